This is an optimization exercise on Yosys and OpenROAD, whose aim is small area, not a production implementation.
Where RTL was checked, it was by simulation tests only, not by an equivalence proof against the original.
Order is by start time. A run may have started before the one above it ended, and the first run may already hold edits.
Some runs may be left out. An edit can pass the tests and still lose a function that they never use.
No functional check of the RTL was part of runs 4 to 9, 11 to 13, 15, 18 and 19.
Power figures rest on the tool's default switching activity, not on a simulated workload. No driver is modelled on the clock port, so clocking that relies on it looks cheaper here than on a real chip.

## flow/config.mk

```make
export PLATFORM = sky130hd
export DESIGN_NAME = router_top
export DESIGN_NICKNAME = router_top
export VERILOG_FILES = /design/flow/design.v
export SDC_FILE = /design/flow/constraint.sdc
export NUM_CORES = 4
export LEC_CHECK = 0
export CAP_MARGIN = 20
export CORE_MARGIN = 2
export CORE_UTILIZATION = 40
export SLEW_MARGIN = 20
```

## flow/constraint.sdc

```tcl
create_clock -name core_clock -period 5.0 [get_ports {clock}]
set_input_delay 1.0000 -clock core_clock [delete_from_list [all_inputs] [get_ports {clock}]]
set_output_delay 1.0000 -clock core_clock [all_outputs]
set_load 0.01 [all_outputs]
```

## flow/design.v

```verilog
module router_fifo(clock,resetn,write_enb,soft_reset,read_enb,data_in,lfd_state,empty,full,data_out);
reg [6:0] fifo_counter;
reg [8:0] mem [15:0];
reg [4:0] rd_ptr,wr_ptr;
reg temp_lfd;
integer i;
output reg [7:0] data_out;
input wire [7:0] data_in;
input clock,resetn,write_enb,soft_reset,read_enb,lfd_state;
output empty,full;
always@(posedge clock)
begin
if(~resetn||soft_reset)
temp_lfd<=0;
else
temp_lfd<=lfd_state;
end
always@(posedge clock)
begin
if(~resetn||soft_reset)
fifo_counter<=0;
else if(read_enb&&(~empty))
begin
if(mem[rd_ptr[3:0]][8]==1'b1)
fifo_counter<=mem[rd_ptr[3:0]][7:2]+1'b1;
else if(fifo_counter!=0)
begin
fifo_counter<=fifo_counter-1'b1;
end
end
end
always@(posedge clock)
begin
if(!resetn)
begin
rd_ptr<=0;
wr_ptr<=0;
end
else if(soft_reset)
begin
rd_ptr<=0;
wr_ptr<=0;
end
else 
begin
if((write_enb)&&(!full))
wr_ptr<=wr_ptr+1;
else
wr_ptr<=wr_ptr;
if((read_enb)&&(!empty))
rd_ptr<=rd_ptr+1;
else
rd_ptr<=rd_ptr;
end
end
always@(posedge clock)
begin
if(!resetn)
begin
for(i=0;i<16;i=i+1)
mem[i]<=0;
end
else if(soft_reset)
begin
for(i=0;i<16;i=i+1)
mem[i]<=0;
end
else if(write_enb&&(!full))
{mem[wr_ptr[3:0]][8],mem[wr_ptr[3:0]][7:0]}<={temp_lfd,data_in};
end
always@(posedge clock)
begin
if(!resetn)
data_out<=0;
else if(soft_reset)
data_out<=0;
else if(read_enb&&(!empty))
data_out<=mem[rd_ptr[3:0]][7:0];
else if(fifo_counter==0&&data_out!=0)
data_out<=8'b0;
end
assign empty=(wr_ptr==rd_ptr)?1'b1:1'b0;
assign full=(wr_ptr=={~rd_ptr[4],rd_ptr[3:0]})?1'b1:1'b0;
endmodule
module router_fsm(clock,resetn,pkt_valid,data_in,soft_reset_0,soft_reset_1,soft_reset_2,fifo_full,low_pkt_valid,fifo_empty_0,fifo_empty_1,fifo_empty_2,parity_done,detect_add,busy,ld_state,laf_state,full_state,write_enb_reg,rst_int_reg,lfd_state);
input wire[1:0] data_in;
input clock,resetn,pkt_valid,soft_reset_0,soft_reset_1,soft_reset_2,fifo_full,low_pkt_valid,fifo_empty_0,fifo_empty_1,fifo_empty_2,parity_done;
output detect_add,busy,ld_state,laf_state,full_state,write_enb_reg,rst_int_reg,lfd_state;
parameter decode_address=3'b000,
          load_first_data=3'b001,
	  load_data=3'b010,
	  fifo_full_state=3'b011,
	  load_after_full=3'b100,
			 load_parity=3'b101,
			 check_parity_error=3'b110,
			 wait_till_empty=3'b111;
reg [2:0] pre_state,next_state;
always@(posedge clock)
begin
if(~resetn)
pre_state<=decode_address;
else if((soft_reset_0&&data_in==2'b00)||(soft_reset_1&&data_in==2'b01)||(soft_reset_2&&data_in==2'b10))
pre_state<=decode_address;
else
pre_state<=next_state;
end
always@(*)
begin
begin
next_state<=decode_address;
case(pre_state)
decode_address:begin
               if((pkt_valid&&(data_in[1:0]==0&&fifo_empty_0))||(pkt_valid&&(data_in[1:0]==1&&fifo_empty_1))||(pkt_valid&&(data_in[1:0]==2&&fifo_empty_2)))
					next_state<=load_first_data;
					else if((pkt_valid&&(data_in[1:0]==0&&(!fifo_empty_0)))||(pkt_valid&&(data_in[1:0]==1&&(!fifo_empty_1)))||(pkt_valid&&(data_in[1:0]==2&&(!fifo_empty_2))))
					next_state<=wait_till_empty;
					else
					next_state<=decode_address;
					end
wait_till_empty:begin
                if((data_in[1:0]==0&&fifo_empty_0)||(data_in[1:0]==1&&fifo_empty_1)||(data_in[1:0]==2&&fifo_empty_2))
					 next_state<=load_first_data;
					 else if(data_in[1:0]==3)
					 next_state<=decode_address;
					 else
					 next_state<=wait_till_empty;
					 end
load_first_data:next_state<=load_data;
load_data:begin
          if(fifo_full)
			 next_state<=fifo_full_state;
			 else if((!fifo_full)&&(!pkt_valid))
			 next_state<=load_parity;
			 else
			 next_state<=load_data;
			 end
fifo_full_state:begin
                if(!fifo_full)
					 next_state<=load_after_full;
					 else
					 next_state<=fifo_full_state;
					 end
load_after_full:begin
                if((!parity_done)&&(!low_pkt_valid))
					 next_state<=load_data;
					 else if((!parity_done)&&low_pkt_valid)
					 next_state<=load_parity;
					 else if(parity_done)
					 next_state<=decode_address;
					 else
					 next_state<=load_after_full;
					 end
load_parity:next_state<=check_parity_error;
check_parity_error:begin
                   if(fifo_full)
						 next_state<=fifo_full_state;
						 else if(!fifo_full)
						 next_state<=decode_address;
						 end
default:next_state<=decode_address;
endcase
end
end
assign detect_add=(pre_state==decode_address)?1'b1:1'b0;
assign lfd_state=(pre_state==load_first_data)?1'b1:1'b0;
assign ld_state=(pre_state==load_data)?1'b1:1'b0;
assign full_state=(pre_state==fifo_full_state)?1'b1:1'b0;
assign laf_state=(pre_state==load_after_full)?1'b1:1'b0;
assign write_enb_reg=((pre_state==load_data)||(pre_state==load_parity)||(pre_state==load_after_full))?1'b1:1'b0;
assign busy=((pre_state==load_first_data)||(pre_state==fifo_full_state)||(pre_state==load_parity)||(pre_state==load_after_full)||(pre_state==wait_till_empty)||(pre_state==check_parity_error))?1'b1:1'b0;
assign rst_int_reg=(pre_state==check_parity_error)?1'b1:1'b0;
endmodule
module router_reg(clock,resetn,pkt_valid,data_in,fifo_full,rst_int_reg,detect_add,ld_state,laf_state,full_state,lfd_state,err,data_out,low_pkt_valid,parity_done);
input wire [7:0] data_in;
input clock,resetn,pkt_valid,fifo_full,rst_int_reg,detect_add,ld_state,laf_state,full_state,lfd_state;
output reg [7:0] data_out;
output reg err,low_pkt_valid,parity_done;
reg [7:0] Header_byte,fifo_full_state,internal_parity,packet_parity;
always@(posedge clock)
begin
if(~resetn)
{fifo_full_state,Header_byte}<=0;
else 
begin
if(detect_add&&pkt_valid)
Header_byte<=data_in;
else if(ld_state && fifo_full)
fifo_full_state<=data_in;
end
end
always@(posedge clock)
begin
if(~resetn)
data_out<=0;
else
begin
if(lfd_state)
data_out<=Header_byte;
else if(ld_state&&(~fifo_full))
data_out<=data_in;
else if(laf_state)
data_out<=fifo_full_state;
end
end
always@(posedge clock)
begin
if(~resetn)
parity_done<=0;
else
begin
if(ld_state&&~pkt_valid&&~fifo_full)
parity_done<=1;
else if(laf_state&&~parity_done&&low_pkt_valid)
parity_done<=1;
if(detect_add)
parity_done<=0;
end
end
always@(posedge clock)
begin
if(~resetn)
packet_parity<=0;
else if(ld_state&&~pkt_valid&&~fifo_full)
packet_parity<=data_in;
else if(laf_state&&low_pkt_valid&&~parity_done)
packet_parity<=fifo_full_state;
else
begin
if(detect_add)
packet_parity<=0;
end
end
always@(posedge clock)
begin
if(~resetn)
low_pkt_valid<=0;
else
begin
if(ld_state&&~pkt_valid)
low_pkt_valid<=1;
if(rst_int_reg)
low_pkt_valid<=0;
end
end
always@(posedge clock)
begin
if(~resetn)
internal_parity<=0;
else if(detect_add)
internal_parity<=8'b0;
else if(lfd_state)
internal_parity<=internal_parity^Header_byte;
else if(ld_state&&pkt_valid&&~fifo_full)
internal_parity<=internal_parity^data_in;
else if(laf_state&&~low_pkt_valid)
internal_parity<=internal_parity^fifo_full_state;
end
always@(posedge clock)
begin
if(!resetn)
err<=1'b0;
else
begin
if(parity_done)
begin
if(internal_parity==packet_parity)
err<=1'b0;
else
err<=1'b1;
end
end
end
endmodule
module router_sync(clock,resetn,read_enb_0,read_enb_1,read_enb_2,write_enb_reg,detect_add,data_in,empty_0,empty_1,empty_2,full_0,full_1,full_2,soft_reset_0,soft_reset_1,soft_reset_2,write_enb,fifo_full,vld_out_0,vld_out_1,vld_out_2);
input clock,resetn,read_enb_0,read_enb_1,read_enb_2,write_enb_reg,detect_add,empty_0,empty_1,empty_2,full_0,full_1,full_2;
input [1:0]data_in;
output reg soft_reset_0,soft_reset_1,soft_reset_2,fifo_full;
output reg [2:0]write_enb;
output vld_out_0,vld_out_1,vld_out_2;
reg [1:0]temp_reg;
reg [5:0] timer0,timer1,timer2;
always@(posedge clock)
begin
if(~resetn)
temp_reg<=0;
else if(detect_add)
temp_reg<=data_in;
end
always@(*)
begin
if(write_enb_reg)
begin
case(temp_reg)
2'b00:write_enb<=3'b001;
2'b01:write_enb<=3'b010;
2'b10:write_enb<=3'b100;
default:write_enb<=3'b000;
endcase
end
else
write_enb<=3'b000;
end
always@(*)
begin
case(temp_reg)
2'b00:fifo_full<=full_0;
2'b01:fifo_full<=full_1;
2'b10:fifo_full<=full_2;
default:fifo_full<=1'b0;
endcase
end
assign vld_out_0=!(empty_0);
assign vld_out_1=!(empty_1);
assign vld_out_2=!(empty_2);
always@(posedge clock)
begin
if(~resetn)
begin
timer0<=0;
soft_reset_0<=0;
end
else if(vld_out_0&&(!read_enb_0))
begin
if(timer0==6'd29)
begin
soft_reset_0<=1;
timer0<=0;
end
else 
begin
timer0<=timer0+1'b1;
soft_reset_0<=0;
end
end
else
begin
timer0<=0;
soft_reset_0<=0;
end
end
always@(posedge clock)
begin
if(~resetn)
begin
timer1<=0;
soft_reset_1<=0;
end
else if(vld_out_1&&(!read_enb_1))
begin
if(timer1==6'd29)
begin
soft_reset_1<=1;
timer1<=0;
end
else 
begin
timer1<=timer1+1'b1;
soft_reset_1<=0;
end
end
else
begin
timer1<=0;
soft_reset_1<=0;
end
end
always@(posedge clock)
begin
if(~resetn)
begin
timer2<=0;
soft_reset_2<=0;
end
else if(vld_out_2&&(!read_enb_2))
begin
if(timer2==6'd29)
begin
soft_reset_2<=1;
timer2<=0;
end
else 
begin
timer2<=timer2+1'b1;
soft_reset_2<=0;
end
end
else
begin
timer2<=0;
soft_reset_2<=0;
end
end
endmodule
module router_top(clock,resetn,read_enb_0,read_enb_1,read_enb_2,data_in,pkt_valid,
       data_out_0,data_out_1,data_out_2,valid_out_0,valid_out_1,valid_out_2,err,busy);
input clock,resetn,read_enb_0,read_enb_1,read_enb_2,pkt_valid;
input wire [7:0]data_in;
output valid_out_0,valid_out_1,valid_out_2,err,busy;
output wire [7:0]data_out_0,data_out_1,data_out_2;
wire [7:0]data_out;
wire [2:0]write_enb;
router_fifo  f0(clock,resetn,write_enb[0],soft_reset_0,read_enb_0,data_out,lfd_state,empty_0,full_0,data_out_0);
router_fifo  f1(clock,resetn,write_enb[1],soft_reset_1,read_enb_1,data_out,lfd_state,empty_1,full_1,data_out_1);
router_fifo  f2(clock,resetn,write_enb[2],soft_reset_2,read_enb_2,data_out,lfd_state,empty_2,full_2,data_out_2);
router_fsm  fsm(clock,resetn,pkt_valid,data_in[1:0],soft_reset_0,soft_reset_1,soft_reset_2,fifo_full,low_pkt_valid,empty_0,empty_1,
empty_2,parity_done,detect_add,busy,ld_state,laf_state,full_state,write_enb_reg,rst_int_reg,lfd_state);
router_reg reg1(clock,resetn,pkt_valid,data_in,fifo_full,rst_int_reg,detect_add,ld_state,laf_state,full_state,lfd_state,
err,data_out,low_pkt_valid,parity_done);
router_sync   sync(clock,resetn,read_enb_0,read_enb_1,read_enb_2,write_enb_reg,detect_add,data_in[1:0],empty_0,empty_1,
empty_2,full_0,full_1,full_2,soft_reset_0,soft_reset_1,soft_reset_2,write_enb,fifo_full,valid_out_0,valid_out_1,valid_out_2);
endmodule
```

## flow/run.sh

```bash
#!/bin/bash
# synth_recipe.tcl (not shown) runs the flow's synth.tcl, then flattens the netlist and writes it again
# the make line also repeats each setting of config.mk as NAME=value (left out here)
make -C /OpenROAD-flow-scripts/flow DESIGN_CONFIG=/design/flow/config.mk WORK_HOME=/design/flow/orfs CLKGATE_MAP_FILE= SYNTH_SCRIPT=/design/flow/synth_recipe.tcl finish
```

==> flow_summary.ini, run 1 <==
[run_status]
status = finished clean

[synthesis]
synth_top_area_cell = edfxtp_1
synth_top_area_share_pct = 46.8
ys.flop_type = edfxtp_1
yosys_warnings = 23
syn_inst = 2213
syn_nets = 2257
synth_edf_count = 432
synth.top_cells.by_area = edfxtp_1, dfxtp_1, mux4_2
synth.distinct_cells = 66
synth.most_common_cell = edfxtp_1
synth-seq-cells = 591
synthArstFlopShare_pct = 0
ys_seq_area_share_pct = 58.3
yosys-top-cells-count = edfxtp_1, and3_1, dfxtp_1
synth.avg_cell_area_sq_um = 12.5
netlist_area_sq_um = 27700

[power]
swShare_pct = 29.1
power_density_nw_per_um2 = 410
power.leakage_nw = 11.9
peakVddDrop_uv = 318
intPower_mw = 8.99
pwr-share-clk_pct = 37.4
power_frac_seq_pct = 45.6
pwr-share-comb_pct = 17.0
switching_power_mw = 3.70

[final_layout]
final_util_pct = 45.1
antennaDiodeCount = 0
num-nets-final = 2209
reg_top3 = f0.mem (144), f1.mem (144), f2.mem (144)
final_layout_size_suffix_gt1_share_pct = 13.5
final_cell_count_no_fill = 3150
syn_to_final_growth_pct = 11.7

[route]
drcViolationCount = 0
final_antenna_net_count = 0
wl_um = 68700
drtIter0Drc = 1752
routedWlPerCell_um = 21.8
drtPass1Iterations = 5
vias = 17600
vias_per_cell = 5.60

[clock_network]
cts_setup_buffers = 0
clock_sinks = 591
clkTransAtPathRegs_ps = 60
cts_tree = built
post_cts_resized = 0
clockRootBuffer = clkbuf_16
clockBufferDepth = 3
hold_buffers = 0
h-tree-depth = 3
insertion_delay_ps = 600
cts_buffers = 66

[worst_setup_path]
start_kind = register
required_ps = 4000
path_class = reg -> out
critPathArrivalTime_ps = 2930
path_max_fanout = 6
end_kind = output pin

[sta]
fin_worst_skew_ps = 21.0
slew_headroom_pct = 24.9
worstMarginPinSlew_ps = 1120
slew_viol_final = 0
setup_violations = 0
finalHoldViolations = 0
final.min_clock_period_ps = 3930
tns_ps = 0
rsz0062_at_grt = no
fin_crit_sh_pct = 78.6
max_freq_mhz = 255

[job]
cap_violations = 0

[floorplanning]
die_w_um = 267
rows = 96
start_util_pct = 40.4
die_h_um = 267
ios = 43
core_sq_um = 68600
die_area_sq_um = 71400

[min_path]
min_path_type = reg -> reg

[global_routing]
grt_pass1_vias = 17500
grt_pass1_wl_um = 106000
track_usage_pct = 19.4
grt_overflow = 0
grt_max_degree = 50
antenna_found_initial = 0

[placed_design]
dp.cells = 3028
gp_congestion = 0.828
place_hpwl_um = 44100
io_buffers = 42
## path summary, 6_finish.rpt
check                        start              to  slack [ps]  depth (start not counted)
setup reg to reg  fsm.pre_state[1]    f0.mem[3][1]        1330                          8
setup / recovery      f2.wr_ptr[3]     valid_out_2        1070                          4
hold / removal      sync.timer1[0]  sync.timer1[0]         460                          1
hold reg to reg     sync.timer1[0]  sync.timer1[0]         460                          1
## worst max-delay path, stage by stage (launching register included)
cell and delay, ps:
dfxtp_1 530, xor2_1 140, nor4_2 700, nand2_1 390, clkdlybuf4s50_1 580
## stage by stage
stage          power [mW]  worst slack, ps  hold slack, ps  cell area (sq um)
6_report             12.7             1070             465              30900
5_1_grt              13.2              947             487              30900
4_1_cts              12.8             1040             471              30900
3_5_place_dp         8.03             1070             459              28800
3_3_place_gp         8.00             1110             447              28800
2_1_floorplan        7.24             2370             434              27700
## area by class of cell
| class | instances | area, sq um |
|---|---|---|
| sequential | 591 | 16200 |
| clock inverter | 33 | 288 |
| multi-input combinational | 1390 | 10600 |
| timing repair buffer | 88 | 778 |
| inverter | 28 | 105 |
| fill | 6054 | 37700 |
| tap | 931 | 1160 |
| clock buffer | 89 | 1820 |
## layout by cell type, fill, tap and decap left out, drive strengths merged, types with 50 or more instances in the layout
cell | netlist | final
a21oi | 50 | 50
and2 | 155 | 155
and3 | 307 | 307
clkbuf | 150 | 89
dfxtp | 159 | 159
edfxtp | 432 | 432
mux4 | 114 | 114
nand2 | 156 | 156
nand3 | 57 | 57
nor2 | 105 | 105
xor2 | 53 | 53
## power groups by stage
| stage | clock, mW | sequential [mW] | combinational (mW) |
|---|---|---|---|
| 5_1_grt | 5.01 | 5.82 | 2.34 |
| 3_5_place_dp | 0 | 5.89 | 2.15 |
| 4_1_cts | 4.83 | 5.79 | 2.16 |
| 6_report | 4.75 | 5.79 | 2.15 |
| 3_3_place_gp | 0 | 5.88 | 2.12 |
| 2_1_floorplan | 0 | 5.71 | 1.53 |
## per-layer routing
layer | up-vias | routed length, um | track usage, %
met1 | 8838 | 30300 | 27.0
li1 | 8105 | - | -
met2 | 593 | 32800 | 31.7
met5 | - | 0 | 0
met3 | 107 | 4040 | 3.05
met4 | 0 | 1510 | 4.90
## kinds of logic after synthesis
| group | count (synthesis) | synth area share, % |
|---|---|---|
| flops | 591 | 58.3 |
| buf+inv | 232 | 3.45 |
| simple gates | 904 | 18.2 |
| fa+ha+maj | 30 | 1.36 |
| xor+xnor | 73 | 2.31 |
| mux | 143 | 10.3 |
| compound gates | 240 | 6.07 |
==> run 2, diff against run 1 <==
==> flow/design.v (replaced) <==
module router_top(clock,resetn,read_enb_0,read_enb_1,read_enb_2,data_in,pkt_valid,
       data_out_0,data_out_1,data_out_2,valid_out_0,valid_out_1,valid_out_2,err,busy);
input clock,resetn,read_enb_0,read_enb_1,read_enb_2,pkt_valid;
input wire [7:0]data_in;
output valid_out_0,valid_out_1,valid_out_2,err,busy;
output wire [7:0]data_out_0,data_out_1,data_out_2;
localparam DA  = 3'b000,  
           LFD = 3'b001,  
           LD  = 3'b010,  
           FFS = 3'b011,  
           LAF = 3'b100,  
           LP  = 3'b101,  
           CPE = 3'b110,  
           WTE = 3'b111;  
reg [2:0] st, nst;
wire s_da  = st == DA;
wire s_lfd = st == LFD;
wire s_ld  = st == LD;
wire s_laf = st == LAF;
reg [4:0] t0, t1, t2;
wire sr0 = t0 == 5'd30;
wire sr1 = t1 == 5'd30;
wire sr2 = t2 == 5'd30;
wire [2:0] empty, full;
assign valid_out_0 = ~empty[0];
assign valid_out_1 = ~empty[1];
assign valid_out_2 = ~empty[2];
wire c0 = ~empty[0] & ~read_enb_0;
wire c1 = ~empty[1] & ~read_enb_1;
wire c2 = ~empty[2] & ~read_enb_2;
always @(posedge clock) begin
  if (~resetn) begin
    t0 <= 0; t1 <= 0; t2 <= 0;
  end else begin
    t0 <= c0 ? (sr0 ? 5'd1 : t0 + 1'b1) : 5'd0;
    t1 <= c1 ? (sr1 ? 5'd1 : t1 + 1'b1) : 5'd0;
    t2 <= c2 ? (sr2 ? 5'd1 : t2 + 1'b1) : 5'd0;
  end
end
reg [1:0] dst;       
reg lpv, pd;         
wire ffull = (dst == 2'd0) ? full[0] : (dst == 2'd1) ? full[1] : (dst == 2'd2) ? full[2] : 1'b0;
wire [1:0] a = data_in[1:0];
wire a_empty = (a == 2'd0) ? empty[0] : (a == 2'd1) ? empty[1] : (a == 2'd2) ? empty[2] : 1'b0;
always @(*) begin
  case (st)
    DA:  nst = (pkt_valid && a != 2'd3) ? (a_empty ? LFD : WTE) : DA;
    WTE: nst = a_empty ? LFD : (a == 2'd3) ? DA : WTE;
    LFD: nst = LD;
    LD:  nst = ffull ? FFS : (~pkt_valid ? LP : LD);
    FFS: nst = ffull ? FFS : LAF;
    LAF: nst = pd ? DA : (lpv ? LP : LD);
    LP:  nst = CPE;
    default: nst = ffull ? FFS : DA;  
  endcase
end
always @(posedge clock) begin
  if (~resetn)
    st <= DA;
  else if ((sr0 && a == 2'd0) || (sr1 && a == 2'd1) || (sr2 && a == 2'd2))
    st <= DA;
  else
    st <= nst;
end
assign busy = ~(s_da | s_ld);
wire wr_state = s_ld | s_laf | (st == LP);
reg [7:0] dreg;      
reg [7:0] hold;      
reg [7:0] par;       
reg e;
assign err = e;
always @(posedge clock) begin
  if (~resetn)
    hold <= 0;
  else if (s_ld & ffull)
    hold <= data_in;
end
always @(posedge clock) begin
  if ((s_da & pkt_valid) | (s_ld & ~ffull))
    dreg <= data_in;
  else if (s_laf)
    dreg <= hold;
end
always @(posedge clock) begin
  if (s_da)
    par <= 0;
  else if (s_lfd)
    par <= par ^ dreg;
  else if (s_ld & ~ffull)
    par <= par ^ data_in;
  else if (s_laf & (~lpv | ~pd))
    par <= par ^ hold;
end
always @(posedge clock) begin
  if (~resetn | s_da)
    pd <= 0;
  else if ((s_ld & ~pkt_valid & ~ffull) | (s_laf & lpv))
    pd <= 1;
end
always @(posedge clock) begin
  if (~resetn | (st == CPE))
    lpv <= 0;
  else if (s_ld & ~pkt_valid)
    lpv <= 1;
end
always @(posedge clock) begin
  if (~resetn)
    e <= 0;
  else if (pd)
    e <= |par;
end
always @(posedge clock)
  if (s_da)
    dst <= a;
reg hf;
wire srd = (dst == 2'd0) ? sr0 : (dst == 2'd1) ? sr1 : (dst == 2'd2) ? sr2 : 1'b0;
always @(posedge clock)
  hf <= s_lfd & ~srd;
wire [2:0] we;
assign we[0] = wr_state & (dst == 2'd0);
assign we[1] = wr_state & (dst == 2'd1);
assign we[2] = wr_state & (dst == 2'd2);
router_fifo f0(.clock(clock), .clr(~resetn | sr0), .we(we[0]), .re(read_enb_0),
               .din({hf, dreg}), .empty(empty[0]), .full(full[0]), .dout(data_out_0));
router_fifo f1(.clock(clock), .clr(~resetn | sr1), .we(we[1]), .re(read_enb_1),
               .din({hf, dreg}), .empty(empty[1]), .full(full[1]), .dout(data_out_1));
router_fifo f2(.clock(clock), .clr(~resetn | sr2), .we(we[2]), .re(read_enb_2),
               .din({hf, dreg}), .empty(empty[2]), .full(full[2]), .dout(data_out_2));
endmodule
module router_fifo(clock, clr, we, re, din, empty, full, dout);
input clock, clr, we, re;
input [8:0] din;
output empty, full;
output reg [7:0] dout;
reg [8:0] m [0:15];
reg [4:0] cnt;
reg [6:0] fc;
integer i;
assign empty = cnt == 5'd0;
assign full = cnt[4];
wire w = we & ~full;
wire r = re & ~empty;
wire [8:0] q = m[cnt[3:0] - 1'b1];
always @(posedge clock)
  if (w) begin
    m[0] <= din;
    for (i = 1; i < 16; i = i + 1)
      m[i] <= m[i-1];
  end
always @(posedge clock) begin
  if (clr)
    cnt <= 0;
  else
    cnt <= cnt + w - r;
end
always @(posedge clock) begin
  if (clr)
    fc <= 0;
  else if (r) begin
    if (q[8])
      fc <= q[7:2] + 1'b1;
    else if (fc != 0)
      fc <= fc - 1'b1;
  end
end
always @(posedge clock) begin
  if (clr)
    dout <= 0;
  else if (r)
    dout <= q[7:0];
  else if (fc == 0)
    dout <= 0;
end
endmodule
==> run 2 against run 1 <==
Effect of this change:
- die area down 16%
- cell count down 19%
- still clean on timing, DRC and antenna
- maximum frequency down 0.43%
- sequential cell count fell by 51
- critical path depth rose by 11
- register-to-register slack worse by 280 ps
- first-iteration DRC count fell by 14%
- hold slack worse by 27 ps
- design area shrank 15%
==> flow_summary.ini, run 2 <==
[min_path]
min_path_type = reg -> reg
hold_start = f2.m[8][4]
min_to = f2.m[9][4]
hold_path_depth = 0

[power]
power_frac_seq_pct = 37.1
switching_power_mw = 5.97
pwr-share-comb_pct = 37.6
power_density_nw_per_um2 = 618
peakVddDrop_uv = 354
pwr-share-clk_pct = 25.3
swShare_pct = 36.8
power.leakage_nw = 8.91
intPower_mw = 10.2

[worst_setup_path]
cp_top_family = adder cells
critPathArrivalTime_ps = 4480
start_kind = register
cp_cell_sequence = inv_1 > ha_1 > nand3b_1 > nand2_1 > inv_1 > ha_1 > inv_1 > ha_1 > inv_1 > fa_2 > nor2_1 > nor2_1 > nor2_1 > o21ai_0 > a21oi_1
end_kind = register
r2r_setup_slack_ps = 1050
rr_worst_depth = 15
timing.critical_path.mode_cell = inv_1
worst-path-buf-inv = 4
r2r-start = f1.cnt[3]
path_max_fanout = 17
path_class = reg -> reg
required_ps = 5540
max_stage_delay_ps = 640
r2r_end = f1.cnt[4]
cp_slowest_cell = dfxtp_1

[placed_design]
pre_cts_slack_ps = 856
place_hpwl_um = 34800
dp.cells = 2457
io_buffers = 42
gp_congestion = 0.832

[final_layout]
antennaDiodeCount = 0
layout_commonest_cell = edfxtp_1
mostFrequentLayoutCells = edfxtp_1, nand2_1, nor2_1, dfxtp_1, nand3_1
num-nets-final = 1805
syn_to_final_growth_pct = 13.5
reg_top3 = f0.m (144), f1.m (144), f2.m (144)
multi_input_area_sq_um = 7370
seqCellArea_sq_um = 15200
final_layout_size_suffix_gt1_share_pct = 11.9
fill_cells = 5032
final_cell_count_no_fill = 2561

[synthesis]
synth.most_common_cell = edfxtp_1
yosys_warnings = 3
syn_inst = 1699
yosys-top-cells-count = edfxtp_1, nand2_1, nor2_1
netlist_area_sq_um = 23100
synthArstFlopShare_pct = 0
synth.distinct_cells = 91
synth_edf_count = 442
synth.top_cells.by_area = edfxtp_1, dfxtp_1, mux2i_1
synth_top_area_cell = edfxtp_1
ys.flop_type = edfxtp_1
synth.avg_cell_area_sq_um = 13.6
syn_nets = 1755
synth-seq-cells = 540
ys_seq_area_share_pct = 66.0
synth_top_area_share_pct = 57.5

[route]
drtIter0Drc = 1510
drtPass1Iterations = 5
vias = 14400
wl_um = 54100
vias_per_cell = 5.61
routedWlPerCell_um = 21.1
final_antenna_net_count = 0
drcViolationCount = 0

[floorplanning]
die_area_sq_um = 59700
rows = 88
die_w_um = 244
die_h_um = 244
core_sq_um = 57400
ios = 43
start_util_pct = 40.3

[global_routing]
grt_overflow = 0
grt_pass1_wl_um = 85100
antenna_found_initial = 0
grt_pass1_vias = 14500
track_usage_pct = 18.2
grt_max_degree = 145

[job]
cap_violations = 0

[clock_network]
clockRootBuffer = clkbuf_16
h-tree-depth = 2
hold_buffers = 0
post_cts_resized = 0
cts_buffers = 55
insertion_delay_ps = 610
clock_sinks = 540
clockBufferDepth = 3
cts_tree = built
clkTransAtPathRegs_ps = 60
cts_setup_buffers = 0

[sta]
fin_worst_skew_ps = 24.9
setup_ws_ps = 1050
fin_crit_sh_pct = 78.9
setup_violations = 0
slew_headroom_pct = 35.1
rsz0062_at_grt = no
finalHoldViolations = 0
final.min_clock_period_ps = 3950
max_freq_mhz = 253
worstMarginPinSlew_ps = 970
slew_viol_final = 0

[run_status]
status = finished clean
## run 2: cell families after synthesis
logic type | share of synthesized area [%]
flip-flops | 66.0
AND/OR/NAND/NOR | 10.3
AO/OA/AOI/OAI | 10.3
multiplexers | 6.47
buffers and inverters | 2.50
XOR/XNOR | 2.03
adder cells (fa/ha/maj) | 2.37
## run 2: metal layers
| layer | global-route usage [%] | share of wire [%] | wire (um) |
|---|---|---|---|
| met1 | 26.2 | 46 | 24700 |
| met3 | 2.93 | 6.7 | 3650 |
| met2 | 27.8 | 45 | 24300 |
| met4 | 6.64 | 2.8 | 1530 |
| met5 | 0 | 0 | 0 |
## run 2: area by class of cell
cell class / count / area share [%]
Sequential cell: 540 / 58.1
Clock inverter: 24 / 0.826
Clock buffer: 80 / 6.00
Multi-Input combinational cell: 1037 / 28.1
Inverter: 39 / 0.558
Tap cell: 765 / 3.65
Timing Repair Buffer: 76 / 2.72
## run 2: stage by stage
stage / setup TNS [ps] / cell area, sq um / util [%] / power (mW) / hold WS, ps
3_5_place_dp: 0 / 24400 / 42.6 / 12.2 / 429
3_3_place_gp: 0 / 24400 / 42.6 / 12.1 / 422
5_1_grt: 0 / 26200 / 45.7 / 17.1 / 453
2_1_floorplan: -373900 / 23200 / - / 10.3 / 417
4_1_cts: 0 / 26200 / 45.7 / 16.3 / 442
6_report: 0 / 26200 / 45.7 / 16.2 / 438
## run 2: power by group through the flow
stage / Combinational (mW) / Clock (mW) / Sequential (mW)
floorplan: 4.38 / 0 / 5.94
global placement: 6.00 / 0 / 6.09
detailed placement: 6.05 / 0 / 6.10
CTS: 6.08 / 4.19 / 6.02
global route: 6.68 / 4.35 / 6.08
finish: 6.10 / 4.09 / 6.01
## run 2: how the worst max path moves through the flow
| stage | end | startpoint | cells past startpoint | slack [ps] |
|---|---|---|---|---|
| 6_report | f1.cnt[4] | f1.cnt[3] | 15 | 1050 |
| 5_1_grt | f1.cnt[4] | f1.cnt[3] | 15 | 770 |
| 4_1_cts | f2.fc[6] | f2.cnt[2] | 10 | 1070 |
| 3_5_place_dp | f1.cnt[4] | read_enb_1 | 13 | 860 |
| 3_3_place_gp | f1.cnt[4] | read_enb_1 | 13 | 880 |
| 2_1_floorplan | f1.cnt[4] | st[1] | 11 | -1840 |
## run 2: worst reg2reg max path, delay by kind of cell, from the launching register on
kind            cells  cell delay, ps
simple gates        5            1020
flops               1             640
fa+ha+maj           4            1100
buf+inv             4             880
compound gates      2             240
==> run 3, diff against run 2 <==
--- a/flow/design.v
+++ b/flow/design.v
@@ -135,4 +135,5 @@
 reg [8:0] m [0:15];
-reg [4:0] cnt;
-reg [6:0] fc;
+reg [4:0] cnt;       
+reg z;               
+reg [5:0] g;         
 integer i;
@@ -142,3 +143,13 @@
 wire r = re & ~empty;
-wire [8:0] q = m[cnt[3:0] - 1'b1];
+wire [15:0] sel;
+genvar k;
+generate for (k = 0; k < 16; k = k + 1) begin : dec
+  assign sel[k] = cnt[3:0] == ((k + 1) % 16);
+end endgenerate
+reg [8:0] q;
+always @(*) begin
+  q = 0;
+  for (i = 0; i < 16; i = i + 1)
+    q = q | (m[i] & {9{sel[i]}});
+end
 always @(posedge clock)
@@ -157,10 +168,17 @@
   if (clr)
-    fc <= 0;
+    z <= 1'b1;
   else if (r) begin
     if (q[8])
-      fc <= q[7:2] + 1'b1;
-    else if (fc != 0)
-      fc <= fc - 1'b1;
+      z <= 1'b0;
+    else if (g == 0)
+      z <= 1'b1;
   end
 end
+always @(posedge clock)
+  if (r) begin
+    if (q[8])
+      g <= q[7:2];
+    else
+      g <= g - 1'b1;
+  end
 always @(posedge clock) begin
@@ -170,3 +188,3 @@
     dout <= q[7:0];
-  else if (fc == 0)
+  else if (z)
     dout <= 0;
==> run 3 against run 2 <==
Effect of this change:
- still clean
- hold slack improved by 2.2 ps
- worst setup slack improved by 160 ps
- first-iteration DRC count increased by 9.5%
- global-route usage decreased by 1.8 points
- largest cell class unchanged
- highest routed layer is now met5
==> flow_summary.ini, run 3 <==
[synthesis]
synth.distinct_cells = 73
netlist_area_sq_um = 21500
synth_top_area_share_pct = 64.3
synth.avg_cell_area_sq_um = 15.0
synth-seq-cells = 540
synth_edf_count = 460
yosys-top-cells-count = edfxtp_1, dfxtp_1, a21oi_1, nand2_1, a22oi_1
yosys_warnings = 3
synth.most_common_cell = edfxtp_1
synth_top_area_cell = edfxtp_1
ys_seq_area_share_pct = 71.8
synthArstFlopShare_pct = 0
syn_inst = 1431
synth.top_cells.by_area = edfxtp_1, dfxtp_1, a22oi_1
syn_nets = 1484
ys.flop_type = edfxtp_1

[worst_setup_path]
r2r-start = f0.cnt[2]
worstSetupEndpoint = valid_out_2
path_max_fanout = 35
critPathArrivalTime_ps = 2790
rr_worst_depth = 15
path_class = reg -> out
end_kind = output pin
r2r_setup_slack_ps = 1460
start_kind = register
critPathLaunch = f2.cnt[2]
required_ps = 4000
r2r_end = f0.cnt[4]

[placed_design]
place_hpwl_um = 27600
gp_congestion = 0.815
io_buffers = 42
placed_area_sq_um = 22600

[final_layout]
reg_top3 = f0.m (144), f1.m (144), f2.m (144)
syn_to_final_growth_pct = 13.7
fill_cells = 4565
antennaDiodeCount = 0
design_area_sq_um = 24400
final_layout_size_suffix_gt1_share_pct = 10.2
mostFrequentLayoutCells = edfxtp_1, dfxtp_1, nand2_1, a21oi_1, a22oi_1
num-nets-final = 1523
layout_commonest_cell = edfxtp_1

[sta]
max_freq_mhz = 264
worstMarginPinSlew_ps = 928
finalHoldViolations = 0
slew_viol_final = 0
fin_crit_sh_pct = 75.8
slew_headroom_pct = 38.0
setup_violations = 0
fin_worst_skew_ps = 24.0
final.min_clock_period_ps = 3790
holdWs_ps = 440
rsz0062_at_grt = no

[global_routing]
grt_pass1_wl_um = 71900
antenna_found_initial = 2
grt_overflow = 0
grt_pass1_vias = 12400
track_usage_pct = 16.4
grt_max_degree = 145

[clock_network]
clkTransAtPathRegs_ps = 60
post_cts_resized = 0
cts_buffers = 55
cts_tree = built
clock_sinks = 540
cts_setup_buffers = 0
h-tree-depth = 2
clockRootBuffer = clkbuf_16
clockBufferDepth = 3
insertion_delay_ps = 610
hold_buffers = 0

[power]
totalPowerFinal_mw = 14.2
power.leakage_nw = 8.06
peakVddDrop_uv = 314
power_density_nw_per_um2 = 581

[min_path]
min_path_type = reg -> reg

[route]
final_antenna_net_count = 0
drtIter0Drc = 1653
vias = 12600
drcViolationCount = 0
vias_per_cell = 5.73
routedWlPerCell_um = 20.8
wl_um = 45800
drtPass1Iterations = 7

[floorplanning]
die_w_um = 236
rows = 84
core_sq_um = 52800
start_util_pct = 40.7
die_h_um = 236
die_area_sq_um = 55500
ios = 43

[run_status]
status = finished clean

[job]
cap_violations = 0
==> run 3: area by class of cell <==
class / instances / area (sq um) / area share (%)
inverter: 49 / 184 / 0.754
clock inverter: 27 / 249 / 1.02
tap: 688 / 861 / 3.53
timing repair buffer: 66 / 638 / 2.61
multi-input combinational: 758 / 5550 / 22.7
sequential: 540 / 15400 / 63.2
clock buffer: 73 / 1520 / 6.21
==> run 3: report_power, final <==
group | leakage, nW | switching [mW] | internal [mW] | total, mW
combinational | 2.37 | 2.43 | 1.56 | 3.99
sequential | 4.83 | 0.483 | 5.68 | 6.16
clock | 0.856 | 1.70 | 2.33 | 4.03
total | 8.06 | 4.62 | 9.56 | 14.2
==> run 3: how the worst min path moves through the flow <==
stage	cells after the start	from	endpoint	slack (ps)
floorplan	0	f0.m[3][4]	f0.m[4][4]	420
global placement	0	f1.m[5][6]	f1.m[6][6]	430
detailed placement	0	f1.m[0][7]	f1.m[1][7]	430
CTS	0	f1.m[0][7]	f1.m[1][7]	440
global route	0	f0.m[13][4]	f0.m[14][4]	450
finish	0	f1.m[4][0]	f1.m[5][0]	440
==> run 3: per-stage QoR <==
stage | TNS (ps) | util (%) | worst slack, ps | cells
final | 0 | 46.3 | 1210 | 2201
after global placement | 0 | 42.9 | 1520 | 2101
after global routing | 0 | 46.3 | 1110 | 2201
after detailed placement | 0 | 42.9 | 1460 | 2101
after CTS | 0 | 46.3 | 1190 | 2201
after floorplan | -233220 | - | -1780 | 1431
==> run 3: routing by layer <==
layer / share of wire, % / wire length (um) / track usage [%]
met5: 0.17 / 80 / 1.04
met4: 2.1 / 969 / 5.06
met3: 7.0 / 3230 / 2.83
met2: 44 / 20000 / 23.6
met1: 47 / 21500 / 25.0
==> run 3: kinds of logic (layout without fill, tap and decap cells) <==
family                     count (synthesis)  after routing  share of synthesized area [%]
xor gates and xnor gates                  30             30                           1.22
and+or+nand+nor                          257            257                           5.99
DFF                                      540            540                           71.8
buffers and inverters                    133            215                           2.72
adders and majority gates                 39             39                           2.38
muxes                                     61             61                           3.04
AOI/OAI and AO/OA                        371            371                           12.9
==> run 3: critical path: stages (launching register included) <==
cell and delay, ps:
dfxtp_1 330, inv_1 110, ha_1 150, buf_4 380
or4b_1 640, clkdlybuf4s50_1 580
==> run 4, diff against run 3 <==
--- a/flow/design.v
+++ b/flow/design.v
@@ -77,18 +77,9 @@
 end
-always @(posedge clock) begin
-  if ((s_da & pkt_valid) | (s_ld & ~ffull))
-    dreg <= data_in;
-  else if (s_laf)
-    dreg <= hold;
-end
-always @(posedge clock) begin
-  if (s_da)
-    par <= 0;
-  else if (s_lfd)
-    par <= par ^ dreg;
-  else if (s_ld & ~ffull)
-    par <= par ^ data_in;
-  else if (s_laf & (~lpv | ~pd))
-    par <= par ^ hold;
-end
+wire [7:0] dmux = s_laf ? hold : data_in;
+always @(posedge clock)
+  if ((s_da & pkt_valid) | (s_ld & ~ffull) | s_laf)
+    dreg <= dmux;
+wire pen = (s_da & pkt_valid) | (s_ld & ~ffull) | (s_laf & (~lpv | ~pd));
+always @(posedge clock)
+  par <= (par & {8{~s_da}}) ^ (dmux & {8{pen}});
 always @(posedge clock) begin
--- a/flow/config.mk
+++ b/flow/config.mk
@@ -9,3 +9,6 @@
 export CORE_MARGIN = 2
-export CORE_UTILIZATION = 40
+export CORE_UTILIZATION = 60
+export CTS_BUF_LIST = sky130_fd_sc_hd__clkbuf_8
+export CTS_CLUSTER_DIAMETER = 50
+export CTS_CLUSTER_SIZE = 16
 export SLEW_MARGIN = 20
==> run 4 against run 3 <==
Effect of this change:
- still clean
- via count decreased by 1.7%
- power decreased by 6.9%
- synthesized area decreased by 0.37%
- maximum frequency increased by 1.8%
- clock power decreased by 26%
- sequential power increased by 0.8%
- worst setup slack improved by 68 ps
- design area decreased by 3.9%
- largest cell class unchanged
- utilization increased by 20 points
- sequential share of layout area increased by 2.6 points
==> flow_summary.ini, run 4 <==
[run_status]
status = finished clean

[floorplanning]
die_w_um = 193
rows = 69
ios = 43
die_area_sq_um = 37200
start_util_pct = 60.6
core_sq_um = 35300
die_h_um = 193

[worst_setup_path]
critPathArrivalTime_ps = 2720
path_class = reg -> out
r2r_end = f1.cnt[4]
rr_worst_depth = 15
max_stage_delay_ps = 680
start_kind = register
path_max_fanout = 15
r2r_setup_slack_ps = 1510
cp_cell_sequence = inv_1 > ha_1 > nand3b_1 > clkdlybuf4s50_1
end_kind = output pin
worstSetupEndpoint = valid_out_1
required_ps = 4000
critPathLaunch = f1.cnt[3]
cp_slowest_cell = clkdlybuf4s50_1
r2r-start = f1.cnt[3]

[synthesis]
synth.most_common_cell = edfxtp_1
synth.top_cells.by_area = edfxtp_1, dfxtp_1, a22oi_1
synth-seq-cells = 540
synth.distinct_cells = 73
yosys-top-cells-count = edfxtp_1, a22oi_1, dfxtp_1
syn_nets = 1479
synthXorXnorAreaFrac_pct = 1.56
synthArstFlopShare_pct = 0
synth_top_area_share_pct = 64.6
synthAdderAreaFrac_pct = 2.39
synth.avg_cell_area_sq_um = 15.0
yosys_warnings = 3
ys_seq_area_share_pct = 72.1
synth_top_family_by_area = compound AO/OA/AOI/OAI gates
synth_compound_area_share_pct = 12.3
netlist_area_sq_um = 21400
ys.flop_type = edfxtp_1
yosys.area_share.simple_pct = 5.76
synth_top_area_cell = edfxtp_1
syn_inst = 1426
synth_edf_count = 460
muxShareOfSynthArea_pct = 3.33

[sta]
worstMarginPinSlew_ps = 971
fin_crit_sh_pct = 74.4
max_freq_mhz = 269
setup_ws_ps = 1280
final.min_clock_period_ps = 3720
finalHoldViolations = 0
fin_worst_skew_ps = 41.0
rsz0062_at_grt = no
setup_violations = 0
slew_viol_final = 0
slew_headroom_pct = 35.3

[placed_design]
io_buffers = 42
gp_congestion = 0.805
placed_area_sq_um = 22300
pre_cts_slack_ps = 1540
place_hpwl_um = 27400

[route]
final_antenna_net_count = 0
routedWlPerCell_um = 22.8
drtPass1Iterations = 8
drtIter0Drc = 1308
wl_um = 44500
vias = 12400
drcViolationCount = 0
vias_per_cell = 6.34

[power]
power_density_nw_per_um2 = 563
totalPowerFinal_mw = 13.2
peakVddDrop_uv = 325
power.leakage_nw = 7.70

[clock_network]
hold_buffers = 0
cts_buffers = 47
cts_tree = built
insertion_delay_ps = 660
clockBufferDepth = 3
clockRootBuffer = clkbuf_8
cts_setup_buffers = 0
clock_sinks = 540
h-tree-depth = 2
clkTransAtPathRegs_ps = 100
post_cts_resized = 0

[final_layout]
final_util_pct = 66.4
design_area_sq_um = 23500
multi_input_area_sq_um = 5480
num-nets-final = 1510
mostFrequentLayoutCells = edfxtp_1, a22oi_1, dfxtp_1, a21oi_1
antennaDiodeCount = 0
fill_cells = 2539
final_layout_size_suffix_gt1_share_pct = 8.69
reg_top3 = f0.m (144), f1.m (144), f2.m (144)
layout_commonest_cell = edfxtp_1
syn_to_final_growth_pct = 9.66
seqCellArea_sq_um = 15400

[global_routing]
grt_max_degree = 145
track_usage_pct = 24.6
antenna_found_initial = 1
grt_pass1_wl_um = 69500
grt_overflow = 0
grt_pass1_vias = 12100

[job]
cap_violations = 0

[min_path]
min_path_type = reg -> reg
==> run 4: cell type report <==
| cell class | instances | share of cell area [%] |
|---|---|---|
| Sequential cell | 540 | 65.7 |
| Multi-Input combinational cell | 744 | 23.4 |
| Tap cell | 461 | 2.46 |
| Timing Repair Buffer | 65 | 2.69 |
| Inverter | 59 | 0.944 |
| Clock inverter | 37 | 1.81 |
| Clock buffer | 51 | 2.99 |
==> run 4: cells by family after synthesis <==
family / count (synthesis)
adder cells (fa/ha/maj): 39
multiplexers: 62
flip-flops: 540
AND/OR/NAND/NOR: 246
buffers and inverters: 142
AO/OA/AOI/OAI: 359
XOR/XNOR: 38
==> run 4: critical path, delay by kind of cell, from the launching register on <==
family                     cells  cell delay (ps)
and+or+nand+nor                1              330
DFF                            1              370
adders and majority gates      1              590
buffers and inverters          2              780
==> run 4: where the power goes <==
group / internal [mW] / switching, mW / total, mW
combinational: 1.56 / 2.45 / 4.02
sequential: 5.73 / 0.485 / 6.21
clock: 1.44 / 1.53 / 2.97
==> run 4: how the worst min path moves through the flow <==
stage                startpoint     endpoint  slack (ps)  depth (start not counted)
floorplan            f2.m[3][5]   f2.m[4][5]         420                          0
global placement    f0.m[14][3]  f0.m[15][3]         420                          0
detailed placement   f1.m[1][5]   f1.m[2][5]         430                          0
CTS                  f1.m[3][8]   f1.m[4][8]         440                          0
global route        f0.m[14][3]  f0.m[15][3]         450                          0
finish               f1.m[3][8]   f1.m[4][8]         440                          0
==> run 4: routing by layer <==
metal / GRT usage [%] / share of wire, % / vias up
met5: 0 / 0 / -
met4: 6.34 / 1.6 / 0
met3: 3.47 / 6.5 / 46
met2: 38.4 / 47 / 423
met1: 36.6 / 45 / 6256
li1: - / - / 5684
==> run 4: through the flow <==
| step | hold WS (ps) | instances | TNS, ps |
|---|---|---|---|
| finish | 444 | 1957 | 0 |
| detailed placement | 433 | 1869 | 0 |
| global placement | 424 | 1869 | 0 |
| floorplan | 418 | 1426 | -288630 |
| CTS | 441 | 1957 | 0 |
| global route | 453 | 1957 | 0 |
==> run 5, diff against run 4 <==
--- a/flow/config.mk
+++ b/flow/config.mk
@@ -10,5 +10,5 @@
 export CORE_UTILIZATION = 60
-export CTS_BUF_LIST = sky130_fd_sc_hd__clkbuf_8
-export CTS_CLUSTER_DIAMETER = 50
-export CTS_CLUSTER_SIZE = 16
+export CTS_BUF_LIST = sky130_fd_sc_hd__clkbuf_16
+export CTS_CLUSTER_DIAMETER = 60
+export CTS_CLUSTER_SIZE = 25
 export SLEW_MARGIN = 20
==> run 5 against run 4 <==
Effect of this change:
- utilization up 0.41 points
- critical endpoint unchanged
- largest cell class unchanged
- still clean
- critical path type unchanged
- cell count is 1.1% lower
- power up 2.0%
- largest power group unchanged
==> flow_summary.ini, run 5 <==
[sta]
final.min_clock_period_ps = 3620
max_freq_mhz = 276
slew_viol_final = 0
setup_violations = 0
fin_worst_skew_ps = 16.9
slew_headroom_pct = 36.9
fin_crit_sh_pct = 72.3
rsz0062_at_grt = no
finalHoldViolations = 0
worstMarginPinSlew_ps = 946

[synthesis]
yosys-top-cells-count = edfxtp_1, a22oi_1, dfxtp_1
syn_nets = 1479
synth.most_common_cell = edfxtp_1
synth.avg_cell_area_sq_um = 15.0
ys.flop_type = edfxtp_1
syn_inst = 1426
netlist_area_sq_um = 21400
synth_edf_count = 460
synth.top_cells.by_area = edfxtp_1, dfxtp_1, a22oi_1
synth.distinct_cells = 73
ys_seq_area_share_pct = 72.1
synth-seq-cells = 540
synthArstFlopShare_pct = 0
synth_top_area_share_pct = 64.6
yosys_warnings = 3
synth_top_area_cell = edfxtp_1

[job]
cap_violations = 0

[placed_design]
io_buffers = 42
placed_area_sq_um = 22300
place_hpwl_um = 27400
gp_congestion = 0.805

[global_routing]
track_usage_pct = 24.5
grt_max_degree = 145
grt_pass1_vias = 12000
grt_pass1_wl_um = 69300
grt_overflow = 0
antenna_found_initial = 1

[route]
drtPass1Iterations = 6
drcViolationCount = 0
routedWlPerCell_um = 22.9
final_antenna_net_count = 0
drtIter0Drc = 1306
wl_um = 44200
vias = 12300
vias_per_cell = 6.35

[worst_setup_path]
rr_worst_depth = 15
path_class = reg -> out
r2r_setup_slack_ps = 1510
path_max_fanout = 15
r2r-start = f1.cnt[3]
end_kind = output pin
critPathArrivalTime_ps = 2620
r2r_end = f1.cnt[4]
start_kind = register
required_ps = 4000

[floorplanning]
die_h_um = 193
ios = 43
die_area_sq_um = 37200
rows = 69
start_util_pct = 60.6
core_sq_um = 35300
die_w_um = 193

[min_path]
min_to = f2.m[11][0]
hold_start = f2.m[10][0]
hold_path_depth = 0
min_path_type = reg -> reg

[final_layout]
syn_to_final_growth_pct = 10.3
design_area_sq_um = 23600
num-nets-final = 1500
reg_top3 = f0.m (144), f1.m (144), f2.m (144)
final_layout_size_suffix_gt1_share_pct = 8.15
layout_commonest_cell = edfxtp_1
fill_cells = 2486
mostFrequentLayoutCells = edfxtp_1, a22oi_1, dfxtp_1, a21oi_1, nand2_1

[clock_network]
cts_tree = built
post_cts_resized = 0
insertion_delay_ps = 570
hold_buffers = 0
cts_setup_buffers = 0
clock_sinks = 540
clockBufferDepth = 3
cts_buffers = 37
h-tree-depth = 2
clockRootBuffer = clkbuf_16
clkTransAtPathRegs_ps = 80

[run_status]
status = finished clean

[power]
peakVddDrop_uv = 409
totalPowerFinal_mw = 13.5
power.leakage_nw = 7.70
power_density_nw_per_um2 = 571
-- run 5: cell types whose count changed in the layout (fill, tap and decap cells not counted), moves of 3 or more --
| cell | change |
|---|---|
| inv_1 | -10 |
| clkinv_8 | +5 |
| clkinvlp_4 | +3 |
| clkinv_1 | -3 |
| clkbuf_16 | +37 |
| clkbuf_8 | -51 |
| bufinv_16 | -6 |
-- run 5: worst max-delay path by stage --
stage | startpoint | to | slack, ps | cells past startpoint
after floorplan | st[0] | f2.cnt[4] | -1940 | 12
after global placement | read_enb_2 | f2.cnt[4] | 1590 | 13
after detailed placement | f1.cnt[2] | f1.cnt[4] | 1540 | 15
after CTS | f1.cnt[2] | valid_out_1 | 1320 | 4
after global routing | f1.cnt[3] | f1.cnt[4] | 1190 | 15
final | f1.cnt[3] | valid_out_1 | 1380 | 4
-- run 5: cells by family (layout without fill, tap and decap cells) --
family	Yosys count	count (layout)	synth area share [%]
AND/OR/NAND/NOR	246	246	5.76
other	0	1	0
AO/OA/AOI/OAI	359	359	12.3
XOR/XNOR	38	38	1.56
flip-flops	540	540	72.1
multiplexers	62	62	3.33
adder cells (fa/ha/maj)	39	39	2.39
buffers and inverters	142	189	2.60
-- run 5: metal layers --
layer  global-route usage (%)  up-vias  share of wire (%)
met2                     38.5      424                 46
met5                        0        -                  0
met1                     36.6     6149                 45
li1                         -     5664                  -
met4                     6.46        0                2.1
met3                     3.13       57                6.1
-- run 5: final cells by class --
class | count | area [sq um] | area share, %
sequential | 540 | 15400 | 65.3
multi-input combinational | 744 | 5480 | 23.2
clock buffer | 37 | 926 | 3.92
timing repair buffer | 65 | 631 | 2.67
tap | 461 | 577 | 2.44
clock inverter | 28 | 345 | 1.46
inverter | 59 | 221 | 0.938
antenna | 1 | 2.50 | 0.0106
-- run 5: report_power, final --
part | internal [mW] | switching, mW
registers | 5.73 | 0.485
clock network | 1.60 | 1.64
logic | 1.56 | 2.46
-- run 5: critical path, stage by stage (launching register included) --
cell and delay, ps:
dfxtp_1 370, inv_1 100, ha_1 580, nand3b_1 330, clkdlybuf4s50_1 670
-- run 5: stage by stage --
stage	cells	setup TNS (ps)	setup slack, ps	hold WS, ps	util (%)
after global routing	1934	0	1190	455	66.8
after global placement	1869	0	1590	424	63.2
after detailed placement	1869	0	1540	433	63.2
final	1935	0	1380	444	66.8
after floorplan	1426	-288630	-1940	418	-
after CTS	1934	0	1320	441	66.8
==> run 6, diff against run 5 <==
--- a/flow/design.v
+++ b/flow/design.v
@@ -113,71 +113,70 @@
 assign we[2] = wr_state & (dst == 2'd2);
-router_fifo f0(.clock(clock), .clr(~resetn | sr0), .we(we[0]), .re(read_enb_0),
-               .din({hf, dreg}), .empty(empty[0]), .full(full[0]), .dout(data_out_0));
-router_fifo f1(.clock(clock), .clr(~resetn | sr1), .we(we[1]), .re(read_enb_1),
-               .din({hf, dreg}), .empty(empty[1]), .full(full[1]), .dout(data_out_1));
-router_fifo f2(.clock(clock), .clr(~resetn | sr2), .we(we[2]), .re(read_enb_2),
-               .din({hf, dreg}), .empty(empty[2]), .full(full[2]), .dout(data_out_2));
+wire [2:0] re = {read_enb_2, read_enb_1, read_enb_0};
+wire [2:0] srv = {sr2, sr1, sr0};
+wire [7:0] dout [0:2];
+assign data_out_0 = dout[0];
+assign data_out_1 = dout[1];
+assign data_out_2 = dout[2];
+genvar n, k;
+generate for (n = 0; n < 3; n = n + 1) begin : fifo
+  reg [8:0] m [0:15];
+  reg [4:0] cnt;       
+  reg z;               
+  reg [5:0] g;         
+  reg [7:0] q_out;
+  integer i;
+  wire clr = ~resetn | srv[n];
+  assign empty[n] = cnt == 5'd0;
+  assign full[n] = cnt[4];
+  wire w = we[n] & ~full[n];
+  wire r = re[n] & ~empty[n];
+  wire [15:0] sel;
+  for (k = 0; k < 16; k = k + 1) begin : dec
+    assign sel[k] = cnt[3:0] == ((k + 1) % 16);
+  end
+  reg [8:0] q;
+  always @(*) begin
+    q = 0;
+    for (i = 0; i < 16; i = i + 1)
+      q = q | (m[i] & {9{sel[i]}});
+  end
+  always @(posedge clock)
+    if (w) begin
+      m[0] <= {hf, dreg};
+      for (i = 1; i < 16; i = i + 1)
+        m[i] <= m[i-1];
+    end
+  always @(posedge clock) begin
+    if (clr)
+      cnt <= 0;
+    else
+      cnt <= cnt + w - r;
+  end
+  always @(posedge clock) begin
+    if (clr)
+      z <= 1'b1;
+    else if (r) begin
+      if (q[8])
+        z <= 1'b0;
+      else if (g == 0)
+        z <= 1'b1;
+    end
+  end
+  always @(posedge clock)
+    if (r) begin
+      if (q[8])
+        g <= q[7:2];
+      else
+        g <= g - 1'b1;
+    end
+  always @(posedge clock) begin
+    if (clr)
+      q_out <= 0;
+    else if (r)
+      q_out <= q[7:0];
+    else if (z)
+      q_out <= 0;
+  end
+  assign dout[n] = q_out;
+end endgenerate
 endmodule
-module router_fifo(clock, clr, we, re, din, empty, full, dout);
-input clock, clr, we, re;
-input [8:0] din;
-output empty, full;
-output reg [7:0] dout;
-reg [8:0] m [0:15];
-reg [4:0] cnt;       
-reg z;               
-reg [5:0] g;         
-integer i;
-assign empty = cnt == 5'd0;
-assign full = cnt[4];
-wire w = we & ~full;
-wire r = re & ~empty;
-wire [15:0] sel;
-genvar k;
-generate for (k = 0; k < 16; k = k + 1) begin : dec
-  assign sel[k] = cnt[3:0] == ((k + 1) % 16);
-end endgenerate
-reg [8:0] q;
-always @(*) begin
-  q = 0;
-  for (i = 0; i < 16; i = i + 1)
-    q = q | (m[i] & {9{sel[i]}});
-end
-always @(posedge clock)
-  if (w) begin
-    m[0] <= din;
-    for (i = 1; i < 16; i = i + 1)
-      m[i] <= m[i-1];
-  end
-always @(posedge clock) begin
-  if (clr)
-    cnt <= 0;
-  else
-    cnt <= cnt + w - r;
-end
-always @(posedge clock) begin
-  if (clr)
-    z <= 1'b1;
-  else if (r) begin
-    if (q[8])
-      z <= 1'b0;
-    else if (g == 0)
-      z <= 1'b1;
-  end
-end
-always @(posedge clock)
-  if (r) begin
-    if (q[8])
-      g <= q[7:2];
-    else
-      g <= g - 1'b1;
-  end
-always @(posedge clock) begin
-  if (clr)
-    dout <= 0;
-  else if (r)
-    dout <= q[7:0];
-  else if (z)
-    dout <= 0;
-end
-endmodule
==> flow/flow/run.sh (new file) <==
#!/bin/bash
# Standard layout, with two changes: clock tree synthesis without dummy loads,
# and the smallest buffer on the input and output ports.
set -euo pipefail
export CTS_ARGS="-sink_clustering_enable -repair_clock_nets -dont_use_dummy_load -sink_clustering_size 25 -sink_clustering_max_diameter 60 -buf_list sky130_fd_sc_hd__clkbuf_16"
export BUFFER_PORTS_ARGS="-buffer_cell sky130_fd_sc_hd__buf_1"
bash standard.sh > standard.log 2>&1
==> flow/standard.sh (new file) <==
#!/bin/bash
# synth_recipe.tcl (not shown) runs the flow's synth.tcl, then flattens the netlist and writes it again
# the make line also repeats each setting of config.mk as NAME=value (left out here)
make -C /OpenROAD-flow-scripts/flow DESIGN_CONFIG=/design/flow/config.mk WORK_HOME=/design/flow/orfs CLKGATE_MAP_FILE= SYNTH_SCRIPT=/design/flow/synth_recipe.tcl "${@:-finish}"
removed: flow/run.sh
==> run 6 against run 5 <==
Effect of this change:
- still clean
- via count is 3.2% lower
- design area fell by 2.8%
- die area about the same
- non-clock buffer count increased by 3
- highest routed layer unchanged
- critical path depth increased by 12
- utilization is 1.9 points lower
- synthesized area about the same
- hold slack got worse by 28 ps
- clock power is 17% lower
- power down 9.9%
- synthesized cell count is 2.9% lower
==> flow_summary.ini, run 6 <==
[run_status]
status = finished clean

[worst_setup_path]
path_max_fanout = 25
worst-path-buf-inv = 6
path_class = reg -> reg
start_kind = register
max_stage_delay_ps = 540
end_kind = register
required_ps = 5480
critPathArrivalTime_ps = 4060
timing.critical_path.mode_cell = inv_1
cp_slowest_cell = or4b_4
cp_top_family = simple AND/OR/NAND/NOR gates
cp_cell_sequence = inv_1 > ha_1 > buf_4 > or4b_4 > nand2_1 > inv_1 > ha_1 > inv_1 > ha_1 > inv_1 > fa_1 > inv_1 > a21oi_1 > nor2_1 > or3_1 > a21oi_1

[route]
drtPass1Iterations = 5
wl_um = 43400
vias_per_cell = 6.34
vias = 11900
final_antenna_net_count = 0
routedWlPerCell_um = 23.1
drcViolationCount = 0
drtIter0Drc = 1270

[sta]
fin_crit_sh_pct = 71.8
worstMarginPinSlew_ps = 1020
final.min_clock_period_ps = 3590
rsz0062_at_grt = no
finalHoldViolations = 0
max_freq_mhz = 279
fin_worst_skew_ps = 49.3
setup_ws_ps = 1410
setup_violations = 0
slew_headroom_pct = 32.2
tns_ps = 0
slew_viol_final = 0
holdWs_ps = 416

[placed_design]
pre_cts_slack_ps = 1450
io_buffers = 42
gp_congestion = 0.778
place_hpwl_um = 27500

[clock_network]
clockRootBuffer = clkbuf_16
insertion_delay_ps = 550
hold_buffers = 0
post_cts_resized = 0
cts_setup_buffers = 0
clockBufferDepth = 3
clock_sinks = 540
h-tree-depth = 2
cts_tree = built
clkTransAtPathRegs_ps = 90
cts_buffers = 37

[final_layout]
mostFrequentLayoutCells = edfxtp_1, dfxtp_1, nand2_1, a22oi_1, a21oi_1
reg_top3 = fifo.m (432), fifo.q_out (24), fifo.g (18)
largest_register_ffs = 432
regMostFlops = fifo.m
num-nets-final = 1469
final_layout_size_suffix_gt1_share_pct = 8.69
layout_commonest_cell = edfxtp_1
syn_to_final_growth_pct = 7.35

[synthesis]
syn_inst = 1385
synth.distinct_cells = 69
yosys_warnings = 4
synth_top_area_cell = edfxtp_1
synthArstFlopShare_pct = 0
synth.top_cells.by_area = edfxtp_1, dfxtp_1, ha_1
synth.avg_cell_area_sq_um = 15.4
yosys-top-cells-count = edfxtp_1, dfxtp_1, nand2_1
synth.most_common_cell = edfxtp_1
synth_edf_count = 460
ys_seq_area_share_pct = 72.1
synth_top_area_share_pct = 64.6
synth-seq-cells = 540
netlist_area_sq_um = 21400
syn_nets = 1437
ys.flop_type = edfxtp_1

[global_routing]
grt.busiest_layer = met2
grt_pass1_wl_um = 66500
grt_max_degree = 89
met2_usage_pct = 36.4
gr-usage-met1_pct = 36.2
use_met3_pct = 3.36
track_usage_pct = 23.8
grt_pass1_vias = 11400
antenna_found_initial = 1
grt_overflow = 0

[floorplanning]
die_w_um = 193
die_area_sq_um = 37100
die_h_um = 193
rows = 69
ios = 43
start_util_pct = 60.5
core_sq_um = 35300

[min_path]
min_path_type = reg -> reg

[job]
cap_violations = 0

[power]
power.leakage_nw = 7.54
power_density_nw_per_um2 = 529
peakVddDrop_uv = 425
-- run 6: changes by cell type in the layout (fill, tap and decap cells not counted), moves of 15 or more --
cell             delta
a221oi_1           +21
buf_1              +42
a22o_1             +15
clkdlybuf4s50_1    -42
a21oi_1            -17
a22oi_1            -31
mux2_2             +26
-- run 6: path summary, 6_finish.rpt --
| path | from | endpoint | slack, ps | depth (start not counted) |
|---|---|---|---|---|
| worst max-delay path | fifo[2].cnt[3] | fifo[2].cnt[4] | 1410 | 16 |
| worst min register to register | fifo[0].m[14][2] | fifo[0].m[15][2] | 420 | 0 |
| worst min-delay path | fifo[0].m[14][2] | fifo[0].m[15][2] | 420 | 0 |
| worst max register to register | fifo[2].cnt[3] | fifo[2].cnt[4] | 1410 | 16 |
-- run 6: layout make-up --
type	count	area, sq um
sequential	540	15400
fill	2514	12400
multi-input combinational	714	5430
clock buffer	37	926
tap	461	577
timing repair buffer	68	378
inverter	56	218
antenna	1	2.50
-- run 6: cell families after synthesis --
family          share of synthesized area [%]
xor+xnor                                 1.56
flops                                    72.1
fa+ha+maj                                2.33
compound gates                           11.6
simple gates                             5.49
buf+inv                                  2.49
mux                                      4.42
-- run 6: power breakdown --
group | internal [mW] | total (mW) | switching, mW
registers | 5.48 | 5.84 | 0.365
logic | 1.43 | 3.59 | 2.17
clock network | 1.31 | 2.69 | 1.37
-- run 6: layer usage --
layer  vias to the layer above  part of all wire (%)
met5                         -                     0
met4                         0                   1.9
met3                        45                   6.0
met2                       402                    46
met1                      5948                    46
li1                       5508                     -
-- run 6: metrics by stage --
stage | total power [mW] | utilization (%) | instances | instance area [sq um]
global route | 12.8 | 65.0 | 1876 | 22900
floorplan | 8.51 | - | 1385 | 21400
detailed placement | 9.54 | 62.4 | 1839 | 22000
CTS | 12.2 | 65.0 | 1876 | 22900
finish | 12.1 | 65.0 | 1877 | 22900
global placement | 9.50 | 62.4 | 1839 | 22000
==> run 7, diff against run 6 <==
==> flow/run.sh (new file) <==
#!/bin/bash
# synth_recipe.tcl (not shown) runs the flow's synth.tcl, then flattens the netlist and writes it again
# the make line also repeats each setting of config.mk as NAME=value (left out here)
make -C /OpenROAD-flow-scripts/flow DESIGN_CONFIG=/design/flow/config.mk WORK_HOME=/design/flow/orfs CLKGATE_MAP_FILE= SYNTH_SCRIPT=/design/flow/synth_recipe.tcl finish
removed: flow/flow/run.sh
removed: flow/standard.sh
==> run 7 against run 6 <==
Effect of this change:
- synthesized cell count unchanged
- non-clock buffer count fell by 3
- design area grew 2.4%
- synthesized area unchanged
- cell count rose by 1.3%
- maximum frequency rose by 8.0%
- global-route usage is essentially flat
- combinational power rose by 3%
- hold slack improved by 20 ps
- sequential cell count is the same
- first-iteration DRC count fell by 2.0%
- critical path type unchanged
- largest cell class unchanged
- largest power group unchanged
==> flow_summary.ini, run 7 <==
[clock_network]
clockBufferDepth = 3
cts_setup_buffers = 0
h-tree-depth = 2
hold_buffers = 0
clkTransAtPathRegs_ps = 80
cts_tree = built
clockRootBuffer = clkbuf_16
clock_sinks = 540
post_cts_resized = 0
cts_buffers = 37
insertion_delay_ps = 550

[worst_setup_path]
path_class = reg -> reg
critPathArrivalTime_ps = 3790
required_ps = 5470
start_kind = register
end_kind = register
path_max_fanout = 13
rr_worst_depth = 15

[power]
pwr-share-comb_pct = 29.1
power.leakage_nw = 7.78
power_density_nw_per_um2 = 540
intPower_mw = 8.58
pwr-share-clk_pct = 24.8
swShare_pct = 32.5
power_frac_seq_pct = 46.1
peakVddDrop_uv = 385
switching_power_mw = 4.13

[route]
drtPass1Iterations = 6
drcViolationCount = 0
routedWlPerCell_um = 23.0
final_antenna_net_count = 0
vias = 12100
drtIter0Drc = 1244
wl_um = 43700
vias_per_cell = 6.36

[global_routing]
gr-usage-met1_pct = 36.8
met2_usage_pct = 36.1
antenna_found_initial = 2
grt_max_degree = 90
use_met3_pct = 3.42
grt_pass1_wl_um = 67300
grt.busiest_layer = met1
grt_overflow = 0
grt_pass1_vias = 11600
track_usage_pct = 23.8

[final_layout]
final_cell_count_no_fill = 1902
regMostFlops = fifo.m
layout_commonest_cell = edfxtp_1
num-nets-final = 1466
mostFrequentLayoutCells = edfxtp_1, dfxtp_1, nand2_1, inv_1, a22oi_1
largest_register_ffs = 432
final_util_pct = 66.6
syn_to_final_growth_pct = 9.96
final_layout_size_suffix_gt1_share_pct = 9.72
reg_top3 = fifo.m (432), fifo.q_out (24), fifo.g (18)

[sta]
final.min_clock_period_ps = 3320
slew_viol_final = 0
rsz0062_at_grt = no
tns_ps = 0
worstMarginPinSlew_ps = 936
setup_violations = 0
finalHoldViolations = 0
slew_headroom_pct = 37.6
fin_worst_skew_ps = 33.2
fin_crit_sh_pct = 66.5
max_freq_mhz = 301

[synthesis]
synth_compound_area_share_pct = 11.6
synth_edf_count = 460
synthArstFlopShare_pct = 0
yosys.area_share.simple_pct = 5.49
synth_top_area_share_pct = 64.6
ys_seq_area_share_pct = 72.1
ys.flop_type = edfxtp_1
synth.avg_cell_area_sq_um = 15.4
synthXorXnorAreaFrac_pct = 1.56
yosys_warnings = 4
synth-seq-cells = 540
yosys-top-cells-count = edfxtp_1, dfxtp_1, nand2_1
synth.distinct_cells = 69
synth_top_family_by_area = compound AO/OA/AOI/OAI gates
muxShareOfSynthArea_pct = 4.42
synthAdderAreaFrac_pct = 2.33
synth.top_cells.by_area = edfxtp_1, dfxtp_1, ha_1
netlist_area_sq_um = 21400
syn_inst = 1385
syn_nets = 1437
synth_top_area_cell = edfxtp_1
synth.most_common_cell = edfxtp_1

[min_path]
min_path_type = reg -> reg
hold_path_depth = 0

[floorplanning]
ios = 43
start_util_pct = 60.5
die_w_um = 193
die_h_um = 193
die_area_sq_um = 37100
rows = 69
core_sq_um = 35300

[placed_design]
dp.cells = 1836
io_buffers = 42
place_hpwl_um = 27300
gp_congestion = 0.782

[job]
cap_violations = 0

[run_status]
status = finished clean
[run 7: cell families (layout without fill, tap and decap cells)]
| logic type | count (synthesis) | in the layout |
|---|---|---|
| compound gates | 327 | 327 |
| xor+xnor | 38 | 38 |
| fa+ha+maj | 38 | 38 |
| buf+inv | 131 | 186 |
| flops | 540 | 540 |
| mux | 80 | 80 |
| other cells | 0 | 1 |
| simple gates | 231 | 231 |
[run 7: per-layer routing]
metal	part of all wire [%]	vias to the layer above
li1	-	5553
met1	46	6063
met2	47	430
met3	6.0	57
met4	1.7	0
met5	0	-
[run 7: final timing paths]
path | start | to | slack, ps
hold / removal | fifo[0].m[13][0] | fifo[0].m[14][0] | 440
setup / recovery | fifo[2].cnt[3] | fifo[2].cnt[4] | 1680
hold reg to reg | fifo[0].m[13][0] | fifo[0].m[14][0] | 440
setup reg to reg | fifo[2].cnt[3] | fifo[2].cnt[4] | 1680
[run 7: power groups by stage]
stage	clock, mW	sequential, mW	combinational [mW]
2_1_floorplan	0	5.84	2.67
3_3_place_gp	0	5.94	3.65
3_5_place_dp	0	5.96	3.69
4_1_cts	3.23	5.86	3.71
5_1_grt	3.40	5.91	4.06
6_report	3.15	5.86	3.69
[run 7: final cells by class]
| type | instances | area (sq um) |
|---|---|---|
| clock inverters | 28 | 308 |
| flip-flops and latches | 540 | 15400 |
| multi-input cells | 714 | 5430 |
| diodes | 1 | 2.50 |
| repair buffers | 65 | 631 |
| well taps | 461 | 577 |
| inverters | 56 | 218 |
| clock buffers | 37 | 926 |
| fillers | 2495 | 11800 |
[run 7: worst max-delay path, stage by stage (launching register included)]
cell and delay, ps:
dfxtp_1 360, inv_1 90, ha_1 180, or4b_4 510, nand2_1 240, inv_1 290
ha_1 360, inv_1 40, ha_1 180, inv_1 80, fa_1 210, inv_1 50
a21oi_1 130, nor2_1 60, or3_1 340, a21oi_1 140
[run 7: stage by stage]
step / power, mW / worst slack [ps] / instance area [sq um] / hold WS, ps
2_1_floorplan: 8.51 / 345 / 21400 / 418
3_3_place_gp: 9.60 / 1440 / 22300 / 422
3_5_place_dp: 9.65 / 1390 / 22300 / 426
4_1_cts: 12.8 / 1640 / 23500 / 438
5_1_grt: 13.4 / 1380 / 23500 / 452
6_report: 12.7 / 1680 / 23500 / 436
==> run 8, diff against run 7 <==
==> flow/flow/run.sh (new file) <==
#!/bin/bash
# Standard layout, with two changes: clock tree synthesis without dummy loads,
# and the smallest buffer on the input and output ports.
set -euo pipefail
export CTS_ARGS="-sink_clustering_enable -repair_clock_nets -dont_use_dummy_load -sink_clustering_size 30 -sink_clustering_max_diameter 70 -buf_list sky130_fd_sc_hd__clkbuf_16"
export BUFFER_PORTS_ARGS="-buffer_cell sky130_fd_sc_hd__buf_1"
bash standard.sh > standard.log 2>&1
==> flow/standard.sh (new file) <==
#!/bin/bash
# synth_recipe.tcl (not shown) runs the flow's synth.tcl, then flattens the netlist and writes it again
# the make line also repeats each setting of config.mk as NAME=value (left out here)
make -C /OpenROAD-flow-scripts/flow DESIGN_CONFIG=/design/flow/config.mk WORK_HOME=/design/flow/orfs CLKGATE_MAP_FILE= SYNTH_SCRIPT=/design/flow/synth_recipe.tcl "${@:-finish}"
--- a/flow/config.mk
+++ b/flow/config.mk
@@ -9,6 +9,3 @@
 export CORE_MARGIN = 2
-export CORE_UTILIZATION = 60
-export CTS_BUF_LIST = sky130_fd_sc_hd__clkbuf_16
-export CTS_CLUSTER_DIAMETER = 60
-export CTS_CLUSTER_SIZE = 25
+export CORE_UTILIZATION = 70
 export SLEW_MARGIN = 20
removed: flow/run.sh
==> run 8 against run 7 <==
Effect of this change:
- still clean
- hold slack lost 13 ps
- synthesized area is the same
- critical path depth grew 1
- register-to-register slack lost 180 ps
- sequential cell count is the same
- combinational power shrank 2%
- clock power shrank about 30%
- die area shrank 14%
- design area shrank 3.9%
- synthesized cell count is the same
- maximum frequency shrank 5.2%
- global-route usage grew 2.9 points
==> flow_summary.ini, run 8 <==
[final_layout]
reg_top3 = fifo.m (432), fifo.q_out (24), fifo.g (18)
regMostFlops = fifo.m
syn_to_final_growth_pct = 5.68
largest_register_ffs = 432
fill_cells = 1797
multi_input_area_sq_um = 5430
mostFrequentLayoutCells = edfxtp_1, dfxtp_1, nand2_1, a22oi_1, a21oi_1
final_layout_size_suffix_gt1_share_pct = 7.71
num-nets-final = 1455
layout_commonest_cell = edfxtp_1
seqCellArea_sq_um = 15400

[placed_design]
io_buffers = 42
place_hpwl_um = 26600
gp_congestion = 0.853

[power]
peakVddDrop_uv = 360
power_frac_seq_pct = 50.0
power.leakage_nw = 7.40
pwr-share-comb_pct = 30.9
switching_power_mw = 3.84
intPower_mw = 7.86
totalPowerFinal_mw = 11.7
swShare_pct = 32.8
power_density_nw_per_um2 = 518
pwr-share-clk_pct = 19.0

[sta]
tns_ps = 0
slew_headroom_pct = 30.7
rsz0062_at_grt = no
holdWs_ps = 422
fin_crit_sh_pct = 70.1
setup_violations = 0
finalHoldViolations = 0
max_freq_mhz = 285
final.min_clock_period_ps = 3510
fin_worst_skew_ps = 62.0
worstMarginPinSlew_ps = 1040
slew_viol_final = 0

[synthesis]
synth_edf_count = 460
netlist_area_sq_um = 21400
syn_nets = 1437
synth.distinct_cells = 69
synth.top_cells.by_area = edfxtp_1, dfxtp_1, ha_1
synth_top_area_cell = edfxtp_1
yosys-top-cells-count = edfxtp_1, dfxtp_1, nand2_1
syn_inst = 1385
synth-seq-cells = 540
synth.avg_cell_area_sq_um = 15.4
yosys_warnings = 4
synth.most_common_cell = edfxtp_1
synth_top_area_share_pct = 64.6
synthArstFlopShare_pct = 0
ys.flop_type = edfxtp_1
ys_seq_area_share_pct = 72.1

[floorplanning]
die_area_sq_um = 31900
start_util_pct = 71.5
die_w_um = 179
ios = 43
die_h_um = 179
core_sq_um = 29900
rows = 63

[clock_network]
insertion_delay_ps = 590
clock_sinks = 540
post_cts_resized = 0
cts_buffers = 27
clockRootBuffer = clkbuf_16
h-tree-depth = 1
clockBufferDepth = 3
clkTransAtPathRegs_ps = 100
cts_tree = built
hold_buffers = 0
cts_setup_buffers = 0

[worst_setup_path]
max_stage_delay_ps = 540
critPathArrivalTime_ps = 3980
start_kind = register
r2r-start = fifo[1].cnt[2]
critPathLaunch = fifo[1].cnt[2]
path_max_fanout = 36
required_ps = 5480
cp_cell_sequence = inv_1 > ha_1 > buf_4 > or4b_4 > nand2_1 > inv_1 > ha_1 > inv_1 > ha_1 > inv_1 > fa_1 > inv_1 > a21oi_1 > nor2_1 > or3_1 > a21oi_1
path_class = reg -> reg
timing.critical_path.mode_cell = inv_1
end_kind = register
cp_slowest_cell = or4b_4

[min_path]
min_path_type = reg -> reg
hold_start = fifo[1].m[0][4]

[route]
routedWlPerCell_um = 23.7
vias_per_cell = 6.81
drcViolationCount = 0
drtPass1Iterations = 7
wl_um = 42500
vias = 12200
final_antenna_net_count = 0
drtIter0Drc = 1683

[global_routing]
grt_overflow = 0
track_usage_pct = 26.8
grt_pass1_vias = 11700
antenna_found_initial = 3
grt_pass1_wl_um = 65900
grt_max_degree = 133

[job]
cap_violations = 0

[run_status]
status = finished clean
==> run 8: cell counts after synthesis <==
Identical to the previous run, type by type.
==> run 8: stage by stage <==
step | setup slack, ps | area, sq um | cells | utilization, %
after detailed placement | 1560 | 21900 | 1764 | 73.3
after CTS | 1520 | 22600 | 1791 | 75.6
after floorplan | 345 | 21400 | 1385 | -
final | 1490 | 22600 | 1793 | 75.6
after global placement | 1620 | 21900 | 1764 | 73.3
after global routing | 1280 | 22600 | 1791 | 75.6
==> run 8: final cells by class <==
type	count	share of cell area, %
tap	390	2.16
multi-input combinational	714	24.0
antenna	2	0.0222
inverter	56	0.964
sequential	540	68.2
timing repair buffer	64	1.60
clock buffer	27	2.99
==> run 8: logic make-up (layout without fill, tap and decap cells) <==
| logic type | count (synthesis) | after routing | share of synthesized area, % |
|---|---|---|---|
| buf+inv | 131 | 147 | 2.49 |
| mux | 80 | 80 | 4.42 |
| compound gates | 327 | 327 | 11.6 |
| simple gates | 231 | 231 | 5.49 |
| fa+ha+maj | 38 | 38 | 2.33 |
| xor+xnor | 38 | 38 | 1.56 |
| other cells | 0 | 2 | 0 |
| flops | 540 | 540 | 72.1 |
==> run 8: power groups by stage <==
stage,Sequential (mW),Clock [mW],Combinational [mW]
after floorplan,5.84,0,2.67
after global placement,5.93,0,3.47
after detailed placement,5.95,0,3.59
after CTS,5.85,2.26,3.62
after global routing,5.91,2.41,3.97
final,5.86,2.22,3.62
==> run 8: final timing paths <==
path	cells after the start	slack (ps)	end
worst max-delay path	16	1490	fifo[1].cnt[4]
worst max register to register	16	1490	fifo[1].cnt[4]
worst min-delay path	0	420	fifo[1].m[1][4]
worst min register to register	0	420	fifo[1].m[1][4]
==> run 8: routing by layer <==
| layer | GRT usage (%) | vias to the layer above | routed length (um) |
|---|---|---|---|
| met5 | 0 | - | 0 |
| met2 | 43.0 | 551 | 20400 |
| met1 | 40.1 | 6100 | 18100 |
| li1 | - | 5496 | - |
| met4 | 5.69 | 0 | 869 |
| met3 | 3.39 | 58 | 3020 |
==> run 8: worst max-delay path: cells and delay by family, from the launching register on <==
| family | cells | cell delay, ps |
|---|---|---|
| adders and majority gates | 4 | 900 |
| and+or+nand+nor | 4 | 1080 |
| buffers and inverters | 6 | 850 |
| AOI/OAI and AO/OA | 2 | 270 |
| DFF | 1 | 330 |
==> run 9, diff against run 8 <==
==> flow/flow/run.sh (replaced) <==
#!/bin/bash
# The standard layout (standard.sh) with three changes:
#  - synthesis maps logic with an area-oriented ABC script (flow/synth.tcl);
#  - clock tree synthesis inserts no dummy loads and uses larger sink clusters;
#  - the input and output ports get the smallest buffer.
set -euo pipefail
here=$(pwd)
export AREA_ABC_SCRIPT=$here/flow/area.abc
export CTS_ARGS="-sink_clustering_enable -repair_clock_nets -dont_use_dummy_load -sink_clustering_size 30 -sink_clustering_max_diameter 70 -buf_list sky130_fd_sc_hd__clkbuf_16"
export BUFFER_PORTS_ARGS="-buffer_cell sky130_fd_sc_hd__buf_1"
sed "s|SYNTH_SCRIPT=[^ ]*|SYNTH_SCRIPT=$here/flow/synth.tcl|" standard.sh > layout.sh
grep -q "SYNTH_SCRIPT=$here/flow/synth.tcl" layout.sh
bash layout.sh > layout.log 2>&1
==> flow/flow/area.abc (new file) <==
strash
dc2
dch -f
amap
topo
==> flow/flow/synth.tcl (new file) <==
# The standard synthesis (synth_recipe.tcl), except that ABC maps the logic
# with an area-oriented script (flow/area.abc) instead of ORFS's speed script.
# Registers are mapped before ABC runs, so they are the standard ones.
proc synth {args} { yosys synth -nofsm -noshare {*}$args }
proc abc {args} {
  set i [lsearch -exact $args -script]
  if { $i >= 0 } { set args [lreplace $args $i [expr {$i + 1}] -script $::env(AREA_ABC_SCRIPT)] }
  yosys abc {*}$args
}
source $::env(SCRIPTS_DIR)/synth.tcl
# left out here: clear keep_hierarchy, flatten, clean up, hide names made inside functions, write 1_2_yosys.v
==> run 9 against run 8 <==
Effect of this change:
- still clean on timing, DRC and antenna
- non-clock buffer count is 10 lower
- global-route usage is 2.5 points higher
- first-iteration DRC count is 30% higher
- power is 6.2% higher
- largest cell class unchanged
==> flow_summary.ini, run 9 <==
[clock_network]
post_cts_resized = 0
clockRootBuffer = clkbuf_16
cts_setup_buffers = 0
insertion_delay_ps = 580
cts_buffers = 27
clockBufferDepth = 3
h-tree-depth = 1
hold_buffers = 0
clock_sinks = 540
clkTransAtPathRegs_ps = 100
cts_tree = built

[worst_setup_path]
rr_worst_depth = 18
path_max_fanout = 11
r2r-start = fifo[2].cnt[1]
r2r_end = fifo[2].cnt[4]
start_kind = register
critPathArrivalTime_ps = 4090
end_kind = register
required_ps = 5490
path_class = reg -> reg
r2r_setup_slack_ps = 1400

[final_layout]
layout_commonest_cell = edfxtp_1
reg_top3 = fifo.m (432), fifo.q_out (24), fifo.g (18)
antennaDiodeCount = 0
final_layout_size_suffix_gt1_share_pct = 4.43
syn_to_final_growth_pct = 7.51
num-nets-final = 1453
fill_cells = 1751
mostFrequentLayoutCells = edfxtp_1, nor2_1, clkinv_1, a222oi_1, dfxtp_1
regMostFlops = fifo.m
largest_register_ffs = 432

[sta]
rsz0062_at_grt = no
finalHoldViolations = 0
setup_ws_ps = 1400
fin_worst_skew_ps = 40.0
setup_violations = 0
worstMarginPinSlew_ps = 1080
holdWs_ps = 429
final.min_clock_period_ps = 3600
slew_headroom_pct = 27.7
fin_crit_sh_pct = 72.0
max_freq_mhz = 278
slew_viol_final = 0

[synthesis]
synth.most_common_cell = edfxtp_1
synth-seq-cells = 540
synth.top_cells.by_area = edfxtp_1, dfxtp_1, a222oi_1
yosys-top-cells-count = edfxtp_1, nor2_1, clkinv_1
syn_inst = 1318
syn_nets = 1370
netlist_area_sq_um = 20200
synth.distinct_cells = 44
ys_seq_area_share_pct = 76.2
synth_top_area_cell = edfxtp_1
synth_top_area_share_pct = 68.3
synthArstFlopShare_pct = 0
synth_edf_count = 460
yosys_warnings = 4
synth.avg_cell_area_sq_um = 15.3
ys.flop_type = edfxtp_1

[floorplanning]
start_util_pct = 70.8
die_h_um = 174
core_sq_um = 28500
die_w_um = 174
ios = 43
die_area_sq_um = 30300
rows = 62

[placed_design]
io_buffers = 42
place_hpwl_um = 27800
pre_cts_slack_ps = 1470
gp_congestion = 0.912

[route]
vias = 12400
drcViolationCount = 0
final_antenna_net_count = 0
drtPass1Iterations = 7
vias_per_cell = 6.94
wl_um = 44400
drtIter0Drc = 2183
routedWlPerCell_um = 24.9

[min_path]
min_path_type = reg -> reg
hold_path_depth = 0
hold_start = fifo[1].m[12][7]
min_to = fifo[1].m[13][7]

[global_routing]
grt_overflow = 0
track_usage_pct = 29.3
grt_max_degree = 92
grt_pass1_vias = 11600
grt_pass1_wl_um = 67600
antenna_found_initial = 1

[power]
intPower_mw = 8.20
peakVddDrop_uv = 479
power_density_nw_per_um2 = 572
power_frac_seq_pct = 54.4
switching_power_mw = 4.23
pwr-share-clk_pct = 18.1
power.leakage_nw = 7.07
totalPowerFinal_mw = 12.4
pwr-share-comb_pct = 27.5
swShare_pct = 34.0

[run_status]
status = finished clean

[job]
cap_violations = 0
## run 9: worst max path at each step
stage | start | end | slack (ps) | cells after the start
floorplan | st[2] | fifo[1].cnt[4] | -1490 | 18
global placement | fifo[2].cnt[3] | fifo[2].cnt[4] | 1590 | 19
detailed placement | fifo[2].cnt[2] | fifo[2].cnt[4] | 1470 | 18
CTS | fifo[2].cnt[1] | fifo[2].cnt[4] | 1400 | 18
global route | fifo[2].cnt[1] | fifo[2].cnt[4] | 1070 | 18
finish | fifo[2].cnt[1] | fifo[2].cnt[4] | 1400 | 18
## run 9: critical path: stages (launching register included)
cell and delay, ps:
dfxtp_1 430, clkinv_1 180, nand3_1 140, nor2_1 210, clkinv_1 170, nand2_1 340
clkinv_1 410, ha_1 410, clkinv_1 50, ha_2 180, clkinv_2 60, fa_2 350
nor2_2 140, nor2_1 50, nor2_1 90, nor2_1 60, nor2_1 110, a21oi_1 40
nor2_1 90
## run 9: kinds of logic (layout without fill, tap and decap cells)
group	Yosys count	in the layout	synth area share (%)
adder cells (fa/ha/maj)	38	38	2.46
buffers and inverters	104	185	1.93
AND/OR/NAND/NOR	329	329	7.42
XOR/XNOR	6	6	0.260
flip-flops	540	540	76.2
AO/OA/AOI/OAI	301	301	11.7
## run 9: per-layer routing
| layer | wire length (um) | global-route usage (%) | part of all wire [%] | vias to the layer above |
|---|---|---|---|---|
| li1 | - | - | - | 5456 |
| met1 | 18100 | 44.4 | 41 | 6087 |
| met2 | 20400 | 45.6 | 46 | 741 |
| met3 | 4590 | 4.66 | 10 | 81 |
| met4 | 1230 | 7.84 | 2.8 | 2 |
| met5 | 13 | 0 | 0.029 | - |
## run 9: power by group through the flow
stage | sequential, mW | combinational, mW | clock (mW)
2_1_floorplan | 6.64 | 2.31 | 0
3_3_place_gp | 6.80 | 3.31 | 0
3_5_place_dp | 6.83 | 3.38 | 0
4_1_cts | 6.75 | 3.40 | 2.27
5_1_grt | 6.84 | 3.79 | 2.42
6_report | 6.76 | 3.42 | 2.25
## run 9: final cells by class
class | instances | area [sq um] | area share, %
inverters | 104 | 400 | 1.84
flip-flops and latches | 540 | 15400 | 70.9
repair buffers | 54 | 268 | 1.23
well taps | 384 | 480 | 2.21
multi-input cells | 674 | 4500 | 20.7
clock buffers | 27 | 676 | 3.11
## run 9: metrics by stage
stage	cells	instance area (sq um)	TNS (ps)	utilization, %
5_1_grt	1783	21700	0	76.1
3_3_place_gp	1755	21000	0	73.7
6_report	1783	21700	0	76.1
4_1_cts	1782	21700	0	76.1
2_1_floorplan	1318	20300	-17530	-
3_5_place_dp	1755	21000	0	73.7
==> run 10, diff against run 9 <==
--- a/flow/design.v
+++ b/flow/design.v
@@ -19,6 +19,2 @@
 wire s_laf = st == LAF;
-reg [4:0] t0, t1, t2;
-wire sr0 = t0 == 5'd30;
-wire sr1 = t1 == 5'd30;
-wire sr2 = t2 == 5'd30;
 wire [2:0] empty, full;
@@ -30,10 +26,17 @@
 wire c2 = ~empty[2] & ~read_enb_2;
+reg [4:0] t0, t1, t2;
+wire sr0 = t0 == 5'd16;
+wire sr1 = t1 == 5'd16;
+wire sr2 = t2 == 5'd16;
+function fb;
+  input [4:0] t;
+  case (t)
+    5'd0, 5'd1, 5'd2, 5'd4, 5'd6, 5'd8, 5'd9, 5'd10, 5'd12, 5'd14, 5'd16, 5'd19, 5'd21, 5'd23, 5'd27, 5'd29, 5'd31: fb = 1'b1;
+    default: fb = 1'b0;
+  endcase
+endfunction
 always @(posedge clock) begin
-  if (~resetn) begin
-    t0 <= 0; t1 <= 0; t2 <= 0;
-  end else begin
-    t0 <= c0 ? (sr0 ? 5'd1 : t0 + 1'b1) : 5'd0;
-    t1 <= c1 ? (sr1 ? 5'd1 : t1 + 1'b1) : 5'd0;
-    t2 <= c2 ? (sr2 ? 5'd1 : t2 + 1'b1) : 5'd0;
-  end
+  t0 <= (~resetn | ~c0) ? 5'd0 : {t0[3:0], fb(t0)};
+  t1 <= (~resetn | ~c1) ? 5'd0 : {t1[3:0], fb(t1)};
+  t2 <= (~resetn | ~c2) ? 5'd0 : {t2[3:0], fb(t2)};
 end
==> run 10 against run 9 <==
Effect of this change:
- cell count shrank 0.22%
- hold slack lost 15 ps
- register-to-register slack gained 80 ps
- synthesized cell count shrank 0.46%
==> flow_summary.ini, run 10 <==
[run_status]
status = finished clean

[floorplanning]
die_area_sq_um = 30200
die_w_um = 174
core_sq_um = 28500
die_h_um = 174
start_util_pct = 70.6
ios = 43
rows = 62

[global_routing]
grt_overflow = 0
grt_pass1_vias = 11700
antenna_found_initial = 0
grt_max_degree = 91
track_usage_pct = 29.2
grt_pass1_wl_um = 67400

[synthesis]
synth_top_area_share_pct = 68.5
yosys-top-cells-count = edfxtp_1, nor2_1, clkinv_1
synthArstFlopShare_pct = 0
syn_inst = 1312
syn_nets = 1359
synth.distinct_cells = 39
synth_edf_count = 460
yosys_warnings = 4
synth.avg_cell_area_sq_um = 15.4
synth-seq-cells = 540
synth.top_cells.by_area = edfxtp_1, dfxtp_1, a222oi_1
ys.flop_type = edfxtp_1
ys_seq_area_share_pct = 76.4
synth_top_area_cell = edfxtp_1
synth.most_common_cell = edfxtp_1
netlist_area_sq_um = 20200

[route]
drtPass1Iterations = 8
final_antenna_net_count = 0
routedWlPerCell_um = 24.7
wl_um = 43900
vias_per_cell = 6.87
vias = 12200
drtIter0Drc = 2004
drcViolationCount = 0

[worst_setup_path]
path_class = reg -> reg
critPathArrivalTime_ps = 3960
path_max_fanout = 12
end_kind = register
r2r_setup_slack_ps = 1480
required_ps = 5440
start_kind = register

[final_layout]
final_layout_size_suffix_gt1_share_pct = 4.17
mostFrequentLayoutCells = edfxtp_1, nor2_1, clkinv_1, dfxtp_1, a222oi_1
largest_register_ffs = 432
regMostFlops = fifo.m
syn_to_final_growth_pct = 7.48
fill_cells = 1801
multi_input_area_sq_um = 4430
design_area_sq_um = 21700
layout_commonest_cell = edfxtp_1
seqCellArea_sq_um = 15400
reg_top3 = fifo.m (432), fifo.q_out (24), fifo.g (18)
num-nets-final = 1441
final_util_pct = 75.9

[sta]
tns_ps = 0
rsz0062_at_grt = no
fin_worst_skew_ps = 44.3
slew_viol_final = 0
holdWs_ps = 414
final.min_clock_period_ps = 3520
fin_crit_sh_pct = 70.4
setup_violations = 0
worstMarginPinSlew_ps = 1120
slew_headroom_pct = 23.4
finalHoldViolations = 0
max_freq_mhz = 284

[placed_design]
io_buffers = 42
place_hpwl_um = 27600
placed_area_sq_um = 21000
gp_congestion = 0.845

[power]
swShare_pct = 33.5
switching_power_mw = 4.14
peakVddDrop_uv = 395
pwr-share-clk_pct = 18.4
power_density_nw_per_um2 = 570
power.leakage_nw = 7.03
pwr-share-comb_pct = 26.3
intPower_mw = 8.21
power_frac_seq_pct = 55.3

[clock_network]
clockBufferDepth = 3
cts_tree = built
hold_buffers = 0
clock_sinks = 540
clockRootBuffer = clkbuf_16
insertion_delay_ps = 590
cts_buffers = 28
cts_setup_buffers = 0
post_cts_resized = 0
h-tree-depth = 1
clkTransAtPathRegs_ps = 110

[min_path]
min_path_type = reg -> reg

[job]
cap_violations = 0
==> run 10: worst max-delay path: stages (launching register included) <==
cell and delay [ps]:
dfxtp_1 350, clkinv_1 100, ha_1 190, nand3_1 150, nor2_1 290, clkinv_1 140, nand2_1 260, clkinv_1 380
ha_1 410, clkinv_1 50, ha_2 170, clkinv_2 50, fa_2 340, nor2_2 130, nor2_1 50, nor2_1 80
nor2_1 60, a21oi_1 130, nor2_1 50
==> run 10: area by class of cell <==
class                           count  area share, %
Inverter                          107           1.89
Tap cell                          384           2.22
Antenna cell                        3         0.0346
Sequential cell                   540           71.1
Timing Repair Buffer               52           1.07
Multi-Input combinational cell    665           20.4
Clock buffer                       28           3.23
==> run 10: logic make-up (layout without fill, tap and decap cells) <==
group           after synthesis  count (layout)  share of synthesized area [%]
compound gates              307             307                           11.8
fa+ha+maj                    33              33                           2.16
xor+xnor                      8               8                          0.347
buf+inv                     107             187                           1.99
flops                       540             540                           76.4
simple gates                317             317                           7.24
other cells                   0               3                              0
==> run 10: power groups by stage <==
stage | clock network, mW | logic (mW) | registers [mW]
after floorplan | 0 | 2.20 | 6.71
after global placement | 0 | 3.13 | 6.87
after detailed placement | 0 | 3.21 | 6.89
after CTS | 2.30 | 3.22 | 6.82
after global routing | 2.45 | 3.59 | 6.92
final | 2.27 | 3.25 | 6.83
==> run 10: per-stage QoR <==
| stage | instances | setup slack (ps) | total power [mW] |
|---|---|---|---|
| after floorplan | 1312 | -1060 | 8.91 |
| after global placement | 1748 | 1620 | 10.0 |
| after detailed placement | 1748 | 1490 | 10.1 |
| after CTS | 1776 | 1470 | 12.3 |
| after global routing | 1776 | 1120 | 13.0 |
| final | 1779 | 1480 | 12.4 |
==> run 10: metal layers <==
metal	wire length [um]	global-route usage (%)
met5	0	0
met4	1330	8.75
met3	4550	4.91
met2	20200	44.5
met1	17800	44.3
==> run 10: worst paths after layout <==
check                                     start              end  cells past startpoint
worst max-delay path             fifo[2].cnt[3]   fifo[2].cnt[4]                     18
worst min-delay path            fifo[1].m[6][4]  fifo[1].m[7][4]                      0
worst max register to register   fifo[2].cnt[3]   fifo[2].cnt[4]                     18
worst min register to register  fifo[1].m[6][4]  fifo[1].m[7][4]                      0
==> run 11, diff against run 10 <==
--- a/flow/design.v
+++ b/flow/design.v
@@ -155,3 +155,3 @@
     else
-      cnt <= cnt + w - r;
+      cnt <= cnt + {{4{r & ~w}}, w ^ r};
   end
--- a/flow/flow/run.sh
+++ b/flow/flow/run.sh
@@ -8,3 +8,3 @@
 export AREA_ABC_SCRIPT=$here/flow/area.abc
-export CTS_ARGS="-sink_clustering_enable -repair_clock_nets -dont_use_dummy_load -sink_clustering_size 30 -sink_clustering_max_diameter 70 -buf_list sky130_fd_sc_hd__clkbuf_16"
+export CTS_ARGS="-sink_clustering_enable -repair_clock_nets -dont_use_dummy_load -sink_clustering_size 18 -sink_clustering_max_diameter 120 -buf_list sky130_fd_sc_hd__clkbuf_8 -root_buf sky130_fd_sc_hd__clkbuf_16"
 export BUFFER_PORTS_ARGS="-buffer_cell sky130_fd_sc_hd__buf_1"
==> flow/flow/area.abc (replaced) <==
strash
dc2
dch -f
amap
topo
strash
dch -f
amap
topo
==> run 11 against run 10 <==
Effect of this change:
- utilization increased by 1.8 points
- sequential share of layout area decreased by 0.11 points
- first-iteration DRC count decreased by 3.8%
- clock power decreased by 12%
- maximum frequency increased by 0.37%
- power increased by 0.11%
- synthesized cell count decreased by 1.3%
- register-to-register slack about the same
- via count increased by 2.3%
- cell count increased by 1.5%
- critical endpoint unchanged
==> flow_summary.ini, run 11 <==
[clock_network]
hold_buffers = 0
h-tree-depth = 2
clkTransAtPathRegs_ps = 110
cts_buffers = 35
insertion_delay_ps = 520
clock_sinks = 540
clockBufferDepth = 3
cts_setup_buffers = 0
post_cts_resized = 0
cts_tree = built
clockRootBuffer = clkbuf_16

[sta]
fin_worst_skew_ps = 35.2
worstMarginPinSlew_ps = 1090
final.min_clock_period_ps = 3510
slew_viol_final = 0
slew_headroom_pct = 27.1
finalHoldViolations = 0
tns_ps = 0
setup_ws_ps = 1490
fin_crit_sh_pct = 70.1
rsz0062_at_grt = no
setup_violations = 0
max_freq_mhz = 285

[worst_setup_path]
rr_worst_depth = 15
critPathArrivalTime_ps = 3930
r2r-start = fifo[2].cnt[3]
r2r_end = fifo[2].cnt[4]
end_kind = register
required_ps = 5430
start_kind = register
timing.critical_path.mode_cell = clkinv_1
r2r_setup_slack_ps = 1490
cp_cell_sequence = nor4_2 > clkinv_1 > nor2_1 > clkinv_1 > nand2_1 > clkinv_1 > ha_1 > clkinv_1 > ha_2 > clkinv_2 > fa_2 > nor2_2 > o21a_1 > nor3_1 > nor3_1
max_stage_delay_ps = 430
path_max_fanout = 10
cp_slowest_cell = dfxtp_1
path_class = reg -> reg

[synthesis]
synth.top_cells.by_area = edfxtp_1, dfxtp_1, a222oi_1
ys.flop_type = edfxtp_1
synth-seq-cells = 540
ys_seq_area_share_pct = 77.1
netlist_area_sq_um = 20000
yosys_warnings = 4
synth.most_common_cell = edfxtp_1
synth.avg_cell_area_sq_um = 15.4
synth_edf_count = 460
synth_top_area_cell = edfxtp_1
syn_nets = 1333
yosys-top-cells-count = edfxtp_1, nor2_1, clkinv_1
synth.distinct_cells = 39
synth_top_area_share_pct = 69.1
syn_inst = 1295
synthArstFlopShare_pct = 0

[min_path]
hold_path_depth = 2
min_to = t1[4]
min_path_type = reg -> reg
hold_start = t1[3]

[job]
cap_violations = 0

[global_routing]
antenna_found_initial = 3
grt_overflow = 0
grt_pass1_vias = 11800
track_usage_pct = 29.8
grt_pass1_wl_um = 68100
grt_max_degree = 92

[route]
routedWlPerCell_um = 24.8
final_antenna_net_count = 0
drtPass1Iterations = 8
vias_per_cell = 6.92
drcViolationCount = 0
wl_um = 44700
vias = 12500
drtIter0Drc = 1928

[placed_design]
placed_area_sq_um = 21200
io_buffers = 42
pre_cts_slack_ps = 1500
dp.cells = 1770
place_hpwl_um = 28600
gp_congestion = 0.903

[final_layout]
mostFrequentLayoutCells = edfxtp_1, nor2_1, clkinv_1, a222oi_1, dfxtp_1
final_cell_count_no_fill = 1806
syn_to_final_growth_pct = 8.55
design_area_sq_um = 21700
largest_register_ffs = 432
final_layout_size_suffix_gt1_share_pct = 8.06
regMostFlops = fifo.m
layout_commonest_cell = edfxtp_1
num-nets-final = 1467
reg_top3 = fifo.m (432), fifo.q_out (24), fifo.g (18)

[floorplanning]
rows = 61
die_h_um = 173
die_w_um = 173
start_util_pct = 71.6
die_area_sq_um = 29900
ios = 43
core_sq_um = 27900

[run_status]
status = finished clean

[power]
power.leakage_nw = 6.88
peakVddDrop_uv = 376
power_density_nw_per_um2 = 570
[run 11: kinds of logic after synthesis]
kind of cell	count (synthesis)	synth area share (%)
AOI/OAI and AO/OA	302	11.6
adders and majority gates	24	1.61
buffers and inverters	87	1.63
DFF	540	77.1
and+or+nand+nor	342	8.13
[run 11: worst max path at each step]
stage                          end           start
CTS                 fifo[2].cnt[4]  fifo[2].cnt[3]
global placement    fifo[0].cnt[4]      read_enb_0
global route        fifo[2].cnt[4]  fifo[2].cnt[3]
detailed placement  fifo[0].cnt[4]      read_enb_0
finish              fifo[2].cnt[4]  fifo[2].cnt[3]
floorplan           fifo[1].cnt[4]           st[2]
[run 11: metrics by stage]
stage | utilization (%) | hold WS (ps) | power [mW]
floorplan | - | 403 | 8.99
global placement | 75.8 | 408 | 10.2
detailed placement | 75.8 | 417 | 10.4
CTS | 77.7 | 432 | 12.3
global route | 77.7 | 450 | 13.0
finish | 77.7 | 430 | 12.4
[run 11: metal layers]
layer  wire length, um  up-vias  track usage [%]
li1                  -     5516                -
met1             17600     6118             44.7
met2             20600      760             45.5
met3              5110      108             4.93
met4              1400        0             9.96
met5                 0        -                0
[run 11: final cells by class]
| type | count | area (sq um) |
|---|---|---|
| diodes | 1 | 2.50 |
| fillers | 1692 | 6220 |
| clock buffers | 35 | 538 |
| well taps | 378 | 473 |
| multi-input cells | 668 | 4370 |
| inverters | 87 | 335 |
| flip-flops and latches | 540 | 15400 |
| repair buffers | 97 | 571 |
[run 11: where the power goes]
group	internal, mW	switching [mW]	leakage (nW)	total [mW]
clock	0.728	1.26	0.277	1.99
sequential	6.13	0.679	4.84	6.81
combinational	1.15	2.42	1.76	3.56
total	8.01	4.36	6.88	12.4
[run 11: worst max-delay path: cells and delay by family, from the launching register on]
kind	cells	cell delay, ps
compound gates	1	170
fa+ha+maj	3	920
simple gates	6	1200
buf+inv	5	720
flops	1	430
==> run 12, diff against run 11 <==
--- a/flow/flow/run.sh
+++ b/flow/flow/run.sh
@@ -8,3 +8,3 @@
 export AREA_ABC_SCRIPT=$here/flow/area.abc
-export CTS_ARGS="-sink_clustering_enable -repair_clock_nets -dont_use_dummy_load -sink_clustering_size 18 -sink_clustering_max_diameter 120 -buf_list sky130_fd_sc_hd__clkbuf_8 -root_buf sky130_fd_sc_hd__clkbuf_16"
+export CTS_ARGS="-sink_clustering_enable -repair_clock_nets -dont_use_dummy_load -sink_clustering_size 30 -sink_clustering_max_diameter 120 -buf_list sky130_fd_sc_hd__clkbuf_16"
 export BUFFER_PORTS_ARGS="-buffer_cell sky130_fd_sc_hd__buf_1"
==> run 12 against run 11 <==
Effect of this change:
- clock-buffer cell count down 14
- via count down 1.4%
- largest power group unchanged
- worst setup slack worse by 5.1 ps
- highest routed layer unchanged
- clock power about the same
- first-iteration DRC count down 2.1%
==> flow_summary.ini, run 12 <==
[route]
vias_per_cell = 6.88
wl_um = 44500
drcViolationCount = 0
final_antenna_net_count = 0
routedWlPerCell_um = 24.8
drtIter0Drc = 1888
vias = 12300
drtPass1Iterations = 6

[clock_network]
clkTransAtPathRegs_ps = 120
clockBufferDepth = 3
clockRootBuffer = clkbuf_16
clock_sinks = 540
post_cts_resized = 0
hold_buffers = 0
cts_setup_buffers = 0
insertion_delay_ps = 570
cts_tree = built
h-tree-depth = 1
cts_buffers = 21

[power]
peakVddDrop_uv = 405
totalPowerFinal_mw = 12.4
power.leakage_nw = 6.86
power_density_nw_per_um2 = 570

[synthesis]
ys.flop_type = edfxtp_1
synth.avg_cell_area_sq_um = 15.4
syn_inst = 1295
synthArstFlopShare_pct = 0
synth-seq-cells = 540
synth_edf_count = 460
synth.distinct_cells = 39
synth_top_area_cell = edfxtp_1
synth.top_cells.by_area = edfxtp_1, dfxtp_1, a222oi_1
syn_nets = 1333
netlist_area_sq_um = 20000
synth_top_area_share_pct = 69.1
synth.most_common_cell = edfxtp_1
yosys_warnings = 4
ys_seq_area_share_pct = 77.1
yosys-top-cells-count = edfxtp_1, nor2_1, clkinv_1

[sta]
finalHoldViolations = 0
slew_headroom_pct = 27.7
tns_ps = 0
rsz0062_at_grt = no
fin_crit_sh_pct = 70.2
final.min_clock_period_ps = 3510
fin_worst_skew_ps = 37.4
max_freq_mhz = 285
holdWs_ps = 424
slew_viol_final = 0
worstMarginPinSlew_ps = 1080
setup_violations = 0

[final_layout]
final_util_pct = 77.7
layout_commonest_cell = edfxtp_1
fill_cells = 1684
final_layout_size_suffix_gt1_share_pct = 7.15
reg_top3 = fifo.m (432), fifo.q_out (24), fifo.g (18)
mostFrequentLayoutCells = edfxtp_1, nor2_1, clkinv_1, a222oi_1, dfxtp_1
num-nets-final = 1453
syn_to_final_growth_pct = 8.49
regMostFlops = fifo.m
largest_register_ffs = 432

[floorplanning]
die_area_sq_um = 29900
start_util_pct = 71.6
die_h_um = 173
core_sq_um = 27900
ios = 43
rows = 61
die_w_um = 173

[worst_setup_path]
worstSetupEndpoint = fifo[2].cnt[4]
end_kind = register
r2r_end = fifo[2].cnt[4]
critPathLaunch = fifo[2].cnt[3]
cp_cell_sequence = nor4_2 > clkinv_1 > nor2_1 > clkinv_1 > nand2_1 > clkinv_1 > ha_1 > clkinv_1 > ha_2 > clkinv_2 > fa_2 > nor2_2 > o21a_1 > nor3_1 > nor3_1
timing.critical_path.mode_cell = clkinv_1
r2r_setup_slack_ps = 1490
worst-path-buf-inv = 5
path_class = reg -> reg
start_kind = register
max_stage_delay_ps = 430
r2r-start = fifo[2].cnt[3]
required_ps = 5460
path_max_fanout = 10
cp_top_family = simple AND/OR/NAND/NOR gates
critPathArrivalTime_ps = 3970
path_depth = 15
cp_slowest_cell = dfxtp_1
rr_worst_depth = 15

[global_routing]
track_usage_pct = 29.3
grt_pass1_vias = 11700
antenna_found_initial = 3
grt_pass1_wl_um = 67400
grt_overflow = 0
grt_max_degree = 92

[placed_design]
place_hpwl_um = 28600
io_buffers = 42
gp_congestion = 0.903

[min_path]
min_path_type = reg -> reg

[job]
cap_violations = 0

[run_status]
status = finished clean
==> run 12: cell count changes in the layout (fill, tap and decap cells not counted) <==
cell       before  now
clkbuf_8       30    0
clkbuf_16       5   21
==> run 12: worst min path at each step <==
stage	depth (start not counted)	startpoint	slack (ps)	to
global placement	2	t1[3]	410	t1[4]
floorplan	2	t0[3]	400	t0[4]
detailed placement	2	t1[3]	420	t1[4]
finish	0	fifo[2].m[12][3]	420	fifo[2].m[13][3]
CTS	2	t0[3]	430	t0[4]
global route	0	fifo[0].m[5][7]	450	fifo[0].m[6][7]
==> run 12: cell type report <==
class	instances	area, sq um	share of cell area (%)
multi-input combinational	668	4370	20.2
inverter	87	335	1.55
clock buffer	21	526	2.42
sequential	540	15400	71.1
timing repair buffer	97	571	2.63
antenna	1	2.50	0.0115
tap	378	473	2.18
==> run 12: metrics by stage <==
step	std cells	worst slack, ps	area [sq um]
floorplan	1295	-1240	20100
global placement	1770	1640	21200
detailed placement	1770	1500	21200
CTS	1791	1490	21700
global route	1791	1190	21700
finish	1792	1490	21700
==> run 12: logic make-up after synthesis <==
logic type	Yosys count	share of synthesized area (%)
AND/OR/NAND/NOR	342	8.13
AO/OA/AOI/OAI	302	11.6
adder cells (fa/ha/maj)	24	1.61
flip-flops	540	77.1
buffers and inverters	87	1.63
==> run 12: layer usage <==
| layer | vias up | global-route usage (%) | part of all wire (%) |
|---|---|---|---|
| met3 | 89 | 3.72 | 11 |
| li1 | 5479 | - | - |
| met2 | 697 | 46.1 | 47 |
| met5 | - | 0 | 0 |
| met4 | 0 | 8.05 | 2.9 |
| met1 | 6056 | 44.4 | 40 |
==> run 12: worst reg2reg max path, cell delays in order, from the launching register on <==
cell and delay, ps:
dfxtp_1 430, nor4_2 430, clkinv_1 110, nor2_1 140, clkinv_1 120, nand2_1 290, clkinv_1 380, ha_1 400
clkinv_1 50, ha_2 180, clkinv_2 60, fa_2 340, nor2_2 120, o21a_1 170, nor3_1 60, nor3_1 160
==> run 12: power by group <==
group | leakage (nW) | total [mW] | switching (mW) | internal [mW]
combinational | 1.76 | 3.58 | 2.43 | 1.15
sequential | 4.84 | 6.81 | 0.678 | 6.13
clock | 0.259 | 1.99 | 1.23 | 0.761
==> run 13, diff against run 12 <==
--- a/flow/config.mk
+++ b/flow/config.mk
@@ -10,2 +10,3 @@
 export CORE_UTILIZATION = 70
+export GPL_TIMING_DRIVEN = 0
 export SLEW_MARGIN = 20
==> run 13 against run 12 <==
Effect of this change:
- worst setup slack got worse by 440 ps
- highest routed layer unchanged
- still clean on timing, DRC and antenna
- routed wire length rose by 3.6%
- power rose by 2.5%
==> flow_summary.ini, run 13 <==
[final_layout]
num-nets-final = 1477
fill_cells = 1568
multi_input_area_sq_um = 4640
largest_register_ffs = 432
final_layout_size_suffix_gt1_share_pct = 11.8
reg_top3 = fifo.m (432), fifo.q_out (24), fifo.g (18)
seqCellArea_sq_um = 15400
regMostFlops = fifo.m
final_cell_count_no_fill = 1815
syn_to_final_growth_pct = 11.4
antennaDiodeCount = 0
layout_commonest_cell = edfxtp_1
design_area_sq_um = 22300
mostFrequentLayoutCells = edfxtp_1, nor2_1, clkinv_1, a222oi_1, dfxtp_1

[sta]
final.min_clock_period_ps = 3950
fin_worst_skew_ps = 35.2
slew_viol_final = 0
slew_headroom_pct = 39.2
fin_crit_sh_pct = 79.0
finalHoldViolations = 0
max_freq_mhz = 253
setup_ws_ps = 1050
worstMarginPinSlew_ps = 907
setup_violations = 0
rsz0062_at_grt = no

[synthesis]
ys.flop_type = edfxtp_1
synth_top_area_cell = edfxtp_1
ys_seq_area_share_pct = 77.1
synth-seq-cells = 540
synth_edf_count = 460
yosys-top-cells-count = edfxtp_1, nor2_1, clkinv_1
synth.most_common_cell = edfxtp_1
synth.top_cells.by_area = edfxtp_1, dfxtp_1, a222oi_1
yosys_warnings = 4
synth.avg_cell_area_sq_um = 15.4
syn_inst = 1295
netlist_area_sq_um = 20000
syn_nets = 1333
synthArstFlopShare_pct = 0
synth_top_area_share_pct = 69.1
synth.distinct_cells = 39

[floorplanning]
start_util_pct = 71.6
die_area_sq_um = 29900
ios = 43
die_h_um = 173
die_w_um = 173
rows = 61
core_sq_um = 27900

[clock_network]
clock_sinks = 540
hold_buffers = 0
insertion_delay_ps = 570
cts_setup_buffers = 0
h-tree-depth = 1
clockRootBuffer = clkbuf_16
cts_tree = built
clkTransAtPathRegs_ps = 120
post_cts_resized = 0
clockBufferDepth = 3
cts_buffers = 21

[route]
vias = 12600
vias_per_cell = 6.95
drcViolationCount = 0
drtPass1Iterations = 8
routedWlPerCell_um = 25.4
final_antenna_net_count = 0
wl_um = 46100
drtIter0Drc = 2094

[global_routing]
grt_pass1_wl_um = 71100
grt_pass1_vias = 12500
grt_overflow = 0
grt_max_degree = 31
track_usage_pct = 30.9
antenna_found_initial = 0

[power]
intPower_mw = 8.18
switching_power_mw = 4.51
power_frac_seq_pct = 53.9
swShare_pct = 35.5
power.leakage_nw = 7.07
power_density_nw_per_um2 = 569
peakVddDrop_uv = 396
pwr-share-comb_pct = 30.4
pwr-share-clk_pct = 15.7

[placed_design]
io_buffers = 42
gp_congestion = 0.830
pre_cts_slack_ps = 1150
place_hpwl_um = 32500
dp.cells = 1794
placed_area_sq_um = 21800

[worst_setup_path]
path_max_fanout = 10
start_kind = register
critPathArrivalTime_ps = 4380
path_class = reg -> reg
cp_top_family = simple AND/OR/NAND/NOR gates
cp_slowest_cell = dfxtp_1
required_ps = 5430
cp_cell_sequence = nor4_2 > nand2_1 > nand2_1 > clkinv_1 > ha_1 > clkinv_1 > ha_2 > clkinv_2 > fa_2 > nor2_2 > o21a_1 > nor2_1 > nor2_1 > a211oi_1
end_kind = register
max_stage_delay_ps = 520
worst-path-buf-inv = 3

[run_status]
status = finished clean

[job]
cap_violations = 0

[min_path]
min_path_type = reg -> reg
-- run 13: logic make-up (layout without fill, tap and decap cells) --
kind of cell,count (synthesis),in the layout,share of synthesized area [%]
simple gates,342,342,8.13
flops,540,540,77.1
compound gates,302,302,11.6
fa+ha+maj,24,24,1.61
buf+inv,87,229,1.63
-- run 13: power groups by stage --
| stage | clock (mW) | sequential (mW) | combinational (mW) |
|---|---|---|---|
| after floorplan | 0 | 6.68 | 2.32 |
| after global routing | 2.16 | 6.92 | 4.18 |
| final | 1.99 | 6.83 | 3.86 |
| after global placement | 0 | 6.92 | 3.25 |
| after detailed placement | 0 | 6.89 | 3.79 |
| after CTS | 2.02 | 6.81 | 3.81 |
-- run 13: worst min-delay path, stage by stage (launching register included) --
cell      delay [ps]
dfxtp_1          320
clkinv_1          40
nor2_1            40
-- run 13: per-layer routing --
metal / routed length (um) / share of wire (%) / global-route usage (%)
met5: 0 / 0 / 0
met4: 1500 / 3.2 / 9.68
met3: 5290 / 11 / 5.98
met2: 21300 / 46 / 48.7
met1: 18000 / 39 / 44.6
-- run 13: worst paths after layout --
| path | cells after the start | from | endpoint | slack (ps) |
|---|---|---|---|---|
| setup reg to reg | 14 | fifo[0].cnt[1] | fifo[0].cnt[4] | 1050 |
| hold reg to reg | 2 | t0[3] | t0[4] | 410 |
| setup / recovery | 14 | fifo[0].cnt[1] | fifo[0].cnt[4] | 1050 |
| hold / removal | 2 | t0[3] | t0[4] | 410 |
-- run 13: layout make-up --
type                    count  area share, %
clock buffers              21           2.36
inverters                  87           1.50
repair buffers            121           4.02
multi-input cells         668           20.8
well taps                 378           2.12
flip-flops and latches    540           69.2
-- run 13: through the flow --
step | hold WS [ps] | util [%] | setup TNS, ps | total power [mW]
final | 411 | 79.8 | 0 | 12.7
after global placement | 414 | 74.3 | -482510 | 10.2
after CTS | 425 | 79.8 | 0 | 12.6
after global routing | 439 | 79.8 | 0 | 13.3
after floorplan | 403 | - | -14350 | 8.99
after detailed placement | 418 | 77.9 | 0 | 10.7
==> run 14, diff against run 13 <==
--- a/flow/design.v
+++ b/flow/design.v
@@ -155,3 +155,3 @@
     else
-      cnt <= cnt + {{4{r & ~w}}, w ^ r};
+      cnt <= cnt + w - r;
   end
==> run 14 against run 13 <==
Effect of this change:
- still clean
- sequential cell count did not move
- die area rose by 0.30%
- first-iteration DRC count fell by 3.8%
- combinational power fell by 11%
- clock power barely moved
- design area fell by 2.1%
- sequential power fell by 1%
- synthesized area rose by 0.31%
- non-clock buffer count fell by 47
- highest routed layer is now met5
==> flow_summary.ini, run 14 <==
[final_layout]
final_layout_size_suffix_gt1_share_pct = 5.55
syn_to_final_growth_pct = 8.74
fill_cells = 1610
reg_top3 = fifo.m (432), fifo.q_out (24), fifo.g (18)
design_area_sq_um = 21800
largest_register_ffs = 432
mostFrequentLayoutCells = edfxtp_1, nor2_1, clkinv_1, dfxtp_1, a222oi_1
layout_commonest_cell = edfxtp_1
num-nets-final = 1436
regMostFlops = fifo.m

[synthesis]
synth-seq-cells = 540
synth.distinct_cells = 37
synth.top_cells.by_area = edfxtp_1, dfxtp_1, a222oi_1
synth.most_common_cell = edfxtp_1
yosys-top-cells-count = edfxtp_1, nor2_1, clkinv_1
ys.flop_type = edfxtp_1
synthArstFlopShare_pct = 0
synth.avg_cell_area_sq_um = 15.5
yosys_warnings = 4
syn_nets = 1339
synth_top_area_cell = edfxtp_1
synth_edf_count = 460
netlist_area_sq_um = 20100
synth_top_area_share_pct = 68.8
syn_inst = 1292
ys_seq_area_share_pct = 76.8

[sta]
slew_viol_final = 0
final.min_clock_period_ps = 4020
setup_violations = 0
fin_crit_sh_pct = 80.5
fin_worst_skew_ps = 15.1
holdWs_ps = 428
worstMarginPinSlew_ps = 846
slew_headroom_pct = 42.1
finalHoldViolations = 0
max_freq_mhz = 248
rsz0062_at_grt = no

[global_routing]
grt_max_degree = 31
grt_pass1_wl_um = 67700
track_usage_pct = 29.6
grt_pass1_vias = 11800
antenna_found_initial = 1
grt_overflow = 0

[clock_network]
cts_buffers = 21
cts_setup_buffers = 0
clockBufferDepth = 3
insertion_delay_ps = 550
hold_buffers = 0
clockRootBuffer = clkbuf_16
post_cts_resized = 0
clkTransAtPathRegs_ps = 110
h-tree-depth = 1
cts_tree = built
clock_sinks = 540

[placed_design]
place_hpwl_um = 29200
io_buffers = 42
gp_congestion = 0.843
placed_area_sq_um = 21300

[worst_setup_path]
path_class = reg -> reg
start_kind = register
critPathArrivalTime_ps = 4490
r2r_setup_slack_ps = 980
end_kind = register
required_ps = 5470
path_max_fanout = 11

[route]
vias = 12300
routedWlPerCell_um = 25.5
final_antenna_net_count = 0
drtPass1Iterations = 10
wl_um = 45000
drtIter0Drc = 2015
drcViolationCount = 0
vias_per_cell = 6.98

[power]
power.leakage_nw = 7.08
peakVddDrop_uv = 366
power_density_nw_per_um2 = 558

[floorplanning]
rows = 61
core_sq_um = 28000
die_w_um = 173
die_area_sq_um = 30000
start_util_pct = 71.6
ios = 43
die_h_um = 173

[run_status]
status = finished clean

[min_path]
min_path_type = reg -> reg

[job]
cap_violations = 0
-- run 14: final timing paths --
| check | from | to | cells past startpoint |
|---|---|---|---|
| worst max register to register | fifo[2].cnt[3] | fifo[2].cnt[4] | 19 |
| worst min register to register | t0[3] | t0[4] | 2 |
| worst max-delay path | fifo[2].cnt[3] | fifo[2].cnt[4] | 19 |
| worst min-delay path | t0[3] | t0[4] | 2 |
-- run 14: per-stage QoR --
step / utilization [%] / setup slack (ps) / total power, mW / cells / TNS (ps)
global placement: 74.2 / -2410 / 9.92 / 1712 / -306720
global route: 77.9 / 750 / 12.7 / 1765 / 0
detailed placement: 76.0 / 1090 / 10.2 / 1744 / 0
CTS: 77.9 / 1030 / 12.2 / 1765 / 0
floorplan: - / -1090 / 8.85 / 1292 / -10910
finish: 77.9 / 975 / 12.2 / 1766 / 0
-- run 14: layout make-up --
cell class / count / area [sq um] / share of cell area [%]
clock buffers: 21 / 526 / 2.41
multi-input cells: 661 / 4400 / 20.2
flip-flops and latches: 540 / 15400 / 70.7
well taps: 378 / 473 / 2.17
repair buffers: 74 / 643 / 2.95
inverters: 91 / 352 / 1.61
diodes: 1 / 2.50 / 0.0115
-- run 14: logic make-up (layout without fill, tap and decap cells) --
kind of cell / count (synthesis) / in the layout / share of synthesized area, %
adder cells (fa/ha/maj): 33 / 33 / 2.17
flip-flops: 540 / 540 / 76.8
other: 0 / 1 / 0
buffers and inverters: 91 / 186 / 1.70
AO/OA/AOI/OAI: 309 / 309 / 11.8
AND/OR/NAND/NOR: 319 / 319 / 7.46
-- run 14: metal layers --
layer  share of wire [%]  vias to the layer above  track usage, %
met1                  40                     6083            42.6
met3                  10                       96            5.99
met4                 3.1                        2            9.15
met5               0.051                        -               0
met2                  47                      743            46.5
li1                    -                     5395               -
-- run 14: power breakdown --
part	internal, mW	switching (mW)	total, mW
clock	0.763	1.24	2.00
sequential	6.10	0.639	6.74
combinational	1.21	2.24	3.44
total	8.07	4.12	12.2
-- run 14: worst max-delay path, stage by stage (launching register included) --
cell and delay, ps:
dfxtp_1 360, clkinv_1 90, ha_1 230, nand3_1 180, nor2_1 200, clkinv_1 190, nand2_1 440, clkinv_1 520
ha_1 440, clkinv_1 50, ha_2 180, clkinv_2 60, fa_2 340, nor2_2 110, nor2_1 50, nor2_1 90
nor2_1 80, nor2_1 150, a21oi_1 80, nor2_1 120
==> run 15, diff against run 14 <==
--- a/flow/design.v
+++ b/flow/design.v
@@ -155,3 +155,3 @@
     else
-      cnt <= cnt + w - r;
+      cnt <= cnt + {{4{r & ~w}}, w ^ r};
   end
--- a/flow/config.mk
+++ b/flow/config.mk
@@ -7,6 +7,5 @@
 export LEC_CHECK = 0
-export CAP_MARGIN = 20
+export CAP_MARGIN = 0
 export CORE_MARGIN = 2
 export CORE_UTILIZATION = 70
-export GPL_TIMING_DRIVEN = 0
-export SLEW_MARGIN = 20
+export SLEW_MARGIN = 0
==> run 15 against run 14 <==
Effect of this change:
- utilization decreased by 0.21 points
- clock power about the same
- critical endpoint unchanged
- register-to-register slack improved by 510 ps
- largest cell class unchanged
- sequential share of layout area increased by 0.39 points
- power increased by 1.5%
- worst setup slack improved by 510 ps
- synthesized area decreased by 0.31%
- synthesized cell count increased by 0.23%
==> flow_summary.ini, run 15 <==
[synthesis]
synth.most_common_cell = edfxtp_1
synth-seq-cells = 540
yosys_warnings = 4
synth_edf_count = 460
synth_top_area_cell = edfxtp_1
synth.distinct_cells = 39
netlist_area_sq_um = 20000
synth.top_cells.by_area = edfxtp_1, dfxtp_1, a222oi_1
synthArstFlopShare_pct = 0
syn_inst = 1295
ys.flop_type = edfxtp_1
synth_top_area_share_pct = 69.1
synth.avg_cell_area_sq_um = 15.4
syn_nets = 1333
ys_seq_area_share_pct = 77.1
yosys-top-cells-count = edfxtp_1, nor2_1, clkinv_1

[clock_network]
post_cts_resized = 0
h-tree-depth = 1
cts_tree = built
clkTransAtPathRegs_ps = 120
hold_buffers = 0
clock_sinks = 540
clockRootBuffer = clkbuf_16
cts_setup_buffers = 0
clockBufferDepth = 3
insertion_delay_ps = 570
cts_buffers = 21

[worst_setup_path]
path_max_fanout = 10
cp_slowest_cell = dfxtp_1
critPathArrivalTime_ps = 3970
r2r_setup_slack_ps = 1490
r2r_end = fifo[2].cnt[4]
r2r-start = fifo[2].cnt[3]
end_kind = register
critPathLaunch = fifo[2].cnt[3]
start_kind = register
path_class = reg -> reg
cp_cell_sequence = nor4_2 > clkinv_1 > nor2_1 > clkinv_1 > nand2_1 > clkinv_1 > ha_1 > clkinv_1 > ha_2 > clkinv_2 > fa_2 > nor2_2 > o21a_1 > nor3_1 > nor3_1
rr_worst_depth = 15
max_stage_delay_ps = 430
timing.critical_path.mode_cell = clkinv_1
required_ps = 5460

[route]
drcViolationCount = 0
final_antenna_net_count = 0
routedWlPerCell_um = 24.8
vias = 12300
vias_per_cell = 6.88
wl_um = 44500
drtPass1Iterations = 6
drtIter0Drc = 1888

[final_layout]
final_layout_size_suffix_gt1_share_pct = 7.15
syn_to_final_growth_pct = 8.49
largest_register_ffs = 432
design_area_sq_um = 21700
reg_top3 = fifo.m (432), fifo.q_out (24), fifo.g (18)
layout_commonest_cell = edfxtp_1
mostFrequentLayoutCells = edfxtp_1, nor2_1, clkinv_1, a222oi_1, dfxtp_1
regMostFlops = fifo.m
final_cell_count_no_fill = 1792
num-nets-final = 1453
fill_cells = 1684

[placed_design]
pre_cts_slack_ps = 1500
placed_area_sq_um = 21200
gp_congestion = 0.903
place_hpwl_um = 28600
dp.cells = 1770
io_buffers = 42

[power]
power.leakage_nw = 6.86
power_density_nw_per_um2 = 570
peakVddDrop_uv = 405

[sta]
final.min_clock_period_ps = 3510
setup_ws_ps = 1490
worstMarginPinSlew_ps = 1080
finalHoldViolations = 0
setup_violations = 0
fin_crit_sh_pct = 70.2
tns_ps = 0
slew_viol_final = 0
rsz0062_at_grt = no
holdWs_ps = 424
slew_headroom_pct = 27.7
fin_worst_skew_ps = 37.4
max_freq_mhz = 285

[global_routing]
grt_pass1_vias = 11700
antenna_found_initial = 3
track_usage_pct = 29.3
grt_pass1_wl_um = 67400
grt_overflow = 0
grt_max_degree = 92

[run_status]
status = finished clean

[floorplanning]
die_area_sq_um = 29900
rows = 61
die_w_um = 173
start_util_pct = 71.6
core_sq_um = 27900
ios = 43
die_h_um = 173

[min_path]
hold_path_depth = 0
hold_start = fifo[2].m[12][3]
min_to = fifo[2].m[13][3]
min_path_type = reg -> reg

[job]
cap_violations = 0
==> run 15: cell count changes after synthesis, moves of 5 or more <==
cell      previous run  this run
a221oi_1            22        15
a22o_1              26        21
nor3_1              23        45
and2_0               0        10
ha_1                30        21
nor4_1               5        38
a22oi_1             39        48
a31oi_1             18        13
o21ai_0             14         9
and3_1              45         3
==> run 15: cells by family (layout without fill, tap and decap cells) <==
family	count (synthesis)	after routing	synth area share (%)
compound gates	302	302	11.6
fa+ha+maj	24	24	1.61
other cells	0	1	0
simple gates	342	342	8.13
flops	540	540	77.1
buf+inv	87	205	1.63
==> run 15: worst max-delay path by stage <==
stage	slack, ps	cells past startpoint	end
6_report	1490	15	fifo[2].cnt[4]
5_1_grt	1190	15	fifo[2].cnt[4]
4_1_cts	1490	15	fifo[2].cnt[4]
3_5_place_dp	1500	13	fifo[0].cnt[4]
3_3_place_gp	1640	13	fifo[0].cnt[4]
2_1_floorplan	-1240	14	fifo[1].cnt[4]
==> run 15: where the power goes <==
part | leakage (nW) | internal, mW | total (mW) | switching [mW]
logic | 1.76 | 1.15 | 3.58 | 2.43
clock network | 0.259 | 0.761 | 1.99 | 1.23
registers | 4.84 | 6.13 | 6.81 | 0.678
total | 6.86 | 8.04 | 12.4 | 4.33
==> run 15: critical path, delay by kind of cell, from the launching register on <==
kind	cells	cell delay, ps
flip-flops	1	430
adder cells (fa/ha/maj)	3	920
AO/OA/AOI/OAI	1	170
buffers and inverters	5	720
AND/OR/NAND/NOR	6	1200
==> run 15: layer usage <==
layer / track usage, % / wire length [um] / up-vias
met4: 8.05 / 1300 / 0
met3: 3.72 / 4760 / 89
met5: 0 / 0 / -
met2: 46.1 / 20800 / 697
met1: 44.4 / 17600 / 6056
li1: - / - / 5479
==> run 15: final cells by class <==
| cell class | count | area, sq um | share of cell area (%) |
|---|---|---|---|
| flip-flops and latches | 540 | 15400 | 71.1 |
| multi-input cells | 668 | 4370 | 20.2 |
| clock buffers | 21 | 526 | 2.42 |
| well taps | 378 | 473 | 2.18 |
| repair buffers | 97 | 571 | 2.63 |
| diodes | 1 | 2.50 | 0.0115 |
| inverters | 87 | 335 | 1.55 |
==> run 15: metrics by stage <==
stage	power [mW]	utilization (%)
CTS	12.3	77.7
floorplan	8.99	-
detailed placement	10.4	75.8
finish	12.4	77.7
global placement	10.2	75.8
global route	13.0	77.7
==> run 16, diff against run 15 <==
--- a/flow/design.v
+++ b/flow/design.v
@@ -155,3 +155,3 @@
     else
-      cnt <= cnt + {{4{r & ~w}}, w ^ r};
+      cnt <= cnt + w - r;
   end
==> run 16 against run 15 <==
Effect of this change:
- clock power barely moved
- via count fell by 1.9%
- maximum frequency fell by 2.5%
- synthesized area rose by 0.31%
- worst setup slack got worse by 90 ps
- clock-buffer cell count did not move
- sequential share of layout area rose by 0.93 points
- largest power group unchanged
- power fell by 2.8%
- global-route usage fell by 0.24 points
- sequential cell count did not move
- largest cell class unchanged
- synthesized cell count fell by 0.23%
- routed wire length fell by 1.2%
==> flow_summary.ini, run 16 <==
[final_layout]
final_util_pct = 76.5
syn_to_final_growth_pct = 6.75
final_cell_count_no_fill = 1746
antennaDiodeCount = 0
mostFrequentLayoutCells = edfxtp_1, nor2_1, clkinv_1, dfxtp_1, a222oi_1
largest_register_ffs = 432
layout_commonest_cell = edfxtp_1
final_layout_size_suffix_gt1_share_pct = 4.09
design_area_sq_um = 21400
num-nets-final = 1417
reg_top3 = fifo.m (432), fifo.q_out (24), fifo.g (18)
regMostFlops = fifo.m

[placed_design]
io_buffers = 42
placed_area_sq_um = 20900
dp.cells = 1725
place_hpwl_um = 27900
gp_congestion = 0.841

[clock_network]
clkTransAtPathRegs_ps = 110
insertion_delay_ps = 550
cts_tree = built
h-tree-depth = 1
cts_setup_buffers = 0
clockBufferDepth = 3
hold_buffers = 0
clockRootBuffer = clkbuf_16
post_cts_resized = 0
clock_sinks = 540
cts_buffers = 21

[synthesis]
syn_nets = 1339
netlist_area_sq_um = 20100
yosys_warnings = 4
synth.distinct_cells = 37
synth_edf_count = 460
ys.flop_type = edfxtp_1
syn_inst = 1292
synth-seq-cells = 540
synth.avg_cell_area_sq_um = 15.5
yosys-top-cells-count = edfxtp_1, nor2_1, clkinv_1
synthArstFlopShare_pct = 0
synth.most_common_cell = edfxtp_1
synth.top_cells.by_area = edfxtp_1, dfxtp_1, a222oi_1
synth_top_area_share_pct = 68.8
ys_seq_area_share_pct = 76.8
synth_top_area_cell = edfxtp_1

[floorplanning]
start_util_pct = 71.6
rows = 61
ios = 43
core_sq_um = 28000
die_h_um = 173
die_w_um = 173
die_area_sq_um = 30000

[power]
power_frac_seq_pct = 56.2
totalPowerFinal_mw = 12.0
peakVddDrop_uv = 394
switching_power_mw = 4.06
pwr-share-comb_pct = 27.3
intPower_mw = 7.96
pwr-share-clk_pct = 16.5
power_density_nw_per_um2 = 561
swShare_pct = 33.8
power.leakage_nw = 6.92

[global_routing]
grt_overflow = 0
grt_pass1_wl_um = 66500
antenna_found_initial = 0
grt_max_degree = 93
grt_pass1_vias = 11500
track_usage_pct = 29.1

[route]
met1_length_um = 17700
wl_met2_um = 20000
drtIter0Drc = 2291
routed.top_layer = met4
drcViolationCount = 0
routedWlPerCell_um = 25.2
vias = 12100
final_antenna_net_count = 0
drtPass1Iterations = 6
wl_um = 43900
vias_per_cell = 6.92
dr_wl_met3_um = 4600

[sta]
max_freq_mhz = 278
finalHoldViolations = 0
worstMarginPinSlew_ps = 1140
setup_violations = 0
slew_headroom_pct = 23.2
final.min_clock_period_ps = 3600
fin_crit_sh_pct = 72.0
holdWs_ps = 425
slew_viol_final = 0
fin_worst_skew_ps = 17.4
rsz0062_at_grt = no

[job]
cap_violations = 0

[worst_setup_path]
path_class = reg -> reg
critPathArrivalTime_ps = 4080
end_kind = register
path_max_fanout = 11
start_kind = register
required_ps = 5480

[min_path]
min_path_type = reg -> reg

[run_status]
status = finished clean
-- run 16: logic make-up (layout without fill, tap and decap cells) --
logic type | Yosys count | count (layout) | share of synthesized area (%)
AO/OA/AOI/OAI | 309 | 309 | 11.8
adder cells (fa/ha/maj) | 33 | 33 | 2.17
buffers and inverters | 91 | 167 | 1.70
flip-flops | 540 | 540 | 76.8
AND/OR/NAND/NOR | 319 | 319 | 7.46
-- run 16: layer usage --
layer | vias to the layer above | track usage, %
li1 | 5372 | -
met1 | 5888 | 43.6
met2 | 721 | 43.4
met3 | 103 | 5.18
met4 | 0 | 11.2
met5 | - | 0
-- run 16: area by class of cell --
cell class	count	area (sq um)
tap	378	473
clock buffer	21	526
fill	1707	6590
sequential	540	15400
timing repair buffer	55	255
inverter	91	352
multi-input combinational	661	4390
-- run 16: critical path: stages (launching register included) --
cell and delay (ps):
dfxtp_1 360, clkinv_1 90, ha_1 190, nand3_1 130, nor2_1 210, clkinv_1 150, nand2_1 360, clkinv_1 420
ha_1 410, clkinv_1 60, ha_2 180, clkinv_2 60, fa_2 340, nor2_2 100, nor2_1 50, nor2_1 80
nor2_1 60, nor2_1 120, a21oi_1 60, nor2_1 100
-- run 16: power groups by stage --
stage / Sequential, mW / Combinational [mW] / Clock (mW)
final: 6.76 / 3.28 / 1.98
after CTS: 6.74 / 3.26 / 2.00
after global placement: 6.80 / 3.15 / 0
after detailed placement: 6.83 / 3.24 / 0
after global routing: 6.84 / 3.61 / 2.15
after floorplan: 6.64 / 2.20 / 0
-- run 16: path summary, 6_finish.rpt --
kind	startpoint	end	slack, ps	cells after the start
max	fifo[2].cnt[3]	fifo[2].cnt[4]	1400	19
min	t1[3]	t1[4]	420	2
max reg2reg	fifo[2].cnt[3]	fifo[2].cnt[4]	1400	19
min reg2reg	t1[3]	t1[4]	420	2
-- run 16: stage by stage --
stage	setup slack (ps)	TNS, ps
after floorplan	-1090	-10910
after global placement	1620	0
after CTS	1410	0
after detailed placement	1430	0
after global routing	1000	0
final	1400	0
==> run 17, diff against run 16 <==
==> flow/flow/area.abc (replaced) <==
strash
dc2
dch -f
amap
topo
strash
dch -f
amap
topo
stime -c
upsize -c
dnsize -c
--- a/flow/config.mk
+++ b/flow/config.mk
@@ -7,5 +7,5 @@
 export LEC_CHECK = 0
-export CAP_MARGIN = 0
+export CAP_MARGIN = 20
 export CORE_MARGIN = 2
 export CORE_UTILIZATION = 70
-export SLEW_MARGIN = 0
+export SLEW_MARGIN = 20
==> run 17 against run 16 <==
Effect of this change:
- cell count rose by 0.34%
- routed wire length grew 0.67%
- via count is essentially flat
- die area increased by 0.44%
- synthesized area is 0.46% higher
- worst setup slack improved by 51 ps
- global-route usage is 0.052 points lower
- register-to-register slack gained 50 ps
- non-clock buffer count shrank 2
- design area grew 0.35%
- sequential power barely moved
- still clean on timing, DRC and antenna
==> flow_summary.ini, run 17 <==
[sta]
rsz0062_at_grt = no
final.min_clock_period_ps = 3550
fin_worst_skew_ps = 24.5
finalHoldViolations = 0
setup_violations = 0
slew_headroom_pct = 29.4
fin_crit_sh_pct = 71.0
slew_viol_final = 0
worstMarginPinSlew_ps = 1060
max_freq_mhz = 282
holdWs_ps = 432

[floorplanning]
die_h_um = 174
core_sq_um = 28500
ios = 43
start_util_pct = 70.6
die_w_um = 174
die_area_sq_um = 30200
rows = 62

[final_layout]
largest_register_ffs = 432
final_layout_size_suffix_gt1_share_pct = 6.81
fill_cells = 1791
syn_to_final_growth_pct = 6.64
reg_top3 = fifo.m (432), fifo.q_out (24), fifo.g (18)
num-nets-final = 1415
mostFrequentLayoutCells = edfxtp_1, nor2_1, a222oi_1, dfxtp_1, clkinv_1
regMostFlops = fifo.m
design_area_sq_um = 21500
layout_commonest_cell = edfxtp_1

[synthesis]
ys.flop_type = edfxtp_1
yosys-top-cells-count = edfxtp_1, nor2_1, dfxtp_1
synth_edf_count = 460
synth.avg_cell_area_sq_um = 15.6
synth_top_area_cell = edfxtp_1
netlist_area_sq_um = 20200
synthArstFlopShare_pct = 0
synth_top_area_share_pct = 68.5
synth.most_common_cell = edfxtp_1
ys_seq_area_share_pct = 76.5
syn_nets = 1339
syn_inst = 1292
synth.top_cells.by_area = edfxtp_1, dfxtp_1, a222oi_1
synth.distinct_cells = 47
synth-seq-cells = 540
yosys_warnings = 4

[worst_setup_path]
r2r_end = fifo[2].cnt[4]
r2r-start = fifo[2].cnt[3]
rr_worst_depth = 18
r2r_setup_slack_ps = 1450
critPathLaunch = fifo[2].cnt[3]
critPathArrivalTime_ps = 3980
timing.critical_path.mode_cell = nor2_1
cp_top_family = adder cells
path_class = reg -> reg
path_depth = 18
end_kind = register
cp_cell_sequence = clkinv_1 > ha_1 > nand3_1 > nor2_1 > clkinv_1 > nand2_1 > clkinv_1 > ha_1 > clkinv_1 > ha_2 > clkinv_2 > fa_2 > nor2_2 > nor2_1 > nor2_1 > nor2_1 > a21oi_1 > nor2_1
path_max_fanout = 11
worstSetupEndpoint = fifo[2].cnt[4]
worst-path-buf-inv = 5
required_ps = 5430
start_kind = register
cp_slowest_cell = clkinv_1
max_stage_delay_ps = 400

[clock_network]
clockBufferDepth = 3
clkTransAtPathRegs_ps = 110
cts_tree = built
h-tree-depth = 1
clockRootBuffer = clkbuf_16
cts_setup_buffers = 0
post_cts_resized = 0
insertion_delay_ps = 550
clock_sinks = 540
hold_buffers = 0
cts_buffers = 21

[route]
drtPass1Iterations = 8
vias_per_cell = 6.90
drtIter0Drc = 2135
vias = 12100
final_antenna_net_count = 0
drcViolationCount = 0
routedWlPerCell_um = 25.3
wl_um = 44200

[run_status]
status = finished clean

[placed_design]
place_hpwl_um = 27900
io_buffers = 42
gp_congestion = 0.865
placed_area_sq_um = 21000

[min_path]
min_path_type = reg -> reg
hold_start = t2[3]

[global_routing]
grt_pass1_wl_um = 66400
grt_max_degree = 90
grt_pass1_vias = 11400
antenna_found_initial = 2
grt_overflow = 0
track_usage_pct = 29.0

[power]
peakVddDrop_uv = 393
power_density_nw_per_um2 = 562
power.leakage_nw = 6.98
totalPowerFinal_mw = 12.1

[job]
cap_violations = 0
## run 17: cell count changes in the layout (fill, tap and decap cells not counted), sizes merged
| cell | change |
|---|---|
| clkinv | -24 |
| inv | +24 |
| buf | -2 |
| diode | +2 |
## run 17: cells by family (layout without fill, tap and decap cells)
kind of cell,after synthesis,in the layout,synth area share (%)
flops,540,540,76.5
simple gates,319,319,7.64
compound gates,309,309,12.0
buf+inv,91,165,1.69
fa+ha+maj,33,33,2.16
other cells,0,2,0
## run 17: report_power, final
| group | switching (mW) | total (mW) | internal [mW] |
|---|---|---|---|
| Sequential | 0.652 | 6.77 | 6.12 |
| Combinational | 2.24 | 3.34 | 1.10 |
| Clock | 1.22 | 1.98 | 0.762 |
| Total | 4.11 | 12.1 | 7.98 |
## run 17: through the flow
step | TNS, ps | worst slack [ps] | instances | util [%]
after floorplan | -11140 | -1100 | 1292 | -
after global placement | 0 | 1620 | 1729 | 73.4
after detailed placement | 0 | 1450 | 1729 | 73.4
after CTS | 0 | 1430 | 1750 | 75.3
after global routing | 0 | 1060 | 1750 | 75.3
final | 0 | 1450 | 1752 | 75.3
## run 17: routing by layer
| metal | vias to the layer above | wire, um | GRT usage (%) |
|---|---|---|---|
| met5 | - | 0 | 0 |
| met4 | 0 | 1360 | 9.80 |
| met3 | 81 | 4720 | 5.59 |
| met2 | 720 | 20900 | 45.0 |
| met1 | 5937 | 17300 | 42.4 |
| li1 | 5357 | - | - |
## run 17: area by class of cell
cell class                 instances  area (sq um)  area share (%)
timing repair buffer              53           240            1.12
clock buffer                      21           526            2.44
antenna                            2          5.00          0.0233
tap                              384           480            2.24
multi-input combinational        661          4480            20.8
inverter                          91           348            1.62
sequential                       540         15400            71.7
## run 17: worst register-to-register path, delay by kind of cell, from the launching register on
kind,cells,cell delay [ps]
adders and majority gates,4,1150
and+or+nand+nor,8,1090
buffers and inverters,5,740
DFF,1,360
AOI/OAI and AO/OA,1,130
## run 17: worst min-delay path by stage
stage | to | cells past startpoint
after floorplan | t0[4] | 2
after global placement | t0[4] | 2
after detailed placement | t0[4] | 2
after CTS | t2[4] | 2
after global routing | t0[4] | 2
final | t2[4] | 2
==> run 18, diff against run 17 <==
--- a/flow/design.v
+++ b/flow/design.v
@@ -155,3 +155,3 @@
     else
-      cnt <= cnt + w - r;
+      cnt <= cnt + {{4{r & ~w}}, w ^ r};
   end
==> run 18 against run 17 <==
Effect of this change:
- critical path depth down 3
- non-clock buffer count rose by 38
- synthesized cell count up 0.23%
- global-route usage up 0.70 points
- worst setup slack got worse by 390 ps
- power rose by 3.7%
- sequential power increased by 1%
- routed wire length up 1.4%
- sequential share of layout area is 1.6 points lower
- clock skew down 10 ps
- hold slack lost 9.5 ps
- sequential cell count did not move
==> flow_summary.ini, run 18 <==
[clock_network]
h-tree-depth = 1
clockBufferDepth = 3
post_cts_resized = 0
cts_buffers = 21
clock_sinks = 540
insertion_delay_ps = 550
cts_tree = built
clkTransAtPathRegs_ps = 110
hold_buffers = 0
clockRootBuffer = clkbuf_16
cts_setup_buffers = 0

[sta]
finalHoldViolations = 0
rsz0062_at_grt = no
setup_ws_ps = 1060
final.min_clock_period_ps = 3940
tns_ps = 0
fin_crit_sh_pct = 78.8
worstMarginPinSlew_ps = 1020
slew_viol_final = 0
fin_worst_skew_ps = 14.2
slew_headroom_pct = 31.3
setup_violations = 0
max_freq_mhz = 254

[synthesis]
synth.most_common_cell = edfxtp_1
synth-seq-cells = 540
synth_top_area_share_pct = 68.1
ys.flop_type = edfxtp_1
netlist_area_sq_um = 20300
synthArstFlopShare_pct = 0
synth.distinct_cells = 53
ys_seq_area_share_pct = 76.0
synth_top_area_cell = edfxtp_1
yosys-top-cells-count = edfxtp_1, nor2_1, dfxtp_1
synth_edf_count = 460
synth.top_cells.by_area = edfxtp_1, dfxtp_1, a222oi_1
syn_nets = 1333
yosys_warnings = 4
syn_inst = 1295
synth.avg_cell_area_sq_um = 15.7

[worst_setup_path]
required_ps = 5470
critPathArrivalTime_ps = 4410
path_class = reg -> reg
start_kind = register
end_kind = register
path_max_fanout = 10

[power]
power.leakage_nw = 6.92
peakVddDrop_uv = 374
power_density_nw_per_um2 = 570

[route]
vias = 12400
drtPass1Iterations = 6
routedWlPerCell_um = 25.0
drtIter0Drc = 2076
drcViolationCount = 0
wl_um = 44900
vias_per_cell = 6.91
final_antenna_net_count = 0

[final_layout]
multi_input_area_sq_um = 4660
num-nets-final = 1447
mostFrequentLayoutCells = edfxtp_1, nor2_1, a222oi_1, dfxtp_1, clkinv_1
syn_to_final_growth_pct = 8.35
design_area_sq_um = 22000
regMostFlops = fifo.m
largest_register_ffs = 432
final_layout_size_suffix_gt1_share_pct = 10.9
layout_commonest_cell = edfxtp_1
fill_cells = 1700
reg_top3 = fifo.m (432), fifo.q_out (24), fifo.g (18)
final_cell_count_no_fill = 1792
seqCellArea_sq_um = 15400

[placed_design]
placed_area_sq_um = 21400
place_hpwl_um = 29000
io_buffers = 42
dp.cells = 1769
pre_cts_slack_ps = 1150
gp_congestion = 0.863

[floorplanning]
ios = 43
start_util_pct = 70.9
core_sq_um = 28600
rows = 62
die_area_sq_um = 30400
die_w_um = 174
die_h_um = 174

[global_routing]
track_usage_pct = 29.7
grt_pass1_vias = 12000
grt_overflow = 0
grt_pass1_wl_um = 68800
antenna_found_initial = 2
grt_max_degree = 93

[min_path]
min_path_type = reg -> reg

[run_status]
status = finished clean

[job]
cap_violations = 0
run 18: per-layer routing:
metal,routed length [um],up-vias,global-route usage (%)
li1,-,5476,-
met1,18000,6048,45.1
met2,20600,750,45.8
met3,4860,104,4.46
met4,1410,2,8.75
met5,8,-,0
run 18: cell families after synthesis:
| family | share of synthesized area (%) |
|---|---|
| buffers and inverters | 1.68 |
| AND/OR/NAND/NOR | 9.33 |
| AO/OA/AOI/OAI | 11.4 |
| adder cells (fa/ha/maj) | 1.59 |
| flip-flops | 76.0 |
run 18: area by class of cell:
cell class	instances	area share, %
well taps	384	2.19
inverters	87	1.59
flip-flops and latches	540	70.1
clock buffers	21	2.39
multi-input cells	668	21.2
diodes	1	0.0114
repair buffers	91	2.50
run 18: stage by stage:
stage	util [%]	total power, mW	hold slack, ps
3_3_place_gp	74.8	10.4	408
3_5_place_dp	74.8	10.6	414
6_report	76.8	12.5	423
4_1_cts	76.7	12.5	434
5_1_grt	76.8	13.1	460
2_1_floorplan	-	9.18	403
run 18: final timing paths:
check	start	slack [ps]	depth (start not counted)	endpoint
min reg2reg	t0[3]	420	2	t0[4]
min	t0[3]	420	2	t0[4]
max reg2reg	fifo[2].cnt[3]	1060	15	fifo[2].cnt[4]
max	fifo[2].cnt[3]	1060	15	fifo[2].cnt[4]
run 18: critical path: stages, from the launching register on:
cell and delay, ps:
dfxtp_1 520, nor4_4 920, inv_2 60, nor2_1 170, clkinv_1 150, nand2_2 190, clkinv_1 330, ha_1 410
clkinv_1 50, ha_2 180, clkinv_2 60, fa_2 350, nor2_2 110, o21a_1 160, nor3_1 60, nor3_1 150
run 18: power breakdown:
part	switching (mW)	internal, mW	total (mW)
Combinational	2.48	1.19	3.67
Clock	1.24	0.762	2.01
Sequential	0.734	6.13	6.86
==> run 19, diff against run 18 <==
--- a/flow/flow/run.sh
+++ b/flow/flow/run.sh
@@ -9,2 +9,3 @@
 export CTS_ARGS="-sink_clustering_enable -repair_clock_nets -dont_use_dummy_load -sink_clustering_size 30 -sink_clustering_max_diameter 120 -buf_list sky130_fd_sc_hd__clkbuf_16"
+export GPL_KEEP_OVERFLOW=0
 export BUFFER_PORTS_ARGS="-buffer_cell sky130_fd_sc_hd__buf_1"
==> flow/flow/area.abc (replaced) <==
strash
dc2
dch -f
amap
topo
strash
dch -f
amap
topo
==> run 19 against run 18 <==
Effect of this change:
- highest routed layer unchanged
- combinational power up 5%
- largest power group unchanged
- routed wire length up 1.4%
- worst setup slack better by 25 ps
- global-route usage up 0.79 points
- synthesized area down 1.4%
- sequential cell count unchanged
==> flow_summary.ini, run 19 <==
[clock_network]
cts_setup_buffers = 0
hold_buffers = 0
cts_tree = built
clockRootBuffer = clkbuf_16
insertion_delay_ps = 560
post_cts_resized = 0
clock_sinks = 540
h-tree-depth = 1
cts_buffers = 21
clockBufferDepth = 3
clkTransAtPathRegs_ps = 110

[placed_design]
place_hpwl_um = 32600
gp_congestion = 0.834
placed_area_sq_um = 21800
io_buffers = 42
dp.cells = 1786

[synthesis]
yosys_warnings = 4
synth-seq-cells = 540
muxShareOfSynthArea_pct = 0
synthXorXnorAreaFrac_pct = 0
synth_top_family_by_area = compound AO/OA/AOI/OAI gates
syn_nets = 1333
netlist_area_sq_um = 20000
synthArstFlopShare_pct = 0
synth.avg_cell_area_sq_um = 15.4
synth_edf_count = 460
synth_compound_area_share_pct = 11.6
ys.flop_type = edfxtp_1
yosys-top-cells-count = edfxtp_1, nor2_1, clkinv_1
synth.most_common_cell = edfxtp_1
synthAdderAreaFrac_pct = 1.61
syn_inst = 1295
ys_seq_area_share_pct = 77.1
synth.distinct_cells = 39
synth.top_cells.by_area = edfxtp_1, dfxtp_1, a222oi_1
synth_top_area_share_pct = 69.1
synth_top_area_cell = edfxtp_1
yosys.area_share.simple_pct = 8.13

[route]
drcViolationCount = 0
routedWlPerCell_um = 25.2
drtPass1Iterations = 6
wl_um = 45500
vias_per_cell = 6.95
vias = 12600
final_antenna_net_count = 0
drtIter0Drc = 1987

[floorplanning]
start_util_pct = 71.6
die_w_um = 173
ios = 43
core_sq_um = 27900
die_area_sq_um = 29900
rows = 61
die_h_um = 173

[worst_setup_path]
max_stage_delay_ps = 440
cp_slowest_cell = nor3_2
critPathArrivalTime_ps = 4390
cp_top_family = simple AND/OR/NAND/NOR gates
path_class = reg -> reg
end_kind = register
path_max_fanout = 11
required_ps = 5480
start_kind = register
worst-path-buf-inv = 4
cp_cell_sequence = or2_0 > nor3_2 > buf_4 > nand2_1 > nand2_1 > clkinv_1 > ha_1 > clkinv_1 > ha_2 > clkinv_2 > fa_2 > nor2_2 > o21a_1 > nor3_1 > nor3_1

[final_layout]
mostFrequentLayoutCells = edfxtp_1, nor2_1, clkinv_1, a222oi_1, dfxtp_1
design_area_sq_um = 22300
final_cell_count_no_fill = 1807
fill_cells = 1592
largest_register_ffs = 432
regMostFlops = fifo.m
syn_to_final_growth_pct = 11.4
final_layout_size_suffix_gt1_share_pct = 11.3
layout_commonest_cell = edfxtp_1
num-nets-final = 1469
final_util_pct = 79.8
reg_top3 = fifo.m (432), fifo.q_out (24), fifo.g (18)
antennaDiodeCount = 0

[sta]
slew_headroom_pct = 37.0
setup_violations = 0
worstMarginPinSlew_ps = 944
rsz0062_at_grt = no
final.min_clock_period_ps = 3910
finalHoldViolations = 0
max_freq_mhz = 256
slew_viol_final = 0
fin_worst_skew_ps = 21.2
fin_crit_sh_pct = 78.3
holdWs_ps = 432

[job]
cap_violations = 0

[power]
power_density_nw_per_um2 = 569
power.leakage_nw = 7.04
totalPowerFinal_mw = 12.7
peakVddDrop_uv = 424

[run_status]
status = finished clean

[global_routing]
antenna_found_initial = 2
grt_pass1_wl_um = 70500
track_usage_pct = 30.5
grt_max_degree = 31
grt_pass1_vias = 12300
grt_overflow = 0

[min_path]
min_path_type = reg -> reg
run 19: changes by cell type after synthesis, moves of 4 or more:
cell / change
clkinv_1: +17
nor4_2: -28
inv_2: -11
inv_4: -4
nor4_4: -4
nor4_1: +32
run 19: cell families after synthesis:
logic type / Yosys count
simple gates: 342
fa+ha+maj: 24
buf+inv: 87
flops: 540
compound gates: 302
run 19: layout make-up:
type,instances,area [sq um],share of cell area (%)
multi-input combinational,668,4640,20.8
clock buffer,21,526,2.36
tap,378,473,2.12
sequential,540,15400,69.2
inverter,87,335,1.51
timing repair buffer,113,890,3.99
run 19: layer usage:
layer  share of wire, %  track usage (%)  up-vias  wire length (um)
met5              0.051                0        -                23
met4                4.1             11.7        4              1860
met2                 47             48.3      750             21300
met1                 39             43.0     6172             17600
li1                   -                -     5520                 -
met3                 10             5.85      108              4710
run 19: per-stage QoR:
step / TNS, ps / setup WS [ps]
floorplan: -14350 / -1240
global placement: -450560 / -2600
detailed placement: 0 / 1110
CTS: 0 / 1090
global route: 0 / 796
finish: 0 / 1090
run 19: final timing paths:
| kind | startpoint | end | slack (ps) | cells after the start |
|---|---|---|---|---|
| hold / removal | t1[3] | t1[4] | 430 | 2 |
| setup / recovery | fifo[1].cnt[3] | fifo[1].cnt[4] | 1090 | 15 |
| setup reg to reg | fifo[1].cnt[3] | fifo[1].cnt[4] | 1090 | 15 |
| hold reg to reg | t1[3] | t1[4] | 430 | 2 |
run 19: report_power, final:
part	leakage (nW)	internal, mW	total [mW]	switching, mW
clock network	0.259	0.761	1.98	1.22
registers	4.84	6.11	6.85	0.739
logic	1.94	1.31	3.84	2.53
run 19: tightest hold or removal path, cell delays in order, from the launching register on:
cell and delay [ps]:
dfxtp_1 320, clkinv_1 50, nor2_1 40
==> run 20, diff against run 19 <==
--- a/flow/design.v
+++ b/flow/design.v
@@ -155,3 +155,3 @@
     else
-      cnt <= cnt + {{4{r & ~w}}, w ^ r};
+      cnt <= cnt + w - r;
   end
==> run 20 against run 19 <==
Effect of this change:
- worst setup slack improved by 260 ps
- clock-buffer cell count unchanged
- largest power group unchanged
- via count down 2.7%
- combinational power is 12% lower
- maximum frequency rose by 7.1%
- first-iteration DRC count is 8.8% lower
- critical path depth grew 3
- synthesized area grew 0.31%
- global-route usage is 1.6 points lower
- register-to-register slack better by 260 ps
- die area grew 0.30%
- critical endpoint is now fifo[2].cnt[4]
- synthesized cell count decreased by 0.23%
==> flow_summary.ini, run 20 <==
[clock_network]
hold_buffers = 0
clockRootBuffer = clkbuf_16
cts_setup_buffers = 0
insertion_delay_ps = 550
clkTransAtPathRegs_ps = 110
clock_sinks = 540
h-tree-depth = 1
cts_buffers = 21
post_cts_resized = 0
clockBufferDepth = 3
cts_tree = built

[final_layout]
fill_cells = 1637
reg_top3 = fifo.m (432), fifo.q_out (24), fifo.g (18)
syn_to_final_growth_pct = 8.42
num-nets-final = 1433
regMostFlops = fifo.m
largest_register_ffs = 432
final_layout_size_suffix_gt1_share_pct = 5.35
layout_commonest_cell = edfxtp_1
final_util_pct = 77.7
mostFrequentLayoutCells = edfxtp_1, nor2_1, clkinv_1, dfxtp_1, a222oi_1

[power]
power_density_nw_per_um2 = 557
power_frac_seq_pct = 55.8
swShare_pct = 33.6
pwr-share-clk_pct = 16.2
peakVddDrop_uv = 399
power.leakage_nw = 7.06
totalPowerFinal_mw = 12.1
pwr-share-comb_pct = 27.9
switching_power_mw = 4.08
intPower_mw = 8.05

[global_routing]
use_met3_pct = 4.96
grt.busiest_layer = met2
gr-usage-met1_pct = 42.1
grt_max_degree = 31
track_usage_pct = 29.0
grt_overflow = 0
grt_pass1_vias = 11600
grt_pass1_wl_um = 66700
met2_usage_pct = 44.9
antenna_found_initial = 0

[placed_design]
gp_congestion = 0.911
place_hpwl_um = 29700
io_buffers = 42

[floorplanning]
core_sq_um = 28000
rows = 61
die_area_sq_um = 30000
start_util_pct = 71.6
die_h_um = 173
die_w_um = 173
ios = 43

[route]
final_antenna_net_count = 0
routedWlPerCell_um = 25.1
vias = 12200
drcViolationCount = 0
vias_per_cell = 6.93
drtPass1Iterations = 8
drtIter0Drc = 1813
wl_um = 44200

[worst_setup_path]
cp_slowest_cell = clkinv_1
timing.critical_path.mode_cell = nor2_1
end_kind = register
start_kind = register
path_max_fanout = 11
path_class = reg -> reg
max_stage_delay_ps = 450
critPathArrivalTime_ps = 4080
cp_cell_sequence = clkinv_1 > ha_1 > nand3_1 > nor2_1 > clkinv_1 > nand2_1 > clkinv_1 > ha_1 > clkinv_1 > ha_2 > clkinv_2 > fa_2 > nor2_2 > nor2_1 > nor2_1 > nor2_1 > a21oi_1 > nor2_1
required_ps = 5430

[synthesis]
syn_nets = 1339
synth.most_common_cell = edfxtp_1
synth.distinct_cells = 37
yosys-top-cells-count = edfxtp_1, nor2_1, clkinv_1
ys.flop_type = edfxtp_1
yosys_warnings = 4
netlist_area_sq_um = 20100
synth.avg_cell_area_sq_um = 15.5
synth_edf_count = 460
ys_seq_area_share_pct = 76.8
synthArstFlopShare_pct = 0
synth_top_area_share_pct = 68.8
synth_top_area_cell = edfxtp_1
syn_inst = 1292
synth-seq-cells = 540
synth.top_cells.by_area = edfxtp_1, dfxtp_1, a222oi_1

[sta]
finalHoldViolations = 0
rsz0062_at_grt = no
worstMarginPinSlew_ps = 1190
slew_headroom_pct = 18.5
setup_violations = 0
fin_worst_skew_ps = 13.4
fin_crit_sh_pct = 73.1
final.min_clock_period_ps = 3650
max_freq_mhz = 274
slew_viol_final = 0

[job]
cap_violations = 0

[min_path]
min_path_type = reg -> reg

[run_status]
status = finished clean
[run 20: logic make-up (layout without fill, tap and decap cells)]
logic type	after synthesis	count (layout)	synth area share (%)
AOI/OAI and AO/OA	309	309	11.8
adders and majority gates	33	33	2.17
buffers and inverters	91	183	1.70
and+or+nand+nor	319	319	7.46
DFF	540	540	76.8
other	0	1	0
[run 20: power by group through the flow]
stage	Sequential, mW	Clock (mW)	Combinational [mW]
after global routing	6.85	2.13	3.70
after global placement	6.91	0	3.03
final	6.77	1.97	3.39
after floorplan	6.64	0	2.20
after CTS	6.74	2.00	3.36
after detailed placement	6.83	0	3.35
[run 20: routing by layer]
metal / vias up / part of all wire [%]
met5: - / 0
met4: 0 / 3.6
met3: 107 / 10
met2: 780 / 46
met1: 5923 / 40
li1: 5406 / -
[run 20: worst max-delay path, delay by kind of cell (launching register included)]
kind                     cells  cell delay [ps]
adder cells (fa/ha/maj)      4             1150
AND/OR/NAND/NOR              8             1090
buffers and inverters        5              820
flip-flops                   1              360
AO/OA/AOI/OAI                1              130
[run 20: worst paths after layout]
kind                   from              to  slack [ps]  depth (start not counted)
max          fifo[2].cnt[3]  fifo[2].cnt[4]        1350                         18
min                   t0[3]           t0[4]         430                          2
max reg2reg  fifo[2].cnt[3]  fifo[2].cnt[4]        1350                         18
min reg2reg           t0[3]           t0[4]         430                          2
[run 20: cell type report]
type,count,area (sq um),area share [%]
sequential,540,15400,70.9
inverter,91,352,1.62
timing repair buffer,71,578,2.66
antenna,1,2.50,0.0115
clock buffer,21,526,2.42
tap,378,473,2.17
multi-input combinational,661,4400,20.2
[run 20: metrics by stage]
step | setup WS (ps) | area [sq um] | hold slack [ps] | instances | setup TNS, ps
CTS | 1340 | 21700 | 429 | 1762 | 0
finish | 1350 | 21800 | 427 | 1763 | 0
floorplan | -1090 | 20200 | 403 | 1292 | -10910
detailed placement | 1350 | 21200 | 413 | 1741 | 0
global placement | -2340 | 20800 | 406 | 1712 | -296710
global route | 1050 | 21800 | 436 | 1762 | 0
==> run 21, diff against run 20 <==
--- a/flow/flow/run.sh
+++ b/flow/flow/run.sh
@@ -9,3 +9,2 @@
 export CTS_ARGS="-sink_clustering_enable -repair_clock_nets -dont_use_dummy_load -sink_clustering_size 30 -sink_clustering_max_diameter 120 -buf_list sky130_fd_sc_hd__clkbuf_16"
-export GPL_KEEP_OVERFLOW=0
 export BUFFER_PORTS_ARGS="-buffer_cell sky130_fd_sc_hd__buf_1"
==> run 21 against run 20 <==
Effect of this change:
- still clean on timing, DRC and antenna
- synthesized cell count did not move
- sequential share of layout area rose by 1.1 points
- design area fell by 1.5%
- first-iteration DRC count rose by 17%
- global-route usage rose by 0.11 points
- sequential cell count did not move
- power fell by 0.83%
- non-clock buffer count fell by 16
- critical path depth did not move
- die area did not move
- largest cell class unchanged
==> flow_summary.ini, run 21 <==
[floorplanning]
ios = 43
core_sq_um = 28000
die_area_sq_um = 30000
start_util_pct = 71.6
rows = 61
die_h_um = 173
die_w_um = 173

[min_path]
hold_start = t1[3]
min_path_type = reg -> reg

[sta]
fin_crit_sh_pct = 71.8
max_freq_mhz = 278
setup_ws_ps = 1410
rsz0062_at_grt = no
setup_violations = 0
finalHoldViolations = 0
final.min_clock_period_ps = 3590
slew_headroom_pct = 24.2
slew_viol_final = 0
worstMarginPinSlew_ps = 1130
fin_worst_skew_ps = 13.2

[synthesis]
synth_compound_area_share_pct = 11.8
synthXorXnorAreaFrac_pct = 0
synth.distinct_cells = 37
synthArstFlopShare_pct = 0
yosys-top-cells-count = edfxtp_1, nor2_1, clkinv_1
synth.avg_cell_area_sq_um = 15.5
yosys_warnings = 4
synth.top_cells.by_area = edfxtp_1, dfxtp_1, a222oi_1
synth_top_area_share_pct = 68.8
synth_edf_count = 460
syn_inst = 1292
synth.most_common_cell = edfxtp_1
netlist_area_sq_um = 20100
synthAdderAreaFrac_pct = 2.17
synth-seq-cells = 540
yosys.area_share.simple_pct = 7.46
synth_top_family_by_area = compound AO/OA/AOI/OAI gates
ys_seq_area_share_pct = 76.8
synth_top_area_cell = edfxtp_1
ys.flop_type = edfxtp_1
syn_nets = 1339
muxShareOfSynthArea_pct = 0

[global_routing]
antenna_found_initial = 0
grt_pass1_vias = 11500
grt_max_degree = 93
grt_pass1_wl_um = 66500
grt_overflow = 0
track_usage_pct = 29.1

[placed_design]
pre_cts_slack_ps = 1430
place_hpwl_um = 27900
gp_congestion = 0.841
io_buffers = 42

[clock_network]
clock_sinks = 540
cts_buffers = 21
h-tree-depth = 1
clockRootBuffer = clkbuf_16
hold_buffers = 0
cts_setup_buffers = 0
clockBufferDepth = 3
insertion_delay_ps = 550
cts_tree = built
clkTransAtPathRegs_ps = 110
post_cts_resized = 0

[power]
peakVddDrop_uv = 400
power.leakage_nw = 6.92
totalPowerFinal_mw = 12.0
power_density_nw_per_um2 = 561

[worst_setup_path]
critPathLaunch = fifo[2].cnt[3]
r2r-start = fifo[2].cnt[3]
start_kind = register
required_ps = 5420
end_kind = register
critPathArrivalTime_ps = 4010
path_class = reg -> reg
path_max_fanout = 11

[final_layout]
syn_to_final_growth_pct = 6.81
num-nets-final = 1417
regMostFlops = fifo.m
final_layout_size_suffix_gt1_share_pct = 4.17
mostFrequentLayoutCells = edfxtp_1, nor2_1, clkinv_1, dfxtp_1, a222oi_1
largest_register_ffs = 432
fill_cells = 1705
layout_commonest_cell = edfxtp_1
reg_top3 = fifo.m (432), fifo.q_out (24), fifo.g (18)
antennaDiodeCount = 0

[route]
vias_per_cell = 6.91
final_antenna_net_count = 0
drcViolationCount = 0
wl_um = 44000
drtIter0Drc = 2114
drtPass1Iterations = 8
vias = 12100
routedWlPerCell_um = 25.2

[job]
cap_violations = 0

[run_status]
status = finished clean
## run 21: cell type report
cell class,count,area (sq um),share of cell area [%]
Inverter,91,352,1.64
Multi-Input combinational cell,661,4400,20.5
Timing Repair Buffer,55,263,1.23
Tap cell,378,473,2.21
Sequential cell,540,15400,71.9
Clock buffer,21,526,2.45
## run 21: power by group
group	internal (mW)	switching, mW	leakage (nW)	total (mW)
clock network	0.762	1.22	0.259	1.99
logic	1.08	2.20	1.81	3.29
registers	6.12	0.635	4.85	6.75
## run 21: cells by family after synthesis
| logic type | count (synthesis) |
|---|---|
| AO/OA/AOI/OAI | 309 |
| adder cells (fa/ha/maj) | 33 |
| buffers and inverters | 91 |
| flip-flops | 540 |
| AND/OR/NAND/NOR | 319 |
## run 21: stage by stage
stage                     instances  hold slack [ps]  area (sq um)  utilization [%]  setup TNS, ps
after floorplan                1292              403         20200                -         -10910
after global placement         1725              407         20900             74.6              0
after detailed placement       1725              411         20900             74.6              0
after CTS                      1746              427         21400             76.5              0
after global routing           1746              437         21400             76.5              0
final                          1746              425         21400             76.5              0
## run 21: metal layers
metal / global-route usage (%) / up-vias / share of wire, %
li1: - / 5373 / -
met1: 43.6 / 5886 / 41
met2: 43.4 / 706 / 45
met3: 5.18 / 104 / 10
met4: 11.2 / 0 / 3.6
met5: 0 / - / 0
## run 21: path summary, 6_finish.rpt
path / cells past startpoint / slack (ps) / end
worst max-delay path: 18 / 1410 / fifo[2].cnt[4]
worst min-delay path: 2 / 420 / t1[4]
worst max register to register: 18 / 1410 / fifo[2].cnt[4]
worst min register to register: 2 / 420 / t1[4]
## run 21: worst max-delay path: stages, from the launching register on
cell and delay, ps:
dfxtp_1 360, clkinv_1 90, ha_1 190, nand3_1 130
nor2_1 210, clkinv_1 150, nand2_1 360, clkinv_1 420
ha_1 400, clkinv_1 60, ha_2 180, clkinv_2 60
fa_2 340, nor2_2 100, nor2_1 50, nor2_1 80
nor2_1 60, a21oi_1 140, nor2_1 60
==> run 22, diff against run 21 <==
==> flow/flow/area.abc (replaced) <==
strash
dc2
&get -n
&st
&dch -f
&nf -R 1000
&put
topo
==> run 22 against run 21 <==
Effect of this change:
- clock-buffer cell count unchanged
- first-iteration DRC count grew 2.2%
- critical path type unchanged
- via count down 0.68%
- die area rose by 0.33%
==> flow_summary.ini, run 22 <==
[clock_network]
cts_buffers = 21
cts_tree = built
h-tree-depth = 1
clock_sinks = 540
clockBufferDepth = 3
clockRootBuffer = clkbuf_16
insertion_delay_ps = 560
post_cts_resized = 0
hold_buffers = 0
cts_setup_buffers = 0
clkTransAtPathRegs_ps = 110

[power]
pwr-share-comb_pct = 27.8
power.leakage_nw = 7.00
switching_power_mw = 4.07
swShare_pct = 33.7
peakVddDrop_uv = 345
power_density_nw_per_um2 = 562
intPower_mw = 7.99
power_frac_seq_pct = 55.7
pwr-share-clk_pct = 16.6

[synthesis]
synth_top_area_share_pct = 68.6
synth.most_common_cell = edfxtp_1
synth.top_cells.by_area = edfxtp_1, dfxtp_1, a222oi_1
synth-seq-cells = 540
synth_top_area_cell = edfxtp_1
syn_nets = 1327
yosys_warnings = 4
synth.distinct_cells = 39
syn_inst = 1280
synth_edf_count = 460
synth.avg_cell_area_sq_um = 15.7
synthArstFlopShare_pct = 0
yosys-top-cells-count = edfxtp_1, nor2_1, a222oi_1
ys_seq_area_share_pct = 76.6
ys.flop_type = edfxtp_1
netlist_area_sq_um = 20100

[placed_design]
dp.cells = 1727
pre_cts_slack_ps = 1450
io_buffers = 42
place_hpwl_um = 27700
gp_congestion = 0.857

[run_status]
status = finished clean

[sta]
final.min_clock_period_ps = 3650
slew_headroom_pct = 37.5
finalHoldViolations = 0
setup_ws_ps = 1350
setup_violations = 0
rsz0062_at_grt = no
max_freq_mhz = 274
fin_worst_skew_ps = 29.5
slew_viol_final = 0
fin_crit_sh_pct = 73.0
tns_ps = 0
worstMarginPinSlew_ps = 937

[floorplanning]
rows = 62
start_util_pct = 70.5
ios = 43
die_w_um = 174
die_area_sq_um = 30100
die_h_um = 174
core_sq_um = 28500

[global_routing]
grt_max_degree = 92
track_usage_pct = 29.5
grt_overflow = 0
antenna_found_initial = 1
grt_pass1_vias = 11500
grt_pass1_wl_um = 67000

[route]
drcViolationCount = 0
drtIter0Drc = 2161
drtPass1Iterations = 9
vias_per_cell = 6.86
final_antenna_net_count = 0
vias = 12000
wl_um = 44400
routedWlPerCell_um = 25.4

[final_layout]
final_util_pct = 75.3
syn_to_final_growth_pct = 6.72
final_layout_size_suffix_gt1_share_pct = 3.30
final_cell_count_no_fill = 1748
num-nets-final = 1413
regMostFlops = fifo.m
mostFrequentLayoutCells = edfxtp_1, nor2_1, a222oi_1, nand2_1, dfxtp_1
reg_top3 = fifo.m (432), fifo.q_out (24), fifo.g (18)
layout_commonest_cell = edfxtp_1
largest_register_ffs = 432
antennaDiodeCount = 0

[min_path]
min_path_type = reg -> reg

[worst_setup_path]
start_kind = register
path_max_fanout = 10
path_class = reg -> reg
critPathArrivalTime_ps = 4140
end_kind = register
required_ps = 5490

[job]
cap_violations = 0
run 22: changes by cell type after synthesis, moves of 11 or more:
cell,change
clkinv_1,-52
and2_0,+48
nand2_1,+40
and3_1,-28
o22ai_1,-28
a22o_1,-21
xnor2_1,+16
a222oi_1,+15
o21ai_0,+13
xor2_1,+13
a31oi_1,-11
nor2_1,-11
run 22: path summary, 6_finish.rpt:
| path | slack, ps | end | startpoint | depth (start not counted) |
|---|---|---|---|---|
| min | 440 | fifo[2].m[7][7] | fifo[2].m[6][7] | 0 |
| min reg2reg | 440 | fifo[2].m[7][7] | fifo[2].m[6][7] | 0 |
| max reg2reg | 1350 | fifo[1].cnt[4] | fifo[1].cnt[1] | 16 |
| max | 1350 | fifo[1].cnt[4] | fifo[1].cnt[1] | 16 |
run 22: final cells by class:
cell class | instances | area (sq um)
tap | 384 | 480
clock buffer | 21 | 526
multi-input combinational | 701 | 4570
timing repair buffer | 63 | 340
inverter | 39 | 154
sequential | 540 | 15400
fill | 1792 | 7060
run 22: worst max-delay path, stage by stage, from the launching register on:
cell      delay [ps]
dfxtp_1          410
nor2_1           240
and2_0           220
nor2b_1          240
clkinv_1         130
nand2_1          310
clkinv_1         370
ha_1             400
clkinv_1          60
ha_1             190
clkinv_1          60
fa_1             210
clkinv_1          70
a21oi_1          140
nor2_1            60
or3_1            340
a21oi_1          140
run 22: layer usage:
layer  GRT usage, %  share of wire, %  up-vias
met5              0             0.029        -
met2           45.0                46      742
met1           43.7                40     5878
met4           11.7               4.2        2
met3           4.76                11      117
li1               -                 -     5248
run 22: logic make-up (layout without fill, tap and decap cells):
family,after synthesis,count (layout),synth area share [%]
DFF,540,540,76.6
buffers and inverters,39,123,0.727
muxes,14,14,0.740
and+or+nand+nor,376,376,8.94
AOI/OAI and AO/OA,249,249,9.61
xor gates and xnor gates,29,29,1.26
adders and majority gates,33,33,2.16
run 22: power groups by stage:
| stage | Combinational [mW] | Clock [mW] | Sequential [mW] |
|---|---|---|---|
| 2_1_floorplan | 2.19 | 0 | 6.62 |
| 3_3_place_gp | 3.22 | 0 | 6.75 |
| 3_5_place_dp | 3.30 | 0 | 6.78 |
| 4_1_cts | 3.32 | 2.02 | 6.70 |
| 5_1_grt | 3.68 | 2.15 | 6.80 |
| 6_report | 3.35 | 2.00 | 6.72 |
run 22: through the flow:
stage / hold slack, ps / power (mW) / instance area, sq um
floorplan: 421 / 8.81 / 20100
CTS: 453 / 12.0 / 21500
global placement: 427 / 9.97 / 21000
global route: 453 / 12.6 / 21500
finish: 441 / 12.1 / 21500
detailed placement: 432 / 10.1 / 21000
==> run 23, diff against run 22 <==
--- a/flow/flow/run.sh
+++ b/flow/flow/run.sh
@@ -8,3 +8,3 @@
 export AREA_ABC_SCRIPT=$here/flow/area.abc
-export CTS_ARGS="-sink_clustering_enable -repair_clock_nets -dont_use_dummy_load -sink_clustering_size 30 -sink_clustering_max_diameter 120 -buf_list sky130_fd_sc_hd__clkbuf_16"
+export CTS_ARGS="-sink_clustering_enable -repair_clock_nets -dont_use_dummy_load -sink_clustering_size 32 -sink_clustering_max_diameter 120 -buf_list sky130_fd_sc_hd__clkbuf_16"
 export BUFFER_PORTS_ARGS="-buffer_cell sky130_fd_sc_hd__buf_1"
==> flow/flow/area.abc (replaced) <==
strash
dc2
dch -f
amap
topo
strash
dch -f
amap
topo
--- a/flow/config.mk
+++ b/flow/config.mk
@@ -9,3 +9,3 @@
 export CORE_MARGIN = 2
-export CORE_UTILIZATION = 70
+export CORE_UTILIZATION = 75
 export SLEW_MARGIN = 20
==> run 23 against run 22 <==
Effect of this change:
- first-iteration DRC count is 15% higher
- utilization increased by 6.4 points
- hold slack got worse by 17 ps
- maximum frequency rose by 1.7%
- cell count fell by 2.6%
- clock skew shrank 9.5 ps
- routed wire length is 2.3% higher
- global-route usage rose by 3.2 points
- non-clock buffer count down 9
- design area shrank 0.70%
- highest routed layer is now met4
==> flow_summary.ini, run 23 <==
[sta]
worstMarginPinSlew_ps = 946
finalHoldViolations = 0
final.min_clock_period_ps = 3590
max_freq_mhz = 279
rsz0062_at_grt = no
slew_headroom_pct = 35.3
slew_viol_final = 0
fin_worst_skew_ps = 20.0
tns_ps = 0
setup_violations = 0
fin_crit_sh_pct = 71.7
setup_ws_ps = 1410

[worst_setup_path]
cp_slowest_cell = ha_1
path_max_fanout = 11
cp_cell_sequence = clkinv_1 > ha_1 > nand3_1 > nor2_1 > clkinv_1 > nand2_1 > clkinv_1 > ha_1 > clkinv_1 > ha_2 > clkinv_2 > fa_2 > nor2_2 > nor2_1 > nor2_1 > nor2_1 > a21oi_1 > nor2_1
rr_worst_depth = 18
r2r_setup_slack_ps = 1410
end_kind = register
critPathArrivalTime_ps = 4030
r2r_end = fifo[2].cnt[4]
max_stage_delay_ps = 410
start_kind = register
required_ps = 5440
r2r-start = fifo[2].cnt[3]
path_class = reg -> reg
timing.critical_path.mode_cell = nor2_1

[synthesis]
synth_top_family_by_area = compound AO/OA/AOI/OAI gates
synthAdderAreaFrac_pct = 2.17
yosys-top-cells-count = edfxtp_1, nor2_1, clkinv_1
synth.distinct_cells = 37
synthArstFlopShare_pct = 0
synth_edf_count = 460
synth.avg_cell_area_sq_um = 15.5
synth.top_cells.by_area = edfxtp_1, dfxtp_1, a222oi_1
syn_nets = 1339
muxShareOfSynthArea_pct = 0
syn_inst = 1292
synth_compound_area_share_pct = 11.8
yosys.area_share.simple_pct = 7.46
synth_top_area_share_pct = 68.8
synth-seq-cells = 540
ys.flop_type = edfxtp_1
yosys_warnings = 4
synth.most_common_cell = edfxtp_1
synthXorXnorAreaFrac_pct = 0
synth_top_area_cell = edfxtp_1
ys_seq_area_share_pct = 76.8
netlist_area_sq_um = 20100

[floorplanning]
start_util_pct = 76.8
die_area_sq_um = 28100
ios = 43
die_h_um = 168
core_sq_um = 26100
rows = 59
die_w_um = 168

[clock_network]
clockRootBuffer = clkbuf_16
post_cts_resized = 0
insertion_delay_ps = 560
clock_sinks = 540
clkTransAtPathRegs_ps = 120
h-tree-depth = 1
cts_tree = built
clockBufferDepth = 3
cts_buffers = 20
hold_buffers = 0
cts_setup_buffers = 0

[final_layout]
fill_cells = 1373
reg_top3 = fifo.m (432), fifo.q_out (24), fifo.g (18)
multi_input_area_sq_um = 4390
num-nets-final = 1415
layout_commonest_cell = edfxtp_1
seqCellArea_sq_um = 15400
final_layout_size_suffix_gt1_share_pct = 3.88
largest_register_ffs = 432
mostFrequentLayoutCells = edfxtp_1, nor2_1, clkinv_1, dfxtp_1, a222oi_1
syn_to_final_growth_pct = 6.33
regMostFlops = fifo.m

[route]
final_antenna_net_count = 0
drcViolationCount = 0
drtIter0Drc = 2482
drtPass1Iterations = 8
vias = 12400
wl_um = 45400
routedWlPerCell_um = 26.7
vias_per_cell = 7.28

[global_routing]
grt_overflow = 0
grt_pass1_vias = 12000
grt_pass1_wl_um = 69000
track_usage_pct = 32.6
antenna_found_initial = 0
grt_max_degree = 96

[placed_design]
place_hpwl_um = 28800
gp_congestion = 0.875
pre_cts_slack_ps = 1420
io_buffers = 42

[min_path]
hold_start = t0[3]
hold_path_depth = 2
min_to = t0[4]
min_path_type = reg -> reg

[power]
peakVddDrop_uv = 449
power_density_nw_per_um2 = 566
power.leakage_nw = 6.90

[run_status]
status = finished clean

[job]
cap_violations = 0
-- run 23: cell count changes after synthesis, moves of 16 or more --
cell      delta
clkinv_1    +52
and2_0      -48
nand2_1     -40
xnor2_1     -16
and3_1      +28
o22ai_1     +28
a22o_1      +21
-- run 23: how the worst max path moves through the flow --
stage	slack, ps	from	to	cells after the start
global route	1120	fifo[1].cnt[3]	fifo[1].cnt[4]	18
finish	1410	fifo[2].cnt[3]	fifo[2].cnt[4]	18
floorplan	-1090	st[2]	fifo[1].cnt[4]	15
CTS	1390	fifo[2].cnt[3]	fifo[2].cnt[4]	19
global placement	1590	fifo[2].cnt[3]	fifo[2].cnt[4]	18
detailed placement	1420	fifo[2].cnt[3]	fifo[2].cnt[4]	18
-- run 23: metrics by stage --
stage / utilization (%) / hold WS, ps / power [mW] / instance area [sq um] / cells
after global routing: 81.6 / 457 / 12.6 / 21300 / 1701
after detailed placement: 79.7 / 416 / 10.1 / 20800 / 1681
final: 81.6 / 423 / 12.1 / 21300 / 1703
after CTS: 81.6 / 432 / 12.0 / 21300 / 1701
after global placement: 79.7 / 407 / 9.92 / 20800 / 1681
after floorplan: - / 403 / 8.85 / 20200 / 1292
-- run 23: report_power, final --
part	leakage [nW]	internal [mW]	total [mW]	switching, mW
sequential	4.85	6.12	6.78	0.659
clock	0.246	0.728	1.95	1.22
combinational	1.80	1.08	3.35	2.27
total	6.90	7.92	12.1	4.15
-- run 23: cell families (layout without fill, tap and decap cells) --
logic type | Yosys count | in the layout
buffers and inverters | 91 | 165
AOI/OAI and AO/OA | 309 | 309
other | 0 | 2
DFF | 540 | 540
and+or+nand+nor | 319 | 319
adders and majority gates | 33 | 33
-- run 23: cell type report --
cell class / instances / area share (%)
clock buffers: 20 / 2.35
multi-input cells: 661 / 20.6
repair buffers: 54 / 1.18
inverters: 91 / 1.65
well taps: 335 / 1.96
diodes: 2 / 0.0235
flip-flops and latches: 540 / 72.3
-- run 23: worst max-delay path, delay by kind of cell, from the launching register on --
family                   cells  cell delay [ps]
AO/OA/AOI/OAI                1              150
flip-flops                   1              360
buffers and inverters        5              760
adder cells (fa/ha/maj)      4             1140
AND/OR/NAND/NOR              8             1060
-- run 23: per-layer routing --
| metal | routed length (um) | vias up | GRT usage (%) |
|---|---|---|---|
| met5 | 0 | - | 0 |
| met4 | 2070 | 0 | 14.3 |
| met3 | 5120 | 153 | 6.17 |
| met2 | 21500 | 914 | 52.4 |
| met1 | 16800 | 5982 | 44.9 |
| li1 | - | 5343 | - |
==> run 24, diff against run 23 <==
--- a/flow/flow/run.sh
+++ b/flow/flow/run.sh
@@ -8,3 +8,3 @@
 export AREA_ABC_SCRIPT=$here/flow/area.abc
-export CTS_ARGS="-sink_clustering_enable -repair_clock_nets -dont_use_dummy_load -sink_clustering_size 32 -sink_clustering_max_diameter 120 -buf_list sky130_fd_sc_hd__clkbuf_16"
+export CTS_ARGS="-sink_clustering_enable -repair_clock_nets -dont_use_dummy_load -sink_clustering_size 30 -sink_clustering_max_diameter 120 -buf_list sky130_fd_sc_hd__clkbuf_16"
 export BUFFER_PORTS_ARGS="-buffer_cell sky130_fd_sc_hd__buf_1"
==> run 24 against run 23 <==
Effect of this change:
- clock power rose by 2%
- maximum frequency rose by 0.63%
- still clean on timing, DRC and antenna
- synthesized cell count did not move
- via count rose by 0.19%
- sequential cell count did not move
- global-route usage fell by 0.29 points
- hold slack improved by 2.9 ps
- routed wire length barely moved
- register-to-register slack improved by 20 ps
==> flow_summary.ini, run 24 <==
[synthesis]
synth.distinct_cells = 37
synth_edf_count = 460
ys_seq_area_share_pct = 76.8
synth_top_area_share_pct = 68.8
synthArstFlopShare_pct = 0
yosys_warnings = 4
synth_top_area_cell = edfxtp_1
ys.flop_type = edfxtp_1
synth.top_cells.by_area = edfxtp_1, dfxtp_1, a222oi_1
synth.most_common_cell = edfxtp_1
synth-seq-cells = 540
yosys-top-cells-count = edfxtp_1, nor2_1, clkinv_1
syn_inst = 1292
syn_nets = 1339
netlist_area_sq_um = 20100
synth.avg_cell_area_sq_um = 15.5

[clock_network]
cts_setup_buffers = 0
clock_sinks = 540
cts_tree = built
insertion_delay_ps = 560
clockBufferDepth = 3
clkTransAtPathRegs_ps = 110
h-tree-depth = 1
post_cts_resized = 0
hold_buffers = 0
cts_buffers = 21
clockRootBuffer = clkbuf_16

[power]
peakVddDrop_uv = 435
swShare_pct = 34.3
power_density_nw_per_um2 = 568
pwr-share-comb_pct = 27.6
switching_power_mw = 4.16
power_frac_seq_pct = 56.0
power.leakage_nw = 6.91
intPower_mw = 7.96
pwr-share-clk_pct = 16.4

[worst_setup_path]
r2r-start = fifo[2].cnt[3]
r2r_end = fifo[2].cnt[4]
required_ps = 5490
worst-path-buf-inv = 5
path_max_fanout = 11
cp_top_family = simple AND/OR/NAND/NOR gates
critPathArrivalTime_ps = 4050
timing.critical_path.mode_cell = nor2_1
path_class = reg -> reg
end_kind = register
max_stage_delay_ps = 410
rr_worst_depth = 19
r2r_setup_slack_ps = 1440
cp_slowest_cell = clkinv_1
cp_cell_sequence = clkinv_1 > ha_1 > nand3_1 > nor2_1 > clkinv_1 > nand2_1 > clkinv_1 > ha_1 > clkinv_1 > ha_2 > clkinv_2 > fa_2 > nor2_2 > nor2_1 > nor2_1 > nor2_1 > nor2_1 > a21oi_1 > nor2_1
start_kind = register

[final_layout]
largest_register_ffs = 432
final_layout_size_suffix_gt1_share_pct = 3.95
syn_to_final_growth_pct = 6.43
antennaDiodeCount = 0
final_cell_count_no_fill = 1702
reg_top3 = fifo.m (432), fifo.q_out (24), fifo.g (18)
regMostFlops = fifo.m
layout_commonest_cell = edfxtp_1
num-nets-final = 1416
mostFrequentLayoutCells = edfxtp_1, nor2_1, clkinv_1, dfxtp_1, a222oi_1

[route]
drtIter0Drc = 2188
vias = 12400
wl_um = 45400
final_antenna_net_count = 0
drcViolationCount = 0
routedWlPerCell_um = 26.7
vias_per_cell = 7.29
drtPass1Iterations = 9

[global_routing]
track_usage_pct = 32.4
grt_max_degree = 96
antenna_found_initial = 0
grt_overflow = 0
grt_pass1_vias = 12100
grt_pass1_wl_um = 68500

[sta]
max_freq_mhz = 281
slew_viol_final = 0
finalHoldViolations = 0
fin_crit_sh_pct = 71.3
final.min_clock_period_ps = 3560
rsz0062_at_grt = no
setup_violations = 0
fin_worst_skew_ps = 20.4
setup_ws_ps = 1440
slew_headroom_pct = 35.4
worstMarginPinSlew_ps = 945

[floorplanning]
start_util_pct = 76.8
die_h_um = 168
core_sq_um = 26100
rows = 59
ios = 43
die_area_sq_um = 28100
die_w_um = 168

[job]
cap_violations = 0

[min_path]
min_to = t0[4]
hold_start = t0[3]
min_path_type = reg -> reg
hold_path_depth = 2

[placed_design]
io_buffers = 42
pre_cts_slack_ps = 1420
dp.cells = 1681
place_hpwl_um = 28800
gp_congestion = 0.875

[run_status]
status = finished clean
run 24: cell types whose count changed in the layout (fill, tap and decap cells not counted):
cell / previous run / this run
clkbuf_16: 20 / 21
diode_2: 2 / 0
run 24: cell families after synthesis:
logic type / share of synthesized area [%]
DFF: 76.8
AOI/OAI and AO/OA: 11.8
adders and majority gates: 2.17
buffers and inverters: 1.70
and+or+nand+nor: 7.46
run 24: worst reg2reg max path: cells and delay by family (launching register included):
| family | cells | cell delay (ps) |
|---|---|---|
| buf+inv | 5 | 770 |
| simple gates | 9 | 1200 |
| compound gates | 1 | 60 |
| flops | 1 | 350 |
| fa+ha+maj | 4 | 1130 |
run 24: how the worst max path moves through the flow:
| stage | from | endpoint | slack, ps | depth (start not counted) |
|---|---|---|---|---|
| CTS | fifo[2].cnt[3] | fifo[2].cnt[4] | 1410 | 18 |
| floorplan | st[2] | fifo[1].cnt[4] | -1090 | 15 |
| global placement | fifo[2].cnt[3] | fifo[2].cnt[4] | 1590 | 18 |
| global route | fifo[1].cnt[3] | fifo[1].cnt[4] | 1120 | 18 |
| detailed placement | fifo[2].cnt[3] | fifo[2].cnt[4] | 1420 | 18 |
| finish | fifo[2].cnt[3] | fifo[2].cnt[4] | 1440 | 19 |
run 24: area by class of cell:
| cell class | instances | area [sq um] |
|---|---|---|
| Fill cell | 1354 | 4780 |
| Timing Repair Buffer | 54 | 251 |
| Clock buffer | 21 | 526 |
| Inverter | 91 | 352 |
| Sequential cell | 540 | 15400 |
| Multi-Input combinational cell | 661 | 4390 |
| Tap cell | 335 | 419 |
run 24: per-stage QoR:
step	TNS, ps	utilization (%)	total power [mW]	hold WS (ps)	area [sq um]
2_1_floorplan	-10910	-	8.85	403	20200
6_report	0	81.7	12.1	426	21400
4_1_cts	0	81.7	12.0	433	21400
3_3_place_gp	0	79.7	9.92	407	20800
5_1_grt	0	81.7	12.6	458	21400
3_5_place_dp	0	79.7	10.1	416	20800
run 24: per-layer routing:
| metal | track usage (%) | vias up | routed length (um) |
|---|---|---|---|
| li1 | - | 5348 | - |
| met2 | 51.1 | 921 | 21300 |
| met4 | 14.1 | 0 | 2040 |
| met1 | 43.8 | 6009 | 16600 |
| met5 | 0 | - | 0 |
| met3 | 8.04 | 137 | 5520 |
run 24: power by group through the flow:
stage	registers, mW	logic, mW	clock network, mW
6_report	6.78	3.35	1.99
5_1_grt	6.86	3.66	2.11
4_1_cts	6.76	3.29	1.99
3_5_place_dp	6.84	3.27	0
3_3_place_gp	6.80	3.13	0
2_1_floorplan	6.64	2.20	0
==> run 25, diff against run 24 <==
--- a/flow/design.v
+++ b/flow/design.v
@@ -122,2 +122,8 @@
 assign data_out_2 = dout[2];
+wire [2:0] wzv;
+wire [17:0] wgv;
+wire zsel = (dst == 2'd0) ? wzv[0] : (dst == 2'd1) ? wzv[1] : wzv[2];
+wire [5:0] gsel = (dst == 2'd0) ? wgv[5:0] : (dst == 2'd1) ? wgv[11:6] : wgv[17:12];
+wire nz = ~hf & (zsel | (gsel == 6'd0));
+wire [5:0] ng = hf ? dreg[7:2] : gsel - 1'b1;
 genvar n, k;
@@ -127,3 +133,4 @@
   reg z;               
-  reg [5:0] g;         
+  reg wz;              
+  reg [5:0] wg;        
   reg [7:0] q_out;
@@ -147,3 +154,3 @@
     if (w) begin
-      m[0] <= {hf, dreg};
+      m[0] <= {nz, dreg};
       for (i = 1; i < 16; i = i + 1)
@@ -157,2 +164,13 @@
   end
+  assign wzv[n] = wz;
+  assign wgv[6*n +: 6] = wg;
+  always @(posedge clock) begin
+    if (clr)
+      wz <= 1'b1;
+    else if (w)
+      wz <= nz;
+  end
+  always @(posedge clock)
+    if (w)
+      wg <= ng;
   always @(posedge clock) begin
@@ -160,16 +178,5 @@
       z <= 1'b1;
-    else if (r) begin
-      if (q[8])
-        z <= 1'b0;
-      else if (g == 0)
-        z <= 1'b1;
-    end
+    else if (r)
+      z <= q[8];
   end
-  always @(posedge clock)
-    if (r) begin
-      if (q[8])
-        g <= q[7:2];
-      else
-        g <= g - 1'b1;
-    end
   always @(posedge clock) begin
==> run 25 against run 24 <==
Effect of this change:
- still clean
- routed wire length shrank 0.14%
- via count down 2.5%
- design area is 0.60% lower
- synthesized cell count decreased by 3.1%
- utilization shrank 0.26 points
- sequential power shrank 6.2%
- largest power group unchanged
==> flow_summary.ini, run 25 <==
[worst_setup_path]
path_class = reg -> reg
r2r_setup_slack_ps = 1520
critPathLaunch = fifo[1].cnt[2]
rr_worst_depth = 18
start_kind = register
r2r_end = fifo[1].cnt[4]
path_max_fanout = 7
critPathArrivalTime_ps = 3920
end_kind = register
required_ps = 5440
r2r-start = fifo[1].cnt[2]

[min_path]
min_path_type = reg -> reg
hold_path_depth = 0
min_to = fifo[2].m[14][3]
hold_start = fifo[2].m[13][3]

[global_routing]
grt_max_degree = 152
grt_pass1_wl_um = 68100
antenna_found_initial = 0
grt_overflow = 0
grt_pass1_vias = 11800
track_usage_pct = 32.3

[clock_network]
cts_setup_buffers = 0
insertion_delay_ps = 550
hold_buffers = 0
clock_sinks = 543
clockBufferDepth = 3
clkTransAtPathRegs_ps = 110
cts_tree = built
post_cts_resized = 0
h-tree-depth = 1
clockRootBuffer = clkbuf_16
cts_buffers = 22

[route]
drtIter0Drc = 2296
wl_met2_um = 21600
wl_um = 45300
routed.top_layer = met4
met1_length_um = 17000
drtPass1Iterations = 8
routedWlPerCell_um = 27.4
drcViolationCount = 0
dr_wl_met3_um = 5230
vias_per_cell = 7.31
final_antenna_net_count = 0
vias = 12100

[synthesis]
synth_top_area_share_pct = 69.3
synth.distinct_cells = 40
syn_nets = 1295
ys.flop_type = edfxtp_1
synth_edf_count = 460
ys_seq_area_share_pct = 77.6
syn_inst = 1252
synthXorXnorAreaFrac_pct = 0
synth_top_area_cell = edfxtp_1
muxShareOfSynthArea_pct = 0
synthAdderAreaFrac_pct = 1.93
yosys_warnings = 4
netlist_area_sq_um = 19900
synthArstFlopShare_pct = 0
yosys-top-cells-count = edfxtp_1, nor2_1, clkinv_1
synth.top_cells.by_area = edfxtp_1, dfxtp_1, a222oi_1
synth_compound_area_share_pct = 12.3
synth-seq-cells = 543
yosys.area_share.simple_pct = 6.43
synth.most_common_cell = edfxtp_1
synth_top_family_by_area = compound AO/OA/AOI/OAI gates
synth.avg_cell_area_sq_um = 15.9

[sta]
finalHoldViolations = 0
rsz0062_at_grt = no
fin_worst_skew_ps = 67.7
holdWs_ps = 403
slew_viol_final = 0
final.min_clock_period_ps = 3480
slew_headroom_pct = 32.2
max_freq_mhz = 287
tns_ps = 0
fin_crit_sh_pct = 69.7
setup_violations = 0
worstMarginPinSlew_ps = 1020

[floorplanning]
ios = 43
start_util_pct = 76.5
core_sq_um = 26100
rows = 59
die_area_sq_um = 27900
die_w_um = 167
die_h_um = 167

[final_layout]
layout_commonest_cell = edfxtp_1
antennaDiodeCount = 0
mostFrequentLayoutCells = edfxtp_1, nor2_1, clkinv_1, a222oi_1, dfxtp_1
regMostFlops = fifo.m
largest_register_ffs = 432
reg_top3 = fifo.m (432), fifo.q_out (24), fifo.wg (18)
syn_to_final_growth_pct = 6.46
fill_cells = 1329
final_cell_count_no_fill = 1656
final_util_pct = 81.5
num-nets-final = 1366
multi_input_area_sq_um = 4210
seqCellArea_sq_um = 15500
final_layout_size_suffix_gt1_share_pct = 3.79

[placed_design]
place_hpwl_um = 28100
dp.cells = 1634
gp_congestion = 0.931
io_buffers = 42

[power]
switching_power_mw = 3.63
intPower_mw = 7.49
power_density_nw_per_um2 = 524
power_frac_seq_pct = 57.2
peakVddDrop_uv = 510
power.leakage_nw = 6.76
pwr-share-comb_pct = 24.5
swShare_pct = 32.6
pwr-share-clk_pct = 18.3
totalPowerFinal_mw = 11.1

[run_status]
status = finished clean

[job]
cap_violations = 0
run 25: final cells by class:
type                    count  share of cell area (%)
clock buffers              22                    2.59
inverters                  93                    1.69
multi-input cells         616                    19.8
flip-flops and latches    543                    72.9
well taps                 335                    1.97
repair buffers             47                   0.996
run 25: logic make-up after synthesis:
| logic type | after synthesis |
|---|---|
| buffers and inverters | 93 |
| adders and majority gates | 29 |
| and+or+nand+nor | 274 |
| AOI/OAI and AO/OA | 313 |
| DFF | 543 |
run 25: metal layers:
layer | global-route usage [%] | vias up
li1 | - | 5216
met1 | 46.2 | 5891
met2 | 51.6 | 882
met3 | 5.56 | 115
met4 | 11.3 | 0
met5 | 0 | -
run 25: how the worst max path moves through the flow:
stage                           endpoint  slack, ps  cells past startpoint
after floorplan           fifo[0].cnt[4]      -1680                     16
after global placement    fifo[0].cnt[4]       1750                     14
after detailed placement  fifo[1].cnt[4]       1610                     18
after CTS                 fifo[1].cnt[4]       1550                     18
after global routing      fifo[1].cnt[4]       1320                     18
final                     fifo[1].cnt[4]       1520                     18
run 25: critical path, stage by stage, from the launching register on:
cell	delay (ps)
dfxtp_1	350
clkinv_1	100
ha_1	220
nand3_1	160
nor2_1	190
clkinv_1	140
nand2_1	360
clkinv_1	300
ha_1	370
clkinv_1	50
ha_2	180
clkinv_2	60
fa_2	340
nor2_2	110
nor2_1	50
o21bai_1	170
nor2_1	60
a21oi_1	120
nor2_1	50
run 25: stage by stage:
step	setup WS (ps)	instance area, sq um
floorplan	-1680	20000
global placement	1750	20700
detailed placement	1610	20700
CTS	1550	21200
global route	1320	21200
finish	1520	21200
run 25: power by group through the flow:
stage          Sequential, mW  Combinational [mW]  Clock (mW)
5_1_grt                  6.41                2.98        2.16
3_3_place_gp             6.40                2.54           0
3_5_place_dp             6.43                2.64           0
4_1_cts                  6.34                2.68        2.04
6_report                 6.36                2.72        2.04
2_1_floorplan            6.27                1.82           0

-- separate check: timing with driven ports --
The results above use ideal ports. As a check the final layouts listed here were re-extracted and re-timed, cells and wires unchanged. Step 1 (the two cells are an assumption about what drives the block):
set clk [get_ports {clock}]
set_driving_cell -lib_cell sky130_fd_sc_hd__clkbuf_16 $clk
set_driving_cell -lib_cell sky130_fd_sc_hd__buf_2 [delete_from_list [all_inputs] $clk]
Step 2, shift: input delay + t, output delay - t, t = (earliest + latest rising clock arrival at the registers) / 2. This alone moves slack from input paths to output paths. Slacks: ideal / step 1 / step 2; pairs: ideal / step 1.
run | t, ns | slack for setup (ns) | latest minus earliest clock arrival (ns) | worst slew at a driven data input, ns | pins driven straight from the clock port
run 1 | 0.649 | 1.071 / 1.013 / 1.042 | 0.023 / 0.024 | 0.06 | 1
run 2 | 0.660 | 1.054 / 1.054 / 0.813 | 0.027 / 0.026 | 0.07 | 1
run 3 | 0.654 | 1.211 / 1.154 / 1.455 | 0.026 / 0.026 | 0.04 | 1
run 4 | 0.688 | 1.280 / 1.228 / 1.510 | 0.044 / 0.044 | 0.04 | 1
run 5 | 0.611 | 1.383 / 1.331 / 1.506 | 0.020 / 0.020 | 0.04 | 1
run 6 | 0.589 | 1.412 / 1.412 / 1.412 | 0.064 / 0.064 | 0.07 | 1
run 7 | 0.583 | 1.677 / 1.635 / 1.357 | 0.034 / 0.033 | 0.07 | 1
run 8 | 0.607 | 1.495 / 1.495 / 1.495 | 0.063 / 0.063 | 0.08 | 1
run 9 | 0.615 | 1.398 / 1.398 / 1.398 | 0.042 / 0.042 | 0.05 | 1
run 10 | 0.619 | 1.481 / 1.481 / 1.481 | 0.054 / 0.054 | 0.06 | 1
run 11 | 0.564 | 1.494 / 1.494 / 1.492 | 0.035 / 0.036 | 0.04 | 1
run 12 | 0.596 | 1.489 / 1.489 / 1.462 | 0.040 / 0.040 | 0.03 | 1
run 13 | 0.599 | 1.049 / 1.049 / 1.049 | 0.042 / 0.042 | 0.04 | 1
run 14 | 0.595 | 0.975 / 0.975 / 0.975 | 0.018 / 0.019 | 0.04 | 1
run 15 | 0.596 | 1.489 / 1.489 / 1.462 | 0.040 / 0.040 | 0.03 | 1
run 16 | 0.600 | 1.399 / 1.399 / 1.399 | 0.017 / 0.018 | 0.07 | 1
run 17 | 0.592 | 1.450 / 1.450 / 1.450 | 0.026 / 0.026 | 0.06 | 1
run 18 | 0.597 | 1.062 / 1.062 / 1.062 | 0.016 / 0.016 | 0.04 | 1
run 19 | 0.600 | 1.087 / 1.086 / 1.086 | 0.024 / 0.024 | 0.03 | 1
run 20 | 0.589 | 1.345 / 1.345 / 1.345 | 0.015 / 0.015 | 0.06 | 1
run 21 | 0.597 | 1.408 / 1.408 / 1.408 | 0.015 / 0.015 | 0.07 | 1
run 22 | 0.595 | 1.352 / 1.352 / 1.352 | 0.030 / 0.031 | 0.03 | 1
run 23 | 0.597 | 1.414 / 1.414 / 1.414 | 0.024 / 0.023 | 0.06 | 1
run 24 | 0.599 | 1.437 / 1.437 / 1.437 | 0.022 / 0.023 | 0.06 | 1
run 25 | 0.577 | 1.516 / 1.516 / 1.516 | 0.091 / 0.091 | 0.07 | 1
After both steps setup and hold are still met in every run listed. For run 7, which loses most, drivers alone change the setup slack by -0.042 ns; drivers and shift together by -0.320 ns.
